This is an optimization exercise on Yosys and OpenROAD, whose aim is small area and a short achievable clock period, not a production implementation. At most, simulation tests tie the RTL to the original design; equivalence was not proved. The runs stand in the order in which they began. Some may have run side by side, so a run need not build on the results above it, and the first need not be the original design. Some runs may be left out. An edit can pass the tests and still lose a function that they never use. The RTL of run 5 was laid out without a check of its function.

$ cat flow/config.mk
export PLATFORM = sky130hd
export DESIGN_NAME = ssemi_adc_decimator_core
export DESIGN_NICKNAME = ssemi_adc_decimator_core
export VERILOG_FILES = /design/flow/design.v
export SDC_FILE = /design/flow/constraint.sdc
export NUM_CORES = 4
export LEC_CHECK = 0
export CAP_MARGIN = 20
export CORE_MARGIN = 2
export CORE_UTILIZATION = 45
export PLACE_DENSITY = 0.6
export SLEW_MARGIN = 20
$ cat flow/constraint.sdc
create_clock -name core_clock -period 12.0 [get_ports {i_clk}]
set_input_delay 2.4000 -clock core_clock [delete_from_list [all_inputs] [get_ports {i_clk}]]
set_output_delay 2.4000 -clock core_clock [all_outputs]
set_load 0.01 [all_outputs]
$ cat flow/design.v
`timescale 1ns/1ps
module ssemi_adc_decimator_cic_filter #(
    parameter CIC_STAGES = 5,
    parameter DECIMATION_FACTOR = 64,
    parameter INPUT_DATA_WIDTH = 16,
    parameter OUTPUT_DATA_WIDTH = 32
) (
    input  wire i_clk,            
    input  wire i_rst_n,          
    input  wire i_enable,         
    input  wire i_valid,          
    input  wire [INPUT_DATA_WIDTH-1:0] i_data,     
    output reg  [OUTPUT_DATA_WIDTH-1:0] o_data,    
    output reg  o_valid           
);
    localparam REG_WIDTH = INPUT_DATA_WIDTH + CIC_STAGES * $clog2(DECIMATION_FACTOR);
    localparam CNT_WIDTH = $clog2(DECIMATION_FACTOR);
    reg [CNT_WIDTH-1:0] decimation_counter;
    reg decimation_enable;
    always @(posedge i_clk or negedge i_rst_n) begin
        if (!i_rst_n) begin
            decimation_counter <= {CNT_WIDTH{1'b0}};
            decimation_enable <= 1'b0;
        end else if (!i_enable) begin
            decimation_counter <= {CNT_WIDTH{1'b0}};
            decimation_enable <= 1'b0;
        end else if (i_valid) begin
            decimation_counter <= decimation_counter + 1'b1;
            decimation_enable <= (decimation_counter == DECIMATION_FACTOR - 1);
        end else begin
            decimation_enable <= 1'b0;
        end
    end
    reg [REG_WIDTH-1:0] integrator_regs [0:CIC_STAGES-1];
    genvar i;
    generate
        for (i = 0; i < CIC_STAGES; i = i + 1) begin : integrator_stages
            wire [REG_WIDTH-1:0] addend;
            if (i == 0) begin : first
                assign addend = {{(REG_WIDTH-INPUT_DATA_WIDTH){i_data[INPUT_DATA_WIDTH-1]}}, i_data};
            end else begin : later
                assign addend = integrator_regs[i-1];
            end
            always @(posedge i_clk or negedge i_rst_n) begin
                if (!i_rst_n) begin
                    integrator_regs[i] <= {REG_WIDTH{1'b0}};
                end else if (!i_enable) begin
                    integrator_regs[i] <= {REG_WIDTH{1'b0}};
                end else if (i_valid) begin
                    integrator_regs[i] <= integrator_regs[i] + addend;
                end
            end
        end
    endgenerate
    reg  [REG_WIDTH-1:0] comb_delay [0:CIC_STAGES-1];
    wire [REG_WIDTH-1:0] comb_out   [0:CIC_STAGES];
    assign comb_out[0] = integrator_regs[CIC_STAGES-1];
    genvar j;
    generate
        for (j = 0; j < CIC_STAGES; j = j + 1) begin : comb_stages
            assign comb_out[j+1] = comb_out[j] - comb_delay[j];
            always @(posedge i_clk or negedge i_rst_n) begin
                if (!i_rst_n) begin
                    comb_delay[j] <= {REG_WIDTH{1'b0}};
                end else if (!i_enable) begin
                    comb_delay[j] <= {REG_WIDTH{1'b0}};
                end else if (decimation_enable) begin
                    comb_delay[j] <= comb_out[j];
                end
            end
        end
    endgenerate
    always @(posedge i_clk or negedge i_rst_n) begin
        if (!i_rst_n) begin
            o_data <= {OUTPUT_DATA_WIDTH{1'b0}};
            o_valid <= 1'b0;
        end else if (!i_enable) begin
            o_data <= {OUTPUT_DATA_WIDTH{1'b0}};
            o_valid <= 1'b0;
        end else begin
            if (decimation_enable) begin
                o_data <= comb_out[CIC_STAGES][REG_WIDTH-1 -: OUTPUT_DATA_WIDTH];
            end
            o_valid <= decimation_enable;
        end
    end
endmodule
module ssemi_adc_decimator_fir_filter #(
    parameter NUM_TAPS = 4,
    parameter COEFF_WIDTH = 18,
    parameter INPUT_DATA_WIDTH = 32,
    parameter OUTPUT_DATA_WIDTH = 24,
    parameter OUTPUT_SHIFT = 24
) (
    input  wire i_clk,            
    input  wire i_rst_n,          
    input  wire i_enable,         
    input  wire i_valid,          
    input  wire [INPUT_DATA_WIDTH-1:0] i_data,    
    output reg  [OUTPUT_DATA_WIDTH-1:0] o_data,   
    output reg  o_valid,          
    output reg  o_overflow,       
    output reg  o_underflow,      
    input  wire i_coeff_we,       
    input  wire [$clog2(NUM_TAPS)-1:0] i_coeff_addr,  
    input  wire [COEFF_WIDTH-1:0] i_coeff_data        
);
    localparam PROD_WIDTH = INPUT_DATA_WIDTH + COEFF_WIDTH;
    localparam ACC_WIDTH = PROD_WIDTH + $clog2(NUM_TAPS);
    localparam SHIFTED_WIDTH = ACC_WIDTH - OUTPUT_SHIFT;
    reg [COEFF_WIDTH-1:0] coeff_regs [0:NUM_TAPS-1];
    localparam [8*COEFF_WIDTH-1:0] DEFAULT_COEFFS = {
        18'h0FFF9, 18'h0FFFA,
        18'h0FFFB, 18'h0FFFC,
        18'h0FFFD, 18'h0FFFE,
        18'h0FFFF, 18'h10000
    };
    genvar c;
    generate
        for (c = 0; c < NUM_TAPS; c = c + 1) begin : coeff_update
            always @(posedge i_clk or negedge i_rst_n) begin
                if (!i_rst_n) begin
                    coeff_regs[c] <= (c < 8) ? DEFAULT_COEFFS[(c % 8)*COEFF_WIDTH +: COEFF_WIDTH] : {COEFF_WIDTH{1'b0}};
                end else if (i_coeff_we && i_coeff_addr == c) begin
                    coeff_regs[c] <= i_coeff_data;
                end
            end
        end
    endgenerate
    reg  [INPUT_DATA_WIDTH-1:0] data_delay_line [1:NUM_TAPS-1];
    wire [INPUT_DATA_WIDTH-1:0] tap_data [0:NUM_TAPS-1];
    assign tap_data[0] = i_data;
    genvar d;
    generate
        for (d = 1; d < NUM_TAPS; d = d + 1) begin : delay_line
            assign tap_data[d] = data_delay_line[d];
            always @(posedge i_clk or negedge i_rst_n) begin
                if (!i_rst_n) begin
                    data_delay_line[d] <= {INPUT_DATA_WIDTH{1'b0}};
                end else if (!i_enable) begin
                    data_delay_line[d] <= {INPUT_DATA_WIDTH{1'b0}};
                end else if (i_valid) begin
                    data_delay_line[d] <= tap_data[d-1];
                end
            end
        end
    endgenerate
    wire signed [ACC_WIDTH-1:0] mult_results [0:NUM_TAPS-1];
    wire signed [ACC_WIDTH-1:0] partial_sums [0:NUM_TAPS];
    assign partial_sums[0] = {ACC_WIDTH{1'b0}};
    genvar m;
    generate
        for (m = 0; m < NUM_TAPS; m = m + 1) begin : mult_stages
            assign mult_results[m] = $signed(tap_data[m]) * $signed(coeff_regs[m]);
            assign partial_sums[m+1] = partial_sums[m] + mult_results[m];
        end
    endgenerate
    wire signed [SHIFTED_WIDTH-1:0] shifted = partial_sums[NUM_TAPS] >>> OUTPUT_SHIFT;
    wire signed [SHIFTED_WIDTH-1:0] max_out = (1 <<< (OUTPUT_DATA_WIDTH-1)) - 1;
    wire signed [SHIFTED_WIDTH-1:0] min_out = -(1 <<< (OUTPUT_DATA_WIDTH-1));
    wire over  = shifted > max_out;
    wire under = shifted < min_out;
    always @(posedge i_clk or negedge i_rst_n) begin
        if (!i_rst_n) begin
            o_data <= {OUTPUT_DATA_WIDTH{1'b0}};
            o_valid <= 1'b0;
            o_overflow <= 1'b0;
            o_underflow <= 1'b0;
        end else if (!i_enable) begin
            o_data <= {OUTPUT_DATA_WIDTH{1'b0}};
            o_valid <= 1'b0;
            o_overflow <= 1'b0;
            o_underflow <= 1'b0;
        end else begin
            if (i_valid) begin
                if (over) begin
                    o_data <= {1'b0, {(OUTPUT_DATA_WIDTH-1){1'b1}}};
                end else if (under) begin
                    o_data <= {1'b1, {(OUTPUT_DATA_WIDTH-1){1'b0}}};
                end else begin
                    o_data <= shifted[OUTPUT_DATA_WIDTH-1:0];
                end
                o_overflow <= over;
                o_underflow <= under;
            end
            o_valid <= i_valid;
        end
    end
endmodule
module ssemi_adc_decimator_core (
    input  wire        i_clk,           
    input  wire        i_rst_n,         
    input  wire        i_enable,        
    input  wire        i_valid,         
    input  wire [15:0] i_data,          
    input  wire        i_coeff_we,      
    input  wire [1:0]  i_coeff_addr,    
    input  wire [17:0] i_coeff_data,    
    output wire        o_valid,         
    output wire [23:0] o_data,          
    output wire        o_overflow,      
    output wire        o_underflow      
);
    wire        cic_valid;
    wire [31:0] cic_data;
    ssemi_adc_decimator_cic_filter #(
        .CIC_STAGES(5),
        .DECIMATION_FACTOR(64),
        .INPUT_DATA_WIDTH(16),
        .OUTPUT_DATA_WIDTH(32)
    ) u_cic_filter (
        .i_clk(i_clk),
        .i_rst_n(i_rst_n),
        .i_enable(i_enable),
        .i_valid(i_valid),
        .i_data(i_data),
        .o_data(cic_data),
        .o_valid(cic_valid)
    );
    ssemi_adc_decimator_fir_filter #(
        .NUM_TAPS(4),
        .COEFF_WIDTH(18),
        .INPUT_DATA_WIDTH(32),
        .OUTPUT_DATA_WIDTH(24),
        .OUTPUT_SHIFT(24)
    ) u_fir_filter (
        .i_clk(i_clk),
        .i_rst_n(i_rst_n),
        .i_enable(i_enable),
        .i_valid(cic_valid),
        .i_data(cic_data),
        .o_data(o_data),
        .o_valid(o_valid),
        .o_overflow(o_overflow),
        .o_underflow(o_underflow),
        .i_coeff_we(i_coeff_we),
        .i_coeff_addr(i_coeff_addr),
        .i_coeff_data(i_coeff_data)
    );
endmodule
$ cat flow/run.sh
#!/bin/bash
# synth_recipe.tcl (not shown) runs the flow's synth.tcl, then flattens the netlist and writes it again
# the make line also repeats each setting of config.mk as NAME=value (left out here)
make -C /OpenROAD-flow-scripts/flow DESIGN_CONFIG=/design/flow/config.mk WORK_HOME=/design/flow/orfs CLKGATE_MAP_FILE= SYNTH_SCRIPT=/design/flow/synth_recipe.tcl finish
==> results.sh, run 1 <==
export IMPL_finalSetupTns_ns=0
export IMPL_max_slew_worst_pin_slew_ns=1.15
export IMPL_die_w_um=548
export IMPL_fin_worst_skew_ns=0.0840
export IMPL_layout_nets=17800
export IMPL_numCtsBuffers=95
export IMPL_cts_sink_count=695
export IMPL_ys_types=101
export IMPL_place_detailed_hpwl_mm=280
export IMPL_ant_nets=0
export IMPL_slew_viol_final=0
export IMPL_root_buffer="clkbuf_16"
export IMPL_outcome="no timing/DRC/antenna violations"
export IMPL_yosysMostFrequentCell="inv_1"
export IMPL_drive_gt1_share_pct=4.16
export IMPL_clock_latency_ns=0.76
export IMPL_yosys_warnings=6
export IMPL_cap_violations=0
export IMPL_rsz0062_at_grt="false"
export IMPL_syn_inst=14700
export IMPL_cts_tree="built"
export IMPL_multi_input_area_sq_um=103000
export IMPL_seq_area_frac_synth_pct=13.1
export IMPL_r2r_end="u_fir_filter.o_data[7]$_DFFE_PN0P_"
export IMPL_synth_commonest_cells="inv_1, fa_1, nand2_1"
export IMPL_cts_clk_slew_worst_paths_ns=0.06
export IMPL_fill_cells=28100
export IMPL_start_kind="flip-flop"
export IMPL_slew_headroom_pct=23.5
export IMPL_crit_path_end_kind="flip-flop"
export IMPL_dieHeight_um=548
export IMPL_io_pins=68
export IMPL_wirelength_mm=342
export IMPL_grt_max_degree=151
export IMPL_seqCellArea_sq_um=17500
export IMPL_synth_area_leaders="fa_1, dfrtp_1, ha_1"
export IMPL_rrSetupSlack_ns=0.51
export IMPL_syn_to_final_growth_pct=6.28
export IMPL_yosysTopAreaCell="fa_1"
export IMPL_hold_class="flip-flop to flip-flop"
export IMPL_post_drt_via_cell_ratio=5.26
export IMPL_min_to="u_cic_filter.comb_delay[3][30]$_DFFE_PN0P_"
export IMPL_setup_viol=0
export IMPL_core_area_sq_um=294000
export IMPL_vias=96900
export IMPL_grt_ovfl_total=0
export IMPL_drc=0
export IMPL_htreeDepth=3
export IMPL_port_buffers=67
export IMPL_initial_core_util_pct=45.3
export IMPL_timing_rr_start="u_fir_filter.data_delay_line[3][11]$_DFFE_PN0P_"
export IMPL_worstPathRequired_ns=12.60
export IMPL_arrival_ns=12.08
export IMPL_die_area_sq_um=300000
export IMPL_dpl_cell_area_sq_um=138000
export IMPL_slowest_stage="dfrtp_1"
export IMPL_drtIter0Drc=5766
export IMPL_syn_cell_area_sq_um=133000
export IMPL_critPathMostFrequentCell="fa_1"
export IMPL_antenna_found_initial=11
export IMPL_syn_area_per_cell_sq_um=9.04
export IMPL_cts_buffer_depth=3
export IMPL_async_flop_share_pct=100
export IMPL_grt_pass1_wl_mm=564
export IMPL_path_class="flip-flop to flip-flop"
export IMPL_cts_hold_buf=0
export IMPL_final_hold_viol_count=0
export IMPL_rows=199
export IMPL_critPathMaxStageDelay_ns=0.93
export IMPL_reg2reg_depth=38
export IMPL_yosys_register_bits=695
export IMPL_grt_pass1_vias=101000
export IMPL_worstPathMaxFanout=23
export IMPL_hold_start="u_cic_filter.comb_delay[3][30]$_DFFE_PN0P_"
export IMPL_gp_congestion=0.898
export IMPL_synth_edf_count=0
export IMPL_synth_flop_cell="dfrtp_1"
export IMPL_synth_top_area_share_pct=34.9
export IMPL_min_path_cells=1
export IMPL_dr_pass1_iters=7
export IMPL_period_share_pct=95.7
export IMPL_wl_per_cell_um=18.6
export IMPL_grt_total_usage_pct=23.4
export IMPL_final_area_sq_um=142000
export IMPL_fmax_mhz=87.1
export IMPL_finalCriticalPeriod_ns=11.49
## final cells by class
cell class	instances	share of cell area [%]
tap	3919	3.46
multi-input combinational	10500	72.6
clock buffer	128	1.87
inverter	2821	7.48
clock inverter	47	0.568
timing repair buffer	287	1.68
sequential	695	12.4
antenna	6	0.0106
## worst max-delay path: cells and delay by family, from the launching register on
kind                     cells  cell delay, ns
AND/OR/NAND/NOR              5            0.95
AO/OA/AOI/OAI               13            3.06
buffers and inverters        8            0.85
flip-flops                   1            0.93
XOR/XNOR                     2            0.99
adder cells (fa/ha/maj)     10            4.50
## kinds of logic (layout without fill, tap and decap cells)
kind of cell	Yosys count	in the layout	synth area share (%)
and+or+nand+nor	4136	4137	15.2
adders and majority gates	3304	3304	44.1
AOI/OAI and AO/OA	1963	1963	9.68
other	0	6	0
xor gates and xnor gates	626	626	4.12
DFF	695	695	13.1
buffers and inverters	3505	3283	9.90
muxes	502	502	3.84
## per-stage QoR
step           worst slack (ns)  hold slack, ns  utilization [%]  cells
2_1_floorplan              1.68           0.479                -  14700
3_3_place_gp              0.465           0.506             46.9  18300
3_5_place_dp              0.299           0.510             46.9  18300
4_1_cts                   0.232           0.524             48.1  18400
5_1_grt                 0.00427           0.552             48.1  18400
6_report                  0.514           0.520             48.1  18400
## placed cells by master (no fill, tap or decap), drive strengths merged, types with 82 or more instances in the layout
cell type,instances
mux2i,430
nand2,1863
nand3,124
fa,2321
o21a,100
dfrtp,648
xnor2,424
nor2,371
inv,2826
a21o,383
xor2,202
buf,223
nand2b,156
clkbuf,128
ha,983
and2,699
a21oi,592
o21ai,335
nor2b,550
nor3,82
o21bai,98
## layer usage
| layer | wire [um] | global-route usage, % | part of all wire, % | up-vias |
|---|---|---|---|---|
| met2 | 162000 | 38.9 | 47 | 1937 |
| met4 | 8130 | 5.02 | 2.4 | 0 |
| li1 | - | - | - | 45300 |
| met1 | 156000 | 32.9 | 46 | 49300 |
| met3 | 15800 | 2.46 | 4.6 | 392 |
| met5 | 0 | 0 | 0 | - |
## flip-flops by register name (all words and copies together) (netlist names), 6 cells and up
| register | cells |
|---|---|
| u_cic_filter.integrator_regs | 230 |
| u_cic_filter.o_data | 32 |
| u_fir_filter.o_data | 24 |
| u_cic_filter.comb_delay | 230 |
| u_cic_filter.decimation_counter | 6 |
| u_fir_filter.data_delay_line | 96 |
| u_fir_filter.coeff_regs | 72 |
## how the worst max path moves through the flow
stage | slack, ns | to | startpoint
2_1_floorplan | 1.68 | u_cic_filter.o_data[31]$_DFFE_PN0P_ | u_cic_filter.integrator_regs[4][0]$_DFFE_PN0P_
3_3_place_gp | 0.46 | u_fir_filter.o_data[0]$_DFFE_PN0P_ | u_fir_filter.coeff_regs[1][3]$_DFFE_PN1P_
3_5_place_dp | 0.30 | u_cic_filter.o_data[31]$_DFFE_PN0P_ | u_cic_filter.integrator_regs[4][0]$_DFFE_PN0P_
4_1_cts | 0.23 | u_cic_filter.o_data[31]$_DFFE_PN0P_ | u_cic_filter.integrator_regs[4][0]$_DFFE_PN0P_
5_1_grt | 0.004 | u_cic_filter.o_data[31]$_DFFE_PN0P_ | u_cic_filter.integrator_regs[4][0]$_DFFE_PN0P_
6_report | 0.51 | u_fir_filter.o_data[7]$_DFFE_PN0P_ | u_fir_filter.data_delay_line[3][11]$_DFFE_PN0P_
## what timing repair did
action                     CTS  global route
setup endpoints to repair    0            32
resized for setup            0            47
setup buffers                0             2
hold endpoints to repair     0             0
Power of run 1 is not shown: the default activity estimate is doubtful for this run.
==> run 2: changes to the inputs <==
==> flow/design.v (replaced) <==
`timescale 1ns/1ps
module ssemi_adc_decimator_rca #(
    parameter N = 7
) (
    input  wire [N-1:0] a,
    input  wire [N-1:0] b,
    input  wire         ci,
    output wire [N-1:0] s,
    output wire         co
);
    wire [N:0] c;
    assign c[0] = ci;
    genvar i;
    generate
        for (i = 0; i < N; i = i + 1) begin : bit_
            assign s[i]   = a[i] ^ b[i] ^ c[i];
            assign c[i+1] = (a[i] & b[i]) | (c[i] & (a[i] ^ b[i]));
        end
    endgenerate
    assign co = c[N];
endmodule
module ssemi_adc_decimator_da_tree (
    input  wire [20:0] s_in,
    input  wire [20:0] c_in,
    input  wire [18:0] r0,
    input  wire [18:0] r1,
    input  wire [18:0] r2,
    input  wire [18:0] r3,
    input  wire [2:0]  nc,
    input  wire        k20,
    input  wire        k21,
    output wire [1:0]  o,
    output wire [20:0] s_out,
    output wire [20:0] c_out
);
  wire t0s = c_in[0] ^ nc[0] ^ s_in[0];
  wire t0c = (c_in[0] & nc[0]) | (s_in[0] & (c_in[0] ^ nc[0]));
  wire t1s = t0s ^ r0[0] ^ r1[0];
  wire t1c = (t0s & r0[0]) | (r1[0] & (t0s ^ r0[0]));
  wire t2s = r2[0] ^ r3[0] ^ t1s;
  wire t2c = (r2[0] & r3[0]) | (t1s & (r2[0] ^ r3[0]));
  wire t3s = c_in[1] ^ nc[1] ^ s_in[1];
  wire t3c = (c_in[1] & nc[1]) | (s_in[1] & (c_in[1] ^ nc[1]));
  wire t4s = t0c ^ t3s ^ r0[1];
  wire t4c = (t0c & t3s) | (r0[1] & (t0c ^ t3s));
  wire t5s = r1[1] ^ r2[1] ^ r3[1];
  wire t5c = (r1[1] & r2[1]) | (r3[1] & (r1[1] ^ r2[1]));
  wire t6s = t1c ^ t4s ^ t5s;
  wire t6c = (t1c & t4s) | (t5s & (t1c ^ t4s));
  wire t7s = t2c ^ t6s;
  wire t7c = t2c & t6s;
  wire t8s = c_in[2] ^ nc[2] ^ s_in[2];
  wire t8c = (c_in[2] & nc[2]) | (s_in[2] & (c_in[2] ^ nc[2]));
  wire t9s = t3c ^ t8s ^ r0[2];
  wire t9c = (t3c & t8s) | (r0[2] & (t3c ^ t8s));
  wire t10s = r1[2] ^ r2[2] ^ r3[2];
  wire t10c = (r1[2] & r2[2]) | (r3[2] & (r1[2] ^ r2[2]));
  wire t11s = t4c ^ t5c ^ t10s;
  wire t11c = (t4c & t5c) | (t10s & (t4c ^ t5c));
  wire t12s = t9s ^ t6c ^ t11s;
  wire t12c = (t9s & t6c) | (t11s & (t9s ^ t6c));
  wire t13s = c_in[3] ^ s_in[3] ^ t8c;
  wire t13c = (c_in[3] & s_in[3]) | (t8c & (c_in[3] ^ s_in[3]));
  wire t14s = r0[3] ^ r1[3] ^ r2[3];
  wire t14c = (r0[3] & r1[3]) | (r2[3] & (r0[3] ^ r1[3]));
  wire t15s = r3[3] ^ t13s ^ t10c;
  wire t15c = (r3[3] & t13s) | (t10c & (r3[3] ^ t13s));
  wire t16s = t9c ^ t14s ^ t15s;
  wire t16c = (t9c & t14s) | (t15s & (t9c ^ t14s));
  wire t17s = t11c ^ t12c;
  wire t17c = t11c & t12c;
  wire t18s = c_in[4] ^ s_in[4] ^ r0[4];
  wire t18c = (c_in[4] & s_in[4]) | (r0[4] & (c_in[4] ^ s_in[4]));
  wire t19s = r1[4] ^ r2[4] ^ r3[4];
  wire t19c = (r1[4] & r2[4]) | (r3[4] & (r1[4] ^ r2[4]));
  wire t20s = t13c ^ t14c ^ t18s;
  wire t20c = (t13c & t14c) | (t18s & (t13c ^ t14c));
  wire t21s = t19s ^ t15c ^ t20s;
  wire t21c = (t19s & t15c) | (t20s & (t19s ^ t15c));
  wire t22s = t16c ^ t21s;
  wire t22c = t16c & t21s;
  wire t23s = c_in[5] ^ s_in[5] ^ r0[5];
  wire t23c = (c_in[5] & s_in[5]) | (r0[5] & (c_in[5] ^ s_in[5]));
  wire t24s = r1[5] ^ r2[5] ^ r3[5];
  wire t24c = (r1[5] & r2[5]) | (r3[5] & (r1[5] ^ r2[5]));
  wire t25s = t18c ^ t19c ^ t23s;
  wire t25c = (t18c & t19c) | (t23s & (t18c ^ t19c));
  wire t26s = t24s ^ t20c ^ t25s;
  wire t26c = (t24s & t20c) | (t25s & (t24s ^ t20c));
  wire t27s = t21c ^ t26s;
  wire t27c = t21c & t26s;
  wire t28s = c_in[6] ^ s_in[6] ^ r0[6];
  wire t28c = (c_in[6] & s_in[6]) | (r0[6] & (c_in[6] ^ s_in[6]));
  wire t29s = r1[6] ^ r2[6] ^ r3[6];
  wire t29c = (r1[6] & r2[6]) | (r3[6] & (r1[6] ^ r2[6]));
  wire t30s = t23c ^ t24c ^ t28s;
  wire t30c = (t23c & t24c) | (t28s & (t23c ^ t24c));
  wire t31s = t29s ^ t25c ^ t30s;
  wire t31c = (t29s & t25c) | (t30s & (t29s ^ t25c));
  wire t32s = t26c ^ t31s;
  wire t32c = t26c & t31s;
  wire t33s = c_in[7] ^ s_in[7] ^ r0[7];
  wire t33c = (c_in[7] & s_in[7]) | (r0[7] & (c_in[7] ^ s_in[7]));
  wire t34s = r1[7] ^ r2[7] ^ r3[7];
  wire t34c = (r1[7] & r2[7]) | (r3[7] & (r1[7] ^ r2[7]));
  wire t35s = t28c ^ t29c ^ t33s;
  wire t35c = (t28c & t29c) | (t33s & (t28c ^ t29c));
  wire t36s = t34s ^ t30c ^ t35s;
  wire t36c = (t34s & t30c) | (t35s & (t34s ^ t30c));
  wire t37s = t31c ^ t36s;
  wire t37c = t31c & t36s;
  wire t38s = c_in[8] ^ s_in[8] ^ r0[8];
  wire t38c = (c_in[8] & s_in[8]) | (r0[8] & (c_in[8] ^ s_in[8]));
  wire t39s = r1[8] ^ r2[8] ^ r3[8];
  wire t39c = (r1[8] & r2[8]) | (r3[8] & (r1[8] ^ r2[8]));
  wire t40s = t33c ^ t34c ^ t38s;
  wire t40c = (t33c & t34c) | (t38s & (t33c ^ t34c));
  wire t41s = t39s ^ t35c ^ t40s;
  wire t41c = (t39s & t35c) | (t40s & (t39s ^ t35c));
  wire t42s = t36c ^ t41s;
  wire t42c = t36c & t41s;
  wire t43s = c_in[9] ^ s_in[9] ^ r0[9];
  wire t43c = (c_in[9] & s_in[9]) | (r0[9] & (c_in[9] ^ s_in[9]));
  wire t44s = r1[9] ^ r2[9] ^ r3[9];
  wire t44c = (r1[9] & r2[9]) | (r3[9] & (r1[9] ^ r2[9]));
  wire t45s = t38c ^ t39c ^ t43s;
  wire t45c = (t38c & t39c) | (t43s & (t38c ^ t39c));
  wire t46s = t44s ^ t40c ^ t45s;
  wire t46c = (t44s & t40c) | (t45s & (t44s ^ t40c));
  wire t47s = t41c ^ t46s;
  wire t47c = t41c & t46s;
  wire t48s = c_in[10] ^ s_in[10] ^ r0[10];
  wire t48c = (c_in[10] & s_in[10]) | (r0[10] & (c_in[10] ^ s_in[10]));
  wire t49s = r1[10] ^ r2[10] ^ r3[10];
  wire t49c = (r1[10] & r2[10]) | (r3[10] & (r1[10] ^ r2[10]));
  wire t50s = t43c ^ t44c ^ t48s;
  wire t50c = (t43c & t44c) | (t48s & (t43c ^ t44c));
  wire t51s = t49s ^ t45c ^ t50s;
  wire t51c = (t49s & t45c) | (t50s & (t49s ^ t45c));
  wire t52s = t46c ^ t51s;
  wire t52c = t46c & t51s;
  wire t53s = c_in[11] ^ s_in[11] ^ r0[11];
  wire t53c = (c_in[11] & s_in[11]) | (r0[11] & (c_in[11] ^ s_in[11]));
  wire t54s = r1[11] ^ r2[11] ^ r3[11];
  wire t54c = (r1[11] & r2[11]) | (r3[11] & (r1[11] ^ r2[11]));
  wire t55s = t48c ^ t49c ^ t53s;
  wire t55c = (t48c & t49c) | (t53s & (t48c ^ t49c));
  wire t56s = t54s ^ t50c ^ t55s;
  wire t56c = (t54s & t50c) | (t55s & (t54s ^ t50c));
  wire t57s = t51c ^ t56s;
  wire t57c = t51c & t56s;
  wire t58s = c_in[12] ^ s_in[12] ^ r0[12];
  wire t58c = (c_in[12] & s_in[12]) | (r0[12] & (c_in[12] ^ s_in[12]));
  wire t59s = r1[12] ^ r2[12] ^ r3[12];
  wire t59c = (r1[12] & r2[12]) | (r3[12] & (r1[12] ^ r2[12]));
  wire t60s = t53c ^ t54c ^ t58s;
  wire t60c = (t53c & t54c) | (t58s & (t53c ^ t54c));
  wire t61s = t59s ^ t55c ^ t60s;
  wire t61c = (t59s & t55c) | (t60s & (t59s ^ t55c));
  wire t62s = t56c ^ t61s;
  wire t62c = t56c & t61s;
  wire t63s = c_in[13] ^ s_in[13] ^ r0[13];
  wire t63c = (c_in[13] & s_in[13]) | (r0[13] & (c_in[13] ^ s_in[13]));
  wire t64s = r1[13] ^ r2[13] ^ r3[13];
  wire t64c = (r1[13] & r2[13]) | (r3[13] & (r1[13] ^ r2[13]));
  wire t65s = t58c ^ t59c ^ t63s;
  wire t65c = (t58c & t59c) | (t63s & (t58c ^ t59c));
  wire t66s = t64s ^ t60c ^ t65s;
  wire t66c = (t64s & t60c) | (t65s & (t64s ^ t60c));
  wire t67s = t61c ^ t66s;
  wire t67c = t61c & t66s;
  wire t68s = c_in[14] ^ s_in[14] ^ r0[14];
  wire t68c = (c_in[14] & s_in[14]) | (r0[14] & (c_in[14] ^ s_in[14]));
  wire t69s = r1[14] ^ r2[14] ^ r3[14];
  wire t69c = (r1[14] & r2[14]) | (r3[14] & (r1[14] ^ r2[14]));
  wire t70s = t63c ^ t64c ^ t68s;
  wire t70c = (t63c & t64c) | (t68s & (t63c ^ t64c));
  wire t71s = t69s ^ t65c ^ t70s;
  wire t71c = (t69s & t65c) | (t70s & (t69s ^ t65c));
  wire t72s = t66c ^ t71s;
  wire t72c = t66c & t71s;
  wire t73s = c_in[15] ^ s_in[15] ^ r0[15];
  wire t73c = (c_in[15] & s_in[15]) | (r0[15] & (c_in[15] ^ s_in[15]));
  wire t74s = r1[15] ^ r2[15] ^ r3[15];
  wire t74c = (r1[15] & r2[15]) | (r3[15] & (r1[15] ^ r2[15]));
  wire t75s = t68c ^ t69c ^ t73s;
  wire t75c = (t68c & t69c) | (t73s & (t68c ^ t69c));
  wire t76s = t74s ^ t70c ^ t75s;
  wire t76c = (t74s & t70c) | (t75s & (t74s ^ t70c));
  wire t77s = t71c ^ t76s;
  wire t77c = t71c & t76s;
  wire t78s = c_in[16] ^ s_in[16] ^ r0[16];
  wire t78c = (c_in[16] & s_in[16]) | (r0[16] & (c_in[16] ^ s_in[16]));
  wire t79s = r1[16] ^ r2[16] ^ r3[16];
  wire t79c = (r1[16] & r2[16]) | (r3[16] & (r1[16] ^ r2[16]));
  wire t80s = t73c ^ t74c ^ t78s;
  wire t80c = (t73c & t74c) | (t78s & (t73c ^ t74c));
  wire t81s = t79s ^ t75c ^ t80s;
  wire t81c = (t79s & t75c) | (t80s & (t79s ^ t75c));
  wire t82s = t76c ^ t81s;
  wire t82c = t76c & t81s;
  wire t83s = c_in[17] ^ s_in[17] ^ r0[17];
  wire t83c = (c_in[17] & s_in[17]) | (r0[17] & (c_in[17] ^ s_in[17]));
  wire t84s = r1[17] ^ r2[17] ^ r3[17];
  wire t84c = (r1[17] & r2[17]) | (r3[17] & (r1[17] ^ r2[17]));
  wire t85s = t78c ^ t79c ^ t83s;
  wire t85c = (t78c & t79c) | (t83s & (t78c ^ t79c));
  wire t86s = t84s ^ t80c ^ t85s;
  wire t86c = (t84s & t80c) | (t85s & (t84s ^ t80c));
  wire t87s = t81c ^ t86s;
  wire t87c = t81c & t86s;
  wire t88s = c_in[18] ^ s_in[18] ^ r0[18];
  wire t88c = (c_in[18] & s_in[18]) | (r0[18] & (c_in[18] ^ s_in[18]));
  wire t89s = r1[18] ^ r2[18] ^ r3[18];
  wire t89c = (r1[18] & r2[18]) | (r3[18] & (r1[18] ^ r2[18]));
  wire t90s = t83c ^ t84c ^ t88s;
  wire t90c = (t83c & t84c) | (t88s & (t83c ^ t84c));
  wire t91s = t89s ^ t85c ^ t90s;
  wire t91c = (t89s & t85c) | (t90s & (t89s ^ t85c));
  wire t92s = t86c ^ t91s;
  wire t92c = t86c & t91s;
  wire t93s = c_in[19] ^ s_in[19] ^ t88c;
  wire t93c = (c_in[19] & s_in[19]) | (t88c & (c_in[19] ^ s_in[19]));
  wire t94s = t89c ^ t93s ^ t90c;
  wire t94c = (t89c & t93s) | (t90c & (t89c ^ t93s));
  wire t95s = t91c ^ t94s;
  wire t95c = t91c & t94s;
  wire t96s = c_in[20] ^ k20 ^ s_in[20];
  wire t96c = (c_in[20] & k20) | (s_in[20] & (c_in[20] ^ k20));
  wire t97s = t96s ^ t93c ^ t94c;
  wire t97c = (t96s & t93c) | (t94c & (t96s ^ t93c));
  wire t98s = k21 ^ t96c;
  wire t98c = k21 & t96c;
  assign o[0] = t2s;
  assign o[1] = t7s;
  assign s_out[0] = t7c;
  assign c_out[0] = t12s;
  assign s_out[1] = t16s;
  assign c_out[1] = t17s;
  assign s_out[2] = t17c;
  assign c_out[2] = t22s;
  assign s_out[3] = t22c;
  assign c_out[3] = t27s;
  assign s_out[4] = t27c;
  assign c_out[4] = t32s;
  assign s_out[5] = t32c;
  assign c_out[5] = t37s;
  assign s_out[6] = t37c;
  assign c_out[6] = t42s;
  assign s_out[7] = t42c;
  assign c_out[7] = t47s;
  assign s_out[8] = t47c;
  assign c_out[8] = t52s;
  assign s_out[9] = t52c;
  assign c_out[9] = t57s;
  assign s_out[10] = t57c;
  assign c_out[10] = t62s;
  assign s_out[11] = t62c;
  assign c_out[11] = t67s;
  assign s_out[12] = t67c;
  assign c_out[12] = t72s;
  assign s_out[13] = t72c;
  assign c_out[13] = t77s;
  assign s_out[14] = t77c;
  assign c_out[14] = t82s;
  assign s_out[15] = t82c;
  assign c_out[15] = t87s;
  assign s_out[16] = t87c;
  assign c_out[16] = t92s;
  assign s_out[17] = t92c;
  assign c_out[17] = t95s;
  assign s_out[18] = t95c;
  assign c_out[18] = t97s;
  assign s_out[19] = t97c;
  assign c_out[19] = t98s;
  assign s_out[20] = t98c;
  assign c_out[20] = 1'b0;
endmodule
module ssemi_adc_decimator_core (
    input  wire        i_clk,           
    input  wire        i_rst_n,         
    input  wire        i_enable,        
    input  wire        i_valid,         
    input  wire [15:0] i_data,          
    input  wire        i_coeff_we,      
    input  wire [1:0]  i_coeff_addr,    
    input  wire [17:0] i_coeff_data,    
    output wire        o_valid,         
    output wire [23:0] o_data,          
    output wire        o_overflow,      
    output wire        o_underflow      
);
    localparam [5:0] PH_LAST = 6'd35;
    reg        r_acc;      
    reg        r_clr;      
    reg [15:0] r_x;        
    always @(posedge i_clk or negedge i_rst_n) begin
        if (!i_rst_n) begin
            r_acc <= 1'b0;
            r_clr <= 1'b1;
            r_x   <= 16'd0;
        end else begin
            r_acc <= i_enable & i_valid;
            r_clr <= ~i_enable;
            r_x   <= i_data & {16{i_enable & i_valid}};
        end
    end
    reg       zp;          
    reg       dp;          
    reg [5:0] cnt;         
    reg [5:0] ph;          
    wire      ev = r_acc & (&cnt);
    always @(posedge i_clk or negedge i_rst_n) begin
        if (!i_rst_n) begin
            zp  <= 1'b1;
            dp  <= 1'b0;
            cnt <= 6'd0;
            ph  <= 6'd0;
        end else begin
            zp  <= r_clr;
            dp  <= ev;
            cnt <= r_clr ? 6'd0 : cnt + {5'd0, r_acc};
            if (r_clr)
                ph <= 6'd0;
            else if (ev)
                ph <= 6'd1;
            else if (ph != 6'd0 && ph != PH_LAST)
                ph <= ph + 6'd1;
            else
                ph <= 6'd0;
        end
    end
    wire [6:0] zc, gc, dc;
    reg  [6:1] zr, gr, dr;
    assign zc = {zr, zp};
    assign gc = {gr, r_acc & ~zp};
    assign dc = {dr, dp};
    always @(posedge i_clk or negedge i_rst_n) begin
        if (!i_rst_n) begin
            zr <= 6'h3f;
            gr <= 6'h00;
            dr <= 6'h00;
        end else begin
            zr <= zc[5:0];
            gr <= gc[5:0];
            dr <= dc[5:0];
        end
    end
    reg [6:0] x1;
    reg       x14a, x14b;
    reg [6:1] sg;
    always @(posedge i_clk or negedge i_rst_n) begin
        if (!i_rst_n) begin
            x1   <= 7'd0;
            x14a <= 1'b0;
            x14b <= 1'b0;
            sg   <= 6'd0;
        end else begin
            x1   <= r_x[13:7];
            x14a <= r_x[14];
            x14b <= x14a;
            sg   <= {sg[5:1], r_x[15]};
        end
    end
    wire [48:0] xs = {{3{1'b0}}, {4{sg[6]}}, {7{sg[5]}}, {7{sg[4]}}, {7{sg[3]}},
                      {6{sg[2]}}, x14b, x1, r_x[6:0]};
    reg [45:0] I0, I1, I2, I3, J;
    reg [29:0] cyf;        
    genvar d;
    generate
        for (d = 0; d < 7; d = d + 1) begin : seg
            localparam LO = 7 * d;
            localparam WD = (d == 6) ? 4 : 7;
            wire mI = ~zc[d];
            wire mJ = ~(zc[d] | dc[d]);
            wire g  = gc[d];
            wire [4:0] ci;
            wire [4:0] co;
            wire [WD-1:0] s0, s1, s2, s3, s4;
            if (d == 0) begin : c0_
                assign ci = 5'd0;
            end else begin : cn_
                assign ci = cyf[5*(d-1) +: 5];
            end
            ssemi_adc_decimator_rca #(.N(WD)) a0 (
                .a(I0[LO +: WD] & {WD{mI}}), .b(xs[LO +: WD]),
                .ci(ci[0]), .s(s0), .co(co[0]));
            ssemi_adc_decimator_rca #(.N(WD)) a1 (
                .a(I1[LO +: WD] & {WD{mI}}), .b(I0[LO +: WD] & {WD{g}}),
                .ci(ci[1]), .s(s1), .co(co[1]));
            ssemi_adc_decimator_rca #(.N(WD)) a2 (
                .a(I2[LO +: WD] & {WD{mI}}), .b(I1[LO +: WD] & {WD{g}}),
                .ci(ci[2]), .s(s2), .co(co[2]));
            ssemi_adc_decimator_rca #(.N(WD)) a3 (
                .a(I3[LO +: WD] & {WD{mI}}), .b(I2[LO +: WD] & {WD{g}}),
                .ci(ci[3]), .s(s3), .co(co[3]));
            ssemi_adc_decimator_rca #(.N(WD)) a4 (
                .a(J[LO +: WD] & {WD{mJ}}), .b(I3[LO +: WD] & {WD{g}}),
                .ci(ci[4]), .s(s4), .co(co[4]));
            always @(posedge i_clk) begin
                I0[LO +: WD] <= s0;
                I1[LO +: WD] <= s1;
                I2[LO +: WD] <= s2;
                I3[LO +: WD] <= s3;
                J[LO +: WD]  <= s4;
            end
            if (d < 6) begin : cy_
                always @(posedge i_clk) begin
                    cyf[5*d +: 5] <= co;
                end
            end
        end
    endgenerate
    reg [6:0] mr;          
    always @(posedge i_clk) begin
        case (ph[2:0])
            3'd2:    mr <= J[13:7];
            3'd3:    mr <= J[20:14];
            3'd4:    mr <= J[27:21];
            3'd5:    mr <= J[34:28];
            3'd6:    mr <= J[41:35];
            3'd7:    mr <= {3'd0, J[45:42]};
            default: mr <= J[6:0];
        endcase
    end
    reg         cz;        
    always @(posedge i_clk or negedge i_rst_n) begin
        if (!i_rst_n)
            cz <= 1'b1;
        else if (r_clr)
            cz <= 1'b1;
        else if (ph == 6'd11)
            cz <= 1'b0;
    end
    reg [195:0] Df;        
    reg [20:0]  pipe;      
    reg [4:1]   bc;        
    wire [6:0]  diff4;
    genvar k;
    generate
        for (k = 1; k <= 4; k = k + 1) begin : comb
            wire [6:0] ink;
            if (k == 1) begin : i1_
                assign ink = mr;
            end else begin : in_
                assign ink = pipe[7*(k-2) +: 7];
            end
            wire act = (ph >= k + 1) && (ph <= k + 7);
            wire fst = (ph == k + 1);
            wire [6:0] dk = Df[49*(k-1) +: 7] & {7{~cz}};
            wire [6:0] diff;
            wire       co;
            ssemi_adc_decimator_rca #(.N(7)) sub (
                .a(ink), .b(~dk), .ci(fst | bc[k]), .s(diff), .co(co));
            always @(posedge i_clk) begin
                bc[k] <= co;
                if (act)
                    Df[49*(k-1) +: 49] <= {ink, Df[49*(k-1)+7 +: 42]};
            end
            if (k < 4) begin : p_
                always @(posedge i_clk) pipe[7*(k-1) +: 7] <= diff;
            end else begin : l_
                assign diff4 = diff;
            end
        end
    endgenerate
    reg [31:0] c0;         
    always @(posedge i_clk) begin
        case (ph)
            6'd7:  c0[6:0]   <= diff4;
            6'd8:  c0[13:7]  <= diff4;
            6'd9:  c0[20:14] <= diff4;
            6'd10: c0[27:21] <= diff4;
            6'd11: c0[31:28] <= diff4[3:0];
            default: ;
        endcase
    end
    reg [17:0] h0, h1, h2, h3;
    always @(posedge i_clk or negedge i_rst_n) begin
        if (!i_rst_n) begin
            h0 <= 18'h10000;
            h1 <= 18'h0FFFF;
            h2 <= 18'h0FFFE;
            h3 <= 18'h0FFFD;
        end else if (i_coeff_we) begin
            case (i_coeff_addr)
                2'd0: h0 <= i_coeff_data;
                2'd1: h1 <= i_coeff_data;
                2'd2: h2 <= i_coeff_data;
                default: h3 <= i_coeff_data;
            endcase
        end
    end
    reg [3:1] hv;          
    always @(posedge i_clk or negedge i_rst_n) begin
        if (!i_rst_n)
            hv <= 3'd0;
        else if (r_clr)
            hv <= 3'd0;
        else if (ph == PH_LAST)
            hv <= {hv[2:1], 1'b1};
    end
    wire       enc = (ph >= 6'd8) && (ph <= 6'd23);
    wire       efirst = (ph == 6'd8);
    wire [3:0] e = {~ph[3], ph[2:0]};          
    wire [1:0] p0 = c0 >> {e, 1'b0};
    reg [31:0] ch1, ch2, ch3;   
    reg [3:0]  pv;              
    wire [3:0] b1 = {ch3[1] & hv[3], ch2[1] & hv[2], ch1[1] & hv[1], p0[1]};
    wire [3:0] b0 = {ch3[0] & hv[3], ch2[0] & hv[2], ch1[0] & hv[1], p0[0]};
    wire [3:0] bm = pv & {hv, 1'b1} & {4{~efirst}};
    wire [3:0] one = b0 ^ bm;
    wire [3:0] two = (b1 & ~b0 & ~bm) | (~b1 & b0 & bm);
    wire [3:0] neg = b1;
    wire [2:0] nneg = {2'd0, neg[0]} + {2'd0, neg[1]} + {2'd0, neg[2]} + {2'd0, neg[3]};
    reg [3:0] bone, btwo, bneg;
    reg [2:0] bnc;
    reg       da, dfirst;
    always @(posedge i_clk) begin
        bone   <= one & {4{enc}};
        btwo   <= two & {4{enc}};
        bneg   <= neg & {4{enc}};
        bnc    <= nneg & {3{enc}};
        da     <= enc;
        dfirst <= efirst;
        if (enc) begin
            pv  <= {ch3[1], ch2[1], ch1[1], p0[1]};
            ch1 <= {p0, ch1[31:2]};
            ch2 <= {ch1[1:0], ch2[31:2]};
            ch3 <= {ch2[1:0], ch3[31:2]};
        end
    end
    wire [18:0] rw [0:3];
    wire [17:0] hh [0:3];
    assign hh[0] = h0;
    assign hh[1] = h1;
    assign hh[2] = h2;
    assign hh[3] = h3;
    genvar t;
    generate
        for (t = 0; t < 4; t = t + 1) begin : row
            wire [18:0] m = ({19{bone[t]}} & {hh[t][17], hh[t]}) |
                            ({19{btwo[t]}} & {hh[t], 1'b0});
            wire [18:0] r = m ^ {19{bneg[t]}};
            assign rw[t] = {da & ~r[18], r[17:0]};
        end
    endgenerate
    reg  [20:0] S, C;      
    reg  [27:0] yl;        
    wire [1:0]  o2;
    wire [20:0] sn, cn;
    ssemi_adc_decimator_da_tree u_tree (
        .s_in(S & {21{~dfirst}}),
        .c_in(C & {21{~dfirst}}),
        .r0(rw[0]), .r1(rw[1]), .r2(rw[2]), .r3(rw[3]),
        .nc(bnc), .k20(dfirst), .k21(da),
        .o(o2), .s_out(sn), .c_out(cn)
    );
    always @(posedge i_clk) begin
        S  <= sn;
        C  <= cn;
        yl <= {o2, yl[27:2]};
    end
    wire over  = ~yl[27] & (|yl[26:23]);
    wire under = yl[27] & ~(&yl[26:23]);
    reg [23:0] od;
    reg        oo, ou, ov;
    always @(posedge i_clk) begin
        od <= over ? 24'h7fffff : (under ? 24'h800000 : yl[23:0]);
        oo <= over;
        ou <= under;
    end
    always @(posedge i_clk or negedge i_rst_n) begin
        if (!i_rst_n)
            ov <= 1'b0;
        else
            ov <= (ph == PH_LAST) & i_enable & ~r_clr;
    end
    assign o_valid     = ov;
    assign o_data      = od;
    assign o_overflow  = oo;
    assign o_underflow = ou;
endmodule
==> run 2 against run 1 <==
  * Clock-buffer cell count is 6 lower
  * Sequential share of layout area is 39 points higher
  * Global-route usage is 8.6 points lower
  * Flip-flop and latch count is 176 higher
  * Non-clock buffer count is 205 lower
  * Worst hold slack worse by 0.17 ns
  * Synthesized area is 72% lower
  * Via count is 81% lower
  * Synthesized cell count is 82% lower
  * Final area is 71% lower
  * Wire length is 83% lower
  * Critical path type unchanged
==> results.sh, run 2 <==
export IMPL_outcome="no timing/DRC/antenna violations"
export IMPL_synth_commonest_cells="dfxtp_1, inv_1, fa_1"
export IMPL_htreeDepth=3
export IMPL_synth_top_family_by_area="adder cells"
export IMPL_io_pins=68
export IMPL_worstPathMaxFanout=17
export IMPL_largest_register="Df"
export IMPL_worstPathRequired_ns=12.50
export IMPL_rows=104
export IMPL_synth_flop_cell="dfxtp_1"
export IMPL_min_path_cells=0
export IMPL_grt_pass1_wl_mm=97.9
export IMPL_ant_nets=0
export IMPL_seq_area_frac_synth_pct=58.6
export IMPL_start_kind="flip-flop"
export IMPL_largest_reg_flops=196
export IMPL_final_common_cell="dfxtp_1"
export IMPL_drc=0
export IMPL_final_hold_viol_count=0
export IMPL_synthSimpleGateAreaFrac_pct=9.92
export IMPL_drtIter0Drc=945
export IMPL_cap_violations=0
export IMPL_yosysMostFrequentCell="dfxtp_1"
export IMPL_layout_nets=3148
export IMPL_path_class="flip-flop to flip-flop"
export IMPL_clock_latency_ns=0.64
export IMPL_reg2reg_depth=14
export IMPL_synthXorXnorAreaFrac_pct=2.32
export IMPL_wirelength_mm=59.0
export IMPL_async_flop_share_pct=16.3
export IMPL_rrSetupSlack_ns=6.95
export IMPL_grt_total_usage_pct=14.7
export IMPL_dr_pass1_iters=7
export IMPL_grt_ovfl_total=0
export IMPL_setup_viol=0
export IMPL_crit_path_end_kind="flip-flop"
export IMPL_hold_class="flip-flop to flip-flop"
export IMPL_synth_compound_area_share_pct=2.37
export IMPL_cts_tree="built"
export IMPL_dp_cells=3711
export IMPL_final_util_pct=51.5
export IMPL_wl_per_cell_um=15.2
export IMPL_fmax_mhz=198
export IMPL_yosys_register_bits=871
export IMPL_fin_cells=3885
export IMPL_timing_rr_start="ph[0]$_DFF_PN0_"
export IMPL_slew_headroom_pct=27.6
export IMPL_final_area_sq_um=41500
export IMPL_syn_inst=2667
export IMPL_layout_common_cells="dfxtp_1, inv_1, fa_1"
export IMPL_synth_edf_count=325
export IMPL_cts_buffer_depth=3
export IMPL_finalSetupTns_ns=0
export IMPL_syn_area_per_cell_sq_um=13.7
export IMPL_cts_repair_resized=0
export IMPL_synth_area_leaders="edfxtp_1, dfxtp_1, fa_1"
export IMPL_initial_core_util_pct=45.5
export IMPL_syn_cell_area_sq_um=36600
export IMPL_root_buffer="clkbuf_16"
export IMPL_synth_fa_ha_area_share_pct=19.1
export IMPL_arrival_ns=5.55
export IMPL_grt_max_degree=97
export IMPL_port_buffers=67
export IMPL_gp_congestion=0.844
export IMPL_cts_sink_count=871
export IMPL_drive_gt1_share_pct=9.31
export IMPL_grt_pass1_vias=19300
export IMPL_dieHeight_um=289
export IMPL_post_cts_buffers=0
export IMPL_period_share_pct=42.1
export IMPL_slew_viol_final=0
export IMPL_rsz0062_at_grt="false"
export IMPL_fin_worst_skew_ns=0.0383
export IMPL_min_to="x1[6]$_DFF_PN0_"
export IMPL_hold_start="r_x[13]$_DFF_PN0_"
export IMPL_finalCriticalPeriod_ns=5.05
export IMPL_synth_top_area_share_pct=26.6
export IMPL_numCtsBuffers=91
export IMPL_post_drt_via_cell_ratio=4.66
export IMPL_r2r_end="pipe[6]$_DFF_P_"
export IMPL_die_w_um=289
export IMPL_synth_area_mux_share_pct=2.92
export IMPL_antenna_found_initial=0
export IMPL_syn_to_final_growth_pct=13.3
export IMPL_ys_types=56
export IMPL_yosysTopAreaCell="edfxtp_1"
export IMPL_core_area_sq_um=80500
export IMPL_vias=18100
export IMPL_fill_cells=6780
export IMPL_die_area_sq_um=83700
export IMPL_cts_clk_slew_worst_paths_ns=0.06
export IMPL_cts_hold_buf=0
export IMPL_max_slew_worst_pin_slew_ns=1.08
export IMPL_dpl_cell_area_sq_um=38400
export IMPL_place_detailed_hpwl_mm=39.7
export IMPL_yosys_warnings=1
-- run 2: cell types whose count changed in the layout (fill, tap and decap cells not counted), moves of 572 or more --
| cell | delta |
|---|---|
| a21oi_1 | -572 |
| and2_1 | -578 |
| fa_1 | -1993 |
| ha_1 | -945 |
| inv_1 | -2458 |
| nand2_1 | -1721 |
-- run 2: logic make-up (layout without fill, tap and decap cells) --
family                     after synthesis  in the layout
AOI/OAI and AO/OA                      120            120
adders and majority gates              362            362
other                                    1              2
muxes                                   90             90
DFF                                    871            871
xor gates and xnor gates                97             97
and+or+nand+nor                        666            666
buffers and inverters                  460            617
-- run 2: final cells by class --
cell class,instances,area [sq um],share of cell area [%]
inverters,363,1360,3.28
clock inverters,50,518,1.25
clock buffers,122,2560,6.17
repair buffers,82,792,1.91
flip-flops and latches,871,21500,51.7
diodes,1,2.50,0.00603
multi-input cells,1336,13500,32.5
well taps,1060,1330,3.20
-- run 2: critical path: stages (launching register included) --
cell and delay, ns:
dfrtp_1 0.67, inv_2 0.21, ha_1 0.40, nor2b_1 0.58
a21oi_1 0.19, fa_1 0.45, fa_1 0.45, fa_1 0.43
fa_1 0.39, inv_1 0.08, fa_1 0.16, inv_1 0.05
fa_1 0.37, inv_1 0.08, fa_1 0.41
-- run 2: layer usage --
| layer | track usage (%) | up-vias | wire (um) |
|---|---|---|---|
| met5 | 0 | - | 0 |
| met4 | 5.27 | 0 | 1970 |
| met3 | 2.89 | 138 | 2300 |
| met2 | 24.4 | 304 | 28200 |
| met1 | 19.4 | 9021 | 26500 |
| li1 | - | 8627 | - |
-- run 2: stage by stage --
| stage | setup WS, ns | hold WS [ns] |
|---|---|---|
| final | 6.95 | 0.346 |
| after global routing | 6.69 | 0.355 |
| after CTS | 6.93 | 0.349 |
| after global placement | 7.02 | 0.335 |
| after floorplan | 6.72 | 0.331 |
| after detailed placement | 6.96 | 0.336 |
-- run 2: worst max path at each step --
| stage | from | end | slack, ns | depth (start not counted) |
|---|---|---|---|---|
| after global routing | ph[0]$_DFF_PN0_ | pipe[6]$_DFF_P_ | 6.69 | 14 |
| after floorplan | ph[0]$_DFF_PN0_ | Df[0]$_DFFE_PP_ | 6.72 | 8 |
| after CTS | ph[0]$_DFF_PN0_ | pipe[6]$_DFF_P_ | 6.93 | 14 |
| after detailed placement | ph[0]$_DFF_PN0_ | pipe[6]$_DFF_P_ | 6.96 | 14 |
| after global placement | ph[0]$_DFF_PN0_ | pipe[6]$_DFF_P_ | 7.02 | 14 |
| final | ph[0]$_DFF_PN0_ | pipe[6]$_DFF_P_ | 6.95 | 14 |
Power of run 2 is not shown: the default activity estimate is doubtful for this run.
==> run 3: changes to the inputs <==
--- a/flow/design.v
+++ b/flow/design.v
@@ -330,47 +330,47 @@
                 ph <= 6'd0;
         end
     end
-    wire [6:0] zc, gc, dc;
-    reg  [6:1] zr, gr, dr;
+    wire [7:0] zc, gc, dc;
+    reg  [7:1] zr, gr, dr;
     assign zc = {zr, zp};
     assign gc = {gr, r_acc & ~zp};
     assign dc = {dr, dp};
     always @(posedge i_clk or negedge i_rst_n) begin
         if (!i_rst_n) begin
-            zr <= 6'h3f;
-            gr <= 6'h00;
-            dr <= 6'h00;
+            zr <= 7'h7f;
+            gr <= 7'h00;
+            dr <= 7'h00;
         end else begin
-            zr <= zc[5:0];
-            gr <= gc[5:0];
-            dr <= dc[5:0];
+            zr <= zc[6:0];
+            gr <= gc[6:0];
+            dr <= dc[6:0];
         end
     end
-    reg [6:0] x1;
-    reg       x14a, x14b;
-    reg [6:1] sg;
+    reg [5:0] x1;
+    reg [2:0] x2a, x2b;
+    reg [7:1] sg;
     always @(posedge i_clk or negedge i_rst_n) begin
         if (!i_rst_n) begin
-            x1   <= 7'd0;
-            x14a <= 1'b0;
-            x14b <= 1'b0;
-            sg   <= 6'd0;
+            x1  <= 6'd0;
+            x2a <= 3'd0;
+            x2b <= 3'd0;
+            sg  <= 7'd0;
         end else begin
-            x1   <= r_x[13:7];
-            x14a <= r_x[14];
-            x14b <= x14a;
-            sg   <= {sg[5:1], r_x[15]};
+            x1  <= r_x[11:6];
+            x2a <= r_x[14:12];
+            x2b <= x2a;
+            sg  <= {sg[6:1], r_x[15]};
         end
     end
-    wire [48:0] xs = {{3{1'b0}}, {4{sg[6]}}, {7{sg[5]}}, {7{sg[4]}}, {7{sg[3]}},
-                      {6{sg[2]}}, x14b, x1, r_x[6:0]};
+    wire [47:0] xs = {{2{1'b0}}, {4{sg[7]}}, {6{sg[6]}}, {6{sg[5]}}, {6{sg[4]}},
+                      {6{sg[3]}}, {3{sg[2]}}, x2b, x1, r_x[5:0]};
     reg [45:0] I0, I1, I2, I3, J;
-    reg [29:0] cyf;        
+    reg [34:0] cyf;        
     genvar d;
     generate
-        for (d = 0; d < 7; d = d + 1) begin : seg
-            localparam LO = 7 * d;
-            localparam WD = (d == 6) ? 4 : 7;
+        for (d = 0; d < 8; d = d + 1) begin : seg
+            localparam LO = 6 * d;
+            localparam WD = (d == 7) ? 4 : 6;
             wire mI = ~zc[d];
             wire mJ = ~(zc[d] | dc[d]);
             wire g  = gc[d];
@@ -404,23 +404,24 @@
                 I3[LO +: WD] <= s3;
                 J[LO +: WD]  <= s4;
             end
-            if (d < 6) begin : cy_
+            if (d < 7) begin : cy_
                 always @(posedge i_clk) begin
                     cyf[5*d +: 5] <= co;
                 end
             end
         end
     endgenerate
-    reg [6:0] mr;          
+    reg [5:0] mr;          
     always @(posedge i_clk) begin
         case (ph[2:0])
-            3'd2:    mr <= J[13:7];
-            3'd3:    mr <= J[20:14];
-            3'd4:    mr <= J[27:21];
-            3'd5:    mr <= J[34:28];
-            3'd6:    mr <= J[41:35];
-            3'd7:    mr <= {3'd0, J[45:42]};
-            default: mr <= J[6:0];
+            3'd2:    mr <= J[11:6];
+            3'd3:    mr <= J[17:12];
+            3'd4:    mr <= J[23:18];
+            3'd5:    mr <= J[29:24];
+            3'd6:    mr <= J[35:30];
+            3'd7:    mr <= J[41:36];
+            3'd0:    mr <= {2'd0, J[45:42]};
+            default: mr <= J[5:0];
         endcase
     end
     reg         cz;        
@@ -429,36 +430,35 @@
             cz <= 1'b1;
         else if (r_clr)
             cz <= 1'b1;
-        else if (ph == 6'd11)
+        else if (ph == 6'd12)
             cz <= 1'b0;
     end
-    reg [195:0] Df;        
-    reg [20:0]  pipe;      
+    reg [191:0] Df;        
+    reg [17:0]  pipe;      
     reg [4:1]   bc;        
-    wire [6:0]  diff4;
+    wire [5:0]  diff4;
     genvar k;
     generate
         for (k = 1; k <= 4; k = k + 1) begin : comb
-            wire [6:0] ink;
+            wire [5:0] ink;
             if (k == 1) begin : i1_
                 assign ink = mr;
             end else begin : in_
-                assign ink = pipe[7*(k-2) +: 7];
+                assign ink = pipe[6*(k-2) +: 6];
             end
-            wire act = (ph >= k + 1) && (ph <= k + 7);
-            wire fst = (ph == k + 1);
-            wire [6:0] dk = Df[49*(k-1) +: 7] & {7{~cz}};
-            wire [6:0] diff;
+            wire act = (ph >= k + 1) && (ph <= k + 8);
+            wire [5:0] dk = Df[48*(k-1) +: 6] & {6{~cz}};
+            wire [5:0] diff;
             wire       co;
-            ssemi_adc_decimator_rca #(.N(7)) sub (
-                .a(ink), .b(~dk), .ci(fst | bc[k]), .s(diff), .co(co));
+            ssemi_adc_decimator_rca #(.N(6)) sub (
+                .a(ink), .b(~dk), .ci(bc[k]), .s(diff), .co(co));
             always @(posedge i_clk) begin
-                bc[k] <= co;
+                bc[k] <= (ph == k) | co;    
                 if (act)
-                    Df[49*(k-1) +: 49] <= {ink, Df[49*(k-1)+7 +: 42]};
+                    Df[48*(k-1) +: 48] <= {ink, Df[48*(k-1)+6 +: 42]};
             end
             if (k < 4) begin : p_
-                always @(posedge i_clk) pipe[7*(k-1) +: 7] <= diff;
+                always @(posedge i_clk) pipe[6*(k-1) +: 6] <= diff;
             end else begin : l_
                 assign diff4 = diff;
             end
@@ -467,11 +467,12 @@
     reg [31:0] c0;         
     always @(posedge i_clk) begin
         case (ph)
-            6'd7:  c0[6:0]   <= diff4;
-            6'd8:  c0[13:7]  <= diff4;
-            6'd9:  c0[20:14] <= diff4;
-            6'd10: c0[27:21] <= diff4;
-            6'd11: c0[31:28] <= diff4[3:0];
+            6'd7:  c0[3:0]   <= diff4[5:2];
+            6'd8:  c0[9:4]   <= diff4;
+            6'd9:  c0[15:10] <= diff4;
+            6'd10: c0[21:16] <= diff4;
+            6'd11: c0[27:22] <= diff4;
+            6'd12: c0[31:28] <= diff4[3:0];
             default: ;
         endcase
     end
==> run 3 against run 2 <==
  * Synthesized cell count increased by 2.8%
  * Final cell count rose by 2.0%
  * Synthesized area is 0.64% higher
  * Still clean
==> results.sh, run 3 <==
export IMPL_outcome="no timing/DRC/antenna violations"
export IMPL_path_cells="clkdlybuf4s50_1"
export IMPL_path_buf_inv=1
export IMPL_setup_viol=0
export IMPL_antenna_found_initial=0
export IMPL_cts_sink_count=875
export IMPL_cts_clk_slew_worst_paths_ns=0.06
export IMPL_synth_edf_count=321
export IMPL_ant_nets=0
export IMPL_grt_pass1_wl_mm=101
export IMPL_htreeDepth=3
export IMPL_drtIter0Drc=867
export IMPL_postLayoutSetupSlackWorst_ns=7.95
export IMPL_async_flop_share_pct=17.0
export IMPL_synth_area_leaders="edfxtp_1, dfxtp_1, fa_1"
export IMPL_crit_family="buffers and inverters"
export IMPL_yosysTopAreaCell="edfxtp_1"
export IMPL_yosys_warnings=1
export IMPL_largest_reg_flops=192
export IMPL_worstPathRequired_ns=9.60
export IMPL_syn_inst=2742
export IMPL_yosysMostFrequentCell="inv_1"
export IMPL_syn_area_per_cell_sq_um=13.4
export IMPL_cts_repair_resized=0
export IMPL_grt_total_usage_pct=14.7
export IMPL_fill_cells=6803
export IMPL_grt_pass1_vias=20000
export IMPL_gp_congestion=0.813
export IMPL_drive_gt1_share_pct=10.5
export IMPL_layout_nets=3223
export IMPL_period_share_pct=33.8
export IMPL_grtUsageMet3_pct=2.46
export IMPL_critPathMaxStageDelay_ns=0.70
export IMPL_min_to="x2a[1]$_DFF_PN0_"
export IMPL_met2_usage_pct=24.7
export IMPL_slowest_stage="clkdlybuf4s50_1"
export IMPL_top_usage_layer="met2"
export IMPL_max_slew_worst_pin_slew_ns=1.04
export IMPL_syn_to_final_growth_pct=13.3
export IMPL_dr_pass1_iters=8
export IMPL_hold_class="flip-flop to flip-flop"
export IMPL_dieHeight_um=290
export IMPL_slew_viol_final=0
export IMPL_rrSetupSlack_ns=7.97
export IMPL_fin_cells=3962
export IMPL_place_ws_ns=7.62
export IMPL_syn_cell_area_sq_um=36900
export IMPL_drc=0
export IMPL_initial_core_util_pct=45.6
export IMPL_antenna_cells=0
export IMPL_timing_rr_start="cz$_DFFE_PN1P_"
export IMPL_wl_per_cell_um=15.1
export IMPL_post_drt_via_cell_ratio=4.67
export IMPL_yosys_register_bits=875
export IMPL_final_hold_viol_count=0
export IMPL_die_area_sq_um=84200
export IMPL_synth_commonest_cells="inv_1, dfxtp_1, fa_1"
export IMPL_fin_worst_skew_ns=0.0206
export IMPL_largest_register="Df"
export IMPL_core_area_sq_um=80800
export IMPL_finalCriticalPeriod_ns=4.05
export IMPL_vias=18500
export IMPL_die_w_um=290
export IMPL_cts_buffer_depth=3
export IMPL_final_common_cell="inv_1"
export IMPL_path_class="flip-flop to output pin"
export IMPL_ys_types=52
export IMPL_hold_start="r_x[13]$_DFF_PN0_"
export IMPL_grt_ovfl_total=0
export IMPL_wirelength_mm=59.9
export IMPL_io_pins=68
export IMPL_cts_hold_buf=0
export IMPL_port_buffers=67
export IMPL_dp_cells=3792
export IMPL_cap_violations=0
export IMPL_fmax_mhz=247
export IMPL_worstPathMaxFanout=1
export IMPL_cts_tree="built"
export IMPL_synth_top_area_share_pct=26.2
export IMPL_clock_latency_ns=0.64
export IMPL_layout_common_cells="inv_1, dfxtp_1, fa_1"
export IMPL_grt_max_degree=80
export IMPL_finalSetupTns_ns=0
export IMPL_arrival_ns=1.65
export IMPL_r2r_end="c0[27]$_DFFE_PP_"
export IMPL_rsz0062_at_grt="false"
export IMPL_start_kind="flip-flop"
export IMPL_reg2reg_depth=10
export IMPL_min_path_cells=0
export IMPL_post_cts_buffers=0
export IMPL_slew_headroom_pct=30.5
export IMPL_crit_path_end_kind="output pin"
export IMPL_place_detailed_hpwl_mm=40.8
export IMPL_seq_area_frac_synth_pct=58.5
export IMPL_numCtsBuffers=90
export IMPL_grt_use_met1_pct=19.5
export IMPL_synth_flop_cell="dfxtp_1"
export IMPL_root_buffer="clkbuf_16"
export IMPL_rows=104
[run 3: cells by family after synthesis]
| group | share of synthesized area [%] |
|---|---|
| flops | 58.5 |
| simple gates | 9.60 |
| buf+inv | 5.57 |
| fa+ha+maj | 18.8 |
| compound gates | 2.32 |
| xor+xnor | 2.30 |
| mux | 2.99 |
| other cells | 0.0102 |
[run 3: worst max path at each step]
stage                    start            endpoint  slack (ns)  depth (start not counted)
3_3_place_gp   i_coeff_addr[1]  h3[17]$_DFFE_PN0P_        7.65                          3
4_1_cts           ov$_DFF_PN0_             o_valid        7.91                          1
2_1_floorplan  ph[1]$_DFF_PN0_   Df[144]$_DFFE_PP_        6.34                          7
6_report          ov$_DFF_PN0_             o_valid        7.95                          1
3_5_place_dp   i_coeff_addr[1]  h3[17]$_DFFE_PN0P_        7.62                          3
5_1_grt         cz$_DFFE_PN1P_    c0[27]$_DFFE_PP_        7.74                         10
[run 3: final cells by class]
class | instances | area [sq um] | area share (%)
Tap cell | 1060 | 1330 | 3.18
Multi-Input combinational cell | 1325 | 13300 | 31.9
Clock buffer | 126 | 2610 | 6.26
Clock inverter | 44 | 488 | 1.17
Sequential cell | 875 | 21500 | 51.6
Timing Repair Buffer | 78 | 754 | 1.81
Inverter | 454 | 1700 | 4.08
[run 3: layer usage]
layer  vias up  part of all wire, %
met5         -                    0
met4         0                  2.6
met3       109                  3.3
met2       237                   49
met1      9416                   45
li1       8754                    -
[run 3: metrics by stage]
step / util (%) / hold WS, ns / area (sq um)
after floorplan: - / 0.331 / 36900
after global placement: 47.8 / 0.335 / 38600
after detailed placement: 47.8 / 0.336 / 38600
after CTS: 51.7 / 0.347 / 41700
after global routing: 51.7 / 0.351 / 41800
final: 51.7 / 0.344 / 41800
Power of run 3 is not shown: the default activity estimate is doubtful for this run.
==> run 4: changes to the inputs <==
--- a/flow/design.v
+++ b/flow/design.v
@@ -1,4 +1,23 @@
 `timescale 1ns/1ps
+module ssemi_adc_decimator_fa (
+    input  wire a,
+    input  wire b,
+    input  wire c,
+    output wire s,
+    output wire co
+);
+    assign s  = a ^ b ^ c;
+    assign co = (a & b) | (c & (a ^ b));
+endmodule
+module ssemi_adc_decimator_ha (
+    input  wire a,
+    input  wire b,
+    output wire s,
+    output wire co
+);
+    assign s  = a ^ b;
+    assign co = a & b;
+endmodule
 module ssemi_adc_decimator_rca #(
     parameter N = 7
 ) (
@@ -13,8 +32,8 @@
     genvar i;
     generate
         for (i = 0; i < N; i = i + 1) begin : bit_
-            assign s[i]   = a[i] ^ b[i] ^ c[i];
-            assign c[i+1] = (a[i] & b[i]) | (c[i] & (a[i] ^ b[i]));
+            ssemi_adc_decimator_fa u_fa (
+                .a(a[i]), .b(b[i]), .c(c[i]), .s(s[i]), .co(c[i+1]));
         end
     endgenerate
     assign co = c[N];
@@ -33,204 +52,204 @@
     output wire [20:0] s_out,
     output wire [20:0] c_out
 );
-  wire t0s = c_in[0] ^ nc[0] ^ s_in[0];
-  wire t0c = (c_in[0] & nc[0]) | (s_in[0] & (c_in[0] ^ nc[0]));
-  wire t1s = t0s ^ r0[0] ^ r1[0];
-  wire t1c = (t0s & r0[0]) | (r1[0] & (t0s ^ r0[0]));
-  wire t2s = r2[0] ^ r3[0] ^ t1s;
-  wire t2c = (r2[0] & r3[0]) | (t1s & (r2[0] ^ r3[0]));
-  wire t3s = c_in[1] ^ nc[1] ^ s_in[1];
-  wire t3c = (c_in[1] & nc[1]) | (s_in[1] & (c_in[1] ^ nc[1]));
-  wire t4s = t0c ^ t3s ^ r0[1];
-  wire t4c = (t0c & t3s) | (r0[1] & (t0c ^ t3s));
-  wire t5s = r1[1] ^ r2[1] ^ r3[1];
-  wire t5c = (r1[1] & r2[1]) | (r3[1] & (r1[1] ^ r2[1]));
-  wire t6s = t1c ^ t4s ^ t5s;
-  wire t6c = (t1c & t4s) | (t5s & (t1c ^ t4s));
-  wire t7s = t2c ^ t6s;
-  wire t7c = t2c & t6s;
-  wire t8s = c_in[2] ^ nc[2] ^ s_in[2];
-  wire t8c = (c_in[2] & nc[2]) | (s_in[2] & (c_in[2] ^ nc[2]));
-  wire t9s = t3c ^ t8s ^ r0[2];
-  wire t9c = (t3c & t8s) | (r0[2] & (t3c ^ t8s));
-  wire t10s = r1[2] ^ r2[2] ^ r3[2];
-  wire t10c = (r1[2] & r2[2]) | (r3[2] & (r1[2] ^ r2[2]));
-  wire t11s = t4c ^ t5c ^ t10s;
-  wire t11c = (t4c & t5c) | (t10s & (t4c ^ t5c));
-  wire t12s = t9s ^ t6c ^ t11s;
-  wire t12c = (t9s & t6c) | (t11s & (t9s ^ t6c));
-  wire t13s = c_in[3] ^ s_in[3] ^ t8c;
-  wire t13c = (c_in[3] & s_in[3]) | (t8c & (c_in[3] ^ s_in[3]));
-  wire t14s = r0[3] ^ r1[3] ^ r2[3];
-  wire t14c = (r0[3] & r1[3]) | (r2[3] & (r0[3] ^ r1[3]));
-  wire t15s = r3[3] ^ t13s ^ t10c;
-  wire t15c = (r3[3] & t13s) | (t10c & (r3[3] ^ t13s));
-  wire t16s = t9c ^ t14s ^ t15s;
-  wire t16c = (t9c & t14s) | (t15s & (t9c ^ t14s));
-  wire t17s = t11c ^ t12c;
-  wire t17c = t11c & t12c;
-  wire t18s = c_in[4] ^ s_in[4] ^ r0[4];
-  wire t18c = (c_in[4] & s_in[4]) | (r0[4] & (c_in[4] ^ s_in[4]));
-  wire t19s = r1[4] ^ r2[4] ^ r3[4];
-  wire t19c = (r1[4] & r2[4]) | (r3[4] & (r1[4] ^ r2[4]));
-  wire t20s = t13c ^ t14c ^ t18s;
-  wire t20c = (t13c & t14c) | (t18s & (t13c ^ t14c));
-  wire t21s = t19s ^ t15c ^ t20s;
-  wire t21c = (t19s & t15c) | (t20s & (t19s ^ t15c));
-  wire t22s = t16c ^ t21s;
-  wire t22c = t16c & t21s;
-  wire t23s = c_in[5] ^ s_in[5] ^ r0[5];
-  wire t23c = (c_in[5] & s_in[5]) | (r0[5] & (c_in[5] ^ s_in[5]));
-  wire t24s = r1[5] ^ r2[5] ^ r3[5];
-  wire t24c = (r1[5] & r2[5]) | (r3[5] & (r1[5] ^ r2[5]));
-  wire t25s = t18c ^ t19c ^ t23s;
-  wire t25c = (t18c & t19c) | (t23s & (t18c ^ t19c));
-  wire t26s = t24s ^ t20c ^ t25s;
-  wire t26c = (t24s & t20c) | (t25s & (t24s ^ t20c));
-  wire t27s = t21c ^ t26s;
-  wire t27c = t21c & t26s;
-  wire t28s = c_in[6] ^ s_in[6] ^ r0[6];
-  wire t28c = (c_in[6] & s_in[6]) | (r0[6] & (c_in[6] ^ s_in[6]));
-  wire t29s = r1[6] ^ r2[6] ^ r3[6];
-  wire t29c = (r1[6] & r2[6]) | (r3[6] & (r1[6] ^ r2[6]));
-  wire t30s = t23c ^ t24c ^ t28s;
-  wire t30c = (t23c & t24c) | (t28s & (t23c ^ t24c));
-  wire t31s = t29s ^ t25c ^ t30s;
-  wire t31c = (t29s & t25c) | (t30s & (t29s ^ t25c));
-  wire t32s = t26c ^ t31s;
-  wire t32c = t26c & t31s;
-  wire t33s = c_in[7] ^ s_in[7] ^ r0[7];
-  wire t33c = (c_in[7] & s_in[7]) | (r0[7] & (c_in[7] ^ s_in[7]));
-  wire t34s = r1[7] ^ r2[7] ^ r3[7];
-  wire t34c = (r1[7] & r2[7]) | (r3[7] & (r1[7] ^ r2[7]));
-  wire t35s = t28c ^ t29c ^ t33s;
-  wire t35c = (t28c & t29c) | (t33s & (t28c ^ t29c));
-  wire t36s = t34s ^ t30c ^ t35s;
-  wire t36c = (t34s & t30c) | (t35s & (t34s ^ t30c));
-  wire t37s = t31c ^ t36s;
-  wire t37c = t31c & t36s;
-  wire t38s = c_in[8] ^ s_in[8] ^ r0[8];
-  wire t38c = (c_in[8] & s_in[8]) | (r0[8] & (c_in[8] ^ s_in[8]));
-  wire t39s = r1[8] ^ r2[8] ^ r3[8];
-  wire t39c = (r1[8] & r2[8]) | (r3[8] & (r1[8] ^ r2[8]));
-  wire t40s = t33c ^ t34c ^ t38s;
-  wire t40c = (t33c & t34c) | (t38s & (t33c ^ t34c));
-  wire t41s = t39s ^ t35c ^ t40s;
-  wire t41c = (t39s & t35c) | (t40s & (t39s ^ t35c));
-  wire t42s = t36c ^ t41s;
-  wire t42c = t36c & t41s;
-  wire t43s = c_in[9] ^ s_in[9] ^ r0[9];
-  wire t43c = (c_in[9] & s_in[9]) | (r0[9] & (c_in[9] ^ s_in[9]));
-  wire t44s = r1[9] ^ r2[9] ^ r3[9];
-  wire t44c = (r1[9] & r2[9]) | (r3[9] & (r1[9] ^ r2[9]));
-  wire t45s = t38c ^ t39c ^ t43s;
-  wire t45c = (t38c & t39c) | (t43s & (t38c ^ t39c));
-  wire t46s = t44s ^ t40c ^ t45s;
-  wire t46c = (t44s & t40c) | (t45s & (t44s ^ t40c));
-  wire t47s = t41c ^ t46s;
-  wire t47c = t41c & t46s;
-  wire t48s = c_in[10] ^ s_in[10] ^ r0[10];
-  wire t48c = (c_in[10] & s_in[10]) | (r0[10] & (c_in[10] ^ s_in[10]));
-  wire t49s = r1[10] ^ r2[10] ^ r3[10];
-  wire t49c = (r1[10] & r2[10]) | (r3[10] & (r1[10] ^ r2[10]));
-  wire t50s = t43c ^ t44c ^ t48s;
-  wire t50c = (t43c & t44c) | (t48s & (t43c ^ t44c));
-  wire t51s = t49s ^ t45c ^ t50s;
-  wire t51c = (t49s & t45c) | (t50s & (t49s ^ t45c));
-  wire t52s = t46c ^ t51s;
-  wire t52c = t46c & t51s;
-  wire t53s = c_in[11] ^ s_in[11] ^ r0[11];
-  wire t53c = (c_in[11] & s_in[11]) | (r0[11] & (c_in[11] ^ s_in[11]));
-  wire t54s = r1[11] ^ r2[11] ^ r3[11];
-  wire t54c = (r1[11] & r2[11]) | (r3[11] & (r1[11] ^ r2[11]));
-  wire t55s = t48c ^ t49c ^ t53s;
-  wire t55c = (t48c & t49c) | (t53s & (t48c ^ t49c));
-  wire t56s = t54s ^ t50c ^ t55s;
-  wire t56c = (t54s & t50c) | (t55s & (t54s ^ t50c));
-  wire t57s = t51c ^ t56s;
-  wire t57c = t51c & t56s;
-  wire t58s = c_in[12] ^ s_in[12] ^ r0[12];
-  wire t58c = (c_in[12] & s_in[12]) | (r0[12] & (c_in[12] ^ s_in[12]));
-  wire t59s = r1[12] ^ r2[12] ^ r3[12];
-  wire t59c = (r1[12] & r2[12]) | (r3[12] & (r1[12] ^ r2[12]));
-  wire t60s = t53c ^ t54c ^ t58s;
-  wire t60c = (t53c & t54c) | (t58s & (t53c ^ t54c));
-  wire t61s = t59s ^ t55c ^ t60s;
-  wire t61c = (t59s & t55c) | (t60s & (t59s ^ t55c));
-  wire t62s = t56c ^ t61s;
-  wire t62c = t56c & t61s;
-  wire t63s = c_in[13] ^ s_in[13] ^ r0[13];
-  wire t63c = (c_in[13] & s_in[13]) | (r0[13] & (c_in[13] ^ s_in[13]));
-  wire t64s = r1[13] ^ r2[13] ^ r3[13];
-  wire t64c = (r1[13] & r2[13]) | (r3[13] & (r1[13] ^ r2[13]));
-  wire t65s = t58c ^ t59c ^ t63s;
-  wire t65c = (t58c & t59c) | (t63s & (t58c ^ t59c));
-  wire t66s = t64s ^ t60c ^ t65s;
-  wire t66c = (t64s & t60c) | (t65s & (t64s ^ t60c));
-  wire t67s = t61c ^ t66s;
-  wire t67c = t61c & t66s;
-  wire t68s = c_in[14] ^ s_in[14] ^ r0[14];
-  wire t68c = (c_in[14] & s_in[14]) | (r0[14] & (c_in[14] ^ s_in[14]));
-  wire t69s = r1[14] ^ r2[14] ^ r3[14];
-  wire t69c = (r1[14] & r2[14]) | (r3[14] & (r1[14] ^ r2[14]));
-  wire t70s = t63c ^ t64c ^ t68s;
-  wire t70c = (t63c & t64c) | (t68s & (t63c ^ t64c));
-  wire t71s = t69s ^ t65c ^ t70s;
-  wire t71c = (t69s & t65c) | (t70s & (t69s ^ t65c));
-  wire t72s = t66c ^ t71s;
-  wire t72c = t66c & t71s;
-  wire t73s = c_in[15] ^ s_in[15] ^ r0[15];
-  wire t73c = (c_in[15] & s_in[15]) | (r0[15] & (c_in[15] ^ s_in[15]));
-  wire t74s = r1[15] ^ r2[15] ^ r3[15];
-  wire t74c = (r1[15] & r2[15]) | (r3[15] & (r1[15] ^ r2[15]));
-  wire t75s = t68c ^ t69c ^ t73s;
-  wire t75c = (t68c & t69c) | (t73s & (t68c ^ t69c));
-  wire t76s = t74s ^ t70c ^ t75s;
-  wire t76c = (t74s & t70c) | (t75s & (t74s ^ t70c));
-  wire t77s = t71c ^ t76s;
-  wire t77c = t71c & t76s;
-  wire t78s = c_in[16] ^ s_in[16] ^ r0[16];
-  wire t78c = (c_in[16] & s_in[16]) | (r0[16] & (c_in[16] ^ s_in[16]));
-  wire t79s = r1[16] ^ r2[16] ^ r3[16];
-  wire t79c = (r1[16] & r2[16]) | (r3[16] & (r1[16] ^ r2[16]));
-  wire t80s = t73c ^ t74c ^ t78s;
-  wire t80c = (t73c & t74c) | (t78s & (t73c ^ t74c));
-  wire t81s = t79s ^ t75c ^ t80s;
-  wire t81c = (t79s & t75c) | (t80s & (t79s ^ t75c));
-  wire t82s = t76c ^ t81s;
-  wire t82c = t76c & t81s;
-  wire t83s = c_in[17] ^ s_in[17] ^ r0[17];
-  wire t83c = (c_in[17] & s_in[17]) | (r0[17] & (c_in[17] ^ s_in[17]));
-  wire t84s = r1[17] ^ r2[17] ^ r3[17];
-  wire t84c = (r1[17] & r2[17]) | (r3[17] & (r1[17] ^ r2[17]));
-  wire t85s = t78c ^ t79c ^ t83s;
-  wire t85c = (t78c & t79c) | (t83s & (t78c ^ t79c));
-  wire t86s = t84s ^ t80c ^ t85s;
-  wire t86c = (t84s & t80c) | (t85s & (t84s ^ t80c));
-  wire t87s = t81c ^ t86s;
-  wire t87c = t81c & t86s;
-  wire t88s = c_in[18] ^ s_in[18] ^ r0[18];
-  wire t88c = (c_in[18] & s_in[18]) | (r0[18] & (c_in[18] ^ s_in[18]));
-  wire t89s = r1[18] ^ r2[18] ^ r3[18];
-  wire t89c = (r1[18] & r2[18]) | (r3[18] & (r1[18] ^ r2[18]));
-  wire t90s = t83c ^ t84c ^ t88s;
-  wire t90c = (t83c & t84c) | (t88s & (t83c ^ t84c));
-  wire t91s = t89s ^ t85c ^ t90s;
-  wire t91c = (t89s & t85c) | (t90s & (t89s ^ t85c));
-  wire t92s = t86c ^ t91s;
-  wire t92c = t86c & t91s;
-  wire t93s = c_in[19] ^ s_in[19] ^ t88c;
-  wire t93c = (c_in[19] & s_in[19]) | (t88c & (c_in[19] ^ s_in[19]));
-  wire t94s = t89c ^ t93s ^ t90c;
-  wire t94c = (t89c & t93s) | (t90c & (t89c ^ t93s));
-  wire t95s = t91c ^ t94s;
-  wire t95c = t91c & t94s;
-  wire t96s = c_in[20] ^ k20 ^ s_in[20];
-  wire t96c = (c_in[20] & k20) | (s_in[20] & (c_in[20] ^ k20));
-  wire t97s = t96s ^ t93c ^ t94c;
-  wire t97c = (t96s & t93c) | (t94c & (t96s ^ t93c));
-  wire t98s = k21 ^ t96c;
-  wire t98c = k21 & t96c;
+  wire t0s, t0c;
+  ssemi_adc_decimator_fa u0 (.a(c_in[0]), .b(nc[0]), .c(s_in[0]), .s(t0s), .co(t0c));
+  wire t1s, t1c;
+  ssemi_adc_decimator_fa u1 (.a(t0s), .b(r0[0]), .c(r1[0]), .s(t1s), .co(t1c));
+  wire t2s, t2c;
+  ssemi_adc_decimator_fa u2 (.a(r2[0]), .b(r3[0]), .c(t1s), .s(t2s), .co(t2c));
+  wire t3s, t3c;
+  ssemi_adc_decimator_fa u3 (.a(c_in[1]), .b(nc[1]), .c(s_in[1]), .s(t3s), .co(t3c));
+  wire t4s, t4c;
+  ssemi_adc_decimator_fa u4 (.a(t0c), .b(t3s), .c(r0[1]), .s(t4s), .co(t4c));
+  wire t5s, t5c;
+  ssemi_adc_decimator_fa u5 (.a(r1[1]), .b(r2[1]), .c(r3[1]), .s(t5s), .co(t5c));
+  wire t6s, t6c;
+  ssemi_adc_decimator_fa u6 (.a(t1c), .b(t4s), .c(t5s), .s(t6s), .co(t6c));
+  wire t7s, t7c;
+  ssemi_adc_decimator_ha u7 (.a(t2c), .b(t6s), .s(t7s), .co(t7c));
+  wire t8s, t8c;
+  ssemi_adc_decimator_fa u8 (.a(c_in[2]), .b(nc[2]), .c(s_in[2]), .s(t8s), .co(t8c));
+  wire t9s, t9c;
+  ssemi_adc_decimator_fa u9 (.a(t3c), .b(t8s), .c(r0[2]), .s(t9s), .co(t9c));
+  wire t10s, t10c;
+  ssemi_adc_decimator_fa u10 (.a(r1[2]), .b(r2[2]), .c(r3[2]), .s(t10s), .co(t10c));
+  wire t11s, t11c;
+  ssemi_adc_decimator_fa u11 (.a(t4c), .b(t5c), .c(t10s), .s(t11s), .co(t11c));
+  wire t12s, t12c;
+  ssemi_adc_decimator_fa u12 (.a(t9s), .b(t6c), .c(t11s), .s(t12s), .co(t12c));
+  wire t13s, t13c;
+  ssemi_adc_decimator_fa u13 (.a(c_in[3]), .b(s_in[3]), .c(t8c), .s(t13s), .co(t13c));
+  wire t14s, t14c;
+  ssemi_adc_decimator_fa u14 (.a(r0[3]), .b(r1[3]), .c(r2[3]), .s(t14s), .co(t14c));
+  wire t15s, t15c;
+  ssemi_adc_decimator_fa u15 (.a(r3[3]), .b(t13s), .c(t10c), .s(t15s), .co(t15c));
+  wire t16s, t16c;
+  ssemi_adc_decimator_fa u16 (.a(t9c), .b(t14s), .c(t15s), .s(t16s), .co(t16c));
+  wire t17s, t17c;
+  ssemi_adc_decimator_ha u17 (.a(t11c), .b(t12c), .s(t17s), .co(t17c));
+  wire t18s, t18c;
+  ssemi_adc_decimator_fa u18 (.a(c_in[4]), .b(s_in[4]), .c(r0[4]), .s(t18s), .co(t18c));
+  wire t19s, t19c;
+  ssemi_adc_decimator_fa u19 (.a(r1[4]), .b(r2[4]), .c(r3[4]), .s(t19s), .co(t19c));
+  wire t20s, t20c;
+  ssemi_adc_decimator_fa u20 (.a(t13c), .b(t14c), .c(t18s), .s(t20s), .co(t20c));
+  wire t21s, t21c;
+  ssemi_adc_decimator_fa u21 (.a(t19s), .b(t15c), .c(t20s), .s(t21s), .co(t21c));
+  wire t22s, t22c;
+  ssemi_adc_decimator_ha u22 (.a(t16c), .b(t21s), .s(t22s), .co(t22c));
+  wire t23s, t23c;
+  ssemi_adc_decimator_fa u23 (.a(c_in[5]), .b(s_in[5]), .c(r0[5]), .s(t23s), .co(t23c));
+  wire t24s, t24c;
+  ssemi_adc_decimator_fa u24 (.a(r1[5]), .b(r2[5]), .c(r3[5]), .s(t24s), .co(t24c));
+  wire t25s, t25c;
+  ssemi_adc_decimator_fa u25 (.a(t18c), .b(t19c), .c(t23s), .s(t25s), .co(t25c));
+  wire t26s, t26c;
+  ssemi_adc_decimator_fa u26 (.a(t24s), .b(t20c), .c(t25s), .s(t26s), .co(t26c));
+  wire t27s, t27c;
+  ssemi_adc_decimator_ha u27 (.a(t21c), .b(t26s), .s(t27s), .co(t27c));
+  wire t28s, t28c;
+  ssemi_adc_decimator_fa u28 (.a(c_in[6]), .b(s_in[6]), .c(r0[6]), .s(t28s), .co(t28c));
+  wire t29s, t29c;
+  ssemi_adc_decimator_fa u29 (.a(r1[6]), .b(r2[6]), .c(r3[6]), .s(t29s), .co(t29c));
+  wire t30s, t30c;
+  ssemi_adc_decimator_fa u30 (.a(t23c), .b(t24c), .c(t28s), .s(t30s), .co(t30c));
+  wire t31s, t31c;
+  ssemi_adc_decimator_fa u31 (.a(t29s), .b(t25c), .c(t30s), .s(t31s), .co(t31c));
+  wire t32s, t32c;
+  ssemi_adc_decimator_ha u32 (.a(t26c), .b(t31s), .s(t32s), .co(t32c));
+  wire t33s, t33c;
+  ssemi_adc_decimator_fa u33 (.a(c_in[7]), .b(s_in[7]), .c(r0[7]), .s(t33s), .co(t33c));
+  wire t34s, t34c;
+  ssemi_adc_decimator_fa u34 (.a(r1[7]), .b(r2[7]), .c(r3[7]), .s(t34s), .co(t34c));
+  wire t35s, t35c;
+  ssemi_adc_decimator_fa u35 (.a(t28c), .b(t29c), .c(t33s), .s(t35s), .co(t35c));
+  wire t36s, t36c;
+  ssemi_adc_decimator_fa u36 (.a(t34s), .b(t30c), .c(t35s), .s(t36s), .co(t36c));
+  wire t37s, t37c;
+  ssemi_adc_decimator_ha u37 (.a(t31c), .b(t36s), .s(t37s), .co(t37c));
+  wire t38s, t38c;
+  ssemi_adc_decimator_fa u38 (.a(c_in[8]), .b(s_in[8]), .c(r0[8]), .s(t38s), .co(t38c));
+  wire t39s, t39c;
+  ssemi_adc_decimator_fa u39 (.a(r1[8]), .b(r2[8]), .c(r3[8]), .s(t39s), .co(t39c));
+  wire t40s, t40c;
+  ssemi_adc_decimator_fa u40 (.a(t33c), .b(t34c), .c(t38s), .s(t40s), .co(t40c));
+  wire t41s, t41c;
+  ssemi_adc_decimator_fa u41 (.a(t39s), .b(t35c), .c(t40s), .s(t41s), .co(t41c));
+  wire t42s, t42c;
+  ssemi_adc_decimator_ha u42 (.a(t36c), .b(t41s), .s(t42s), .co(t42c));
+  wire t43s, t43c;
+  ssemi_adc_decimator_fa u43 (.a(c_in[9]), .b(s_in[9]), .c(r0[9]), .s(t43s), .co(t43c));
+  wire t44s, t44c;
+  ssemi_adc_decimator_fa u44 (.a(r1[9]), .b(r2[9]), .c(r3[9]), .s(t44s), .co(t44c));
+  wire t45s, t45c;
+  ssemi_adc_decimator_fa u45 (.a(t38c), .b(t39c), .c(t43s), .s(t45s), .co(t45c));
+  wire t46s, t46c;
+  ssemi_adc_decimator_fa u46 (.a(t44s), .b(t40c), .c(t45s), .s(t46s), .co(t46c));
+  wire t47s, t47c;
+  ssemi_adc_decimator_ha u47 (.a(t41c), .b(t46s), .s(t47s), .co(t47c));
+  wire t48s, t48c;
+  ssemi_adc_decimator_fa u48 (.a(c_in[10]), .b(s_in[10]), .c(r0[10]), .s(t48s), .co(t48c));
+  wire t49s, t49c;
+  ssemi_adc_decimator_fa u49 (.a(r1[10]), .b(r2[10]), .c(r3[10]), .s(t49s), .co(t49c));
+  wire t50s, t50c;
+  ssemi_adc_decimator_fa u50 (.a(t43c), .b(t44c), .c(t48s), .s(t50s), .co(t50c));
+  wire t51s, t51c;
+  ssemi_adc_decimator_fa u51 (.a(t49s), .b(t45c), .c(t50s), .s(t51s), .co(t51c));
+  wire t52s, t52c;
+  ssemi_adc_decimator_ha u52 (.a(t46c), .b(t51s), .s(t52s), .co(t52c));
+  wire t53s, t53c;
+  ssemi_adc_decimator_fa u53 (.a(c_in[11]), .b(s_in[11]), .c(r0[11]), .s(t53s), .co(t53c));
+  wire t54s, t54c;
+  ssemi_adc_decimator_fa u54 (.a(r1[11]), .b(r2[11]), .c(r3[11]), .s(t54s), .co(t54c));
+  wire t55s, t55c;
+  ssemi_adc_decimator_fa u55 (.a(t48c), .b(t49c), .c(t53s), .s(t55s), .co(t55c));
+  wire t56s, t56c;
+  ssemi_adc_decimator_fa u56 (.a(t54s), .b(t50c), .c(t55s), .s(t56s), .co(t56c));
+  wire t57s, t57c;
+  ssemi_adc_decimator_ha u57 (.a(t51c), .b(t56s), .s(t57s), .co(t57c));
+  wire t58s, t58c;
+  ssemi_adc_decimator_fa u58 (.a(c_in[12]), .b(s_in[12]), .c(r0[12]), .s(t58s), .co(t58c));
+  wire t59s, t59c;
+  ssemi_adc_decimator_fa u59 (.a(r1[12]), .b(r2[12]), .c(r3[12]), .s(t59s), .co(t59c));
+  wire t60s, t60c;
+  ssemi_adc_decimator_fa u60 (.a(t53c), .b(t54c), .c(t58s), .s(t60s), .co(t60c));
+  wire t61s, t61c;
+  ssemi_adc_decimator_fa u61 (.a(t59s), .b(t55c), .c(t60s), .s(t61s), .co(t61c));
+  wire t62s, t62c;
+  ssemi_adc_decimator_ha u62 (.a(t56c), .b(t61s), .s(t62s), .co(t62c));
+  wire t63s, t63c;
+  ssemi_adc_decimator_fa u63 (.a(c_in[13]), .b(s_in[13]), .c(r0[13]), .s(t63s), .co(t63c));
+  wire t64s, t64c;
+  ssemi_adc_decimator_fa u64 (.a(r1[13]), .b(r2[13]), .c(r3[13]), .s(t64s), .co(t64c));
+  wire t65s, t65c;
+  ssemi_adc_decimator_fa u65 (.a(t58c), .b(t59c), .c(t63s), .s(t65s), .co(t65c));
+  wire t66s, t66c;
+  ssemi_adc_decimator_fa u66 (.a(t64s), .b(t60c), .c(t65s), .s(t66s), .co(t66c));
+  wire t67s, t67c;
+  ssemi_adc_decimator_ha u67 (.a(t61c), .b(t66s), .s(t67s), .co(t67c));
+  wire t68s, t68c;
+  ssemi_adc_decimator_fa u68 (.a(c_in[14]), .b(s_in[14]), .c(r0[14]), .s(t68s), .co(t68c));
+  wire t69s, t69c;
+  ssemi_adc_decimator_fa u69 (.a(r1[14]), .b(r2[14]), .c(r3[14]), .s(t69s), .co(t69c));
+  wire t70s, t70c;
+  ssemi_adc_decimator_fa u70 (.a(t63c), .b(t64c), .c(t68s), .s(t70s), .co(t70c));
+  wire t71s, t71c;
+  ssemi_adc_decimator_fa u71 (.a(t69s), .b(t65c), .c(t70s), .s(t71s), .co(t71c));
+  wire t72s, t72c;
+  ssemi_adc_decimator_ha u72 (.a(t66c), .b(t71s), .s(t72s), .co(t72c));
+  wire t73s, t73c;
+  ssemi_adc_decimator_fa u73 (.a(c_in[15]), .b(s_in[15]), .c(r0[15]), .s(t73s), .co(t73c));
+  wire t74s, t74c;
+  ssemi_adc_decimator_fa u74 (.a(r1[15]), .b(r2[15]), .c(r3[15]), .s(t74s), .co(t74c));
+  wire t75s, t75c;
+  ssemi_adc_decimator_fa u75 (.a(t68c), .b(t69c), .c(t73s), .s(t75s), .co(t75c));
+  wire t76s, t76c;
+  ssemi_adc_decimator_fa u76 (.a(t74s), .b(t70c), .c(t75s), .s(t76s), .co(t76c));
+  wire t77s, t77c;
+  ssemi_adc_decimator_ha u77 (.a(t71c), .b(t76s), .s(t77s), .co(t77c));
+  wire t78s, t78c;
+  ssemi_adc_decimator_fa u78 (.a(c_in[16]), .b(s_in[16]), .c(r0[16]), .s(t78s), .co(t78c));
+  wire t79s, t79c;
+  ssemi_adc_decimator_fa u79 (.a(r1[16]), .b(r2[16]), .c(r3[16]), .s(t79s), .co(t79c));
+  wire t80s, t80c;
+  ssemi_adc_decimator_fa u80 (.a(t73c), .b(t74c), .c(t78s), .s(t80s), .co(t80c));
+  wire t81s, t81c;
+  ssemi_adc_decimator_fa u81 (.a(t79s), .b(t75c), .c(t80s), .s(t81s), .co(t81c));
+  wire t82s, t82c;
+  ssemi_adc_decimator_ha u82 (.a(t76c), .b(t81s), .s(t82s), .co(t82c));
+  wire t83s, t83c;
+  ssemi_adc_decimator_fa u83 (.a(c_in[17]), .b(s_in[17]), .c(r0[17]), .s(t83s), .co(t83c));
+  wire t84s, t84c;
+  ssemi_adc_decimator_fa u84 (.a(r1[17]), .b(r2[17]), .c(r3[17]), .s(t84s), .co(t84c));
+  wire t85s, t85c;
+  ssemi_adc_decimator_fa u85 (.a(t78c), .b(t79c), .c(t83s), .s(t85s), .co(t85c));
+  wire t86s, t86c;
+  ssemi_adc_decimator_fa u86 (.a(t84s), .b(t80c), .c(t85s), .s(t86s), .co(t86c));
+  wire t87s, t87c;
+  ssemi_adc_decimator_ha u87 (.a(t81c), .b(t86s), .s(t87s), .co(t87c));
+  wire t88s, t88c;
+  ssemi_adc_decimator_fa u88 (.a(c_in[18]), .b(s_in[18]), .c(r0[18]), .s(t88s), .co(t88c));
+  wire t89s, t89c;
+  ssemi_adc_decimator_fa u89 (.a(r1[18]), .b(r2[18]), .c(r3[18]), .s(t89s), .co(t89c));
+  wire t90s, t90c;
+  ssemi_adc_decimator_fa u90 (.a(t83c), .b(t84c), .c(t88s), .s(t90s), .co(t90c));
+  wire t91s, t91c;
+  ssemi_adc_decimator_fa u91 (.a(t89s), .b(t85c), .c(t90s), .s(t91s), .co(t91c));
+  wire t92s, t92c;
+  ssemi_adc_decimator_ha u92 (.a(t86c), .b(t91s), .s(t92s), .co(t92c));
+  wire t93s, t93c;
+  ssemi_adc_decimator_fa u93 (.a(c_in[19]), .b(s_in[19]), .c(t88c), .s(t93s), .co(t93c));
+  wire t94s, t94c;
+  ssemi_adc_decimator_fa u94 (.a(t89c), .b(t93s), .c(t90c), .s(t94s), .co(t94c));
+  wire t95s, t95c;
+  ssemi_adc_decimator_ha u95 (.a(t91c), .b(t94s), .s(t95s), .co(t95c));
+  wire t96s, t96c;
+  ssemi_adc_decimator_fa u96 (.a(c_in[20]), .b(k20), .c(s_in[20]), .s(t96s), .co(t96c));
+  wire t97s, t97c;
+  ssemi_adc_decimator_fa u97 (.a(t96s), .b(t93c), .c(t94c), .s(t97s), .co(t97c));
+  wire t98s, t98c;
+  ssemi_adc_decimator_ha u98 (.a(k21), .b(t96c), .s(t98s), .co(t98c));
   assign o[0] = t2s;
   assign o[1] = t7s;
   assign s_out[0] = t7c;
--- a/flow/config.mk
+++ b/flow/config.mk
@@ -10,3 +10,5 @@
 export CORE_UTILIZATION = 45
 export PLACE_DENSITY = 0.6
 export SLEW_MARGIN = 20
+export SYNTH_HIERARCHICAL = 1
+export SYNTH_MINIMUM_KEEP_SIZE = 0
==> run 4 against run 3 <==
  * Synthesized area down 2.6%
  * Flip-flop and latch count increased by 1
  * Via count down 9.4%
  * First-iteration DRC count up 6.0%
  * Synthesized cell count down 15%
  * Fmax is 1.2% higher
  * Clock skew is 0.0034 ns higher
  * Wire length down 4.7%
  * Die area down 2.5%
  * Register-to-register slack gained 0.15 ns
  * Sequential share of layout area rose by 1.8 points
  * Critical path depth unchanged
  * Critical path type unchanged
  * Largest cell class unchanged
  * Highest routed layer unchanged
==> results.sh, run 4 <==
export IMPL_outcome="no timing/DRC/antenna violations"
export IMPL_yosys_warnings=7
export IMPL_critPathMaxStageDelay_ns=0.57
export IMPL_drive_gt1_share_pct=12.5
export IMPL_slew_viol_final=0
export IMPL_grt_ovfl_total=0
export IMPL_dp_cells=3342
export IMPL_final_common_cell="dfxtp_1"
export IMPL_yosysTopAreaCell="edfxtp_1"
export IMPL_synth_top_area_share_pct=26.8
export IMPL_finalSetupTns_ns=0
export IMPL_ys_types=53
export IMPL_root_buffer="clkbuf_16"
export IMPL_layout_nets=2790
export IMPL_setup_viol=0
export IMPL_port_buffers=67
export IMPL_yosysMostFrequentCell="dfxtp_1"
export IMPL_clock_latency_ns=0.63
export IMPL_path_buf_inv=1
export IMPL_numCtsBuffers=91
export IMPL_rsz0062_at_grt="false"
export IMPL_die_w_um=286
export IMPL_period_share_pct=33.4
export IMPL_crit_path_end_kind="output pin"
export IMPL_cap_violations=0
export IMPL_arrival_ns=1.60
export IMPL_largest_reg_flops=192
export IMPL_yosys_register_bits=876
export IMPL_path_cells="clkdlybuf4s50_1"
export IMPL_grt_pass1_vias=18500
export IMPL_post_drt_via_cell_ratio=4.78
export IMPL_io_pins=68
export IMPL_crit_family="buffers and inverters"
export IMPL_antenna_found_initial=0
export IMPL_htreeDepth=3
export IMPL_hold_class="flip-flop to flip-flop"
export IMPL_worstPathRequired_ns=9.60
export IMPL_seq_area_frac_synth_pct=60.1
export IMPL_syn_inst=2341
export IMPL_wl_per_cell_um=16.3
export IMPL_vias=16800
export IMPL_place_detailed_hpwl_mm=37.8
export IMPL_dr_pass1_iters=5
export IMPL_drtIter0Drc=919
export IMPL_ant_nets=0
export IMPL_max_slew_worst_pin_slew_ns=1.05
export IMPL_fmax_mhz=250
export IMPL_syn_cell_area_sq_um=35900
export IMPL_start_kind="flip-flop"
export IMPL_synth_edf_count=321
export IMPL_async_flop_share_pct=17.0
export IMPL_initial_core_util_pct=45.5
export IMPL_cts_sink_count=876
export IMPL_layout_common_cells="dfxtp_1, fa_1, edfxtp_1"
export IMPL_fill_cells=6585
export IMPL_slew_headroom_pct=29.9
export IMPL_syn_area_per_cell_sq_um=15.3
export IMPL_cts_hold_buf=0
export IMPL_core_area_sq_um=79000
export IMPL_rows=103
export IMPL_fin_cells=3512
export IMPL_cts_clk_slew_worst_paths_ns=0.06
export IMPL_syn_to_final_growth_pct=12.4
export IMPL_post_cts_buffers=0
export IMPL_fin_worst_skew_ns=0.0240
export IMPL_wirelength_mm=57.1
export IMPL_gp_congestion=0.780
export IMPL_dieHeight_um=286
export IMPL_largest_register="Df"
export IMPL_path_class="flip-flop to output pin"
export IMPL_grt_pass1_wl_mm=96.7
export IMPL_drc=0
export IMPL_grt_total_usage_pct=14.6
export IMPL_slowest_stage="clkdlybuf4s50_1"
export IMPL_synth_flop_cell="dfxtp_1"
export IMPL_grt_max_degree=76
export IMPL_cts_repair_resized=0
export IMPL_final_hold_viol_count=0
export IMPL_worstPathMaxFanout=1
export IMPL_synth_area_leaders="edfxtp_1, dfxtp_1, fa_1"
export IMPL_finalCriticalPeriod_ns=4.00
export IMPL_cts_buffer_depth=3
export IMPL_antenna_cells=0
export IMPL_synth_commonest_cells="dfxtp_1, fa_1, edfxtp_1"
export IMPL_cts_tree="built"
export IMPL_die_area_sq_um=82100
## run 4: cell count changes in the layout (fill, tap and decap cells not counted), moves of 56 or more
cell / change
inv_1: -447
and2_1: +155
nand2b_1: -146
nor2b_1: +132
nand2_1: -122
xnor2_1: +56
xor2_1: -66
## run 4: metrics by stage
stage	hold slack (ns)	worst slack (ns)	utilization [%]	instance area [sq um]
3_5_place_dp	0.336	7.58	47.3	37400
2_1_floorplan	0.331	7.70	-	35900
4_1_cts	0.347	7.96	51.1	40400
6_report	0.344	8.00	51.1	40400
5_1_grt	0.353	7.94	51.1	40400
3_3_place_gp	0.334	7.60	47.3	37400
## run 4: cell type report
class / count / area (sq um) / share of cell area (%)
flip-flops and latches: 876 / 21600 / 53.4
multi-input cells: 1332 / 13700 / 34.0
clock buffers: 121 / 2580 / 6.38
well taps: 1050 / 1310 / 3.25
repair buffers: 77 / 747 / 1.85
clock inverters: 49 / 428 / 1.06
inverters: 7 / 26.3 / 0.0651
## run 4: worst register-to-register path: cells and delay by family, from the launching register on
family	cells	cell delay, ns
AND/OR/NAND/NOR	2	0.41
flip-flops	1	0.83
adder cells (fa/ha/maj)	6	2.51
## run 4: logic make-up (layout without fill, tap and decap cells)
| family | after synthesis | in the layout | synth area share, % |
|---|---|---|---|
| adder cells (fa/ha/maj) | 364 | 364 | 19.7 |
| flip-flops | 876 | 876 | 60.1 |
| AO/OA/AOI/OAI | 115 | 115 | 2.38 |
| other | 2 | 6 | 0.0209 |
| buffers and inverters | 137 | 254 | 1.91 |
| XOR/XNOR | 87 | 87 | 2.12 |
| multiplexers | 87 | 87 | 3.03 |
| AND/OR/NAND/NOR | 673 | 673 | 10.8 |
## run 4: routing by layer
layer / GRT usage (%) / routed length [um] / vias up
met4: 4.99 / 1510 / 0
met1: 20.3 / 26200 / 8571
li1: - / - / 7879
met2: 23.5 / 27500 / 232
met3: 2.50 / 1820 / 99
met5: 0 / 0 / -
## run 4: worst paths after layout
kind                       slack [ns]        startpoint  cells after the start           endpoint
setup / recovery                 8.00      ov$_DFF_PN0_                      1            o_valid
hold / removal                   0.34  r_x[6]$_DFF_PN0_                      0    x1[0]$_DFF_PN0_
setup reg to reg                 8.12   zr[6]$_DFF_PN1_                      8      J[41]$_DFF_P_
hold reg to reg                  0.34  r_x[6]$_DFF_PN0_                      0    x1[0]$_DFF_PN0_
max in group asynchronous        8.69           i_rst_n                      2  h0[5]$_DFFE_PN0P_
min in group asynchronous        1.80           i_rst_n                      1    x1[0]$_DFF_PN0_
## run 4: Yosys stat by module (local to each module, per instance), excerpt
module                       times used  cells inside  flops+latches
ssemi_adc_decimator_core              1          1943            876
ssemi_adc_decimator_da_tree           1            45              0
ssemi_adc_decimator_fa              334             1              0
ssemi_adc_decimator_ha               19             1              0
Power of run 4 is not shown: the default activity estimate is doubtful for this run.
==> run 5: changes to the inputs <==
--- a/flow/design.v
+++ b/flow/design.v
@@ -309,7 +309,7 @@
     output wire        o_overflow,      
     output wire        o_underflow      
 );
-    localparam [5:0] PH_LAST = 6'd35;
+    localparam [5:0] PH_LAST = 6'd36;
     reg        r_acc;      
     reg        r_clr;      
     reg [15:0] r_x;        
@@ -443,19 +443,20 @@
             default: mr <= J[5:0];
         endcase
     end
-    reg         cz;        
+    reg  [4:1]  cz;        
     always @(posedge i_clk or negedge i_rst_n) begin
         if (!i_rst_n)
-            cz <= 1'b1;
+            cz <= 4'hf;
         else if (r_clr)
-            cz <= 1'b1;
+            cz <= 4'hf;
         else if (ph == 6'd12)
-            cz <= 1'b0;
+            cz <= 4'h0;
     end
     reg [191:0] Df;        
     reg [17:0]  pipe;      
     reg [4:1]   bc;        
     wire [5:0]  diff4;
+    reg  [5:0]  pipe4;
     genvar k;
     generate
         for (k = 1; k <= 4; k = k + 1) begin : comb
@@ -466,7 +467,7 @@
                 assign ink = pipe[6*(k-2) +: 6];
             end
             wire act = (ph >= k + 1) && (ph <= k + 8);
-            wire [5:0] dk = Df[48*(k-1) +: 6] & {6{~cz}};
+            wire [5:0] dk = Df[48*(k-1) +: 6] & {6{~cz[k]}};
             wire [5:0] diff;
             wire       co;
             ssemi_adc_decimator_rca #(.N(6)) sub (
@@ -480,18 +481,19 @@
                 always @(posedge i_clk) pipe[6*(k-1) +: 6] <= diff;
             end else begin : l_
                 assign diff4 = diff;
+                always @(posedge i_clk) pipe4 <= diff;
             end
         end
     endgenerate
     reg [31:0] c0;         
     always @(posedge i_clk) begin
         case (ph)
-            6'd7:  c0[3:0]   <= diff4[5:2];
-            6'd8:  c0[9:4]   <= diff4;
-            6'd9:  c0[15:10] <= diff4;
-            6'd10: c0[21:16] <= diff4;
-            6'd11: c0[27:22] <= diff4;
-            6'd12: c0[31:28] <= diff4[3:0];
+            6'd8:  c0[3:0]   <= pipe4[5:2];
+            6'd9:  c0[9:4]   <= pipe4;
+            6'd10: c0[15:10] <= pipe4;
+            6'd11: c0[21:16] <= pipe4;
+            6'd12: c0[27:22] <= pipe4;
+            6'd13: c0[31:28] <= pipe4[3:0];
             default: ;
         endcase
     end
@@ -520,9 +522,9 @@
         else if (ph == PH_LAST)
             hv <= {hv[2:1], 1'b1};
     end
-    wire       enc = (ph >= 6'd8) && (ph <= 6'd23);
-    wire       efirst = (ph == 6'd8);
-    wire [3:0] e = {~ph[3], ph[2:0]};          
+    wire       enc = (ph >= 6'd9) && (ph <= 6'd24);
+    wire       efirst = (ph == 6'd9);
+    wire [3:0] e = ph[3:0] - 4'd9;             
     wire [1:0] p0 = c0 >> {e, 1'b0};
     reg [31:0] ch1, ch2, ch3;   
     reg [3:0]  pv;              
==> flow/flow/run.sh (new file) <==
#!/bin/bash
set -euo pipefail
export BUFFER_PORTS_ARGS="-buffer_cell sky130_fd_sc_hd__buf_2"
bash standard.sh > standard_flow.log 2>&1
==> flow/standard.sh (new file) <==
#!/bin/bash
# synth_recipe.tcl (not shown) runs the flow's synth.tcl, then flattens the netlist and writes it again
# the make line also repeats each setting of config.mk as NAME=value (left out here)
make -C /OpenROAD-flow-scripts/flow DESIGN_CONFIG=/design/flow/config.mk WORK_HOME=/design/flow/orfs CLKGATE_MAP_FILE= SYNTH_SCRIPT=/design/flow/synth_recipe.tcl "${@:-finish}"
removed: flow/run.sh
==> run 5 against run 4 <==
  * Worst hold slack gained 0.0036 ns
  * Largest cell class unchanged
  * Register-to-register slack lost 0.09 ns
  * Critical path type is now flip-flop to flip-flop
  * Critical path depth grew 12
  * Clock-buffer cell count shrank 5
  * Clock skew grew 0.00090 ns
  * Final area is essentially flat
  * Sequential share of layout area grew 0.33 points
  * Wire length grew 1.8%
==> results.sh, run 5 <==
export IMPL_synth_commonest_cells="dfxtp_1, fa_1, edfxtp_1"
export IMPL_cts_sink_count=882
export IMPL_dieHeight_um=287
export IMPL_drive_gt1_share_pct=14.9
export IMPL_syn_area_per_cell_sq_um=15.3
export IMPL_layout_nets=2809
export IMPL_syn_cell_area_sq_um=36100
export IMPL_wl_per_cell_um=16.5
export IMPL_start_kind="flip-flop"
export IMPL_syn_inst=2357
export IMPL_ys_types=56
export IMPL_path_class="flip-flop to flip-flop"
export IMPL_max_slew_worst_pin_slew_ns=1.02
export IMPL_synth_edf_count=321
export IMPL_drtIter0Drc=879
export IMPL_synth_flop_cell="dfxtp_1"
export IMPL_largest_reg_flops=192
export IMPL_synth_area_leaders="edfxtp_1, dfxtp_1, fa_1"
export IMPL_initial_core_util_pct=45.6
export IMPL_finalCriticalPeriod_ns=3.97
export IMPL_wirelength_mm=58.1
export IMPL_synthSimpleGateAreaFrac_pct=10.7
export IMPL_yosys_register_bits=882
export IMPL_yosys_warnings=7
export IMPL_root_buffer="clkbuf_16"
export IMPL_path_buf_inv=4
export IMPL_vias=17100
export IMPL_critPathMaxStageDelay_ns=0.82
export IMPL_clock_latency_ns=0.63
export IMPL_fill_cells=6632
export IMPL_hold_class="flip-flop to flip-flop"
export IMPL_arrival_ns=4.50
export IMPL_worstPathMaxFanout=16
export IMPL_synth_area_mux_share_pct=2.83
export IMPL_rows=103
export IMPL_die_area_sq_um=82400
export IMPL_place_detailed_hpwl_mm=39.4
export IMPL_grt_ovfl_total=0
export IMPL_post_drt_via_cell_ratio=4.84
export IMPL_rsz0062_at_grt="false"
export IMPL_syn_to_final_growth_pct=11.8
export IMPL_slew_headroom_pct=32.0
export IMPL_dp_cells=3361
export IMPL_worstPathRequired_ns=12.53
export IMPL_synth_compound_area_share_pct=2.51
export IMPL_cts_repair_resized=0
export IMPL_synth_fa_ha_area_share_pct=19.7
export IMPL_fin_cells=3528
export IMPL_antenna_found_initial=0
export IMPL_cap_violations=0
export IMPL_die_w_um=287
export IMPL_io_pins=68
export IMPL_setup_viol=0
export IMPL_ant_nets=0
export IMPL_post_cts_buffers=0
export IMPL_finalSetupTns_ns=0
export IMPL_fin_worst_skew_ns=0.0249
export IMPL_crit_path_end_kind="flip-flop"
export IMPL_htreeDepth=3
export IMPL_slowest_stage="dfrtp_1"
export IMPL_grt_max_degree=98
export IMPL_grt_pass1_wl_mm=98.4
export IMPL_yosysTopAreaCell="edfxtp_1"
export IMPL_dr_pass1_iters=7
export IMPL_synthXorXnorAreaFrac_pct=2.14
export IMPL_largest_register="Df"
export IMPL_period_share_pct=33.1
export IMPL_gp_congestion=0.792
export IMPL_port_buffers=67
export IMPL_antenna_cells=0
export IMPL_final_common_cell="dfxtp_1"
export IMPL_outcome="no timing/DRC/antenna violations"
export IMPL_final_hold_viol_count=0
export IMPL_grt_pass1_vias=18600
export IMPL_cts_clk_slew_worst_paths_ns=0.06
export IMPL_synth_top_family_by_area="adder cells"
export IMPL_crit_family="adder cells"
export IMPL_synth_top_area_share_pct=26.7
export IMPL_fmax_mhz=252
export IMPL_cts_buffer_depth=3
export IMPL_async_flop_share_pct=16.9
export IMPL_slew_viol_final=0
export IMPL_cts_tree="built"
export IMPL_path_cells="inv_1, ha_1, ha_1, inv_1, nor3_1, a22o_1, a311o_1, clkinv_2, fa_1, inv_1, ha_1, ha_1, and2_1"
export IMPL_critPathMostFrequentCell="ha_1"
export IMPL_core_area_sq_um=79100
export IMPL_grt_total_usage_pct=15.0
export IMPL_numCtsBuffers=89
export IMPL_drc=0
export IMPL_yosysMostFrequentCell="dfxtp_1"
export IMPL_layout_common_cells="dfxtp_1, fa_1, edfxtp_1"
export IMPL_cts_hold_buf=0
export IMPL_seq_area_frac_synth_pct=60.1
## run 5: kinds of logic after synthesis
group	Yosys count
buf+inv	143
fa+ha+maj	366
simple gates	672
flops	882
xor+xnor	88
compound gates	123
other cells	2
mux	81
## run 5: routing by layer
layer,global-route usage (%),wire [um],vias up
li1,-,-,7912
met1,20.1,25700,8759
met2,25.0,29100,284
met3,2.24,1830,112
met4,5.05,1510,0
met5,0,0,-
## run 5: worst paths after layout
check                              endpoint  cells after the start  slack [ns]         startpoint
hold reg to reg             x1[4]$_DFF_PN0_                      0        0.35  r_x[10]$_DFF_PN0_
max in group asynchronous  cnt[2]$_DFF_PN0_                      2        8.78            i_rst_n
setup reg to reg             bnc[1]$_DFF_P_                     13        8.03    ph[0]$_DFF_PN0_
hold / removal              x1[4]$_DFF_PN0_                      0        0.35  r_x[10]$_DFF_PN0_
min in group asynchronous   x1[0]$_DFF_PN0_                      1        1.76            i_rst_n
setup / recovery             bnc[1]$_DFF_P_                     13        8.03    ph[0]$_DFF_PN0_
## run 5: per-module statistics from Yosys (local to each module, per instance), excerpt
module	cells inside	flip-flops and latches	cell area [sq um]	copies in the design
ssemi_adc_decimator_core	1959	882	28800	1
ssemi_adc_decimator_da_tree	45	0	334	1
ssemi_adc_decimator_fa	1	0	20.0	334
ssemi_adc_decimator_ha	1	0	12.5	19
## run 5: stage by stage
step           worst slack (ns)  instance area [sq um]  hold slack, ns  utilization [%]
2_1_floorplan              7.03                  36100           0.331                -
3_3_place_gp               8.07                  37200           0.333             47.0
3_5_place_dp               8.00                  37200           0.335             47.0
4_1_cts                    8.02                  40300           0.349             51.0
5_1_grt                    7.78                  40300           0.354             51.0
6_report                   8.03                  40300           0.348             51.0
## run 5: layout make-up
type / count / area, sq um / area share [%]
sequential: 882 / 21700 / 53.8
multi-input combinational: 1336 / 13700 / 34.0
clock buffer: 116 / 2510 / 6.23
tap: 1050 / 1310 / 3.26
clock inverter: 51 / 606 / 1.50
timing repair buffer: 79 / 435 / 1.08
inverter: 14 / 53.8 / 0.133
## run 5: worst reg2reg max path: stages (launching register included)
cell and delay (ns):
dfrtp_1 0.82, inv_1 0.24, ha_1 0.37, ha_1 0.43, inv_1 0.09, nor3_1 0.28, a22o_1 0.19, a311o_1 0.19
clkinv_2 0.10, fa_1 0.54, inv_1 0.04, ha_1 0.19, ha_1 0.27, and2_1 0.13
Power of run 5 is not shown: the default activity estimate is doubtful for this run.
==> run 6: changes to the inputs <==
--- a/flow/design.v
+++ b/flow/design.v
@@ -324,20 +324,14 @@
             r_x   <= i_data & {16{i_enable & i_valid}};
         end
     end
-    reg       zp;          
-    reg       dp;          
     reg [5:0] cnt;         
     reg [5:0] ph;          
     wire      ev = r_acc & (&cnt);
     always @(posedge i_clk or negedge i_rst_n) begin
         if (!i_rst_n) begin
-            zp  <= 1'b1;
-            dp  <= 1'b0;
             cnt <= 6'd0;
             ph  <= 6'd0;
         end else begin
-            zp  <= r_clr;
-            dp  <= ev;
             cnt <= r_clr ? 6'd0 : cnt + {5'd0, r_acc};
             if (r_clr)
                 ph <= 6'd0;
@@ -349,20 +343,20 @@
                 ph <= 6'd0;
         end
     end
-    wire [7:0] zc, gc, dc;
-    reg  [7:1] zr, gr, dr;
-    assign zc = {zr, zp};
-    assign gc = {gr, r_acc & ~zp};
-    assign dc = {dr, dp};
+    reg [7:0] zA, zB, gA, gB, dc;
     always @(posedge i_clk or negedge i_rst_n) begin
         if (!i_rst_n) begin
-            zr <= 7'h7f;
-            gr <= 7'h00;
-            dr <= 7'h00;
+            zA <= 8'hff;
+            zB <= 8'hff;
+            gA <= 8'h00;
+            gB <= 8'h00;
+            dc <= 8'h00;
         end else begin
-            zr <= zc[6:0];
-            gr <= gc[6:0];
-            dr <= dc[6:0];
+            zA <= {zA[6:0], r_clr};
+            zB <= {zB[6:0], r_clr};
+            gA <= {gA[6:0], i_enable & i_valid & ~r_clr};
+            gB <= {gB[6:0], i_enable & i_valid & ~r_clr};
+            dc <= {dc[6:0], ev};
         end
     end
     reg [5:0] x1;
@@ -390,9 +384,11 @@
         for (d = 0; d < 8; d = d + 1) begin : seg
             localparam LO = 6 * d;
             localparam WD = (d == 7) ? 4 : 6;
-            wire mI = ~zc[d];
-            wire mJ = ~(zc[d] | dc[d]);
-            wire g  = gc[d];
+            wire mA = ~zA[d];
+            wire mB = ~zB[d];
+            wire mJ = ~(zB[d] | dc[d]);
+            wire g  = gA[d];
+            wire h  = gB[d];
             wire [4:0] ci;
             wire [4:0] co;
             wire [WD-1:0] s0, s1, s2, s3, s4;
@@ -402,19 +398,19 @@
                 assign ci = cyf[5*(d-1) +: 5];
             end
             ssemi_adc_decimator_rca #(.N(WD)) a0 (
-                .a(I0[LO +: WD] & {WD{mI}}), .b(xs[LO +: WD]),
+                .a(I0[LO +: WD] & {WD{mA}}), .b(xs[LO +: WD]),
                 .ci(ci[0]), .s(s0), .co(co[0]));
             ssemi_adc_decimator_rca #(.N(WD)) a1 (
-                .a(I1[LO +: WD] & {WD{mI}}), .b(I0[LO +: WD] & {WD{g}}),
+                .a(I1[LO +: WD] & {WD{mA}}), .b(I0[LO +: WD] & {WD{g}}),
                 .ci(ci[1]), .s(s1), .co(co[1]));
             ssemi_adc_decimator_rca #(.N(WD)) a2 (
-                .a(I2[LO +: WD] & {WD{mI}}), .b(I1[LO +: WD] & {WD{g}}),
+                .a(I2[LO +: WD] & {WD{mA}}), .b(I1[LO +: WD] & {WD{g}}),
                 .ci(ci[2]), .s(s2), .co(co[2]));
             ssemi_adc_decimator_rca #(.N(WD)) a3 (
-                .a(I3[LO +: WD] & {WD{mI}}), .b(I2[LO +: WD] & {WD{g}}),
+                .a(I3[LO +: WD] & {WD{mB}}), .b(I2[LO +: WD] & {WD{h}}),
                 .ci(ci[3]), .s(s3), .co(co[3]));
             ssemi_adc_decimator_rca #(.N(WD)) a4 (
-                .a(J[LO +: WD] & {WD{mJ}}), .b(I3[LO +: WD] & {WD{g}}),
+                .a(J[LO +: WD] & {WD{mJ}}), .b(I3[LO +: WD] & {WD{h}}),
                 .ci(ci[4]), .s(s4), .co(co[4]));
             always @(posedge i_clk) begin
                 I0[LO +: WD] <= s0;
@@ -522,9 +518,20 @@
         else if (ph == PH_LAST)
             hv <= {hv[2:1], 1'b1};
     end
-    wire       enc = (ph >= 6'd9) && (ph <= 6'd24);
-    wire       efirst = (ph == 6'd9);
-    wire [3:0] e = ph[3:0] - 4'd9;             
+    reg        enc;        
+    reg        efirst;     
+    reg  [3:0] e;          
+    always @(posedge i_clk or negedge i_rst_n) begin
+        if (!i_rst_n) begin
+            enc    <= 1'b0;
+            efirst <= 1'b0;
+            e      <= 4'd0;
+        end else begin
+            enc    <= ~r_clr & (ph >= 6'd8) & (ph <= 6'd23);
+            efirst <= ~r_clr & (ph == 6'd8);
+            e      <= (ph == 6'd8) ? 4'd0 : e + 4'd1;
+        end
+    end
     wire [1:0] p0 = c0 >> {e, 1'b0};
     reg [31:0] ch1, ch2, ch3;   
     reg [3:0]  pv;              
==> run 6 against run 5 <==
  * Worst hold slack gained 0.0038 ns
  * Final area grew 0.50%
  * Fmax grew 2.4%
  * Worst setup slack gained 0.092 ns
  * Flip-flop and latch count grew 7
  * Register-to-register slack gained 0.09 ns
  * Global-route usage shrank 0.14 points
  * Synthesized area grew 0.76%
  * Clock-buffer cell count grew 8
  * Critical path depth shrank 5
  * Wire length grew 0.20%
  * Clock skew shrank 0.0072 ns
  * Largest cell class unchanged
==> results.sh, run 6 <==
export IMPL_cts_clk_slew_worst_paths_ns=0.06
export IMPL_syn_to_final_growth_pct=11.5
export IMPL_reg2reg_depth=8
export IMPL_post_drt_via_cell_ratio=4.77
export IMPL_final_common_cell="dfxtp_1"
export IMPL_synth_flop_cell="dfxtp_1"
export IMPL_die_area_sq_um=83100
export IMPL_fin_worst_skew_ns=0.0177
export IMPL_port_buffers=67
export IMPL_cts_sink_count=889
export IMPL_synth_area_leaders="edfxtp_1, dfxtp_1, fa_1"
export IMPL_synth_commonest_cells="dfxtp_1, fa_1, edfxtp_1"
export IMPL_final_util_pct=50.5
export IMPL_syn_area_per_cell_sq_um=15.3
export IMPL_die_w_um=288
export IMPL_numCtsBuffers=89
export IMPL_min_path_cells=0
export IMPL_dp_cells=3392
export IMPL_cts_repair_resized=0
export IMPL_rows=104
export IMPL_rsz0062_at_grt="false"
export IMPL_cts_hold_buf=0
export IMPL_async_flop_share_pct=17.5
export IMPL_largest_register="Df"
export IMPL_worstPathRequired_ns=12.51
export IMPL_setup_viol=0
export IMPL_arrival_ns=4.38
export IMPL_drtIter0Drc=808
export IMPL_vias=17000
export IMPL_grt_pass1_vias=18700
export IMPL_fin_cells=3558
export IMPL_fmax_mhz=258
export IMPL_synth_area_mux_share_pct=3.08
export IMPL_dieHeight_um=288
export IMPL_grt_total_usage_pct=14.8
export IMPL_start_kind="flip-flop"
export IMPL_wirelength_mm=58.2
export IMPL_wl_per_cell_um=16.4
export IMPL_max_slew_worst_pin_slew_ns=1.06
export IMPL_synthSimpleGateAreaFrac_pct=10.6
export IMPL_hold_class="flip-flop to flip-flop"
export IMPL_seq_area_frac_synth_pct=60.2
export IMPL_clock_latency_ns=0.63
export IMPL_grt_max_degree=95
export IMPL_synthXorXnorAreaFrac_pct=2.14
export IMPL_yosys_register_bits=889
export IMPL_finalSetupTns_ns=0
export IMPL_htreeDepth=3
export IMPL_synth_fa_ha_area_share_pct=19.5
export IMPL_place_detailed_hpwl_mm=38.8
export IMPL_slew_headroom_pct=28.6
export IMPL_initial_core_util_pct=45.3
export IMPL_largest_reg_flops=192
export IMPL_layout_nets=2830
export IMPL_synth_edf_count=321
export IMPL_drive_gt1_share_pct=14.9
export IMPL_yosys_warnings=7
export IMPL_outcome="no timing/DRC/antenna violations"
export IMPL_ant_nets=0
export IMPL_synth_top_family_by_area="adder cells"
export IMPL_ys_types=53
export IMPL_root_buffer="clkbuf_16"
export IMPL_core_area_sq_um=80300
export IMPL_worstPathMaxFanout=26
export IMPL_cts_tree="built"
export IMPL_antenna_found_initial=0
export IMPL_antenna_cells=0
export IMPL_cap_violations=0
export IMPL_final_hold_viol_count=0
export IMPL_grt_pass1_wl_mm=98.0
export IMPL_synth_top_area_share_pct=26.5
export IMPL_yosysTopAreaCell="edfxtp_1"
export IMPL_path_class="flip-flop to flip-flop"
export IMPL_synth_compound_area_share_pct=2.50
export IMPL_layout_common_cells="dfxtp_1, fa_1, edfxtp_1"
export IMPL_dr_pass1_iters=5
export IMPL_yosysMostFrequentCell="dfxtp_1"
export IMPL_post_cts_buffers=0
export IMPL_finalCriticalPeriod_ns=3.88
export IMPL_crit_path_end_kind="flip-flop"
export IMPL_syn_cell_area_sq_um=36300
export IMPL_io_pins=68
export IMPL_drc=0
export IMPL_grt_ovfl_total=0
export IMPL_gp_congestion=0.788
export IMPL_cts_buffer_depth=3
export IMPL_syn_inst=2375
export IMPL_slew_viol_final=0
export IMPL_period_share_pct=32.3
==> run 6: changes by cell type in the layout (fill, tap and decap cells not counted), moves of 6 or more <==
cell,change
nor2_1,+11
mux2i_1,+8
clkbuf_1,+7
dfrtp_1,+6
xnor2_1,+8
a22oi_1,-8
nand2_1,-8
mux2_2,+8
a222oi_1,+6
xor2_1,-7
==> run 6: kinds of logic (layout without fill, tap and decap cells) <==
family / after synthesis / count (layout)
flops: 889 / 889
simple gates: 673 / 673
fa+ha+maj: 366 / 366
buf+inv: 139 / 258
compound gates: 122 / 122
mux: 95 / 95
xor+xnor: 89 / 89
other cells: 2 / 6
==> run 6: area by class of cell <==
cell class	count	area [sq um]
well taps	1060	1330
flip-flops and latches	889	21900
clock buffers	124	2550
fillers	6692	39700
inverters	12	45.0
repair buffers	80	447
clock inverters	42	480
multi-input cells	1351	13800
==> run 6: final timing paths <==
check                                     start              end  slack (ns)
worst max-delay path            zB[2]$_DFF_PN1_    J[17]$_DFF_P_        8.12
worst min-delay path              yl[7]$_DFF_P_    yl[5]$_DFF_P_        0.35
worst max register to register  zB[2]$_DFF_PN1_    J[17]$_DFF_P_        8.12
worst min register to register    yl[7]$_DFF_P_    yl[5]$_DFF_P_        0.35
max in group asynchronous               i_rst_n    enc$_DFF_PN0_        8.90
min in group asynchronous               i_rst_n  sg[1]$_DFF_PN0_        1.79
==> run 6: critical path: stages, from the launching register on <==
cell	delay, ns
dfstp_2	0.87
nor2_1	0.17
and2_1	0.22
fa_1	0.44
fa_1	0.40
fa_1	0.40
fa_1	0.40
fa_1	0.41
fa_1	0.44
==> run 6: Yosys stat by module (local to each module, per instance), a selection <==
module / copies in the design / cells / cell area, sq um
ssemi_adc_decimator_core: 1 / 1977 / 29100
ssemi_adc_decimator_ha: 19 / 1 / 12.5
ssemi_adc_decimator_fa: 334 / 1 / 20.0
ssemi_adc_decimator_da_tree: 1 / 45 / 334
==> run 6: metal layers <==
metal	vias to the layer above	routed length [um]	track usage [%]	share of wire (%)
li1	7972	-	-	-
met1	8654	25800	20.0	44
met2	241	28800	24.3	49
met3	113	1790	2.42	3.1
met4	0	1830	5.40	3.1
met5	-	0	0	0
==> run 6: stage by stage <==
stage               worst slack [ns]  instance area (sq um)  hold slack (ns)
floorplan                       8.04                  36400            0.331
CTS                             8.06                  40500            0.353
detailed placement              7.69                  37500            0.336
global placement                7.79                  37500            0.337
finish                          8.12                  40500            0.351
global route                    7.97                  40500            0.357
Power of run 6 is not shown: the default activity estimate is doubtful for this run.
==> run 7: changes to the inputs <==
--- a/flow/design.v
+++ b/flow/design.v
@@ -343,20 +343,20 @@
                 ph <= 6'd0;
         end
     end
-    reg [7:0] zA, zB, gA, gB, dc;
+    reg [7:0] mAc, mBc, mJc, gA, gB;
     always @(posedge i_clk or negedge i_rst_n) begin
         if (!i_rst_n) begin
-            zA <= 8'hff;
-            zB <= 8'hff;
-            gA <= 8'h00;
-            gB <= 8'h00;
-            dc <= 8'h00;
+            mAc <= 8'h00;
+            mBc <= 8'h00;
+            mJc <= 8'h00;
+            gA  <= 8'h00;
+            gB  <= 8'h00;
         end else begin
-            zA <= {zA[6:0], r_clr};
-            zB <= {zB[6:0], r_clr};
-            gA <= {gA[6:0], i_enable & i_valid & ~r_clr};
-            gB <= {gB[6:0], i_enable & i_valid & ~r_clr};
-            dc <= {dc[6:0], ev};
+            mAc <= {mAc[6:0], ~r_clr};
+            mBc <= {mBc[6:0], ~r_clr};
+            mJc <= {mJc[6:0], ~(r_clr | ev)};
+            gA  <= {gA[6:0], i_enable & i_valid & ~r_clr};
+            gB  <= {gB[6:0], i_enable & i_valid & ~r_clr};
         end
     end
     reg [5:0] x1;
@@ -384,9 +384,9 @@
         for (d = 0; d < 8; d = d + 1) begin : seg
             localparam LO = 6 * d;
             localparam WD = (d == 7) ? 4 : 6;
-            wire mA = ~zA[d];
-            wire mB = ~zB[d];
-            wire mJ = ~(zB[d] | dc[d]);
+            wire mA = mAc[d];
+            wire mB = mBc[d];
+            wire mJ = mJc[d];
             wire g  = gA[d];
             wire h  = gB[d];
             wire [4:0] ci;
--- a/flow/config.mk
+++ b/flow/config.mk
@@ -8,6 +8,8 @@
 export CAP_MARGIN = 20
 export CORE_MARGIN = 2
 export CORE_UTILIZATION = 45
+export CTS_CLUSTER_DIAMETER = 100
+export CTS_CLUSTER_SIZE = 24
 export PLACE_DENSITY = 0.6
 export SLEW_MARGIN = 20
 export SYNTH_HIERARCHICAL = 1
==> run 7 against run 6 <==
  * Still clean on timing, DRC and antenna
  * Fmax up 1.5%
  * Highest routed layer unchanged
  * Final area is 4.5% lower
  * Worst hold slack barely moved
  * Synthesized cell count down 0.29%
  * Critical path type unchanged
  * Synthesized area fell by 0.18%
  * Register-to-register slack gained 0.06 ns
  * Critical path depth grew 1
==> results.sh, run 7 <==
export IMPL_drive_gt1_share_pct=11.2
export IMPL_hold_start="r_x[6]$_DFF_PN0_"
export IMPL_period_share_pct=31.8
export IMPL_syn_cell_area_sq_um=36300
export IMPL_synth_area_leaders="edfxtp_1, dfxtp_1, fa_1"
export IMPL_hold_class="flip-flop to flip-flop"
export IMPL_drc=0
export IMPL_post_drt_via_cell_ratio=4.83
export IMPL_port_buffers=67
export IMPL_critPathMostFrequentCell="fa_1"
export IMPL_post_cts_buffers=0
export IMPL_grt_pass1_wl_mm=96.3
export IMPL_htreeDepth=2
export IMPL_cts_sink_count=889
export IMPL_slew_headroom_pct=26.3
export IMPL_place_detailed_hpwl_mm=38.4
export IMPL_path_buf_inv=1
export IMPL_min_to="x1[0]$_DFF_PN0_"
export IMPL_grt_pass1_vias=18200
export IMPL_worstPathRequired_ns=12.51
export IMPL_synth_flop_cell="dfxtp_1"
export IMPL_crit_family="adder cells"
export IMPL_wirelength_mm=56.9
export IMPL_path_class="flip-flop to flip-flop"
export IMPL_timing_rr_start="cz[3]$_DFFE_PN1P_"
export IMPL_cts_hold_buf=0
export IMPL_yosysMostFrequentCell="and2_1"
export IMPL_final_common_cell="and2_1"
export IMPL_rrSetupSlack_ns=8.18
export IMPL_yosysTopAreaCell="edfxtp_1"
export IMPL_cts_clk_slew_worst_paths_ns=0.09
export IMPL_syn_area_per_cell_sq_um=15.3
export IMPL_seq_area_frac_synth_pct=60.2
export IMPL_ant_nets=0
export IMPL_wl_per_cell_um=16.4
export IMPL_dr_pass1_iters=6
export IMPL_cts_buffer_depth=3
export IMPL_core_area_sq_um=80200
export IMPL_finalCriticalPeriod_ns=3.82
export IMPL_ys_types=53
export IMPL_root_buffer="clkbuf_16"
export IMPL_finalSetupTns_ns=0
export IMPL_clock_latency_ns=0.62
export IMPL_synth_commonest_cells="and2_1, dfxtp_1, fa_1"
export IMPL_layout_common_cells="and2_1, dfxtp_1, fa_1"
export IMPL_layout_nets=2780
export IMPL_grt_max_degree=67
export IMPL_start_kind="flip-flop"
export IMPL_final_hold_viol_count=0
export IMPL_cap_violations=0
export IMPL_r2r_end="bc[2]$_DFF_P_"
export IMPL_fin_worst_skew_ns=0.0363
export IMPL_gp_congestion=0.787
export IMPL_grt_total_usage_pct=14.4
export IMPL_synth_edf_count=321
export IMPL_antenna_found_initial=3
export IMPL_rows=104
export IMPL_syn_inst=2368
export IMPL_max_slew_worst_pin_slew_ns=1.10
export IMPL_slew_viol_final=0
export IMPL_crit_path_end_kind="flip-flop"
export IMPL_slowest_stage="inv_1"
export IMPL_fmax_mhz=262
export IMPL_min_path_cells=0
export IMPL_drtIter0Drc=1041
export IMPL_io_pins=68
export IMPL_die_w_um=288
export IMPL_async_flop_share_pct=17.5
export IMPL_largest_register="Df"
export IMPL_vias=16800
export IMPL_setup_viol=0
export IMPL_worstPathMaxFanout=25
export IMPL_largest_reg_flops=192
export IMPL_numCtsBuffers=43
export IMPL_die_area_sq_um=82900
export IMPL_arrival_ns=4.33
export IMPL_outcome="no timing/DRC/antenna violations"
export IMPL_cts_repair_resized=0
export IMPL_initial_core_util_pct=45.3
export IMPL_cts_tree="built"
export IMPL_reg2reg_depth=9
export IMPL_critPathMaxStageDelay_ns=0.58
export IMPL_synth_top_area_share_pct=26.6
export IMPL_grt_ovfl_total=0
export IMPL_yosys_warnings=7
export IMPL_syn_to_final_growth_pct=6.77
export IMPL_path_cells="inv_1, nand2_1, fa_1, fa_1, fa_1, fa_1, fa_1, fa_1, a31o_1"
export IMPL_dieHeight_um=288
export IMPL_yosys_register_bits=889
export IMPL_rsz0062_at_grt="false"
-- run 7: cell count changes in the layout (fill, tap and decap cells not counted), sizes merged, moves of 4 or more --
cell | before | now
dfrtp | 99 | 107
mux2 | 82 | 75
a221oi | 4 | 10
dfstp | 57 | 49
nor2 | 91 | 82
and2 | 242 | 428
a21oi | 13 | 18
bufinv | 9 | 0
clkbuf | 124 | 74
clkinv | 26 | 3
inv | 17 | 13
buf | 80 | 84
nor2b | 236 | 50
-- run 7: worst max-delay path by stage --
stage                                  from               to  slack (ns)  depth (start not counted)
after global routing                i_rst_n    enc$_DFF_PN0_        7.89                          3
after detailed placement            i_rst_n    enc$_DFF_PN0_        7.48                          3
after global placement              i_rst_n    enc$_DFF_PN0_        7.60                          3
after CTS                           i_rst_n    enc$_DFF_PN0_        8.13                          3
after floorplan             ph[2]$_DFF_PN0_  Df[0]$_DFFE_PP_        7.98                          4
final                     cz[3]$_DFFE_PN1P_    bc[2]$_DFF_P_        8.18                          9
-- run 7: area by class of cell --
| cell class | count | area (sq um) |
|---|---|---|
| antenna | 2 | 5.00 |
| clock buffer | 74 | 1210 |
| clock inverter | 5 | 57.6 |
| fill | 6942 | 41400 |
| inverter | 12 | 45.0 |
| multi-input combinational | 1343 | 13800 |
| sequential | 889 | 21900 |
| tap | 1060 | 1330 |
| timing repair buffer | 84 | 469 |
-- run 7: through the flow --
step	cell area (sq um)	hold WS, ns	setup WS [ns]	utilization, %	instances
final	38700	0.351	8.18	48.3	3469
after global placement	37500	0.334	7.60	46.7	3388
after detailed placement	37500	0.336	7.48	46.7	3388
after global routing	38700	0.364	7.89	48.3	3467
after CTS	38700	0.355	8.13	48.3	3467
after floorplan	36300	0.331	7.98	-	2372
-- run 7: worst register-to-register path, cell delays in order (launching register included) --
cell     delay, ns
dfstp_2       0.37
inv_1         0.58
nand2_1       0.17
fa_1          0.45
fa_1          0.40
fa_1          0.41
fa_1          0.41
fa_1          0.40
fa_1          0.38
a31o_1        0.19
-- run 7: cells by family (layout without fill, tap and decap cells) --
kind of cell,count (synthesis),count (layout),share of synthesized area (%)
flip-flops,889,889,60.2
buffers and inverters,140,175,1.99
multiplexers,88,88,2.87
XOR/XNOR,89,89,2.15
adder cells (fa/ha/maj),366,366,19.6
other,2,8,0.0207
AO/OA/AOI/OAI,131,131,2.66
AND/OR/NAND/NOR,663,663,10.5
-- run 7: per-layer routing --
layer	global-route usage, %	wire length [um]
met5	0	0
met4	3.91	1360
met3	2.08	1900
met2	23.4	27200
met1	20.4	26500
-- run 7: Yosys stat by module, one instance, submodules excluded, a selection --
module	flip-flops and latches	cells
ssemi_adc_decimator_core	889	1970
ssemi_adc_decimator_da_tree	0	45
ssemi_adc_decimator_fa	0	1
ssemi_adc_decimator_ha	0	1
Power of run 7 is not shown: the default activity estimate is doubtful for this run.
==> run 8: changes to the inputs <==
--- a/flow/design.v
+++ b/flow/design.v
@@ -439,14 +439,19 @@
             default: mr <= J[5:0];
         endcase
     end
-    reg  [4:1]  cz;        
+    reg  [4:1]  cv;        
+    reg  [4:1]  cf;        
     always @(posedge i_clk or negedge i_rst_n) begin
-        if (!i_rst_n)
-            cz <= 4'hf;
-        else if (r_clr)
-            cz <= 4'hf;
-        else if (ph == 6'd12)
-            cz <= 4'h0;
+        if (!i_rst_n) begin
+            cv <= 4'h0;
+            cf <= 4'h0;
+        end else begin
+            if (r_clr)
+                cv <= 4'h0;
+            else if (ph == 6'd12)
+                cv <= 4'hf;
+            cf <= {ph == 6'd4, ph == 6'd3, ph == 6'd2, ph == 6'd1};
+        end
     end
     reg [191:0] Df;        
     reg [17:0]  pipe;      
@@ -463,13 +468,13 @@
                 assign ink = pipe[6*(k-2) +: 6];
             end
             wire act = (ph >= k + 1) && (ph <= k + 8);
-            wire [5:0] dk = Df[48*(k-1) +: 6] & {6{~cz[k]}};
+            wire [5:0] dk = Df[48*(k-1) +: 6] & {6{cv[k]}};
             wire [5:0] diff;
             wire       co;
             ssemi_adc_decimator_rca #(.N(6)) sub (
-                .a(ink), .b(~dk), .ci(bc[k]), .s(diff), .co(co));
+                .a(ink), .b(~dk), .ci(bc[k] | cf[k]), .s(diff), .co(co));
             always @(posedge i_clk) begin
-                bc[k] <= (ph == k) | co;    
+                bc[k] <= co;
                 if (act)
                     Df[48*(k-1) +: 48] <= {ink, Df[48*(k-1)+6 +: 42]};
             end
==> run 8 against run 7 <==
  * Die area increased by 0.30%
  * First-iteration DRC count decreased by 8.5%
  * Still clean
  * Wire length increased by 0.61%
  * Critical path type unchanged
  * Worst setup slack improved by 0.15 ns
  * Final cell count unchanged
  * Fmax increased by 4.1%
  * Global-route usage about the same
  * Non-clock buffer count decreased by 2
  * Register-to-register slack improved by 0.15 ns
==> results.sh, run 8 <==
export IMPL_slew_headroom_pct=29.8
export IMPL_drive_gt1_share_pct=11.3
export IMPL_grt_pass1_vias=18200
export IMPL_ys_types=49
export IMPL_synth_area_leaders="edfxtp_1, dfxtp_1, fa_1"
export IMPL_cts_sink_count=893
export IMPL_drc=0
export IMPL_syn_cell_area_sq_um=36400
export IMPL_grt_total_usage_pct=14.4
export IMPL_rrSetupSlack_ns=8.33
export IMPL_synth_edf_count=321
export IMPL_hold_start="r_x[10]$_DFF_PN0_"
export IMPL_core_area_sq_um=80300
export IMPL_setup_viol=0
export IMPL_outcome="no timing/DRC/antenna violations"
export IMPL_cts_buffer_depth=3
export IMPL_post_cts_buffers=0
export IMPL_wl_per_cell_um=16.5
export IMPL_start_kind="flip-flop"
export IMPL_critPathMaxStageDelay_ns=0.93
export IMPL_initial_core_util_pct=45.3
export IMPL_async_flop_share_pct=17.9
export IMPL_htreeDepth=2
export IMPL_syn_area_per_cell_sq_um=15.3
export IMPL_die_area_sq_um=83200
export IMPL_seq_area_frac_synth_pct=60.3
export IMPL_grt_max_degree=103
export IMPL_dieHeight_um=288
export IMPL_place_detailed_hpwl_mm=38.8
export IMPL_fmax_mhz=272
export IMPL_timing_rr_start="cv[3]$_DFFE_PN0P_"
export IMPL_crit_path_end_kind="flip-flop"
export IMPL_path_cells="nand2_1, fa_1, fa_1, fa_1, fa_1, fa_1, fa_1"
export IMPL_fin_worst_skew_ns=0.0256
export IMPL_cts_clk_slew_worst_paths_ns=0.09
export IMPL_period_share_pct=30.6
export IMPL_syn_inst=2375
export IMPL_drtIter0Drc=953
export IMPL_antenna_cells=0
export IMPL_grt_ovfl_total=0
export IMPL_max_slew_worst_pin_slew_ns=1.05
export IMPL_final_common_cell="and2_1"
export IMPL_synth_top_area_share_pct=26.5
export IMPL_worstPathMaxFanout=25
export IMPL_vias=16800
export IMPL_cts_repair_resized=0
export IMPL_slew_viol_final=0
export IMPL_hold_class="flip-flop to flip-flop"
export IMPL_antenna_found_initial=4
export IMPL_dp_cells=3391
export IMPL_reg2reg_depth=7
export IMPL_yosysMostFrequentCell="and2_1"
export IMPL_yosysTopAreaCell="edfxtp_1"
export IMPL_worstPathRequired_ns=12.46
export IMPL_gp_congestion=0.789
export IMPL_finalSetupTns_ns=0
export IMPL_critPathMostFrequentCell="fa_1"
export IMPL_r2r_end="pipe[17]$_DFF_P_"
export IMPL_multi_input_area_sq_um=13800
export IMPL_ant_nets=0
export IMPL_synth_commonest_cells="and2_1, dfxtp_1, fa_1"
export IMPL_largest_reg_flops=192
export IMPL_syn_to_final_growth_pct=6.75
export IMPL_fin_cells=3469
export IMPL_io_pins=68
export IMPL_rsz0062_at_grt="false"
export IMPL_path_class="flip-flop to flip-flop"
export IMPL_arrival_ns=4.13
export IMPL_cts_hold_buf=0
export IMPL_fill_cells=6893
export IMPL_synth_flop_cell="dfxtp_1"
export IMPL_rows=104
export IMPL_seqCellArea_sq_um=22000
export IMPL_finalCriticalPeriod_ns=3.67
export IMPL_die_w_um=288
export IMPL_numCtsBuffers=43
export IMPL_cap_violations=0
export IMPL_yosys_warnings=7
export IMPL_cts_tree="built"
export IMPL_wirelength_mm=57.3
export IMPL_path_buf_inv=0
export IMPL_min_to="x1[4]$_DFF_PN0_"
export IMPL_largest_register="Df"
export IMPL_yosys_register_bits=893
export IMPL_clock_latency_ns=0.61
export IMPL_grt_pass1_wl_mm=96.3
export IMPL_root_buffer="clkbuf_16"
export IMPL_slowest_stage="dfrtp_1"
export IMPL_final_hold_viol_count=0
export IMPL_layout_common_cells="and2_1, dfxtp_1, fa_1"
export IMPL_dr_pass1_iters=5
export IMPL_layout_nets=2783
export IMPL_post_drt_via_cell_ratio=4.84
export IMPL_crit_family="adder cells"
export IMPL_min_path_cells=0
export IMPL_port_buffers=67
run 8: changes by cell type in the layout (fill, tap and decap cells not counted), moves of 3 or more:
cell,delta
o21ai_0,-4
buf_4,-4
a21oi_1,+4
dfrtp_1,+5
or2_2,+4
nand3_1,-3
and2_1,+4
and3_1,+4
run 8: how the worst max path moves through the flow:
stage,from,end,slack (ns),depth (start not counted)
after floorplan,ph[0]$_DFF_PN0_,Df[144]$_DFFE_PP_,6.73,6
after global placement,i_coeff_addr[0],h2[0]$_DFFE_PN0P_,7.99,3
after detailed placement,i_coeff_addr[1],h3[17]$_DFFE_PN0P_,7.95,3
after global routing,cv[3]$_DFFE_PN0P_,pipe4[5]$_DFF_P_,8.11,7
after CTS,cv[3]$_DFFE_PN0P_,pipe[17]$_DFF_P_,8.30,7
final,cv[3]$_DFFE_PN0P_,pipe[17]$_DFF_P_,8.33,7
run 8: per-module statistics from Yosys, one instance, submodules excluded, a selection:
module	flops+latches	copies in the design	area (sq um)	cells inside
ssemi_adc_decimator_core	893	1	29100	1977
ssemi_adc_decimator_da_tree	0	1	334	45
ssemi_adc_decimator_fa	0	334	20.0	1
ssemi_adc_decimator_ha	0	19	12.5	1
run 8: metrics by stage:
stage	hold WS (ns)	area, sq um	setup WS, ns	utilization (%)
finish	0.354	38800	8.33	48.4
floorplan	0.331	36400	6.73	-
global placement	0.335	37500	7.99	46.8
detailed placement	0.336	37500	7.95	46.8
global route	0.361	38800	8.11	48.4
CTS	0.355	38800	8.30	48.4
run 8: metal layers:
metal / wire (um) / global-route usage, % / vias up
met2: 27500 / 23.2 / 248
met5: 0 / 0 / -
met1: 26700 / 20.8 / 8645
met3: 1830 / 1.90 / 80
met4: 1260 / 3.95 / 0
li1: - / - / 7833
run 8: cells by family after synthesis:
logic type,after synthesis,synth area share (%)
buffers and inverters,138,1.96
DFF,893,60.3
adders and majority gates,365,19.5
muxes,89,2.89
AOI/OAI and AO/OA,125,2.52
other,2,0.0206
xor gates and xnor gates,90,2.17
and+or+nand+nor,673,10.7
run 8: worst register-to-register path: stages (launching register included):
cell and delay (ns):
dfrtp_1 0.93, nand2_1 0.18, fa_1 0.45, fa_1 0.39, fa_1 0.38, fa_1 0.38, fa_1 0.39, fa_1 0.45
run 8: layout make-up:
| type | count | area share (%) |
|---|---|---|
| Clock buffer | 73 | 3.17 |
| Sequential cell | 893 | 56.5 |
| Clock inverter | 4 | 0.113 |
| Tap cell | 1060 | 3.41 |
| Timing Repair Buffer | 82 | 1.20 |
| Multi-Input combinational cell | 1348 | 35.5 |
| Inverter | 9 | 0.0870 |
Power of run 8 is not shown: the default activity estimate is doubtful for this run.
==> run 9: changes to the inputs <==
--- a/flow/design.v
+++ b/flow/design.v
@@ -441,19 +441,18 @@
     end
     reg  [4:1]  cv;        
     reg  [4:1]  cf;        
+    wire [4:1]  cvn = {4{~r_clr}} & (cv | {ph == 6'd12, ph == 6'd11, ph == 6'd10, ph == 6'd9});
     always @(posedge i_clk or negedge i_rst_n) begin
         if (!i_rst_n) begin
             cv <= 4'h0;
             cf <= 4'h0;
         end else begin
-            if (r_clr)
-                cv <= 4'h0;
-            else if (ph == 6'd12)
-                cv <= 4'hf;
+            cv <= cvn;
             cf <= {ph == 6'd4, ph == 6'd3, ph == 6'd2, ph == 6'd1};
         end
     end
-    reg [191:0] Df;        
+    reg [167:0] Dh;        
+    reg [23:0]  Dn;        
     reg [17:0]  pipe;      
     reg [4:1]   bc;        
     wire [5:0]  diff4;
@@ -468,15 +467,18 @@
                 assign ink = pipe[6*(k-2) +: 6];
             end
             wire act = (ph >= k + 1) && (ph <= k + 8);
-            wire [5:0] dk = Df[48*(k-1) +: 6] & {6{cv[k]}};
             wire [5:0] diff;
             wire       co;
             ssemi_adc_decimator_rca #(.N(6)) sub (
-                .a(ink), .b(~dk), .ci(bc[k] | cf[k]), .s(diff), .co(co));
+                .a(ink), .b(Dn[6*(k-1) +: 6]), .ci(bc[k] | cf[k]), .s(diff), .co(co));
             always @(posedge i_clk) begin
                 bc[k] <= co;
-                if (act)
-                    Df[48*(k-1) +: 48] <= {ink, Df[48*(k-1)+6 +: 42]};
+                if (act) begin
+                    Dh[42*(k-1) +: 42]  <= {ink, Dh[42*(k-1)+6 +: 36]};
+                    Dn[6*(k-1) +: 6]    <= ~(Dh[42*(k-1) +: 6] & {6{cvn[k]}});
+                end else begin
+                    Dn[6*(k-1) +: 6]    <= Dn[6*(k-1) +: 6] | {6{~cvn[k]}};
+                end
             end
             if (k < 4) begin : p_
                 always @(posedge i_clk) pipe[6*(k-1) +: 6] <= diff;
--- a/flow/config.mk
+++ b/flow/config.mk
@@ -7,10 +7,10 @@
 export LEC_CHECK = 0
 export CAP_MARGIN = 20
 export CORE_MARGIN = 2
-export CORE_UTILIZATION = 45
+export CORE_UTILIZATION = 65
 export CTS_CLUSTER_DIAMETER = 100
 export CTS_CLUSTER_SIZE = 24
-export PLACE_DENSITY = 0.6
+export PLACE_DENSITY = 0.8
 export SLEW_MARGIN = 20
 export SYNTH_HIERARCHICAL = 1
 export SYNTH_MINIMUM_KEEP_SIZE = 0
==> run 9 against run 8 <==
  * Die area decreased by 30%
  * First-iteration DRC count increased by 24%
  * Core utilization increased by 21 points
  * Still clean
  * Worst hold slack got worse by 0.0038 ns
  * Final cell count decreased by 8.1%
  * Critical endpoint is now o_valid
  * Clock skew decreased by 0.0059 ns
  * Final area decreased by 0.90%
  * Wire length decreased by 2.8%
  * Worst setup slack improved by 0.066 ns
  * Flip-flop and latch count increased by 3
==> results.sh, run 9 <==
export IMPL_outcome="no timing/DRC/antenna violations"
export IMPL_numCtsBuffers=43
export IMPL_async_flop_share_pct=18.2
export IMPL_fin_worst_skew_ns=0.0197
export IMPL_cts_tree="built"
export IMPL_arrival_ns=1.21
export IMPL_syn_inst=2405
export IMPL_hold_start="r_x[9]$_DFF_PN0_"
export IMPL_initial_core_util_pct=65.9
export IMPL_path_class="flip-flop to output pin"
export IMPL_syn_area_per_cell_sq_um=15.2
export IMPL_synth_top_area_share_pct=24.5
export IMPL_critPathMaxStageDelay_ns=0.44
export IMPL_timing_rr_start="mBc[3]$_DFF_PN0_"
export IMPL_r2r_end="I3[23]$_DFF_P_"
export IMPL_post_cts_buffers=0
export IMPL_grt_pass1_vias=18300
export IMPL_slowest_stage="dfrtp_1"
export IMPL_slew_viol_final=0
export IMPL_grt_max_degree=108
export IMPL_max_slew_worst_pin_slew_ns=1.07
export IMPL_period_share_pct=30.1
export IMPL_yosysTopAreaCell="edfxtp_1"
export IMPL_synth_area_leaders="edfxtp_1, dfxtp_1, fa_1"
export IMPL_finalCriticalPeriod_ns=3.61
export IMPL_vias=17100
export IMPL_clock_latency_ns=0.60
export IMPL_grtUsageMet3_pct=2.60
export IMPL_grt_pass1_wl_mm=93.6
export IMPL_htreeDepth=2
export IMPL_slew_headroom_pct=28.4
export IMPL_cts_clk_slew_worst_paths_ns=0.10
export IMPL_core_area_sq_um=55300
export IMPL_drc=0
export IMPL_largest_register="Dh"
export IMPL_min_to="x1[3]$_DFF_PN0_"
export IMPL_root_buffer="clkbuf_16"
export IMPL_syn_to_final_growth_pct=5.59
export IMPL_place_ws_ns=7.88
export IMPL_reg2reg_depth=7
export IMPL_grt_use_met1_pct=28.5
export IMPL_grt_total_usage_pct=20.5
export IMPL_die_w_um=241
export IMPL_yosysMostFrequentCell="dfxtp_1"
export IMPL_postLayoutSetupSlackWorst_ns=8.39
export IMPL_rows=86
export IMPL_grt_ovfl_total=0
export IMPL_die_area_sq_um=58000
export IMPL_wl_per_cell_um=17.5
export IMPL_final_util_pct=69.6
export IMPL_fmax_mhz=277
export IMPL_antenna_found_initial=2
export IMPL_crit_path_end_kind="output pin"
export IMPL_ys_types=52
export IMPL_drtIter0Drc=1185
export IMPL_cts_sink_count=896
export IMPL_cts_repair_resized=0
export IMPL_cts_buffer_depth=3
export IMPL_yosys_warnings=7
export IMPL_crit_family="flip-flops"
export IMPL_path_cells="buf_2"
export IMPL_worstPathMaxFanout=1
export IMPL_io_pins=68
export IMPL_final_hold_viol_count=0
export IMPL_rrSetupSlack_ns=8.49
export IMPL_dieHeight_um=241
export IMPL_setup_viol=0
export IMPL_layout_nets=2814
export IMPL_synth_flop_cell="dfxtp_1"
export IMPL_yosys_register_bits=896
export IMPL_start_kind="flip-flop"
export IMPL_worstPathRequired_ns=9.60
export IMPL_cap_violations=0
export IMPL_timing_hold_ws_ns=0.350
export IMPL_place_detailed_hpwl_mm=37.6
export IMPL_finalSetupTns_ns=0
export IMPL_wirelength_mm=55.7
export IMPL_gp_congestion=0.817
export IMPL_ant_nets=0
export IMPL_synth_commonest_cells="dfxtp_1, and2_1, fa_1"
export IMPL_cts_hold_buf=0
export IMPL_synth_edf_count=297
export IMPL_dr_pass1_iters=6
export IMPL_rsz0062_at_grt="false"
export IMPL_met2_usage_pct=33.9
export IMPL_min_path_cells=0
export IMPL_post_drt_via_cell_ratio=5.36
export IMPL_syn_cell_area_sq_um=36500
export IMPL_path_buf_inv=1
export IMPL_layout_common_cells="dfxtp_1, and2_1, fa_1"
export IMPL_top_usage_layer="met2"
export IMPL_largest_reg_flops=168
export IMPL_fill_cells=3619
export IMPL_hold_class="flip-flop to flip-flop"
export IMPL_drive_gt1_share_pct=11.2
export IMPL_final_common_cell="dfxtp_1"
export IMPL_port_buffers=67
export IMPL_seq_area_frac_synth_pct=59.8
export IMPL_antenna_cells=0
run 9: cell types whose count changed in the layout (fill, tap and decap cells not counted), sizes merged, moves of 5 or more:
cell    before  now
a21oi       21   10
dfxtp      412  436
edfxtp     321  297
inv          9   15
nand2       50   45
o211ai       0   24
o21ai        9   14
run 9: area by class of cell:
class                   instances  area (sq um)  area share, %
inverters                      14          52.6          0.137
clock inverters                 2          33.8         0.0878
flip-flops and latches        896         21800           56.6
multi-input cells            1369         14000           36.2
repair buffers                 83           485           1.26
well taps                     748           936           2.43
clock buffers                  77          1250           3.24
run 9: worst max path at each step:
stage                           from            endpoint  slack, ns  cells after the start
floorplan            i_coeff_addr[1]  h0[10]$_DFFE_PN0P_       8.38                      4
global placement             i_rst_n       enc$_DFF_PN0_       7.94                      2
detailed placement           i_rst_n       enc$_DFF_PN0_       7.88                      2
CTS                     ov$_DFF_PN0_             o_valid       8.36                      1
global route        mBc[2]$_DFF_PN0_      I0[17]$_DFF_P_       8.32                      7
finish                  ov$_DFF_PN0_             o_valid       8.39                      1
run 9: metrics by stage:
stage	cell area [sq um]	std cells
2_1_floorplan	36500	2409
3_3_place_gp	37200	3109
3_5_place_dp	37200	3109
4_1_cts	38500	3188
5_1_grt	38500	3189
6_report	38500	3189
run 9: cell families after synthesis:
kind of cell	share of synthesized area (%)
buffers and inverters	2.03
multiplexers	2.90
AND/OR/NAND/NOR	10.6
flip-flops	59.8
AO/OA/AOI/OAI	3.10
adder cells (fa/ha/maj)	19.5
other	0.0206
XOR/XNOR	2.16
run 9: per-module statistics from Yosys (local to each module, per instance), excerpt:
module / flops+latches / cells inside
ssemi_adc_decimator_ha: 0 / 1
ssemi_adc_decimator_da_tree: 0 / 45
ssemi_adc_decimator_core: 896 / 2007
ssemi_adc_decimator_fa: 0 / 1
run 9: layer usage:
layer	routed length [um]	vias up	share of wire, %
li1	-	7954	-
met4	1760	4	3.2
met1	24300	8764	44
met3	1820	111	3.3
met5	27	-	0.049
met2	27700	262	50
Power of run 9 is not shown: the default activity estimate is doubtful for this run.
==> run 10: changes to the inputs <==
--- a/flow/config.mk
+++ b/flow/config.mk
@@ -8,8 +8,8 @@
 export CAP_MARGIN = 20
 export CORE_MARGIN = 2
 export CORE_UTILIZATION = 65
-export CTS_CLUSTER_DIAMETER = 100
-export CTS_CLUSTER_SIZE = 24
+export CTS_CLUSTER_DIAMETER = 110
+export CTS_CLUSTER_SIZE = 28
 export PLACE_DENSITY = 0.8
 export SLEW_MARGIN = 20
 export SYNTH_HIERARCHICAL = 1
==> run 10 against run 9 <==
  * Synthesized area did not move
  * Critical path type unchanged
  * Clock skew grew 0.0041 ns
  * Critical endpoint unchanged
  * Register-to-register slack improved by 0.02 ns
  * Flip-flop and latch count unchanged
==> results.sh, run 10 <==
export IMPL_outcome="no timing/DRC/antenna violations"
export IMPL_initial_core_util_pct=65.9
export IMPL_critPathMaxStageDelay_ns=0.44
export IMPL_top_usage_layer="met2"
export IMPL_synth_area_leaders="edfxtp_1, dfxtp_1, fa_1"
export IMPL_synth_top_family_by_area="adder cells"
export IMPL_ys_types=52
export IMPL_rows=86
export IMPL_drc=0
export IMPL_largest_reg_flops=168
export IMPL_grtUsageMet3_pct=2.47
export IMPL_yosysMostFrequentCell="dfxtp_1"
export IMPL_yosys_register_bits=896
export IMPL_syn_cell_area_sq_um=36500
export IMPL_fill_cells=3669
export IMPL_die_w_um=241
export IMPL_crit_family="flip-flops"
export IMPL_die_area_sq_um=58000
export IMPL_numCtsBuffers=37
export IMPL_drtIter0Drc=1243
export IMPL_post_cts_buffers=0
export IMPL_met2_usage_pct=33.4
export IMPL_layout_common_cells="dfxtp_1, and2_1, fa_1"
export IMPL_final_area_sq_um=38200
export IMPL_synth_fa_ha_area_share_pct=19.5
export IMPL_async_flop_share_pct=18.2
export IMPL_finalSetupTns_ns=0
export IMPL_synthSimpleGateAreaFrac_pct=10.6
export IMPL_antenna_found_initial=1
export IMPL_path_class="flip-flop to output pin"
export IMPL_slew_viol_final=0
export IMPL_slew_headroom_pct=27.8
export IMPL_period_share_pct=29.9
export IMPL_clock_latency_ns=0.60
export IMPL_fin_cells=3174
export IMPL_path_buf_inv=1
export IMPL_grt_ovfl_total=0
export IMPL_yosys_warnings=7
export IMPL_synthXorXnorAreaFrac_pct=2.16
export IMPL_syn_area_per_cell_sq_um=15.2
export IMPL_worstPathRequired_ns=9.60
export IMPL_dieHeight_um=241
export IMPL_fmax_mhz=279
export IMPL_cts_hold_buf=0
export IMPL_vias=17000
export IMPL_grt_pass1_vias=18100
export IMPL_synth_compound_area_share_pct=3.10
export IMPL_grt_use_met1_pct=28.6
export IMPL_synth_edf_count=297
export IMPL_grt_max_degree=108
export IMPL_worstPathMaxFanout=1
export IMPL_wl_per_cell_um=17.3
export IMPL_dpl_cell_area_sq_um=37200
export IMPL_post_drt_via_cell_ratio=5.36
export IMPL_gp_congestion=0.817
export IMPL_root_buffer="clkbuf_16"
export IMPL_ant_nets=0
export IMPL_timing_hold_ws_ns=0.349
export IMPL_drive_gt1_share_pct=10.8
export IMPL_hold_class="flip-flop to flip-flop"
export IMPL_wirelength_mm=55.0
export IMPL_slowest_stage="dfrtp_1"
export IMPL_dp_cells=3109
export IMPL_final_common_cell="dfxtp_1"
export IMPL_cts_clk_slew_worst_paths_ns=0.11
export IMPL_layout_nets=2807
export IMPL_finalCriticalPeriod_ns=3.59
export IMPL_arrival_ns=1.19
export IMPL_cts_tree="built"
export IMPL_start_kind="flip-flop"
export IMPL_cts_buffer_depth=3
export IMPL_antenna_cells=0
export IMPL_path_cells="buf_2"
export IMPL_yosysTopAreaCell="edfxtp_1"
export IMPL_place_detailed_hpwl_mm=37.6
export IMPL_htreeDepth=2
export IMPL_syn_inst=2405
export IMPL_seqCellArea_sq_um=21800
export IMPL_max_slew_worst_pin_slew_ns=1.08
export IMPL_seq_area_frac_synth_pct=59.8
export IMPL_crit_path_end_kind="output pin"
export IMPL_syn_to_final_growth_pct=4.84
export IMPL_synth_area_mux_share_pct=2.90
export IMPL_synth_commonest_cells="dfxtp_1, and2_1, fa_1"
export IMPL_cts_sink_count=896
export IMPL_core_area_sq_um=55300
export IMPL_grt_total_usage_pct=20.3
export IMPL_cap_violations=0
export IMPL_largest_register="Dh"
export IMPL_grt_pass1_wl_mm=92.9
export IMPL_rsz0062_at_grt="false"
export IMPL_fin_worst_skew_ns=0.0238
export IMPL_io_pins=68
export IMPL_port_buffers=67
export IMPL_setup_viol=0
export IMPL_synth_top_area_share_pct=24.5
export IMPL_final_hold_viol_count=0
export IMPL_synth_flop_cell="dfxtp_1"
export IMPL_cts_repair_resized=0
export IMPL_dr_pass1_iters=6
export IMPL_multi_input_area_sq_um=14000
## run 10: cell counts after synthesis
Identical to the previous run, type by type.
## run 10: logic make-up after synthesis
family                   count (synthesis)
flip-flops                             896
AND/OR/NAND/NOR                        666
adder cells (fa/ha/maj)                366
AO/OA/AOI/OAI                          150
buffers and inverters                  144
multiplexers                            91
XOR/XNOR                                90
other                                    2
## run 10: per-module statistics from Yosys (local to each module, per instance), a selection
module                       flops+latches  area [sq um]
ssemi_adc_decimator_fa                   0          20.0
ssemi_adc_decimator_core               896         29200
ssemi_adc_decimator_ha                   0          12.5
ssemi_adc_decimator_da_tree              0           334
## run 10: routing by layer
metal	vias to the layer above	share of wire [%]
met2	253	50
li1	7926	-
met3	108	3.0
met4	2	3.2
met1	8724	44
met5	-	0.024
## run 10: final cells by class
cell class / count / share of cell area, %
clock buffers: 65 / 2.70
inverters: 14 / 0.137
well taps: 748 / 2.45
multi-input cells: 1369 / 36.5
flip-flops and latches: 896 / 57.0
repair buffers: 82 / 1.20
## run 10: final timing paths
kind | from | end | slack (ns) | cells after the start
setup / recovery | ov$_DFF_PN0_ | o_valid | 8.41 | 1
hold / removal | r_x[9]$_DFF_PN0_ | x1[3]$_DFF_PN0_ | 0.35 | 0
setup reg to reg | mBc[4]$_DFF_PN0_ | I1[29]$_DFF_P_ | 8.51 | 7
hold reg to reg | r_x[9]$_DFF_PN0_ | x1[3]$_DFF_PN0_ | 0.35 | 0
max in group asynchronous | i_rst_n | enc$_DFF_PN0_ | 8.67 | 2
min in group asynchronous | i_rst_n | sg[1]$_DFF_PN0_ | 1.89 | 1
## run 10: through the flow
| stage | util (%) | setup WS [ns] |
|---|---|---|
| floorplan | - | 8.38 |
| finish | 69.1 | 8.41 |
| CTS | 69.1 | 8.37 |
| global route | 69.1 | 8.32 |
| global placement | 67.2 | 7.94 |
| detailed placement | 67.2 | 7.88 |
Power of run 10 is not shown: the default activity estimate is doubtful for this run.

re-timing with driven ports:
No port has a modelled driver above. Below, the same layouts with a new extraction and two added sets of constraints.
Step 1 sets driving cells, clkbuf_16 on the clock port and buf_2 on the other inputs (assumed; they add their load-dependent delay and slew).
Step 2 adds t to the input delays and takes it off the output delays; t is the mean of the earliest and latest rising clock arrival at the registers after step 1. Input paths then give back, and output paths get back, about the clock's delay inside the block.
Three values: no drivers, after step 1, after step 2; two values: the first two.
run	t, ns	setup WS [ns]	hold slack, ns	worst register clock-pin slew, ns
run 1	0.815	0.514 / 0.514 / 0.514	0.520 / 0.520 / 0.520	0.07 / 0.07
run 2	0.682	6.947 / 6.947 / 6.947	0.346 / 0.346 / 0.346	0.06 / 0.06
run 3	0.697	7.948 / 7.880 / 7.606	0.344 / 0.344 / 0.344	0.06 / 0.06
run 4	0.689	7.996 / 7.931 / 7.599	0.344 / 0.344 / 0.344	0.06 / 0.06
run 5	0.688	8.029 / 8.029 / 8.029	0.348 / 0.348 / 0.348	0.07 / 0.07
run 6	0.691	8.122 / 8.122 / 8.009	0.351 / 0.351 / 0.351	0.07 / 0.07
run 7	0.663	8.179 / 8.179 / 7.599	0.351 / 0.351 / 0.351	0.10 / 0.10
run 8	0.664	8.328 / 8.328 / 7.926	0.354 / 0.354 / 0.354	0.10 / 0.10
run 9	0.657	8.393 / 8.330 / 7.992	0.350 / 0.350 / 0.350	0.10 / 0.10
run 10	0.650	8.412 / 8.349 / 7.988	0.349 / 0.349 / 0.349	0.11 / 0.11
After both steps every run listed still meets setup and hold. The setup slack of run 7, which loses most, moves by 0.000 ns with the drivers and by -0.580 ns with both steps. The worst setup slack also covers recovery checks on asynchronous resets.
